Background: an optimization exercise with open tools, aiming at small area. Do not read the settings as production practice. Only simulation tests tie the RTL to the original design; equivalence was not proved. The runs stand in the order in which they began. Some may have run side by side, so a run need not build on the results above it, and the first need not be the original design. Some runs may be left out. An edit can pass the tests and still lose a function that they never use. Power and IR drop assume default switching activity.

File: flow/design.v
`timescale 1ns / 1ps
module filtering(
input clock,
input reset,
input [3:0]sel_module,  
input [23:0] rgb_C,
input [7:0] gray_center,
input [7:0] gray_up,
input [7:0] gray_down,
input [7:0] gray_right,
input [7:0] gray_right_down,
input [7:0] gray_right_up,
input [7:0] gray_left,
input [7:0] gray_left_down,
input [7:0] gray_left_up,
input [10:0] Hcount_in,
input [10:0] Vcount_in,
output reg [3:0]red,
output reg [3:0] green,
output reg [3:0] blue, 
output reg [10:0] hc,
output reg [10:0] vc,
input Nblank
);
    reg [7:0] gray_nxt, left_nxt, right_nxt, up_nxt, down_nxt, leftup_nxt, leftdown_nxt, rightup_nxt, rightdown_nxt;      
    reg[7:0] red_o, blue_o, green_o,red_o_nxt,blue_o_nxt,green_o_nxt;             
    reg [15:0] r, b, g;
    reg [15:0] r_nxt,g_nxt,b_nxt;                          
    localparam [7:0] val = 8'b00000110;            
   	reg [7:0] tred,tgreen,tblue,tred_nxt,tgreen_nxt,tblue_nxt;
   	reg [3:0] red_nxt,green_nxt,blue_nxt;
   always @(posedge clock) begin
      vc <= Vcount_in;
      hc <= Hcount_in;
end
always @(posedge clock)begin
    if(reset)begin
        red<=4'b0000;
        green<=4'b0000;
        blue<=4'b0000;
        tred <= 8'b0000_0000;
        tblue<= 8'b0000_0000;
        tgreen<= 8'b0000_0000;
        red_o <= 8'b0000_0000;
        green_o <= 8'b0000_0000;
        blue_o <= 8'b0000_0000;
        r<={16{1'b0}};
        g<={16{1'b0}};
        b<={16{1'b0}};
    end else begin
        red<=red_nxt;
        green<=green_nxt;
        blue<=blue_nxt;
        tred<=tred_nxt;
        tgreen<=tgreen_nxt;
        tblue<=tblue_nxt;
        red_o<=red_o_nxt;
        green_o<=green_o_nxt;
        blue_o<=blue_o_nxt;
        r<=r_nxt;
        g<=g_nxt;
        b<=b_nxt;
    end
end
always @*
	begin		
            red_nxt = red;
            green_nxt = green;
            blue_nxt = blue;
            r_nxt = r;
            g_nxt = g;
            b_nxt = b;
            red_o_nxt = red_o;
            green_o_nxt = green_o;
            blue_o_nxt = blue_o;
            tred_nxt = tred;
            tgreen_nxt = tgreen;
            tblue_nxt = tblue;
            if(Nblank == 1'b1)
            begin
                tblue_nxt= rgb_C[23:16];
                tgreen_nxt = rgb_C[15:8];
                tred_nxt = rgb_C[7:0];
              if(sel_module == 4'b0000)begin
                    tblue_nxt  = rgb_C[23:16];
                    tgreen_nxt = rgb_C[15:8];
                    tred_nxt   = rgb_C[7:0];
                    red_o_nxt   = tred_nxt[7:4];
                    green_o_nxt = tgreen_nxt[7:4];
                    blue_o_nxt  = tblue_nxt[7:4];
                    red_nxt   = {red_o[3],   red_o[2],   red_o[1],   red_o[0]};
                    green_nxt = {green_o[3], green_o[2], green_o[1], green_o[0]};
                    blue_nxt  = {blue_o[3],  blue_o[2],  blue_o[1],  blue_o[0]};                      
                    end
                     else if(sel_module == 4'b0001)begin
                            r_nxt = tred + val;
                            g_nxt = tgreen + val;
                            b_nxt = tblue + val;
                            if(r > 255)begin
                                red_o_nxt = 255/16;
                            end else begin
                                red_o_nxt = r[7:0]/16;
                            end
                            if(g > 255)begin
                                green_o_nxt = 255/16;
                            end else begin
                                green_o_nxt = g[7:0]/16;
                            end
                            if(b > 255)begin
                                blue_o_nxt = 255/16;
                            end else begin
                                blue_o_nxt = b[7:0]/16;
                            end
                            red_nxt = {red_o[3],red_o[2], red_o[1], red_o[0]};
                            green_nxt = {green_o[3],green_o[2], green_o[1], green_o[0]};
                            blue_nxt = {blue_o[3],blue_o[2], blue_o[1], blue_o[0]};
                        end
                    else if(sel_module == 4'b0010) begin
                            r_nxt = tred - val;
                            g_nxt = tgreen - val;
                            b_nxt = tblue - val;
                            if(r > 256)begin
                                red_o_nxt = 0;
                            end else begin
                                red_o_nxt = r[7:0] / 16;
                            end
                            if(g > 256)begin
                                green_o_nxt = 0;
                            end else begin
                                green_o_nxt = g[7:0] / 16;
                            end
                            if(b > 256)begin
                                blue_o_nxt = 0;
                            end else begin
                                blue_o_nxt = b[7:0] / 16;
                            end
                            red_nxt = {red_o[3],red_o[2], red_o[1], red_o[0]};
                            green_nxt = {green_o[3],green_o[2], green_o[1], green_o[0]};
                            blue_nxt = {blue_o[3],blue_o[2], blue_o[1], blue_o[0]};
                        end
                    else if(sel_module == 4'b0011)begin
                        red_o_nxt = ((tred >> 2) + (tred >> 5) + (tgreen >> 1) + (tgreen >> 4)+ (tblue >> 4) + (tblue >> 5))/16;
                        green_o_nxt = ((tred >> 2) + (tred >> 5) + (tgreen >> 1) + (tgreen >> 4)+ (tblue >> 4) + (tblue >> 5))/16;
                        blue_o_nxt = ((tred >> 2) + (tred >> 5) + (tgreen >> 1) + (tgreen >> 4)+ (tblue >> 4) + (tblue >> 5))/16;
                        red_nxt = {red_o[3],red_o[2], red_o[1], red_o[0]};
                        green_nxt = {green_o[3],green_o[2], green_o[1], green_o[0]};
                        blue_nxt = {blue_o[3],blue_o[2], blue_o[1], blue_o[0]}; 
                        r_nxt= red_o ;
                        g_nxt= green_o;
                        b_nxt= blue_o;  
                            end
                 else if(sel_module == 4'b0100)begin         
                        blue_o_nxt = tblue/16;
                        green_o_nxt = tgreen/16;
                        red_o_nxt = 255;
                        red_nxt = {red_o[3],red_o[2], red_o[1], red_o[0]};
                        green_nxt = {green_o[3],green_o[2], green_o[1], green_o[0]};
                        blue_nxt = {blue_o[3],blue_o[2], blue_o[1], blue_o[0]};
                        g_nxt= green_o;
                        b_nxt= blue_o;  
                        r_nxt = red_o;
                    end
               else if(sel_module == 4'b0101) begin
                        red_o_nxt = tred/16;
                        green_o_nxt = tgreen/16;
                        blue_o_nxt = 255;
                        red_nxt = {red_o[3],red_o[2], red_o[1], red_o[0]};
                        green_nxt = {green_o[3],green_o[2], green_o[1], green_o[0]};
                        blue_nxt = {blue_o[3],blue_o[2], blue_o[1], blue_o[0]};
                        r_nxt= red_o ;
                        g_nxt= green_o;
                        b_nxt = blue_o;
                    end
                else if(sel_module == 4'b0110)begin
                        red_o_nxt = tred/16;
                        blue_o_nxt = tblue/16;
                        green_o_nxt = 255;
                        red_nxt = red_o[3:0];
                        green_nxt = green_o[3:0];
                        blue_nxt = blue_o[3:0];
                        r_nxt= red_o ;
                        b_nxt= blue_o;  
                        g_nxt = green_o;
                    end
                else if(sel_module == 4'b0111)begin
                        red_o_nxt = tred/16;
                        blue_o_nxt = tblue/16;
                        green_o_nxt = tgreen/16;
                        red_nxt = rgb_C[3:0];
                        green_nxt = rgb_C[11:8];
                        blue_nxt = rgb_C[19:16];
                        r_nxt= red_o ;
                        g_nxt= green_o;
                        b_nxt= blue_o;
                    end
                else if(sel_module == 4'b1000)begin
                       r_nxt = (gray_center + gray_left + gray_right + gray_up +gray_down +gray_left_up +gray_left_down +gray_right_up +gray_right_down)/9;
                       red_o_nxt = r/16;
                       blue_o_nxt = r/16;
                       green_o_nxt = r/16;
                       red_nxt = red_o[3:0];
                       green_nxt = green_o[3:0];
                       blue_nxt = blue_o[3:0];                
                       g_nxt= green_o;
                       b_nxt= blue_o;
                   end
                else if(sel_module == 4'b1001)begin
                       r_nxt = ((gray_right_up)- gray_left_up + (2*gray_right) - (2*gray_left) + gray_right_down - gray_left_down);
                       g_nxt = ((gray_right_up) + (2*gray_up) + gray_left_up - gray_right_down - (2*gray_down) - gray_left_down);
                       if(r > 1024 & g > 1024)begin
                           b_nxt = -(r + g)/2;
                       end else if(r > 1024 & g < 1024)begin
                           b_nxt = (-r  + g)/2;
                       end else if(r < 1024 & g < 1024)begin
                           b_nxt = (r + g)/2;
                       end else begin
                           b_nxt = (r - g)/2;
                       end
                       red_o_nxt = b/16;
                       blue_o_nxt = b/16;
                       green_o_nxt = b/16;
                      red_nxt = red_o[3:0];
                      green_nxt = green_o[3:0];
                      blue_nxt = blue_o[3:0];
                end
                else if(sel_module == 4'b1010)begin
                            r_nxt = ((8*gray_center) - gray_left - gray_right - gray_up - gray_down - gray_left_up - gray_left_down - gray_right_up - gray_right_down);
                            if(r > 2048)begin
                               red_o_nxt = 0;
                               blue_o_nxt = 0;
                               green_o_nxt = 0;
                            end else if(r > 255) begin
                                  red_o_nxt = 255;
                                  blue_o_nxt = 255;
                                  green_o_nxt = 255;
                            end else begin
                               red_o_nxt = r;
                               blue_o_nxt = r;
                               green_o_nxt = r;
                            end
                           red_nxt = red_o>>4;
                           green_nxt = green_o>>4;
                           blue_nxt = blue_o>>4;
                           g_nxt= green_o;
                           b_nxt= blue_o;
                         end
               else if(sel_module == 4'b1011)begin
                        r_nxt = (gray_center + gray_left_down + gray_right_up)/3;
                        red_o_nxt = r/16;
                        blue_o_nxt = r/16;
                        green_o_nxt = r/16;
                       red_nxt = red_o[3:0];
                       green_nxt = green_o[3:0];
                       blue_nxt = blue_o[3:0];
                       g_nxt= green_o;
                       b_nxt= blue_o;
                     end            
                 else if(sel_module == 4'b1100)begin            
                   r_nxt = (gray_center + gray_left - gray_right - gray_up + gray_down + (2*gray_left_down) -(2*gray_right_up));
                       if(r > 1280)begin
                           red_o_nxt = 0;
                           blue_o_nxt = 0;
                           green_o_nxt = 0;
                       end else if(r > 255) begin
                           red_o_nxt = 255;
                           blue_o_nxt = 255;
                           green_o_nxt = 255;
                       end else begin
                           red_o_nxt = r;
                           blue_o_nxt = r;
                           green_o_nxt = r;
                       end
                       g_nxt= green_o;
                       b_nxt= blue_o;
                      red_nxt = red_o>>4;
                      green_nxt = green_o>>4;
                      blue_nxt = blue_o>>4;
               end
               else if(sel_module == 4'b1101)begin          
                      r_nxt = ((5*gray_center) - gray_left - gray_right - gray_up - gray_down);
                          if(r > 1280)begin
                              red_o_nxt = 0;
                              blue_o_nxt = 0;
                              green_o_nxt = 0;
                          end else if(r > 255) begin
                              red_o_nxt = 256;
                              blue_o_nxt = 256;
                              green_o_nxt = 256;
                          end else begin
                              red_o_nxt = r;
                              blue_o_nxt = r;
                              green_o_nxt = r;
                          end
                         red_nxt = red_o>>4;
                         green_nxt = green_o>>4;
                         blue_nxt = blue_o>>4;
                         g_nxt= green_o;
                         b_nxt= blue_o;
                  end
                else if(sel_module == 4'b1110)begin
                       r_nxt = (gray_up + gray_left_up + gray_right_up)/3;
                       red_o_nxt = r/16;
                       blue_o_nxt = r/16;
                       green_o_nxt = r/16;
                      red_nxt = red_o[3:0];
                      green_nxt = green_o[3:0];
                      blue_nxt = blue_o[3:0];
                      g_nxt= green_o;
                      b_nxt= blue_o;
                    end 
              else if(sel_module == 4'b1111)begin
                          r_nxt = (gray_right_up  + (2*gray_up) + gray_left_up + (2*gray_right) + (4*gray_center) + (2*gray_left) + gray_right_down + (2*gray_down) + (2*gray_left_down))/16;
                          red_o_nxt = r/16;
                          blue_o_nxt = r/16;
                          green_o_nxt = r/16;
                         red_nxt = red_o[3:0];
                         green_nxt = green_o[3:0];
                         blue_nxt = blue_o[3:0];
                         g_nxt= green_o;
                         b_nxt= blue_o;
                  end 
             else begin
                red_nxt = red;
               green_nxt = green;
               blue_nxt = blue;
               r_nxt= r ;
               g_nxt= g;
               b_nxt= b; 
               red_o_nxt = red_o;
               blue_o_nxt = blue_o;
               green_o_nxt = green_o;  
               tblue_nxt= rgb_C[23:16];
               tgreen_nxt = rgb_C[15:8];
               tred_nxt = rgb_C[7:0];
             end         
        end    
            else
                  begin
                      red_nxt = 0;
                      green_nxt = 0;
                      blue_nxt = 0;
                      r_nxt= 0 ;
                      g_nxt= 0;
                      b_nxt= 0; 
                      red_o_nxt = 0;
                      blue_o_nxt = 0;
                      green_o_nxt = 0;  
                      tblue_nxt= rgb_C[23:16];
                      tgreen_nxt = rgb_C[15:8];
                      tred_nxt = rgb_C[7:0];                  
   end           
 end  
    endmodule
File: flow/run.sh
#!/bin/bash
# synth_recipe.tcl (not shown) runs the flow's synth.tcl, then flattens the netlist and writes it again
# the make line also repeats each setting of config.mk as NAME=value (left out here)
make -C /OpenROAD-flow-scripts/flow DESIGN_CONFIG=/design/flow/config.mk WORK_HOME=/design/flow/orfs CLKGATE_MAP_FILE= SYNTH_SCRIPT=/design/flow/synth_recipe.tcl finish
File: flow/config.mk
export PLATFORM = sky130hd
export DESIGN_NAME = filtering
export DESIGN_NICKNAME = filtering
export VERILOG_FILES = /design/flow/design.v
export SDC_FILE = /design/flow/constraint.sdc
export NUM_CORES = 4
export LEC_CHECK = 0
export CAP_MARGIN = 20
export CORE_MARGIN = 2
export CORE_UTILIZATION = 40
export SLEW_MARGIN = 20
File: flow/constraint.sdc
create_clock -name core_clock -period 13.0 [get_ports {clock}]
set_input_delay 2.6000 -clock core_clock [delete_from_list [all_inputs] [get_ports {clock}]]
set_output_delay 2.6000 -clock core_clock [all_outputs]
set_load 0.01 [all_outputs]
==> out/results.tsv, run 1 <==
stage	metric	value	unit
status	status	no timing/DRC/antenna violations	
die	row_count	90	
yosys	synth_nets	3647	
sta	finalSetupViolCount	0	
critical_path	crit_cells	39	
clock_tree	postCtsHoldBufs	0	
die	die_h	251	µm
die	fp.dieW	251	µm
clock_tree	cts_buffers	17	
sta	finalClockSkew	0.0129	ns
yosys	avgSynthCellArea	8.12	µm²
sta	maxSlewViolCount	0	
yosys	synth_cells	3014	
sta	period_needed	12.47	ns
critical_path	rrSetupSlack	7.74	ns
yosys	yosysWarnings	1	
detailed_routing	num_vias	23400	
critical_path	worstSetupStartpointType	input port	
critical_path	end_kind	flop	
detailed_routing	vias_per_cell	5.85	
hold_path	whs_path_depth	2	
detailed_routing	ant_nets	0	
critical_path	critPathMaxFanout	7	
sta	clock.fmax	80.2	MHz
die	die-area	63200	µm²
detailed_routing	wl_per_cell	23.4	µm
critical_path	reg2regPathDepth	22	
sta	timing.final.hold_violations	0	
critical_path	cp.buffers_inverters	6	
yosys	netlist.area_leader.share	20.0	%
sta	fin_crit_sh	95.9	%
critical_path	worstSetupStartpoint	gray_center[1]	
die	start_util	40.5	%
global_routing	grt_max_degree	41	
critical_path	slowest_stage	or4b_4	
yosys	netlist_area	24500	µm²
detailed_routing	drt_iter0_drc	1967	
yosys	synth_cell_type_count	106	
run	cap_violations	0	
yosys	async_flop_share	0	%
clock_tree	cts_resized	0	
clock_tree	clockRootBuffer	clkbuf_16	
clock_tree	clkSinkCount	130	
clock_tree	clkTransAtPathRegs	0.06	ns
layout	area_delta_synth_final	15.2	%
critical_path	r2r_start	r[0]	
clock_tree	cts_setup_buffers	0	
yosys	ys.flop_type	dfxtp_1	
global_routing	grt-ovfl-total	0	
yosys	synth_edf_count	0	
place	dp_hpwl	79.3	mm
yosys	synth_largest_area_cell	fa_1	
clock_tree	clk_latency	0.45	ns
detailed_routing	routed_wl	93.6	mm
global_routing	antenna_found_initial	3	
sta	finalSetupTns	0	ns
yosys	synth-seq-area-share	10.6	%
hold_path	min_from	b[12]	
layout	layout.nets	3838	
hold_path	min_path_type	flop to flop	
die	io_pins	159	
detailed_routing	dr.pass1.iters	6	
detailed_routing	drc	0	
layout	drive_above_1_share	6.74	%
yosys	ys_seq_elements	130	
critical_path	crit_family	compound AO/OA/AOI/OAI gates	
global_routing	grt_use_total	29.5	%
critical_path	cpMostUsedCell	fa_1	
critical_path	crit_arrival	12.80	ns
sta	tightest_slew	1.04	ns
yosys	yosys-top-cells-area	fa_1, ha_1, dfxtp_1	
global_routing	grt_pass1_vias	23300	
layout	n_antenna_cell	0	
clock_tree	cts_tree	built	
global_routing	grt_pass1_wl	142	mm
clock_tree	max-clock-path-buffers	2	
critical_path	crit_required	13.33	ns
sta	maxSlewHeadroom	30.6	%
critical_path	crit_path_max_incr_delay	0.61	ns
critical_path	crit_type	input port to flop	
place	io_buffers	158	
clock_tree	h-tree-depth	4	
place	gp_congestion	0.978	
die	core_area	60500	µm²
layout	final_cells	4000	
place	dp.cells	3968	
-- layer usage --
metal | part of all wire, % | track usage, %
met5 | 0.025 | 0
met3 | 7.9 | 4.45
met1 | 44 | 41.2
met4 | 3.8 | 9.66
met2 | 44 | 46.5
-- synthesized netlist by cell type (30+ instances only) --
cell type  instances
xnor2_1          165
nand2_1          156
a21oi_1          258
xor2_1            49
nor2_1           222
ha_1             263
fa_1             245
mux2i_1           30
o211ai_1          37
a211oi_1          50
dfxtp_1          130
nor2b_1           56
o21bai_1          69
clkbuf_1          78
nand3_1           43
inv_1            448
nor3_1            51
a31oi_1           30
o21ai_0          152
a21o_1            83
-- cells by family after synthesis --
logic type / Yosys count / share of synthesized area, %
XOR/XNOR: 216 / 7.79
buffers and inverters: 539 / 8.34
AND/OR/NAND/NOR: 668 / 13.1
multiplexers: 31 / 1.27
AO/OA/AOI/OAI: 920 / 25.3
adder cells (fa/ha/maj): 510 / 33.6
flip-flops: 130 / 10.6
-- sequential cells by signal, indices dropped and copies added, names as in the netlist --
signal,count
b,16
g,16
r,16
hc,11
vc,11
blue_o,8
green_o,8
red_o,8
tblue,8
tgreen,8
tred,8
blue,4
green,4
red,4
-- through the flow --
step,hold slack [ns],setup slack [ns],utilization (%),area [µm²]
2_1_floorplan,0.425,0.676,-,24500
3_3_place_gp,0.443,-0.0299,45.4,27500
3_5_place_dp,0.448,-0.106,45.4,27500
4_1_cts,0.462,0.303,46.4,28100
5_1_grt,0.484,-0.00461,46.6,28200
6_report,0.463,0.533,46.6,28200
-- final timing paths --
check / end
max: r[1]
min: b[12]
max reg2reg: b[15]
min reg2reg: b[12]
-- placed cells by master, fill, tap and decap left out, drive strengths merged, types with 14 or more instances in the layout --
| master | count |
|---|---|
| a211oi | 56 |
| a21o | 83 |
| a21oi | 260 |
| a221oi | 20 |
| a22oi | 19 |
| a31oi | 32 |
| and2 | 15 |
| and3 | 18 |
| buf | 105 |
| clkbuf | 19 |
| clkdlybuf4s50 | 157 |
| dfxtp | 130 |
| fa | 245 |
| ha | 263 |
| inv | 457 |
| mux2i | 30 |
| nand2 | 159 |
| nand2b | 29 |
| nand3 | 43 |
| nor2 | 222 |
| nor2b | 56 |
| nor3 | 53 |
| nor4 | 16 |
| o211a | 14 |
| o211ai | 39 |
| o21a | 24 |
| o21ai | 161 |
| o21bai | 69 |
| o221ai | 25 |
| o22ai | 15 |
| or3 | 14 |
| xnor2 | 166 |
| xor2 | 50 |
-- tightest hold or removal path, cell delays in order, from the launching register on --
cell and delay, ns:
dfxtp_1 0.33, nand2_1 0.05, o21ai_0 0.06
-- layout make-up --
class	count	area, µm²
Timing Repair Buffer	262	2360
Fill cell	5987	32300
Tap cell	782	978
Multi-Input combinational cell	2345	20000
Sequential cell	130	2600
Clock inverter	13	165
Inverter	449	1690
Clock buffer	19	443
Power of run 1 is left out: the tool's default activity adds up to more than one toggle a clock period on the data nets, which glitch-free logic cannot reach.
==> inputs of run 2 (changes only) <==
==> flow/design.v (replaced) <==
`timescale 1ns / 1ps
module fv_csa #(parameter W = 13) (
    input  [W-1:0] a, b, c,
    output [W-1:0] s, co
);
    wire [W-1:0] m = (a & b) | (a & c) | (b & c);
    assign s  = a ^ b ^ c;
    assign co = {m[W-2:0], 1'b0};
endmodule
module fv_rca #(parameter W = 13) (
    input  [W-1:0] a, b,
    input          ci,
    output [W-1:0] s
);
    wire [W:0] c;
    assign c[0] = ci;
    genvar i;
    generate for (i = 0; i < W; i = i + 1) begin : g
        assign s[i]   = a[i] ^ b[i] ^ c[i];
        assign c[i+1] = (a[i] & b[i]) | (a[i] & c[i]) | (b[i] & c[i]);
    end endgenerate
endmodule
module fv_div3 #(parameter W = 12) (
    input  [W-1:0] x,
    output [W-1:0] q
);
    wire [1:0] rem [0:W];
    assign rem[W] = 2'd0;
    genvar i;
    generate for (i = W - 1; i >= 0; i = i - 1) begin : g
        wire [2:0] v = {rem[i+1], x[i]};
        assign q[i] = rem[i+1][1] | (rem[i+1][0] & x[i]);
        assign rem[i] = q[i] ? v - 3'd3 : v[1:0];
    end endgenerate
endmodule
module filtering(
input clock,
input reset,
input [3:0]sel_module,
input [23:0] rgb_C,
input [7:0] gray_center,
input [7:0] gray_up,
input [7:0] gray_down,
input [7:0] gray_right,
input [7:0] gray_right_down,
input [7:0] gray_right_up,
input [7:0] gray_left,
input [7:0] gray_left_down,
input [7:0] gray_left_up,
input [10:0] Hcount_in,
input [10:0] Vcount_in,
output reg [3:0] red,
output reg [3:0] green,
output reg [3:0] blue,
output reg [10:0] hc,
output reg [10:0] vc,
input Nblank
);
    reg [7:0]  tred, tgreen, tblue;
    reg [7:0]  red_o, green_o, blue_o;
    reg [11:0] r;
    reg        d3, d9;    
    reg [10:0] g;
    reg [11:0] b;
    reg        b15;
    reg [11:0] r_nxt;
    reg        d3_nxt, d9_nxt;
    reg [10:0] g_nxt;
    reg [11:0] b_nxt;
    reg        b15_nxt;
    reg [7:0]  red_o_nxt, green_o_nxt, blue_o_nxt;
    reg [3:0]  red_nxt, green_nxt, blue_nxt;
    wire [7:0] C  = gray_center;
    wire [7:0] U  = gray_up;
    wire [7:0] D  = gray_down;
    wire [7:0] L  = gray_left;
    wire [7:0] R  = gray_right;
    wire [7:0] LU = gray_left_up;
    wire [7:0] RU = gray_right_up;
    wire [7:0] LD = gray_left_down;
    wire [7:0] RD = gray_right_down;
    always @(posedge clock) begin
        vc <= Vcount_in;
        hc <= Hcount_in;
    end
    wire [3:0] sel = sel_module;
    wire m8  = (sel == 4'd8);
    wire m9  = (sel == 4'd9);
    wire m10 = (sel == 4'd10);
    wire m11 = (sel == 4'd11);
    wire m12 = (sel == 4'd12);
    wire m13 = (sel == 4'd13);
    wire m14 = (sel == 4'd14);
    wire m15 = (sel == 4'd15);
    function [8:0] slot;
        input [7:0] x;
        input       one, two, neg;
        begin
            slot = ({9{one}} & {1'b0, x}) | ({9{two}} & {x, 1'b0});
            slot = slot ^ {9{neg}};
        end
    endfunction
    wire [8:0] oL  = slot(L,  m8 | m12 | m10 | m13,       m9 | m15,        m9 | m10 | m13);
    wire [8:0] oR  = slot(R,  m8 | m10 | m12 | m13,       m9 | m15,        m10 | m12 | m13);
    wire [8:0] oU  = slot(U,  m8 | m14 | m10 | m12 | m13, m15,             m10 | m12 | m13);
    wire [8:0] oD  = slot(D,  m8 | m12 | m10 | m13,       m15,             m10 | m13);
    wire [8:0] oLU = slot(m13 ? C : LU, m8 | m14 | m15 | m9 | m10 | m13, 1'b0, m9 | m10);
    wire [8:0] oRU = slot(RU, m8 | m9 | m11 | m14 | m15 | m10, m12,        m10 | m12);
    wire [8:0] oLD = slot(LD, m8 | m11 | m9 | m10,        m12 | m15,       m9 | m10);
    wire [8:0] oRD = slot(RD, m8 | m9 | m15 | m10,        1'b0,            m10) | {7'b0, m12, 1'b0};
    wire [12:0] oC = ({13{m8 | m11}} & {5'b00000, C}) |
                     ({13{m12}}       & {5'b11010, C}) |
                     ({13{m13}}       & {3'b110, C, 2'b11}) |
                     ({13{m15}}       & {3'b000, C, 2'b00}) |
                     ({13{m10}}       & {2'b10, C, 3'b111}) |
                     ({13{m9}}        & 13'h1A03);
    wire        tci = m10 | m12 | m13;
    wire [12:0] s1, c1, s2, c2, s3, c3, s4, c4, s5, c5, s6, c6, s7, c7, T;
    fv_csa #(13) u_c1 ({4'b0, oL}, {4'b0, oR}, {4'b0, oU}, s1, c1);
    fv_csa #(13) u_c2 ({4'b0, oD}, {4'b0, oLU}, {4'b0, oRU}, s2, c2);
    fv_csa #(13) u_c3 ({4'b0, oLD}, {4'b0, oRD}, oC, s3, c3);
    fv_csa #(13) u_c4 (s1, c1, s2, s4, c4);
    fv_csa #(13) u_c5 (c2, s3, c3, s5, c5);
    fv_csa #(13) u_c6 (s4, c4, s5, s6, c6);
    fv_csa #(13) u_c7 (s6, c6, c5, s7, c7);
    fv_rca #(13) u_rt (s7, c7, tci, T);
    wire [10:0] y1s, y1c, y2s, y2c, y3s, y3c, y4s, y4c, Y;
    fv_csa #(11) u_y1 ({3'b0, RU}, {3'b0, LU}, {2'b0, U, 1'b1}, y1s, y1c);
    fv_csa #(11) u_y2 ({3'b111, ~RD}, {3'b111, ~LD}, {2'b11, ~D, 1'b1}, y2s, y2c);
    fv_csa #(11) u_y3 (y1s, y1c, y2s, y3s, y3c);
    fv_csa #(11) u_y4 (y3s, y3c, {y2c[10:1], 1'b1}, y4s, y4c);
    fv_rca #(11) u_ry (y4s, y4c, 1'b1, Y);
    wire [11:0] q1;
    wire [9:0]  q2;
    fv_div3 #(12) u_d1 (r, q1);
    fv_div3 #(10) u_d2 (q1[9:0], q2);
    wire        dv = d3 | d9;
    wire [11:0] rv = d9 ? {4'd0, q2[7:0]} : d3 ? {4'd0, q1[7:0]} : r;
    wire r_gt255  = ~dv & |r[11:8];
    wire r_gt256  = ~dv & (|r[11:9] | (r[8] & |r[7:0]));
    wire g_gt255  = |g[10:8];
    wire g_gt256  = |g[10:9] | (g[8] & |g[7:0]);
    wire b_gt255  = b15 | |b[11:8];
    wire b_gt256  = b15 | |b[11:9] | (b[8] & |b[7:0]);
    wire r_gt1024 = ~dv & (r[11] | (r[10] & |r[9:0]));
    wire r_eq1024 = ~dv & (r == 12'h400);
    wire r_gt1280 = ~dv & (r[11] | (r[10] & (r[9] | (r[8] & |r[7:0]))));
    wire neg_r = r_gt1024;
    wire neg_g = g[10] | r_eq1024;
    wire [12:0] ra = {rv[11], rv} ^ {13{neg_r}};
    wire [12:0] ga = {{2{g[10]}}, g} ^ {13{neg_g}};
    wire [12:0] bs, bc, core;
    fv_csa #(13) u_b1 (ra, ga, {12'b0, neg_g}, bs, bc);
    fv_rca #(13) u_rb (bs, bc, neg_r, core);
    wire m2 = (sel == 4'd2);
    wire [11:0] k6 = m2 ? 12'hFFA : 12'h006;
    wire [11:0] tr6, tg6, tb6;
    fv_rca #(12) u_a1 ({4'b0, tred},   k6, 1'b0, tr6);
    fv_rca #(12) u_a2 ({4'b0, tgreen}, k6, 1'b0, tg6);
    fv_rca #(12) u_a3 ({4'b0, tblue},  k6, 1'b0, tb6);
    wire [7:0] gs1, gc1, gs2, gc2, gs3, gc3, gs4, gc4, gsum;
    fv_csa #(8) u_g1 (tred >> 2, tred >> 5, tgreen >> 1, gs1, gc1);
    fv_csa #(8) u_g2 (tgreen >> 4, tblue >> 4, tblue >> 5, gs2, gc2);
    fv_csa #(8) u_g3 (gs1, gc1, gs2, gs3, gc3);
    fv_csa #(8) u_g4 (gs3, gc3, gc2, gs4, gc4);
    fv_rca #(8) u_g5 (gs4, gc4, 1'b0, gsum);
    wire [3:0] gry = gsum[7:4];
    always @* begin
        red_nxt = 4'd0; green_nxt = 4'd0; blue_nxt = 4'd0;
        red_o_nxt = 8'd0; green_o_nxt = 8'd0; blue_o_nxt = 8'd0;
        r_nxt = 12'd0; d3_nxt = 1'b0; d9_nxt = 1'b0; g_nxt = 11'd0; b_nxt = 12'd0; b15_nxt = 1'b0;
        if (Nblank) begin
            case (sel)
                4'd7:                 begin red_nxt = rgb_C[3:0]; green_nxt = rgb_C[11:8]; blue_nxt = rgb_C[19:16]; end
                4'd10, 4'd12, 4'd13: begin red_nxt = red_o[7:4]; green_nxt = green_o[7:4]; blue_nxt = blue_o[7:4]; end
                default:              begin red_nxt = red_o[3:0]; green_nxt = green_o[3:0]; blue_nxt = blue_o[3:0]; end
            endcase
            r_nxt = {4'd0, red_o}; g_nxt = {3'd0, green_o}; b_nxt = {4'd0, blue_o};
            case (sel)
                4'd0: begin r_nxt = r; d3_nxt = d3; d9_nxt = d9; g_nxt = g; b_nxt = b; b15_nxt = b15; end
                4'd1, 4'd2: begin r_nxt = tr6; g_nxt = tg6[10:0]; b_nxt = tb6; b15_nxt = tb6[11]; end
                4'd8:  begin r_nxt = T[11:0]; d9_nxt = 1'b1; end
                4'd11, 4'd14: begin r_nxt = T[11:0]; d3_nxt = 1'b1; end
                4'd9:  begin r_nxt = T[11:0]; g_nxt = Y; b_nxt = core[12:1]; b15_nxt = core[12] ^ rv[11] ^ g[10]; end
                4'd10, 4'd12, 4'd13: r_nxt = T[11:0];
                4'd15: r_nxt = {3'd0, T[12:4]};
                default: ;
            endcase
            case (sel)
                4'd0: begin red_o_nxt = rgb_C[7:4]; green_o_nxt = rgb_C[15:12]; blue_o_nxt = rgb_C[23:20]; end
                4'd1: begin
                    red_o_nxt   = r_gt255 ? 8'd15 : rv[7:4];
                    green_o_nxt = g_gt255 ? 8'd15 : g[7:4];
                    blue_o_nxt  = b_gt255 ? 8'd15 : b[7:4];
                end
                4'd2: begin
                    red_o_nxt   = r_gt256 ? 8'd0 : rv[7:4];
                    green_o_nxt = g_gt256 ? 8'd0 : g[7:4];
                    blue_o_nxt  = b_gt256 ? 8'd0 : b[7:4];
                end
                4'd3: begin red_o_nxt = gry; green_o_nxt = gry; blue_o_nxt = gry; end
                4'd4: begin red_o_nxt = 8'd255;      green_o_nxt = tgreen[7:4]; blue_o_nxt = tblue[7:4]; end
                4'd5: begin red_o_nxt = tred[7:4];   green_o_nxt = tgreen[7:4]; blue_o_nxt = 8'd255; end
                4'd6: begin red_o_nxt = tred[7:4];   green_o_nxt = 8'd255;      blue_o_nxt = tblue[7:4]; end
                4'd7: begin red_o_nxt = tred[7:4];   green_o_nxt = tgreen[7:4]; blue_o_nxt = tblue[7:4]; end
                4'd9: begin red_o_nxt = b[11:4]; green_o_nxt = b[11:4]; blue_o_nxt = b[11:4]; end
                4'd10: begin
                    red_o_nxt = (~dv & r[11]) ? 8'd0 : (~dv & |r[10:8]) ? 8'd255 : rv[7:0];
                    green_o_nxt = red_o_nxt; blue_o_nxt = red_o_nxt;
                end
                4'd12: begin
                    red_o_nxt = r_gt1280 ? 8'd0 : r_gt255 ? 8'd255 : rv[7:0];
                    green_o_nxt = red_o_nxt; blue_o_nxt = red_o_nxt;
                end
                4'd13: begin
                    red_o_nxt = r_gt255 ? 8'd0 : rv[7:0];
                    green_o_nxt = red_o_nxt; blue_o_nxt = red_o_nxt;
                end
                default: begin red_o_nxt = rv[11:4]; green_o_nxt = rv[11:4]; blue_o_nxt = rv[11:4]; end
            endcase
        end
    end
    always @(posedge clock) begin
        if (reset) begin
            tred <= 8'd0; tgreen <= 8'd0; tblue <= 8'd0;
        end else begin
            tred <= rgb_C[7:0]; tgreen <= rgb_C[15:8]; tblue <= rgb_C[23:16];
        end
        if (reset) begin
            red <= 4'd0; green <= 4'd0; blue <= 4'd0;
            red_o <= 8'd0; green_o <= 8'd0; blue_o <= 8'd0;
            r <= 12'd0; d3 <= 1'b0; d9 <= 1'b0; g <= 11'd0; b <= 12'd0; b15 <= 1'b0;
        end else begin
            red <= red_nxt; green <= green_nxt; blue <= blue_nxt;
            red_o <= red_o_nxt; green_o <= green_o_nxt; blue_o <= blue_o_nxt;
            r <= r_nxt; d3 <= d3_nxt; d9 <= d9_nxt; g <= g_nxt; b <= b_nxt; b15 <= b15_nxt;
        end
    end
endmodule
--- a/flow/config.mk
+++ b/flow/config.mk
@@ -5,6 +5,7 @@
 export SDC_FILE = /design/flow/constraint.sdc
 export NUM_CORES = 4
 export LEC_CHECK = 0
+export ABC_AREA = 1
 export CAP_MARGIN = 20
 export CORE_MARGIN = 2
 export CORE_UTILIZATION = 40
==> run 2 against run 1 <==
Net effect: clock-buffer cell count down 2; synthesized cell count down 49%; fmax up 2.5%; setup slack better by 0.30 ns; final cell count down 48%; sequential share of layout area up 7.1 points; register-to-register slack worse by 6.7 ns; via count down 53%; first-iteration DRC count down 40%; worst hold slack better by 0.0059 ns; non-clock buffer count down 79; synthesized area down 51%; critical endpoint is now r[7].
==> out/results.tsv, run 2 <==
stage	metric	value	unit
yosys	netlist_area	12100	µm²
global_routing	grt-ovfl-total	0	
place	dp.cells	2048	
sta	period_needed	12.17	ns
critical_path	crit_path_max_incr_delay	0.71	ns
layout	reg.largest.list	b: 12 flops, r: 12 flops	
sta	finalSetupViolCount	0	
die	row_count	63	
detailed_routing	routed_wl	39.4	mm
die	die-area	31500	µm²
detailed_routing	drc	0	
global_routing	antenna_found_initial	1	
sta	timing.final.hold_violations	0	
status	status	no timing/DRC/antenna violations	
layout	layout_common_cells	inv_1, nand2_1, clkdlybuf4s50_1	
sta	clock.fmax	82.2	MHz
clock_tree	cts_tree	built	
clock_tree	clk_latency	0.43	ns
critical_path	slowest_stage	nor2_1	
critical_path	crit_type	input port to flop	
place	io_buffers	158	
sta	maxSlewViolCount	0	
layout	multi_input_area	8130	µm²
sta	tightest_slew	1.05	ns
critical_path	crit_arrival	12.51	ns
yosys	synthTopCellsByCount	inv_1, nand2_1, fa_1	
detailed_routing	wl_met2	18.1	mm
clock_tree	h-tree-depth	4	
layout	fillers	2995	
yosys	async_flop_share	0	%
clock_tree	cts_buffers	17	
layout	final_cells	2086	
power_and_ir_drop	irDropWorstVdd	0.000120	V
yosys	yosys-top-cells-area	fa_1, dfxtp_1, inv_1	
detailed_routing	drt_iter0_drc	1185	
yosys	avgSynthCellArea	7.90	µm²
yosys	synth.most_common_cell	inv_1	
layout	seqCellArea	2400	µm²
global_routing	grt_max_degree	43	
critical_path	end_kind	flop	
detailed_routing	wl_met3	3.06	mm
layout	drive_above_1_share	7.43	%
clock_tree	clkSinkCount	120	
yosys	synth_cells	1526	
yosys	netlist.area_leader.share	25.7	%
yosys	ys_seq_elements	120	
place	gp_congestion	0.967	
yosys	synth-seq-area-share	19.9	%
detailed_routing	ant_nets	0	
detailed_routing	wl_per_cell	18.9	µm
place	dp_hpwl	32.5	mm
detailed_routing	vias_per_cell	5.27	
clock_tree	max-clock-path-buffers	2	
power_and_ir_drop	power.density	179	nW/µm²
critical_path	crit_required	13.35	ns
die	die_h	178	µm
yosys	synth_nets	1851	
die	core_area	29600	µm²
clock_tree	clockRootBuffer	clkbuf_16	
run	cap_violations	0	
layout	area_delta_synth_final	22.4	%
yosys	yosysWarnings	3	
layout	final_core_util	49.8	%
clock_tree	clkTransAtPathRegs	0.06	ns
hold_path	min_path_type	flop to flop	
critical_path	worstSetupStartpointType	input port	
detailed_routing	highest_layer	met4	
detailed_routing	dr.pass1.iters	9	
layout	layout.nets	2007	
global_routing	grt_use_total	25.4	%
critical_path	cpMostUsedCell	fa_1	
layout	mostFrequentLayoutCell	inv_1	
die	start_util	40.7	%
sta	maxSlewHeadroom	29.9	%
critical_path	critPathMaxFanout	14	
global_routing	grt_pass1_wl	61.0	mm
die	io_pins	159	
detailed_routing	num_vias	11000	
global_routing	grt_pass1_vias	11000	
yosys	synth_largest_area_cell	fa_1	
detailed_routing	met1_length	17.1	mm
yosys	ys.flop_type	dfxtp_1	
yosys	synth_edf_count	0	
power_and_ir_drop	power.leakage	0.00708	µW
yosys	synth_cell_type_count	45	
clock_tree	postCtsHoldBufs	0	
sta	fin_crit_sh	93.6	%
die	fp.dieW	178	µm
sta	rsz0062_at_grt	no	
sta	finalClockSkew	0.0155	ns
sta	holdWs	0.469	ns
==> run 2: cells by family after synthesis <==
family / share of synthesized area, %
buf+inv: 12.9
compound gates: 15.6
simple gates: 15.7
xor+xnor: 5.44
fa+ha+maj: 30.4
flops: 19.9
==> run 2: layout make-up <==
| class | instances | share of cell area [%] |
|---|---|---|
| tap | 390 | 3.31 |
| antenna | 1 | 0.0170 |
| multi-input combinational | 992 | 55.1 |
| sequential | 120 | 16.3 |
| clock inverter | 15 | 1.05 |
| timing repair buffer | 183 | 12.0 |
| inverter | 368 | 9.36 |
| clock buffer | 17 | 2.88 |
==> run 2: worst paths after layout <==
| path | end | start | slack (ns) | depth (start not counted) |
|---|---|---|---|---|
| max | r[7] | sel_module[2] | 0.83 | 32 |
| min | red[1] | red_o[1] | 0.47 | 2 |
| max reg2reg | b15 | r[11] | 1.01 | 72 |
| min reg2reg | red[1] | red_o[1] | 0.47 | 2 |
==> run 2: per-layer routing <==
layer / track usage [%] / vias to the layer above
met1: 35.3 / 5245
met4: 8.09 / 0
met2: 40.3 / 510
met5: 0 / -
met3: 4.48 / 73
li1: - / 5160
==> run 2: timing repair <==
action	4_1_cts	5_1_grt
gates resized for setup	2	13
pin swaps	0	2
gates cloned	0	0
buffers inserted	0	5
endpoints found under the setup margin	1	4
==> run 2: power breakdown <==
| group | internal (µW) | switching [µW] |
|---|---|---|
| clock network | 270 | 201 |
| logic | 699 | 1040 |
| registers | 394 | 29.1 |
==> run 2: worst max-delay path: cells and delay by family <==
kind | cells | cell delay (ns)
AOI/OAI and AO/OA | 5 | 0.89
adders and majority gates | 14 | 6.32
buffers and inverters | 8 | 1.46
and+or+nand+nor | 4 | 1.10
xor gates and xnor gates | 1 | 0.12
==> run 2: per-stage QoR <==
stage | total power [µW] | instance area (µm²) | TNS [ns] | setup WS [ns]
after floorplan | 1640 | 12100 | 0 | 1.26
after global placement | 2100 | 14100 | 0 | 0.126
after detailed placement | 2140 | 14100 | -0.0567 | -0.0567
after CTS | 2610 | 14700 | 0 | 0.0885
after global routing | 2920 | 14700 | 0 | 0.00270
final | 2640 | 14800 | 0 | 0.833
==> inputs of run 3 (changes only) <==
==> flow/flow/run.sh (new file) <==
#!/bin/bash
# The standard layout with three changes:
#  - after synthesis, flow/faopt.py flips the polarity of full-adder cells to
#    drop inverters that extract_fa leaves between them (registers untouched);
#  - plain buf_1 cells as the port buffers;
#  - a clock tree of clkbuf_4 cells without dummy loads.
set -euo pipefail
export BUFFER_PORTS_ARGS="-buffer_cell sky130_fd_sc_hd__buf_1"
export CTS_ARGS="-sink_clustering_enable -repair_clock_nets -dont_use_dummy_load -buf_list sky130_fd_sc_hd__clkbuf_4"
R=$PWD/orfs/results/$FLOW_PLATFORM/filtering/base
bash standard.sh synth > flow_synth.log 2>&1
cp $R/1_2_yosys.v $R/1_2_yosys.std.v
python3 flow/faopt.py $R/1_2_yosys.std.v $R/1_2_yosys.v > faopt.log 2>&1
rm -f $R/1_synth.odb
bash standard.sh > flow_layout.log 2>&1
==> flow/flow/faopt.py (new file) <==
#!/usr/bin/env python3
"""Full-adder polarity clean-up of a mapped Yosys netlist.

A full adder is self-dual: FA(~a,~b,~c) = (~sum, ~cout).  Yosys's extract_fa
leaves many inverters between adder cells.  This script flips the polarity of
full-adder cells (moving inverters from their inputs to their outputs) where
that lowers the number of inverters, then rebuilds one shared inverter per
signal that still needs its complement.  Registers and all other cells are
left as they are.

usage: faopt.py in.v out.v
"""
import re, sys
from collections import defaultdict

src = open(sys.argv[1]).read()
cell_re = re.compile(r'^  (sky130_fd_sc_hd__\w+) (\S+)\s+\((.*?)\n  \);\n', re.S | re.M)
pin_re = re.compile(r'\.(\w+)\(([^()]*)\)')
OUTS = {'X', 'Y', 'Q', 'Q_N', 'SUM', 'COUT', 'HI', 'LO'}

cells = []
first = None
last = None
for m in cell_re.finditer(src):
    if first is None:
        first = m.start()
    last = m.end()
    pins = [(p, n.strip()) for p, n in pin_re.findall(m.group(3))]
    cells.append([m.group(1), m.group(2), pins])
head, tail = src[:first], src[last:]
assert 'assign' not in src[first:last]

def is_inv(c):
    return re.match(r'sky130_fd_sc_hd__inv_\d+$', c[0]) is not None

def is_fa(c):
    return re.match(r'sky130_fd_sc_hd__fa_\d+$', c[0]) is not None

# inverter map: output net -> input net
inv_of = {}
for c in cells:
    if is_inv(c):
        d = dict(c[2])
        inv_of[d['Y']] = d['A']

def root(net):
    """(root net, polarity) following inverter chains."""
    pol = 0
    seen = 0
    while net in inv_of and seen < 100:
        net = inv_of[net]
        pol ^= 1
        seen += 1
    return net, pol

outnets = set()
for m in re.finditer(r'^\s*output (?:\[(\d+):(\d+)\] )?(\S+);', head, re.M):
    if m.group(1):
        for i in range(int(m.group(2)), int(m.group(1)) + 1):
            outnets.add('%s[%d]' % (m.group(3), i))
    else:
        outnets.add(m.group(3))

# consumers: list of (cell index, pin, root, pol) for every non-inverter input pin
fas = [i for i, c in enumerate(cells) if is_fa(c)]
fa_set = set(fas)
cons = []          # [cell, pin, root, pol]
by_root = defaultdict(list)
for i, c in enumerate(cells):
    if is_inv(c):
        continue
    for p, n in c[2]:
        if p in OUTS:
            continue
        r, pol = root(n)
        cons.append([i, p, r, pol])
        by_root[r].append(len(cons) - 1)
# output ports read a net directly; if it is an inverter output, keep a consumer
for n in outnets:
    r, pol = root(n)
    if pol:
        cons.append([-1, n, r, pol])
        by_root[r].append(len(cons) - 1)

# driver of each root: FA index if driven by an FA output
fa_drv = {}
for i in fas:
    for p, n in cells[i][2]:
        if p in OUTS:
            fa_drv[n] = i

flip = defaultdict(int)
fa_inputs = defaultdict(list)
for k, (ci, p, r, pol) in enumerate(cons):
    if ci in fa_set:
        fa_inputs[ci].append(k)

def need(k):
    ci, p, r, pol = cons[k]
    return pol ^ (flip[ci] if ci in fa_set else 0)

def phys(r):
    return flip[fa_drv[r]] if r in fa_drv else 0

def root_cost(r):
    ph = phys(r)
    return 1 if any(need(k) != ph for k in by_root[r]) else 0

def fa_roots(i):
    rs = set(cons[k][2] for k in fa_inputs[i])
    for p, n in cells[i][2]:
        if p in OUTS:
            rs.add(n)
    return rs

before = sum(root_cost(r) for r in by_root)
changed = True
it = 0
while changed and it < 50:
    changed = False
    it += 1
    for i in fas:
        rs = fa_roots(i)
        c0 = sum(root_cost(r) for r in rs)
        flip[i] ^= 1
        c1 = sum(root_cost(r) for r in rs)
        if c1 < c0:
            changed = True
        else:
            flip[i] ^= 1
after = sum(root_cost(r) for r in by_root)

# rebuild: drop all inverters, add one per root that needs its complement
newcells = [c for c in cells if not is_inv(c)]
idx_map = {}
j = 0
for i, c in enumerate(cells):
    if not is_inv(c):
        idx_map[i] = j
        j += 1
inv_net = {}
extra_wires = []
add_cells = []
n_new = 0
def comp_net(r):
    """net carrying the complement of the physical signal of root r"""
    global n_new
    if r not in inv_net:
        n_new += 1
        name = '_faopt_n%d_' % n_new
        extra_wires.append(name)
        add_cells.append(['sky130_fd_sc_hd__inv_1', '_faopt_i%d_' % n_new, [('A', r), ('Y', name)]])
        inv_net[r] = name
    return inv_net[r]

port_fix = []
for k, (ci, p, r, pol) in enumerate(cons):
    want = need(k)
    net = r if want == phys(r) else comp_net(r)
    if ci == -1:
        port_fix.append((p, net))
        continue
    c = newcells[idx_map[ci]]
    c[2] = [(pp, net if pp == p else nn) for pp, nn in c[2]]
# flipped FAs: nothing to rewire on outputs (their nets now carry the complement,
# which need()/phys() accounted for); inputs were rewired above.

# output ports driven through an inverter: drive the port net from the new inverter
# by renaming: add an inverter whose output is the port net itself.
for pnet, net in port_fix:
    if net == pnet:
        continue
    # the port needs signal 'net'; insert a buffer-free connection: an inverter
    # on the complement gives the same signal
    r = None
    add_cells.append(['sky130_fd_sc_hd__inv_1', '_faopt_o%d_' % len(add_cells),
                      [('A', inv_net_src) if False else ('A', None), ('Y', pnet)]])
    raise SystemExit('output port through inverter: not handled')

out = [head]
for w in extra_wires:
    out.append('  wire %s;\n' % w)
for c in newcells + add_cells:
    out.append('  %s %s (\n%s\n  );\n' % (c[0], c[1], ',\n'.join('    .%s(%s)' % (p, n + ' ' if n.startswith('\\') else n) for p, n in c[2])))
out.append(tail)
open(sys.argv[2], 'w').write(''.join(out))
n_inv_before = sum(1 for c in cells if is_inv(c))
print('faopt: %d FA, %d flipped, inverters %d -> %d (root cost %d -> %d)' %
      (len(fas), sum(flip[i] for i in fas), n_inv_before, len(add_cells), before, after))
==> flow/standard.sh (new file) <==
#!/bin/bash
# synth_recipe.tcl (not shown) runs the flow's synth.tcl, then flattens the netlist and writes it again
# the make line also repeats each setting of config.mk as NAME=value (left out here)
make -C /OpenROAD-flow-scripts/flow DESIGN_CONFIG=/design/flow/config.mk WORK_HOME=/design/flow/orfs CLKGATE_MAP_FILE= SYNTH_SCRIPT=/design/flow/synth_recipe.tcl "${@:-finish}"
removed: flow/run.sh
==> run 3 against run 2 <==
Net effect: critical endpoint is now b15; clock power decreased by 61%; synthesized area decreased by 2.5%; power decreased by 12%; clock skew increased by 0.028 ns; utilization decreased by 4.5 points; fmax increased by 0.83%; still clean; first-iteration DRC count decreased by 15%; critical path depth increased by 46; sequential share of layout area increased by 2.1 points; largest cell class unchanged.
==> out/results.tsv, run 3 <==
stage	metric	value	unit
layout	stdcell_area	13000	µm²
critical_path	crit_type	flop to flop	
yosys	avgSynthCellArea	8.13	µm²
layout	area_delta_synth_final	10.9	%
clock_tree	max-clock-path-buffers	2	
place	pre_cts_slack	0.0739	ns
detailed_routing	wl_per_cell	18.8	µm
sta	fin_crit_sh	92.8	%
power_and_ir_drop	power.switching	1200	µW
power_and_ir_drop	power.leakage	0.00601	µW
critical_path	slowest_stage	fa_1	
critical_path	rrSetupSlack	0.93	ns
clock_tree	clkTransAtPathRegs	0.12	ns
die	start_util	40.8	%
power_and_ir_drop	irDropWorstVdd	0.000111	V
yosys	yosysWarnings	3	
die	io_pins	159	
critical_path	cp.buffers_inverters	15	
global_routing	antenna_found_initial	3	
power_and_ir_drop	cellInternalPower	1120	µW
global_routing	grt-ovfl-total	0	
critical_path	crit_required	13.41	ns
detailed_routing	num_vias	10600	
global_routing	grt_max_degree	51	
layout	mostFrequentLayoutCell	inv_1	
layout	layout.nets	1931	
global_routing	grt_pass1_vias	10700	
yosys	synth_cells	1445	
critical_path	crit_arrival	12.47	ns
power_and_ir_drop	power.density	177	nW/µm²
place	dp_hpwl	30.7	mm
clock_tree	clockRootBuffer	clkbuf_4	
critical_path	worstSetupStartpointType	flop	
die	row_count	62	
detailed_routing	drc	0	
critical_path	cpMostUsedCell	nand2_1	
yosys	synth_nets	1770	
detailed_routing	drt_iter0_drc	1005	
detailed_routing	routed_wl	37.5	mm
global_routing	grt_pass1_wl	59.6	mm
clock_tree	postCtsHoldBufs	0	
clock_tree	cts_buffers	17	
critical_path	end_kind	flop	
detailed_routing	wl_met3	2.94	mm
sta	maxSlewHeadroom	30.0	%
global_routing	grt_use_total	25.2	%
sta	holdWs	0.450	ns
sta	maxSlewViolCount	0	
clock_tree	clkSinkCount	120	
clock_tree	cts_tree	built	
die	die_h	175	µm
layout	drive_above_1_share	6.73	%
detailed_routing	wl_met2	17.4	mm
power_and_ir_drop	p_clk_share	8.0	%
sta	timing.final.hold_violations	0	
power_and_ir_drop	switching_share	51.7	%
detailed_routing	met1_length	16.4	mm
critical_path	r2r_end	b15	
critical_path	critPathMaxFanout	6	
sta	finalSetupTns	0	ns
critical_path	crit_path_max_incr_delay	0.46	ns
yosys	netlist_area	11800	µm²
layout	final_core_util	45.3	%
sta	clock.fmax	82.9	MHz
clock_tree	clk_latency	0.55	ns
detailed_routing	vias_per_cell	5.31	
die	die-area	30800	µm²
layout	reg.largest.list	b: 12 flops, r: 12 flops	
hold_path	min_path_type	flop to flop	
power_and_ir_drop	p_comb_share	73.8	%
clock_tree	h-tree-depth	4	
critical_path	r2r_start	r[11]	
detailed_routing	highest_layer	met4	
hold_path	min_to	green[0]	
hold_path	min_from	green_o[0]	
die	fp.dieW	175	µm
sta	finalClockSkew	0.0432	ns
power_and_ir_drop	pwr-share-seq	18.2	%
sta	finalWorstSetupSlack	0.933	ns
layout	layout_common_cells	inv_1, nand2_1, buf_1	
sta	tightest_slew	1.05	ns
critical_path	crit_family	adder cells	
place	placed_cell_area	12900	µm²
sta	period_needed	12.07	ns
run	cap_violations	0	
hold_path	whs_path_depth	2	
place	gp_congestion	0.921	
die	core_area	28800	µm²
sta	finalSetupViolCount	0	
detailed_routing	dr.pass1.iters	5	
status	status	no timing/DRC/antenna violations	
critical_path	reg2regPathDepth	78	
place	io_buffers	158	
detailed_routing	ant_nets	0	
sta	rsz0062_at_grt	no	
run 3: cell types whose count changed in the layout (fill, tap and decap cells not counted), moves of 2 or more:
cell | previous run | this run
buf_1 | 0 | 158
clkdlybuf4s50_1 | 158 | 0
inv_1 | 353 | 279
clkbuf_16 | 17 | 0
clkbuf_4 | 0 | 17
inv_2 | 13 | 6
inv_6 | 6 | 0
buf_4 | 25 | 30
clkinv_4 | 4 | 0
clkinvlp_4 | 2 | 0
inv_8 | 2 | 0
run 3: final cells by class:
cell class | count | area [µm²]
fillers | 2913 | 15700
clock buffers | 17 | 128
diodes | 2 | 5.00
multi-input cells | 992 | 8120
well taps | 384 | 480
flip-flops and latches | 120 | 2400
inverters | 287 | 1080
repair buffers | 188 | 818
run 3: tightest hold or removal path, stage by stage (launching register included):
cell and delay, ns:
dfxtp_1 0.32, nand2_1 0.06, a21oi_1 0.06
run 3: routing by layer:
layer | up-vias | GRT usage (%)
met5 | - | 0
met4 | 0 | 6.35
met1 | 5101 | 34.9
li1 | 4996 | -
met2 | 428 | 40.5
met3 | 51 | 4.96
run 3: power by group through the flow:
stage                     Sequential [µW]  Combinational, µW  Clock (µW)
after floorplan                       421               1210           0
after global placement                427               1660           0
after detailed placement              428               1690           0
after CTS                             419               1700         189
after global routing                  423               1960         203
final                                 420               1710         185
run 3: stage by stage:
step           power [µW]  std cells
2_1_floorplan        1630       1445
3_3_place_gp         2090       1967
3_5_place_dp         2120       1967
4_1_cts              2310       1984
5_1_grt              2590       1990
6_report             2310       1990
run 3: worst max-delay path by stage:
stage,start,end,slack [ns],cells past startpoint
floorplan,r[11],b15,1.02,75
global placement,r[11],b15,0.44,77
detailed placement,r[11],b15,0.07,73
CTS,r[11],b15,0.05,73
global route,r[11],b15,0.06,78
finish,r[11],b15,0.93,78
run 3: repair_timing:
item	in CTS	in global routing
setup endpoints to repair	0	4
gates resized for setup	0	14
buffers inserted	0	4
==> inputs of run 4 (changes only) <==
--- a/flow/design.v
+++ b/flow/design.v
@@ -61,12 +61,12 @@
     reg [11:0] r;
     reg        d3, d9;    
     reg [10:0] g;
-    reg [11:0] b;
+    reg [11:4] b;
     reg        b15;
     reg [11:0] r_nxt;
     reg        d3_nxt, d9_nxt;
     reg [10:0] g_nxt;
-    reg [11:0] b_nxt;
+    reg [11:4] b_nxt;
     reg        b15_nxt;
     reg [7:0]  red_o_nxt, green_o_nxt, blue_o_nxt;
     reg [3:0]  red_nxt, green_nxt, blue_nxt;
@@ -100,25 +100,31 @@
             slot = slot ^ {9{neg}};
         end
     endfunction
-    wire [8:0] oL  = slot(L,  m8 | m12 | m10 | m13,       m9 | m15,        m9 | m10 | m13);
-    wire [8:0] oR  = slot(R,  m8 | m10 | m12 | m13,       m9 | m15,        m10 | m12 | m13);
-    wire [8:0] oU  = slot(U,  m8 | m14 | m10 | m12 | m13, m15,             m10 | m12 | m13);
-    wire [8:0] oD  = slot(D,  m8 | m12 | m10 | m13,       m15,             m10 | m13);
-    wire [8:0] oLU = slot(m13 ? C : LU, m8 | m14 | m15 | m9 | m10 | m13, 1'b0, m9 | m10);
-    wire [8:0] oRU = slot(RU, m8 | m9 | m11 | m14 | m15 | m10, m12,        m10 | m12);
-    wire [8:0] oLD = slot(LD, m8 | m11 | m9 | m10,        m12 | m15,       m9 | m10);
-    wire [8:0] oRD = slot(RD, m8 | m9 | m15 | m10,        1'b0,            m10) | {7'b0, m12, 1'b0};
+    wire m1 = (sel == 4'd1);
+    wire m2 = (sel == 4'd2);
+    wire m3 = (sel == 4'd3);
+    wire [8:0] oL  = slot(L,  m8 | m12 | m10 | m13,       m9 | m15,        m9 | m12) | ({9{m3}} & {3'b0, tred[7:2]});
+    wire [8:0] oR  = slot(R,  m8 | m10 | m12 | m13,       m9 | m15,        1'b0) | ({9{m3}} & {6'b0, tred[7:5]});
+    wire [8:0] oU  = slot(U,  m8 | m14 | m10 | m12 | m13, m15,             1'b0) | ({9{m3}} & {2'b0, tgreen[7:1]});
+    wire [8:0] oD  = slot(D,  m8 | m12 | m10 | m13,       m15,             m12) | ({9{m3}} & {5'b0, tgreen[7:4]});
+    wire [8:0] oLU = slot(m13 ? C : LU, m8 | m14 | m15 | m9 | m10 | m13, 1'b0, m9 | m13) | ({9{m3}} & {5'b0, tblue[7:4]});
+    wire [8:0] oRU = slot(RU, m8 | m9 | m11 | m14 | m15 | m10, m12,        1'b0) | ({9{m3}} & {6'b0, tblue[7:5]});
+    wire [8:0] oLD = slot(LD, m8 | m11 | m9 | m10,        m12 | m15,       m9 | m12);
+    wire [8:0] oRD = slot(RD, m8 | m9 | m15 | m10,        1'b0,            1'b0) | {7'b0, m12, 1'b0} |
+                     ({9{m1 | m2}} & {1'b0, tred});
     wire [12:0] oC = ({13{m8 | m11}} & {5'b00000, C}) |
-                     ({13{m12}}       & {5'b11010, C}) |
-                     ({13{m13}}       & {3'b110, C, 2'b11}) |
+                     ({13{m12}}       & {5'b11001, ~C}) |
+                     ({13{m13}}       & {3'b111, ~C, 2'b11}) |
                      ({13{m15}}       & {3'b000, C, 2'b00}) |
-                     ({13{m10}}       & {2'b10, C, 3'b111}) |
-                     ({13{m9}}        & 13'h1A03);
-    wire        tci = m10 | m12 | m13;
+                     ({13{m10}}       & {2'b11, ~C, 3'b111}) |
+                     ({13{m9}}        & 13'h1A03) |
+                     ({13{m1}}        & 13'h0006) |
+                     ({13{m2}}        & 13'h1FFA);
+    wire        tci = m12 | m13;
     wire [12:0] s1, c1, s2, c2, s3, c3, s4, c4, s5, c5, s6, c6, s7, c7, T;
     fv_csa #(13) u_c1 ({4'b0, oL}, {4'b0, oR}, {4'b0, oU}, s1, c1);
     fv_csa #(13) u_c2 ({4'b0, oD}, {4'b0, oLU}, {4'b0, oRU}, s2, c2);
-    fv_csa #(13) u_c3 ({4'b0, oLD}, {4'b0, oRD}, oC, s3, c3);
+    fv_csa #(13) u_c3 ({4'b0, oLD}, {{4{m13}}, oRD}, oC, s3, c3);
     fv_csa #(13) u_c4 (s1, c1, s2, s4, c4);
     fv_csa #(13) u_c5 (c2, s3, c3, s5, c5);
     fv_csa #(13) u_c6 (s4, c4, s5, s6, c6);
@@ -137,52 +143,41 @@
     wire        dv = d3 | d9;
     wire [11:0] rv = d9 ? {4'd0, q2[7:0]} : d3 ? {4'd0, q1[7:0]} : r;
     wire r_gt255  = ~dv & |r[11:8];
-    wire r_gt256  = ~dv & (|r[11:9] | (r[8] & |r[7:0]));
     wire g_gt255  = |g[10:8];
-    wire g_gt256  = |g[10:9] | (g[8] & |g[7:0]);
     wire b_gt255  = b15 | |b[11:8];
-    wire b_gt256  = b15 | |b[11:9] | (b[8] & |b[7:0]);
     wire r_gt1024 = ~dv & (r[11] | (r[10] & |r[9:0]));
     wire r_eq1024 = ~dv & (r == 12'h400);
     wire r_gt1280 = ~dv & (r[11] | (r[10] & (r[9] | (r[8] & |r[7:0]))));
-    wire neg_r = r_gt1024;
-    wire neg_g = g[10] | r_eq1024;
-    wire [12:0] ra = {rv[11], rv} ^ {13{neg_r}};
-    wire [12:0] ga = {{2{g[10]}}, g} ^ {13{neg_g}};
+    wire m12_ = m1 | m2;
+    wire neg_r = ~m12_ & r_gt1024;
+    wire neg_g = ~m12_ & (g[10] | r_eq1024);
+    wire [12:0] ra = m12_ ? {5'b0, tblue} : {rv[11], rv} ^ {13{neg_r}};
+    wire [12:0] ga = m12_ ? (m2 ? 13'h1FFA : 13'h0006) : {{2{g[10]}}, g} ^ {13{neg_g}};
     wire [12:0] bs, bc, core;
     fv_csa #(13) u_b1 (ra, ga, {12'b0, neg_g}, bs, bc);
     fv_rca #(13) u_rb (bs, bc, neg_r, core);
-    wire m2 = (sel == 4'd2);
     wire [11:0] k6 = m2 ? 12'hFFA : 12'h006;
-    wire [11:0] tr6, tg6, tb6;
-    fv_rca #(12) u_a1 ({4'b0, tred},   k6, 1'b0, tr6);
+    wire [11:0] tg6;
     fv_rca #(12) u_a2 ({4'b0, tgreen}, k6, 1'b0, tg6);
-    fv_rca #(12) u_a3 ({4'b0, tblue},  k6, 1'b0, tb6);
-    wire [7:0] gs1, gc1, gs2, gc2, gs3, gc3, gs4, gc4, gsum;
-    fv_csa #(8) u_g1 (tred >> 2, tred >> 5, tgreen >> 1, gs1, gc1);
-    fv_csa #(8) u_g2 (tgreen >> 4, tblue >> 4, tblue >> 5, gs2, gc2);
-    fv_csa #(8) u_g3 (gs1, gc1, gs2, gs3, gc3);
-    fv_csa #(8) u_g4 (gs3, gc3, gc2, gs4, gc4);
-    fv_rca #(8) u_g5 (gs4, gc4, 1'b0, gsum);
-    wire [3:0] gry = gsum[7:4];
+    wire [3:0] gry = T[7:4];
     always @* begin
         red_nxt = 4'd0; green_nxt = 4'd0; blue_nxt = 4'd0;
         red_o_nxt = 8'd0; green_o_nxt = 8'd0; blue_o_nxt = 8'd0;
-        r_nxt = 12'd0; d3_nxt = 1'b0; d9_nxt = 1'b0; g_nxt = 11'd0; b_nxt = 12'd0; b15_nxt = 1'b0;
+        r_nxt = 12'd0; d3_nxt = 1'b0; d9_nxt = 1'b0; g_nxt = 11'd0; b_nxt = 8'd0; b15_nxt = 1'b0;
         if (Nblank) begin
             case (sel)
                 4'd7:                 begin red_nxt = rgb_C[3:0]; green_nxt = rgb_C[11:8]; blue_nxt = rgb_C[19:16]; end
                 4'd10, 4'd12, 4'd13: begin red_nxt = red_o[7:4]; green_nxt = green_o[7:4]; blue_nxt = blue_o[7:4]; end
                 default:              begin red_nxt = red_o[3:0]; green_nxt = green_o[3:0]; blue_nxt = blue_o[3:0]; end
             endcase
-            r_nxt = {4'd0, red_o}; g_nxt = {3'd0, green_o}; b_nxt = {4'd0, blue_o};
+            r_nxt = {4'd0, red_o}; g_nxt = {3'd0, green_o}; b_nxt = blue_o[7:4];
             case (sel)
                 4'd0: begin r_nxt = r; d3_nxt = d3; d9_nxt = d9; g_nxt = g; b_nxt = b; b15_nxt = b15; end
-                4'd1, 4'd2: begin r_nxt = tr6; g_nxt = tg6[10:0]; b_nxt = tb6; b15_nxt = tb6[11]; end
+                4'd1, 4'd2: begin r_nxt = T[11:0]; g_nxt = tg6[10:0]; b_nxt = core[11:4]; b15_nxt = core[11]; end
                 4'd8:  begin r_nxt = T[11:0]; d9_nxt = 1'b1; end
                 4'd11, 4'd14: begin r_nxt = T[11:0]; d3_nxt = 1'b1; end
-                4'd9:  begin r_nxt = T[11:0]; g_nxt = Y; b_nxt = core[12:1]; b15_nxt = core[12] ^ rv[11] ^ g[10]; end
-                4'd10, 4'd12, 4'd13: r_nxt = T[11:0];
+                4'd9:  begin r_nxt = T[11:0]; g_nxt = Y; b_nxt = core[12:5]; b15_nxt = core[12] ^ rv[11] ^ g[10]; end
+                4'd10, 4'd12, 4'd13: r_nxt = ~T[11:0];
                 4'd15: r_nxt = {3'd0, T[12:4]};
                 default: ;
             endcase
@@ -194,9 +189,9 @@
                     blue_o_nxt  = b_gt255 ? 8'd15 : b[7:4];
                 end
                 4'd2: begin
-                    red_o_nxt   = r_gt256 ? 8'd0 : rv[7:4];
-                    green_o_nxt = g_gt256 ? 8'd0 : g[7:4];
-                    blue_o_nxt  = b_gt256 ? 8'd0 : b[7:4];
+                    red_o_nxt   = r_gt255 ? 8'd0 : rv[7:4];
+                    green_o_nxt = g_gt255 ? 8'd0 : g[7:4];
+                    blue_o_nxt  = b_gt255 ? 8'd0 : b[7:4];
                 end
                 4'd3: begin red_o_nxt = gry; green_o_nxt = gry; blue_o_nxt = gry; end
                 4'd4: begin red_o_nxt = 8'd255;      green_o_nxt = tgreen[7:4]; blue_o_nxt = tblue[7:4]; end
@@ -229,7 +224,7 @@
         if (reset) begin
             red <= 4'd0; green <= 4'd0; blue <= 4'd0;
             red_o <= 8'd0; green_o <= 8'd0; blue_o <= 8'd0;
-            r <= 12'd0; d3 <= 1'b0; d9 <= 1'b0; g <= 11'd0; b <= 12'd0; b15 <= 1'b0;
+            r <= 12'd0; d3 <= 1'b0; d9 <= 1'b0; g <= 11'd0; b <= 8'd0; b15 <= 1'b0;
         end else begin
             red <= red_nxt; green <= green_nxt; blue <= blue_nxt;
             red_o <= red_o_nxt; green_o <= green_o_nxt; blue_o <= blue_o_nxt;
==> flow/flow/run.sh (replaced) <==
#!/bin/bash
# The standard layout with these changes:
#  - after the standard synthesis, the combinational logic between the
#    registers and adder cells is re-mapped by ABC for area (resyn.ys); the
#    registers, the full/half adder cells and all names of registers stay;
#  - flow/faopt.py flips the polarity of full-adder cells to drop inverters
#    that extract_fa leaves between them;
#  - flow/nlcmp.py checks the result against the standard netlist by random
#    simulation and checks that every register is kept and still read; on
#    any failure the standard netlist is used instead;
#  - plain buf_1 cells as the port buffers;
#  - a clock tree of clkbuf_8 cells under a clkbuf_16 root, no dummy loads.
set -euo pipefail
export BUFFER_PORTS_ARGS="-buffer_cell sky130_fd_sc_hd__buf_1"
export CTS_ARGS="-sink_clustering_enable -repair_clock_nets -dont_use_dummy_load -root_buf sky130_fd_sc_hd__clkbuf_16 -buf_list sky130_fd_sc_hd__clkbuf_8"
R=$PWD/orfs/results/$FLOW_PLATFORM/filtering/base
LIB=$FLOW_HOME/platforms/sky130hd/lib/sky130_fd_sc_hd__tt_025C_1v80.lib
bash standard.sh synth > flow_synth.log 2>&1
cp $R/1_2_yosys.v $R/1_2_yosys.std.v
printf 'strash\ndch -f\nmap -a\nmfs2 -a\nstrash\ndch -f\nmap -a\n' > $PWD/area.abc
cat > $PWD/resyn.ys <<E2
read_liberty -ignore_miss_func $LIB
blackbox sky130_fd_sc_hd__fa_1 sky130_fd_sc_hd__ha_1 sky130_fd_sc_hd__dfxtp_1 sky130_fd_sc_hd__conb_1
read_verilog $R/1_2_yosys.std.v
hierarchy -top $FLOW_TOP
flatten
opt_clean
techmap
opt_expr
opt_clean
abc -liberty $LIB -dont_use *clkdly* -dont_use *dlygate* -dont_use *probe* -dont_use *lpflow* -script $PWD/area.abc
opt_clean -purge
rename -hide w:*.*
opt_clean -purge
write_verilog -noattr -noexpr $R/1_2_yosys.rs.v
E2
ok=0
if yosys -s $PWD/resyn.ys > resyn.log 2>&1; then
  if python3 flow/faopt.py $R/1_2_yosys.rs.v $R/1_2_yosys.opt.v > faopt.log 2>&1; then
    NB=$(grep -c dfxtp_1 $R/1_2_yosys.std.v)
    if NLCMP_LIB=$LIB python3 flow/nlcmp.py $R/1_2_yosys.std.v $R/1_2_yosys.opt.v 60 > nlcmp.log 2>&1 && grep -q "^mismatches 0$" nlcmp.log && grep -q "^registers $NB $NB unread 0 *$" nlcmp.log; then
      ok=1
    fi
  fi
fi
if [ $ok = 1 ]; then
  cp $R/1_2_yosys.opt.v $R/1_2_yosys.v
  echo "using the re-mapped netlist" > netlist_choice.log
else
  python3 flow/faopt.py $R/1_2_yosys.std.v $R/1_2_yosys.v > faopt_std.log 2>&1 || cp $R/1_2_yosys.std.v $R/1_2_yosys.v
  echo "using the standard netlist" > netlist_choice.log
fi
rm -f $R/1_synth.odb
bash standard.sh > flow_layout.log 2>&1
--- a/flow/flow/faopt.py
+++ b/flow/flow/faopt.py
@@ -31,7 +31,7 @@
 assert 'assign' not in src[first:last]
 
 def is_inv(c):
-    return re.match(r'sky130_fd_sc_hd__inv_\d+$', c[0]) is not None
+    return re.match(r'sky130_fd_sc_hd__(clk)?inv_\d+$', c[0]) is not None
 
 def is_fa(c):
     return re.match(r'sky130_fd_sc_hd__fa_\d+$', c[0]) is not None
==> flow/flow/nlcmp.py (new file) <==
#!/usr/bin/env python3
"""Random-simulation check that two mapped netlists with the same registers
compute the same next state: every register input is compared for random
register states and primary inputs, with each cell evaluated from its
liberty function.  usage: NLCMP_LIB=lib nlcmp.py a.v b.v [rounds]
Prints "mismatches N"."""
import re,sys,random
import os
lib=open(os.environ['NLCMP_LIB']).read()
funcs={}
ms=list(re.finditer(r'cell\s*\(\s*"?(sky130_fd_sc_hd__\w+)"?\s*\)',lib))
for i,m in enumerate(ms):
    body=lib[m.end():ms[i+1].start() if i+1<len(ms) else len(lib)]
    f={}
    for pm in re.finditer(r'pin\s*\(\s*"?(\w+)"?\s*\)\s*\{',body):
        seg=body[pm.end():pm.end()+4000]
        fm=re.search(r'\bfunction\s*:\s*"([^"]*)"',seg[:seg.find('pin (') if 'pin (' in seg else len(seg)])
        dm=re.search(r'direction\s*:\s*"?(\w+)',seg)
        if fm and dm and dm.group(1)=='output':
            e=fm.group(1).replace('!','~').replace('*','&').replace('+','|')
            f[pm.group(1)]=compile(e,'f','eval')
    funcs[m.group(1)[17:]]=f
def load(fn):
    s=open(fn).read()
    cells=[]
    for m in re.finditer(r'^  (sky130_fd_sc_hd__\w+) (\S+)\s+\((.*?)\n  \);\n', s, re.S|re.M):
        cells.append((m.group(1)[17:], dict([('_name', m.group(2).strip())] + [(p,n.strip()) for p,n in re.findall(r'\.(\w+)\(([^()]*)\)', m.group(3))])))
    return cells
def topo(cells):
    drv={}
    for i,(t,p) in enumerate(cells):
        for k in funcs.get(t,{}):
            if k in p: drv[p[k]]=i
    order=[];seen={}
    def visit(i):
        if seen.get(i)==2: return
        seen[i]=1
        t,p=cells[i]
        if not t.startswith('dfx'):
            for k,n in p.items():
                if k not in funcs[t] and n in drv and seen.get(drv[n])!=1: visit(drv[n])
        seen[i]=2; order.append(i)
    sys.setrecursionlimit(100000)
    for i in range(len(cells)): visit(i)
    return order
def ev(cells,order,v):
    v=dict(v); v["1'h0"]=0; v["1'h1"]=1
    for i in order:
        t,p=cells[i]
        if t.startswith('dfx'): continue
        env={k:v.get(n,0) for k,n in p.items() if k!='_name'}
        for k,code in funcs[t].items():
            if k in p: v[p[k]]=eval(code,{},env)&1
    return v
A=load(sys.argv[1]); B=load(sys.argv[2])
# registers of B whose output nothing reads (they would be removed later)
srcB=open(sys.argv[2]).read()
ports=set()
for m in re.finditer(r'^\s*output (?:\[(\d+):(\d+)\] )?(\S+);', srcB, re.M):
    if m.group(1):
        ports.update('%s[%d]' % (m.group(3), i) for i in range(int(m.group(2)), int(m.group(1)) + 1))
    else:
        ports.add(m.group(3))
readB=set(n for t,p in B for k,n in p.items() if k!='_name' and k not in funcs[t])
dead=[p['_name'] for t,p in B if t.startswith('dfx') and p['Q'] not in readB and p['Q'] not in ports]
nA=sum(1 for t,p in A if t.startswith('dfx')); nB=sum(1 for t,p in B if t.startswith('dfx'))
print('registers', nA, nB, 'unread', len(dead), ' '.join(dead))
oa=topo(A); ob=topo(B)
ins=set()
for c in (A,B):
    for t,p in c:
        for k,n in p.items():
            if k not in funcs[t] and k!='_name': ins.add(n)
random.seed(1); bad=0
for it in range(int(sys.argv[3]) if len(sys.argv)>3 else 300):
    v={n:random.randrange(2) for n in ins}
    fq={}
    for t,p in A:
        if t.startswith('dfx'): fq[p['_name']]=random.randrange(2)
    v1=dict(v); v2=dict(v)
    for t,p in A:
        if t.startswith('dfx'): v1[p['Q']]=fq[p['_name']]
    for t,p in B:
        if t.startswith('dfx'): v2[p['Q']]=fq[p['_name']]
    va=ev(A,oa,v1); vb=ev(B,ob,v2)
    fb={p['_name']:p for t,p in B if t.startswith('dfx')}
    for ta,pa in A:
        if not ta.startswith('dfx'): continue
        pb=fb[pa['_name']]
        if va.get(pa['D'])!=vb.get(pb['D']): bad+=1
    outs=set(n for t,p in A for k,n in p.items() if k in funcs[t] and not n.startswith('_') and k!='_name')

print('mismatches',bad)
==> run 4 against run 3 <==
Net effect: routed wire length shrank 0.60%; utilization grew 2.1 points; clock skew shrank 0.0046 ns.
==> out/results.tsv, run 4 <==
stage	metric	value	unit
critical_path	crit_arrival	12.36	ns
die	die-area	26200	µm²
critical_path	worstSetupStartpointType	flop	
die	core_area	24400	µm²
detailed_routing	dr.pass1.iters	7	
detailed_routing	num_vias	9868	
layout	layout.nets	1709	
detailed_routing	drc	0	
sta	finalClockSkew	0.0386	ns
die	start_util	40.9	%
critical_path	slowest_stage	fa_1	
critical_path	r2r_end	b15	
die	fp.dieW	162	µm
critical_path	critPathMaxFanout	5	
critical_path	reg2regPathDepth	63	
detailed_routing	routed_wl	37.3	mm
critical_path	crit_path_max_incr_delay	0.47	ns
sta	maxSlewViolCount	0	
global_routing	grt_pass1_wl	56.7	mm
status	status	no timing/DRC/antenna violations	
power_and_ir_drop	power.density	207	nW/µm²
layout	area_delta_synth_final	15.8	%
hold_path	whs_path_depth	2	
place	placed_cell_area	11200	µm²
global_routing	grt_pass1_vias	9747	
sta	fin_crit_sh	93.5	%
clock_tree	max-clock-path-buffers	2	
sta	tightest_slew	0.970	ns
yosys	avgSynthCellArea	8.25	µm²
sta	finalSetupTns	0	ns
critical_path	crit_family	adder cells	
detailed_routing	ant_nets	0	
layout	stdcell_area	11500	µm²
place	pre_cts_slack	-0.0546	ns
clock_tree	clkTransAtPathRegs	0.07	ns
place	io_buffers	158	
power_and_ir_drop	irDropWorstVdd	0.000222	V
die	row_count	57	
place	gp_congestion	1.02	
layout	drive_above_1_share	5.86	%
yosys	synth_nets	1499	
sta	period_needed	12.16	ns
layout	layout_common_cells	inv_1, buf_1, nand2_1	
clock_tree	h-tree-depth	4	
sta	holdWs	0.437	ns
yosys	synth_cells	1209	
clock_tree	cts_buffers	17	
sta	finalSetupViolCount	0	
layout	largest_register_ffs	12	
clock_tree	clockRootBuffer	clkbuf_16	
layout	n_antenna_cell	0	
die	die_h	162	µm
clock_tree	clk_latency	0.38	ns
sta	maxSlewHeadroom	35.3	%
layout	fillers	2496	
hold_path	min_path_type	flop to flop	
yosys	yosysWarnings	3	
layout	mostFrequentLayoutCell	inv_1	
sta	timing.final.hold_violations	0	
clock_tree	cts_tree	built	
critical_path	rrSetupSlack	0.84	ns
detailed_routing	wl_per_cell	21.4	µm
global_routing	grt_use_total	28.8	%
global_routing	antenna_found_initial	0	
clock_tree	clkSinkCount	116	
critical_path	crit_type	flop to flop	
sta	clock.fmax	82.3	MHz
critical_path	cp.buffers_inverters	7	
critical_path	end_kind	flop	
clock_tree	postCtsHoldBufs	0	
layout	final_core_util	47.4	%
global_routing	grt-ovfl-total	0	
hold_path	min_to	blue[3]	
sta	finalWorstSetupSlack	0.842	ns
critical_path	r2r_start	r[10]	
place	dp_hpwl	30.2	mm
global_routing	grt_max_degree	61	
yosys	netlist_area	9970	µm²
run	cap_violations	0	
layout	largest_register	r	
critical_path	crit_required	13.21	ns
die	io_pins	159	
detailed_routing	vias_per_cell	5.67	
power_and_ir_drop	power.leakage	0.00508	µW
hold_path	min_from	blue_o[3]	
detailed_routing	drt_iter0_drc	1109	
## run 4: worst register-to-register path: cells and delay by family, from the launching register on
kind            cells  cell delay, ns
compound gates     12            1.64
xor+xnor           11            1.89
fa+ha+maj          19            5.96
buf+inv             7            0.53
flops               1            0.33
simple gates       14            1.66
## run 4: worst max-delay path by stage
stage,startpoint,endpoint,slack [ns],depth (start not counted)
5_1_grt,r[10],b15,-0.06,63
4_1_cts,r[10],b15,0.02,63
3_3_place_gp,r[10],b15,0.43,63
3_5_place_dp,r[10],b15,-0.05,63
2_1_floorplan,sel_module[3],r[8],0.49,33
6_report,r[10],b15,0.84,63
## run 4: final cells by class
cell class | count | area, µm² | area share, %
multi-input cells | 882 | 6940 | 60.1
flip-flops and latches | 116 | 2320 | 20.1
repair buffers | 191 | 841 | 7.28
inverters | 211 | 792 | 6.86
well taps | 324 | 405 | 3.51
clock buffers | 17 | 245 | 2.12
## run 4: power by group
| part | internal (µW) | total (µW) | switching, µW | leakage, µW |
|---|---|---|---|---|
| logic | 683 | 1710 | 1030 | 0.00400 |
| clock network | 123 | 256 | 133 | 0.000127 |
| registers | 386 | 416 | 30.1 | 0.000954 |
| total | 1190 | 2390 | 1200 | 0.00508 |
## run 4: timing repair
item | 4_1_cts | 5_1_grt
endpoints found under the setup margin | 1 | 4
resized for setup | 2 | 20
pin swaps | 0 | 2
buffers inserted | 0 | 0
## run 4: metal layers
layer | GRT usage [%] | vias up | share of wire (%)
met5 | 0 | - | 0
met4 | 15.4 | 0 | 5.7
met3 | 5.36 | 111 | 8.6
met2 | 45.2 | 555 | 46
met1 | 37.7 | 4697 | 40
li1 | - | 4505 | -
## run 4: per-stage QoR
stage                     instances  total power [µW]
final                          1741              2390
after global routing           1741              2620
after CTS                      1741              2340
after detailed placement       1724              2080
after global placement         1724              2030
after floorplan                1209              1600
==> inputs of run 5 (changes only) <==
--- a/flow/flow/run.sh
+++ b/flow/flow/run.sh
@@ -1,8 +1,9 @@
 #!/bin/bash
 # The standard layout with these changes:
 #  - after the standard synthesis, the combinational logic between the
-#    registers and adder cells is re-mapped by ABC for area (resyn.ys); the
-#    registers, the full/half adder cells and all names of registers stay;
+#    registers and full-adder cells is re-mapped by ABC for area (resyn.ys,
+#    area.abc); the registers, the full-adder cells and the names of the
+#    registers stay;
 #  - flow/faopt.py flips the polarity of full-adder cells to drop inverters
 #    that extract_fa leaves between them;
 #  - flow/nlcmp.py checks the result against the standard netlist by random
@@ -17,10 +18,10 @@
 LIB=$FLOW_HOME/platforms/sky130hd/lib/sky130_fd_sc_hd__tt_025C_1v80.lib
 bash standard.sh synth > flow_synth.log 2>&1
 cp $R/1_2_yosys.v $R/1_2_yosys.std.v
-printf 'strash\ndch -f\nmap -a\nmfs2 -a\nstrash\ndch -f\nmap -a\n' > $PWD/area.abc
+printf 'strash\n&get -n\n&deepsyn -T 60\n&put\ndch -f\nmap -a\nmfs2 -a\nstrash\ndch -f\nmap -a\n' > $PWD/area.abc
 cat > $PWD/resyn.ys <<E2
 read_liberty -ignore_miss_func $LIB
-blackbox sky130_fd_sc_hd__fa_1 sky130_fd_sc_hd__ha_1 sky130_fd_sc_hd__dfxtp_1 sky130_fd_sc_hd__conb_1
+blackbox sky130_fd_sc_hd__fa_1 sky130_fd_sc_hd__dfxtp_1 sky130_fd_sc_hd__conb_1
 read_verilog $R/1_2_yosys.std.v
 hierarchy -top $FLOW_TOP
 flatten
==> run 5 against run 4 <==
Net effect: synthesized cell count is 1.5% lower; fmax is 5.4% higher; synthesized area is 4.4% lower; clock skew is 0.0014 ns lower; power is 14% lower; die area is 4.3% lower; clock-buffer cell count stayed put; first-iteration DRC count is 9.3% lower; sequential power is 1% higher; flip-flop and latch count stayed put; utilization is 0.67 points lower; critical path type is now input port to flop; setup slack better by 0.62 ns.
==> out/results.tsv, run 5 <==
stage	metric	value	unit
layout	area_delta_synth_final	14.6	%
clock_tree	clk_latency	0.38	ns
die	core_area	23400	µm²
power_and_ir_drop	irDropWorstVdd	0.000119	V
yosys	yosysWarnings	3	
layout	largest_register	r	
layout	mostFrequentLayoutCell	inv_1	
global_routing	grt_pass1_vias	9438	
layout	final_core_util	46.7	%
sta	holdWs	0.407	ns
die	start_util	40.7	%
global_routing	antenna_found_initial	1	
sta	finalClockSkew	0.0373	ns
die	fp.dieW	158	µm
clock_tree	cts_tree	built	
layout	largest_register_ffs	12	
detailed_routing	drt_iter0_drc	1006	
sta	maxSlewHeadroom	41.0	%
critical_path	crit_path_max_incr_delay	0.58	ns
die	row_count	56	
global_routing	grt_max_degree	33	
hold_path	min_path_type	flop to flop	
layout	layout.nets	1638	
yosys	avgSynthCellArea	8.00	µm²
critical_path	slowest_stage	nor2_1	
critical_path	crit_arrival	11.75	ns
die	die_h	158	µm
detailed_routing	wl_per_cell	21.1	µm
clock_tree	cts_buffers	17	
global_routing	grtUsageMet3	6.59	%
critical_path	crit_type	input port to flop	
global_routing	grtUsageMet1	38.0	%
global_routing	grt_use_total	29.3	%
detailed_routing	drc	0	
clock_tree	max-clock-path-buffers	2	
yosys	synth_cells	1191	
critical_path	crit_required	13.22	ns
critical_path	end_kind	flop	
power_and_ir_drop	power.density	188	nW/µm²
clock_tree	clkTransAtPathRegs	0.06	ns
detailed_routing	num_vias	9736	
sta	tightest_slew	0.880	ns
yosys	netlist_area	9530	µm²
critical_path	critPathMaxFanout	12	
power_and_ir_drop	power.leakage	0.00464	µW
sta	clock.fmax	86.7	MHz
global_routing	top_usage_layer	met2	
critical_path	cpMostUsedCell	fa_1	
critical_path	worstSetupStartpointType	input port	
detailed_routing	routed_wl	36.0	mm
clock_tree	postCtsHoldBufs	0	
run	cap_violations	0	
sta	maxSlewViolCount	0	
clock_tree	cts_resized	0	
global_routing	grt-ovfl-total	0	
sta	period_needed	11.53	ns
sta	finalSetupTns	0	ns
layout	drive_above_1_share	3.46	%
sta	finalSetupViolCount	0	
status	status	no timing/DRC/antenna violations	
layout	layout_common_cells	inv_1, nor2_1, buf_1	
yosys	synth_nets	1441	
detailed_routing	vias_per_cell	5.71	
sta	rsz0062_at_grt	no	
sta	timing.final.hold_violations	0	
sta	fin_crit_sh	88.7	%
place	gp_congestion	0.975	
layout	fillers	2392	
place	dp_hpwl	29.6	mm
clock_tree	cts_setup_buffers	0	
detailed_routing	dr.pass1.iters	6	
die	die-area	25100	µm²
global_routing	grt_pass1_wl	54.3	mm
layout	n_antenna_cell	0	
clock_tree	clockRootBuffer	clkbuf_16	
place	io_buffers	158	
clock_tree	h-tree-depth	4	
clock_tree	clkSinkCount	116	
global_routing	globalRouteMet2Util	46.3	%
detailed_routing	ant_nets	0	
die	io_pins	159	
## run 5: final timing paths
path                                    start      end  slack, ns  depth (start not counted)
worst max-delay path            sel_module[3]     r[7]       1.47                         29
worst min-delay path                blue_o[1]  blue[1]       0.41                          2
worst max register to register          r[10]      b15       3.09                         45
worst min register to register      blue_o[1]  blue[1]       0.41                          2
## run 5: power by group
| group | internal [µW] | switching, µW |
|---|---|---|
| registers | 389 | 32.1 |
| logic | 503 | 869 |
| clock network | 123 | 132 |
| total | 1020 | 1030 |
## run 5: critical path: cells and delay by family
kind / cells / cell delay (ns)
fa+ha+maj: 14 / 6.31
buf+inv: 8 / 1.17
simple gates: 4 / 0.88
compound gates: 3 / 0.77
## run 5: metal layers
layer | vias to the layer above | routed length [µm]
li1 | 4417 | -
met5 | - | 18
met2 | 615 | 16100
met1 | 4601 | 14300
met4 | 2 | 1750
met3 | 101 | 3830
## run 5: stage by stage
| stage | worst slack (ns) | power [µW] | cell area (µm²) | std cells |
|---|---|---|---|---|
| floorplan | 1.12 | 1320 | 9530 | 1191 |
| global placement | 1.38 | 1750 | 10700 | 1688 |
| detailed placement | 1.19 | 1770 | 10700 | 1688 |
| CTS | 1.54 | 2020 | 10900 | 1705 |
| global route | 0.975 | 2230 | 10900 | 1705 |
| finish | 1.47 | 2050 | 10900 | 1705 |
## run 5: area by class of cell
| class | count | area [µm²] | area share [%] |
|---|---|---|---|
| clock buffer | 17 | 245 | 2.24 |
| tap | 319 | 399 | 3.65 |
| multi-input combinational | 861 | 6410 | 58.7 |
| timing repair buffer | 178 | 743 | 6.80 |
| sequential | 116 | 2320 | 21.3 |
| inverter | 214 | 803 | 7.35 |
==> inputs of run 6 (changes only) <==
--- a/flow/config.mk
+++ b/flow/config.mk
@@ -6,7 +6,7 @@
 export NUM_CORES = 4
 export LEC_CHECK = 0
 export ABC_AREA = 1
-export CAP_MARGIN = 20
+export CAP_MARGIN = 5
 export CORE_MARGIN = 2
 export CORE_UTILIZATION = 40
-export SLEW_MARGIN = 20
+export SLEW_MARGIN = 5
==> run 6 against run 5 <==
Net effect: via count is 0.43% lower; global-route usage grew 1.4 points; flip-flop and latch count unchanged; non-clock buffer count is 9 lower; fmax shrank 3.0%; die area shrank 0.55%; synthesized cell count fell by 0.25%; critical path type unchanged; highest routed layer is now met4.
==> out/results.tsv, run 6 <==
stage	metric	value	unit
place	dp_hpwl	30.9	mm
yosys	synth_nets	1438	
detailed_routing	drt_iter0_drc	998	
die	io_pins	159	
sta	maxSlewViolCount	0	
sta	tightest_slew	1.15	ns
layout	largest_register	r	
critical_path	crit_required	13.23	ns
layout	mostFrequentLayoutCell	inv_1	
place	gp_congestion	0.970	
global_routing	antenna_found_initial	0	
critical_path	cpMostUsedCell	fa_1	
clock_tree	h-tree-depth	4	
sta	maxSlewHeadroom	22.7	%
die	core_area	23300	µm²
clock_tree	max-clock-path-buffers	2	
die	fp.dieW	158	µm
run	cap_violations	0	
global_routing	grt_max_degree	26	
yosys	yosysWarnings	3	
power_and_ir_drop	power.density	175	nW/µm²
layout	layout_common_cells	inv_1, nor2_1, buf_1	
global_routing	grt_pass1_vias	9430	
detailed_routing	drc	0	
global_routing	grt_pass1_wl	56.3	mm
layout	fillers	2469	
sta	period_needed	11.88	ns
detailed_routing	num_vias	9694	
layout	largest_register_ffs	12	
sta	finalClockSkew	0.0214	ns
clock_tree	cts_tree	built	
layout	drive_above_1_share	2.55	%
sta	timing.final.hold_violations	0	
place	placed_cell_area	10600	µm²
detailed_routing	ant_nets	0	
layout	stdcell_area	10800	µm²
layout	n_antenna_cell	0	
clock_tree	clockRootBuffer	clkbuf_16	
critical_path	worstSetupStartpointType	input port	
sta	fin_crit_sh	91.4	%
critical_path	end_kind	flop	
layout	final_core_util	46.3	%
power_and_ir_drop	irDropWorstVdd	0.000103	V
clock_tree	postCtsHoldBufs	0	
sta	finalSetupTns	0	ns
clock_tree	cts_resized	0	
sta	finalSetupViolCount	0	
clock_tree	clkSinkCount	116	
yosys	synth_cells	1188	
die	start_util	40.6	%
clock_tree	clk_latency	0.38	ns
power_and_ir_drop	power.leakage	0.00449	µW
global_routing	grt_use_total	30.7	%
yosys	avgSynthCellArea	7.98	µm²
place	io_buffers	158	
status	status	no timing/DRC/antenna violations	
clock_tree	clkTransAtPathRegs	0.06	ns
layout	layout.nets	1626	
layout	area_delta_synth_final	13.9	%
yosys	netlist_area	9480	µm²
critical_path	crit_path_max_incr_delay	0.71	ns
critical_path	slowest_stage	nor2_1	
die	die-area	24900	µm²
critical_path	critPathMaxFanout	10	
detailed_routing	vias_per_cell	5.73	
die	row_count	56	
clock_tree	cts_buffers	17	
sta	clock.fmax	84.1	MHz
detailed_routing	dr.pass1.iters	6	
detailed_routing	routed_wl	37.8	mm
sta	rsz0062_at_grt	no	
global_routing	grt-ovfl-total	0	
hold_path	min_path_type	flop to flop	
critical_path	rrSetupSlack	2.80	ns
die	die_h	158	µm
critical_path	crit_type	input port to flop	
clock_tree	cts_setup_buffers	0	
critical_path	crit_arrival	12.11	ns
sta	holdWs	0.424	ns
detailed_routing	wl_per_cell	22.3	µm
[run 6: power breakdown]
part | switching [µW] | internal [µW]
clock | 132 | 123
combinational | 770 | 441
sequential | 28.6 | 391
[run 6: area by class of cell]
type	count	area (µm²)	share of cell area, %
Timing Repair Buffer	169	676	6.26
Sequential cell	116	2320	21.5
Multi-Input combinational cell	860	6360	58.9
Tap cell	319	399	3.70
Clock buffer	17	245	2.27
Inverter	212	796	7.37
[run 6: routing by layer]
layer  share of wire, %  routed length, µm  vias up  GRT usage (%)
met2                 47              17700      544           50.0
met1                 40              15200     4662           40.3
met3                8.9               3370      106           5.72
met5                  0                  0        -              0
met4                4.1               1560        0           12.9
li1                   -                  -     4382              -
[run 6: through the flow]
step	total power [µW]	std cells	setup slack (ns)
6_report	1890	1693	1.12
5_1_grt	2030	1693	0.657
4_1_cts	1870	1693	1.20
3_5_place_dp	1610	1676	0.884
3_3_place_gp	1600	1676	1.18
2_1_floorplan	1170	1188	2.58
[run 6: path summary, 6_finish.rpt]
check,from,endpoint,cells past startpoint
max reg2reg,r[11],b15,39
min,blue_o[0],blue[0],2
max,sel_module[3],r[7],29
min reg2reg,blue_o[0],blue[0],2
[run 6: critical path, delay by kind of cell]
kind                     cells  cell delay (ns)
adder cells (fa/ha/maj)     14             5.76
buffers and inverters        6             1.55
AND/OR/NAND/NOR              5             1.55
AO/OA/AOI/OAI                4             0.65
==> inputs of run 7 (changes only) <==
--- a/flow/design.v
+++ b/flow/design.v
@@ -57,7 +57,11 @@
 input Nblank
 );
     reg [7:0]  tred, tgreen, tblue;
-    reg [7:0]  red_o, green_o, blue_o;
+    reg [3:0]  n_r, n_g, n_b;
+    reg        fr, fg, fb, s;
+    wire [7:0] red_o   = {s ? n_g : {4{fr}}, fr ? 4'hF : n_r};
+    wire [7:0] green_o = {s ? n_g : {4{fg}}, fg ? 4'hF : s ? n_r : n_g};
+    wire [7:0] blue_o  = {s ? n_g : {4{fb}}, fb ? 4'hF : s ? n_r : n_b};
     reg [11:0] r;
     reg        d3, d9;    
     reg [10:0] g;
@@ -68,7 +72,9 @@
     reg [10:0] g_nxt;
     reg [11:4] b_nxt;
     reg        b15_nxt;
-    reg [7:0]  red_o_nxt, green_o_nxt, blue_o_nxt;
+    reg [3:0]  n_r_nxt, n_g_nxt, n_b_nxt;
+    reg        fr_nxt, fg_nxt, fb_nxt, s_nxt;
+    reg [7:0]  conv;
     reg [3:0]  red_nxt, green_nxt, blue_nxt;
     wire [7:0] C  = gray_center;
     wire [7:0] U  = gray_up;
@@ -135,7 +141,9 @@
     fv_csa #(11) u_y2 ({3'b111, ~RD}, {3'b111, ~LD}, {2'b11, ~D, 1'b1}, y2s, y2c);
     fv_csa #(11) u_y3 (y1s, y1c, y2s, y3s, y3c);
     fv_csa #(11) u_y4 (y3s, y3c, {y2c[10:1], 1'b1}, y4s, y4c);
-    fv_rca #(11) u_ry (y4s, y4c, 1'b1, Y);
+    wire        m12_ = m1 | m2;
+    wire [10:0] k6 = m2 ? 11'h7FA : 11'h006;
+    fv_rca #(11) u_ry (m12_ ? {3'b0, tgreen} : y4s, m12_ ? k6 : y4c, ~m12_, Y);
     wire [11:0] q1;
     wire [9:0]  q2;
     fv_div3 #(12) u_d1 (r, q1);
@@ -148,7 +156,6 @@
     wire r_gt1024 = ~dv & (r[11] | (r[10] & |r[9:0]));
     wire r_eq1024 = ~dv & (r == 12'h400);
     wire r_gt1280 = ~dv & (r[11] | (r[10] & (r[9] | (r[8] & |r[7:0]))));
-    wire m12_ = m1 | m2;
     wire neg_r = ~m12_ & r_gt1024;
     wire neg_g = ~m12_ & (g[10] | r_eq1024);
     wire [12:0] ra = m12_ ? {5'b0, tblue} : {rv[11], rv} ^ {13{neg_r}};
@@ -156,13 +163,12 @@
     wire [12:0] bs, bc, core;
     fv_csa #(13) u_b1 (ra, ga, {12'b0, neg_g}, bs, bc);
     fv_rca #(13) u_rb (bs, bc, neg_r, core);
-    wire [11:0] k6 = m2 ? 12'hFFA : 12'h006;
-    wire [11:0] tg6;
-    fv_rca #(12) u_a2 ({4'b0, tgreen}, k6, 1'b0, tg6);
     wire [3:0] gry = T[7:4];
     always @* begin
         red_nxt = 4'd0; green_nxt = 4'd0; blue_nxt = 4'd0;
-        red_o_nxt = 8'd0; green_o_nxt = 8'd0; blue_o_nxt = 8'd0;
+        conv = 8'd0;
+        n_r_nxt = 4'd0; n_g_nxt = 4'd0; n_b_nxt = 4'd0;
+        fr_nxt = 1'b0; fg_nxt = 1'b0; fb_nxt = 1'b0; s_nxt = 1'b0;
         r_nxt = 12'd0; d3_nxt = 1'b0; d9_nxt = 1'b0; g_nxt = 11'd0; b_nxt = 8'd0; b15_nxt = 1'b0;
         if (Nblank) begin
             case (sel)
@@ -173,7 +179,7 @@
             r_nxt = {4'd0, red_o}; g_nxt = {3'd0, green_o}; b_nxt = blue_o[7:4];
             case (sel)
                 4'd0: begin r_nxt = r; d3_nxt = d3; d9_nxt = d9; g_nxt = g; b_nxt = b; b15_nxt = b15; end
-                4'd1, 4'd2: begin r_nxt = T[11:0]; g_nxt = tg6[10:0]; b_nxt = core[11:4]; b15_nxt = core[11]; end
+                4'd1, 4'd2: begin r_nxt = T[11:0]; g_nxt = Y; b_nxt = core[11:4]; b15_nxt = core[11]; end
                 4'd8:  begin r_nxt = T[11:0]; d9_nxt = 1'b1; end
                 4'd11, 4'd14: begin r_nxt = T[11:0]; d3_nxt = 1'b1; end
                 4'd9:  begin r_nxt = T[11:0]; g_nxt = Y; b_nxt = core[12:5]; b15_nxt = core[12] ^ rv[11] ^ g[10]; end
@@ -181,37 +187,32 @@
                 4'd15: r_nxt = {3'd0, T[12:4]};
                 default: ;
             endcase
+            case (sel[2:0])
+                3'd1:    conv = b[11:4];
+                3'd2:    conv = (~dv & r[11]) ? 8'd0 : (~dv & |r[10:8]) ? 8'd255 : rv[7:0];
+                3'd4:    conv = r_gt1280 ? 8'd0 : r_gt255 ? 8'd255 : rv[7:0];
+                3'd5:    conv = r_gt255 ? 8'd0 : rv[7:0];
+                default: conv = rv[11:4];
+            endcase
+            fr_nxt = (sel == 4'd4);
+            fg_nxt = (sel == 4'd6);
+            fb_nxt = (sel == 4'd5);
+            s_nxt  = sel[3];
             case (sel)
-                4'd0: begin red_o_nxt = rgb_C[7:4]; green_o_nxt = rgb_C[15:12]; blue_o_nxt = rgb_C[23:20]; end
+                4'd0: begin n_r_nxt = rgb_C[7:4]; n_g_nxt = rgb_C[15:12]; n_b_nxt = rgb_C[23:20]; end
                 4'd1: begin
-                    red_o_nxt   = r_gt255 ? 8'd15 : rv[7:4];
-                    green_o_nxt = g_gt255 ? 8'd15 : g[7:4];
-                    blue_o_nxt  = b_gt255 ? 8'd15 : b[7:4];
+                    n_r_nxt = r_gt255 ? 4'd15 : rv[7:4];
+                    n_g_nxt = g_gt255 ? 4'd15 : g[7:4];
+                    n_b_nxt = b_gt255 ? 4'd15 : b[7:4];
                 end
                 4'd2: begin
-                    red_o_nxt   = r_gt255 ? 8'd0 : rv[7:4];
-                    green_o_nxt = g_gt255 ? 8'd0 : g[7:4];
-                    blue_o_nxt  = b_gt255 ? 8'd0 : b[7:4];
+                    n_r_nxt = r_gt255 ? 4'd0 : rv[7:4];
+                    n_g_nxt = g_gt255 ? 4'd0 : g[7:4];
+                    n_b_nxt = b_gt255 ? 4'd0 : b[7:4];
                 end
-                4'd3: begin red_o_nxt = gry; green_o_nxt = gry; blue_o_nxt = gry; end
-                4'd4: begin red_o_nxt = 8'd255;      green_o_nxt = tgreen[7:4]; blue_o_nxt = tblue[7:4]; end
-                4'd5: begin red_o_nxt = tred[7:4];   green_o_nxt = tgreen[7:4]; blue_o_nxt = 8'd255; end
-                4'd6: begin red_o_nxt = tred[7:4];   green_o_nxt = 8'd255;      blue_o_nxt = tblue[7:4]; end
-                4'd7: begin red_o_nxt = tred[7:4];   green_o_nxt = tgreen[7:4]; blue_o_nxt = tblue[7:4]; end
-                4'd9: begin red_o_nxt = b[11:4]; green_o_nxt = b[11:4]; blue_o_nxt = b[11:4]; end
-                4'd10: begin
-                    red_o_nxt = (~dv & r[11]) ? 8'd0 : (~dv & |r[10:8]) ? 8'd255 : rv[7:0];
-                    green_o_nxt = red_o_nxt; blue_o_nxt = red_o_nxt;
-                end
-                4'd12: begin
-                    red_o_nxt = r_gt1280 ? 8'd0 : r_gt255 ? 8'd255 : rv[7:0];
-                    green_o_nxt = red_o_nxt; blue_o_nxt = red_o_nxt;
-                end
-                4'd13: begin
-                    red_o_nxt = r_gt255 ? 8'd0 : rv[7:0];
-                    green_o_nxt = red_o_nxt; blue_o_nxt = red_o_nxt;
-                end
-                default: begin red_o_nxt = rv[11:4]; green_o_nxt = rv[11:4]; blue_o_nxt = rv[11:4]; end
+                4'd3: begin n_r_nxt = gry; n_g_nxt = gry; n_b_nxt = gry; end
+                4'd4, 4'd5, 4'd6, 4'd7: begin n_r_nxt = tred[7:4]; n_g_nxt = tgreen[7:4]; n_b_nxt = tblue[7:4]; end
+                default: begin n_r_nxt = conv[3:0]; n_g_nxt = conv[7:4]; n_b_nxt = tblue[7:4]; end
             endcase
         end
     end
@@ -223,11 +224,11 @@
         end
         if (reset) begin
             red <= 4'd0; green <= 4'd0; blue <= 4'd0;
-            red_o <= 8'd0; green_o <= 8'd0; blue_o <= 8'd0;
+            n_r <= 4'd0; n_g <= 4'd0; n_b <= 4'd0; fr <= 1'b0; fg <= 1'b0; fb <= 1'b0; s <= 1'b0;
             r <= 12'd0; d3 <= 1'b0; d9 <= 1'b0; g <= 11'd0; b <= 8'd0; b15 <= 1'b0;
         end else begin
             red <= red_nxt; green <= green_nxt; blue <= blue_nxt;
-            red_o <= red_o_nxt; green_o <= green_o_nxt; blue_o <= blue_o_nxt;
+            n_r <= n_r_nxt; n_g <= n_g_nxt; n_b <= n_b_nxt; fr <= fr_nxt; fg <= fg_nxt; fb <= fb_nxt; s <= s_nxt;
             r <= r_nxt; d3 <= d3_nxt; d9 <= d9_nxt; g <= g_nxt; b <= b_nxt; b15 <= b15_nxt;
         end
     end
--- a/flow/flow/run.sh
+++ b/flow/flow/run.sh
@@ -10,10 +10,11 @@
 #    simulation and checks that every register is kept and still read; on
 #    any failure the standard netlist is used instead;
 #  - plain buf_1 cells as the port buffers;
-#  - a clock tree of clkbuf_8 cells under a clkbuf_16 root, no dummy loads.
+#  - a clock tree of clkbuf_4 cells (at most 10 sinks each) under a
+#    clkbuf_16 root, no dummy loads.
 set -euo pipefail
 export BUFFER_PORTS_ARGS="-buffer_cell sky130_fd_sc_hd__buf_1"
-export CTS_ARGS="-sink_clustering_enable -repair_clock_nets -dont_use_dummy_load -root_buf sky130_fd_sc_hd__clkbuf_16 -buf_list sky130_fd_sc_hd__clkbuf_8"
+export CTS_ARGS="-sink_clustering_enable -repair_clock_nets -dont_use_dummy_load -root_buf sky130_fd_sc_hd__clkbuf_16 -buf_list sky130_fd_sc_hd__clkbuf_4 -sink_clustering_size 10"
 R=$PWD/orfs/results/$FLOW_PLATFORM/filtering/base
 LIB=$FLOW_HOME/platforms/sky130hd/lib/sky130_fd_sc_hd__tt_025C_1v80.lib
 bash standard.sh synth > flow_synth.log 2>&1
==> run 7 against run 6 <==
Net effect: highest routed layer unchanged; final cell count rose by 3.5%; critical path depth down 2; clock skew hardly changed; still clean on timing, DRC and antenna.
==> out/results.tsv, run 7 <==
stage	metric	value	unit
status	status	no timing/DRC/antenna violations	
layout	layout.nets	1680	
critical_path	r2r_start	r[10]	
sta	holdWs	0.485	ns
clock_tree	cts_tree	built	
global_routing	grt_max_degree	32	
yosys	netlist_area	9520	µm²
yosys	yosysWarnings	3	
place	dp_hpwl	31.8	mm
hold_path	whs_path_depth	2	
critical_path	r2r_end	b15	
critical_path	rrSetupSlack	2.88	ns
yosys	synth_nets	1488	
global_routing	grtUsageMet1	42.0	%
yosys	synth_cells	1244	
global_routing	grtUsageMet3	4.55	%
layout	drive_above_1_share	3.35	%
global_routing	antenna_found_initial	0	
clock_tree	clk_latency	0.36	ns
layout	multi_input_area	6560	µm²
die	die_h	158	µm
clock_tree	max-clock-path-buffers	2	
die	core_area	23400	µm²
layout	stdcell_area	10900	µm²
critical_path	worstSetupStartpointType	input port	
detailed_routing	ant_nets	0	
die	start_util	40.7	%
critical_path	critPathMaxFanout	10	
sta	timing.final.hold_violations	0	
layout	fillers	2455	
layout	layout_common_cells	inv_1, nor2_1, nand2_1	
global_routing	grt-ovfl-total	0	
layout	seqCellArea	2160	µm²
clock_tree	cts_resized	0	
sta	finalSetupTns	0	ns
die	fp.dieW	158	µm
clock_tree	clkTransAtPathRegs	0.08	ns
detailed_routing	wl_per_cell	22.1	µm
sta	tightest_slew	1.20	ns
critical_path	crit_type	input port to flop	
global_routing	grt_pass1_vias	9650	
sta	maxSlewHeadroom	19.7	%
sta	rsz0062_at_grt	no	
detailed_routing	drt_iter0_drc	954	
clock_tree	cts_buffers	9	
critical_path	crit_arrival	11.84	ns
hold_path	min_path_type	flop to flop	
place	io_buffers	158	
die	io_pins	159	
layout	largest_register	r	
sta	clock.fmax	86.2	MHz
global_routing	grt_use_total	31.3	%
detailed_routing	num_vias	10000	
layout	final_core_util	46.6	%
global_routing	grt_pass1_wl	57.8	mm
place	gp_congestion	0.976	
detailed_routing	vias_per_cell	5.72	
layout	largest_register_ffs	12	
power_and_ir_drop	irDropWorstVdd	0.0000988	V
layout	mostFrequentLayoutCell	inv_1	
detailed_routing	drc	0	
detailed_routing	dr.pass1.iters	6	
clock_tree	postCtsHoldBufs	0	
sta	maxSlewViolCount	0	
yosys	avgSynthCellArea	7.65	µm²
power_and_ir_drop	power.density	181	nW/µm²
run	cap_violations	0	
layout	n_antenna_cell	0	
hold_path	min_from	n_g[0]	
detailed_routing	routed_wl	38.7	mm
clock_tree	cts_setup_buffers	0	
power_and_ir_drop	power.leakage	0.00427	µW
clock_tree	h-tree-depth	3	
clock_tree	clockRootBuffer	clkbuf_16	
critical_path	crit_required	13.24	ns
critical_path	reg2regPathDepth	47	
clock_tree	clkSinkCount	108	
die	row_count	56	
die	die-area	25100	µm²
global_routing	globalRouteMet2Util	50.5	%
hold_path	min_to	g[4]	
layout	area_delta_synth_final	14.7	%
sta	finalClockSkew	0.0210	ns
place	placed_cell_area	10700	µm²
global_routing	top_usage_layer	met2	
sta	finalSetupViolCount	0	
critical_path	end_kind	flop	
sta	fin_crit_sh	89.2	%
sta	period_needed	11.60	ns
run 7: power by group:
part	internal (µW)	switching [µW]
registers	358	26.9
logic	482	861
clock network	123	121
total	963	1010
run 7: worst max path at each step:
stage / slack [ns] / from / endpoint / cells after the start
finish: 1.40 / sel_module[0] / r[8] / 27
global route: 0.93 / sel_module[0] / r[7] / 28
CTS: 1.46 / sel_module[0] / r[8] / 27
detailed placement: 1.09 / sel_module[3] / r[8] / 28
global placement: 1.25 / sel_module[0] / r[8] / 27
floorplan: 0.93 / sel_module[0] / r[8] / 25
run 7: stage by stage:
stage / power [µW] / setup slack, ns / std cells
after floorplan: 1260 / 0.932 / 1244
after CTS: 1950 / 1.46 / 1753
after global routing: 2130 / 0.928 / 1753
final: 1970 / 1.40 / 1753
after detailed placement: 1710 / 1.09 / 1744
after global placement: 1700 / 1.25 / 1744
run 7: layout make-up:
class	instances	share of cell area, %
multi-input cells	923	60.1
clock buffers	9	2.06
flip-flops and latches	108	19.8
well taps	319	3.66
repair buffers	181	7.02
inverters	213	7.32
run 7: critical path, stage by stage:
cell and delay, ns:
buf_1 0.26, inv_1 0.16, nor2_1 0.13, buf_4 0.17, inv_1 0.16, nor2_1 0.47, inv_1 0.40, nand3_1 0.22
a211oi_1 0.09, fa_1 0.58, fa_1 0.45, fa_1 0.57, fa_1 0.44, fa_1 0.41, fa_1 0.46, fa_1 0.46
fa_1 0.46, fa_1 0.50, fa_1 0.47, fa_1 0.46, fa_1 0.47, fa_1 0.47, fa_1 0.44, xor2_1 0.17
a22oi_1 0.16, o21a_1 0.14, a21oi_1 0.06
run 7: layer usage:
metal  vias up  wire length [µm]
met1      4756             15700
met4         0              1640
met3        89              3540
met5         -                 0
li1       4596                 -
met2       592             17800
==> inputs of run 8 (changes only) <==
--- a/flow/flow/run.sh
+++ b/flow/flow/run.sh
@@ -10,11 +10,10 @@
 #    simulation and checks that every register is kept and still read; on
 #    any failure the standard netlist is used instead;
 #  - plain buf_1 cells as the port buffers;
-#  - a clock tree of clkbuf_4 cells (at most 10 sinks each) under a
-#    clkbuf_16 root, no dummy loads.
+#  - a clock tree of clkbuf_8 cells under a clkbuf_16 root, no dummy loads.
 set -euo pipefail
 export BUFFER_PORTS_ARGS="-buffer_cell sky130_fd_sc_hd__buf_1"
-export CTS_ARGS="-sink_clustering_enable -repair_clock_nets -dont_use_dummy_load -root_buf sky130_fd_sc_hd__clkbuf_16 -buf_list sky130_fd_sc_hd__clkbuf_4 -sink_clustering_size 10"
+export CTS_ARGS="-sink_clustering_enable -repair_clock_nets -dont_use_dummy_load -root_buf sky130_fd_sc_hd__clkbuf_16 -buf_list sky130_fd_sc_hd__clkbuf_8"
 R=$PWD/orfs/results/$FLOW_PLATFORM/filtering/base
 LIB=$FLOW_HOME/platforms/sky130hd/lib/sky130_fd_sc_hd__tt_025C_1v80.lib
 bash standard.sh synth > flow_synth.log 2>&1
==> run 8 against run 7 <==
Net effect: largest power group unchanged; sequential share of layout area unchanged; power unchanged; synthesized cell count unchanged; clock-buffer cell count unchanged; flip-flop and latch count unchanged; clock skew unchanged; setup slack unchanged; via count unchanged; worst hold slack unchanged; die area unchanged; critical path depth unchanged; highest routed layer unchanged.
==> out/results.tsv, run 8 <==
stage	metric	value	unit
status	status	no timing/DRC/antenna violations	
die	row_count	56	
sta	clock.fmax	86.2	MHz
die	die_h	158	µm
detailed_routing	wl_per_cell	22.1	µm
clock_tree	cts_resized	0	
clock_tree	cts_buffers	9	
sta	maxSlewViolCount	0	
global_routing	grt-ovfl-total	0	
critical_path	slowest_stage	fa_1	
clock_tree	clockRootBuffer	clkbuf_16	
place	gp_congestion	0.976	
hold_path	min_path_type	flop to flop	
run	cap_violations	0	
place	dp.cells	1744	
critical_path	critPathMaxFanout	10	
critical_path	end_kind	flop	
global_routing	antenna_found_initial	0	
yosys	avgSynthCellArea	7.65	µm²
sta	rsz0062_at_grt	no	
critical_path	crit_type	input port to flop	
layout	largest_register	r	
layout	multi_input_area	6560	µm²
layout	fillers	2455	
clock_tree	max-clock-path-buffers	2	
layout	layout.nets	1680	
clock_tree	cts_setup_buffers	0	
detailed_routing	dr.pass1.iters	6	
layout	final_cells	1753	
sta	period_needed	11.60	ns
yosys	synth_cells	1244	
detailed_routing	drt_iter0_drc	954	
global_routing	grt_pass1_wl	57.8	mm
critical_path	crit_path_max_incr_delay	0.58	ns
detailed_routing	routed_wl	38.7	mm
layout	area_delta_synth_final	14.7	%
die	io_pins	159	
sta	tightest_slew	1.20	ns
layout	drive_above_1_share	3.35	%
global_routing	grt_use_total	31.3	%
critical_path	crit_arrival	11.84	ns
critical_path	crit_required	13.24	ns
power_and_ir_drop	power.leakage	0.00427	µW
layout	largest_register_ffs	12	
power_and_ir_drop	power.switching	1010	µW
clock_tree	cts_tree	built	
power_and_ir_drop	power.density	181	nW/µm²
power_and_ir_drop	switching_share	51.2	%
power_and_ir_drop	p_comb_share	68.1	%
clock_tree	h-tree-depth	3	
sta	finalSetupViolCount	0	
die	die-area	25100	µm²
clock_tree	clkSinkCount	108	
layout	mostFrequentLayoutCell	inv_1	
place	dp_hpwl	31.8	mm
clock_tree	postCtsHoldBufs	0	
layout	seqCellArea	2160	µm²
sta	finalSetupTns	0	ns
layout	layout_common_cells	inv_1, nor2_1, nand2_1	
detailed_routing	num_vias	10000	
layout	n_antenna_cell	0	
critical_path	cpMostUsedCell	fa_1	
sta	fin_crit_sh	89.2	%
yosys	netlist_area	9520	µm²
power_and_ir_drop	irDropWorstVdd	0.0000988	V
clock_tree	clk_latency	0.36	ns
sta	timing.final.hold_violations	0	
global_routing	grt_max_degree	32	
detailed_routing	drc	0	
yosys	synth_nets	1488	
power_and_ir_drop	p_clk_share	12.4	%
power_and_ir_drop	cellInternalPower	963	µW
die	start_util	40.7	%
detailed_routing	ant_nets	0	
detailed_routing	vias_per_cell	5.72	
sta	holdWs	0.485	ns
die	core_area	23400	µm²
sta	maxSlewHeadroom	19.7	%
die	fp.dieW	158	µm
clock_tree	clkTransAtPathRegs	0.08	ns
critical_path	worstSetupStartpointType	input port	
sta	finalClockSkew	0.0210	ns
yosys	yosysWarnings	3	
power_and_ir_drop	pwr-share-seq	19.5	%
place	io_buffers	158	
global_routing	grt_pass1_vias	9650	
-- run 8: layer usage --
layer | part of all wire (%) | vias to the layer above | GRT usage (%)
met4 | 4.2 | 0 | 13.6
met5 | 0 | - | 0
met3 | 9.1 | 89 | 4.55
met1 | 41 | 4756 | 42.0
met2 | 46 | 592 | 50.5
li1 | - | 4596 | -
-- run 8: stage by stage --
| stage | instance area [µm²] | worst slack [ns] | total power [µW] | util (%) |
|---|---|---|---|---|
| detailed placement | 10700 | 1.09 | 1710 | 45.7 |
| floorplan | 9520 | 0.932 | 1260 | - |
| finish | 10900 | 1.40 | 1970 | 46.6 |
| global route | 10900 | 0.928 | 2130 | 46.6 |
| CTS | 10900 | 1.46 | 1950 | 46.6 |
| global placement | 10700 | 1.25 | 1700 | 45.7 |
-- run 8: final timing paths --
| path | start | to | slack [ns] | cells past startpoint |
|---|---|---|---|---|
| hold reg to reg | n_g[0] | g[4] | 0.49 | 2 |
| setup / recovery | sel_module[0] | r[8] | 1.40 | 27 |
| hold / removal | n_g[0] | g[4] | 0.49 | 2 |
| setup reg to reg | r[10] | b15 | 2.88 | 47 |
-- run 8: power by group through the flow --
stage                     Combinational [µW]  Sequential (µW)  Clock [µW]
after floorplan                          874              384           0
after global placement                  1310              392           0
after detailed placement                1310              392           0
after CTS                               1320              385         246
after global routing                    1490              388         257
final                                   1340              385         244
-- run 8: cell type report --
cell class | count | share of cell area (%)
multi-input combinational | 923 | 60.1
sequential | 108 | 19.8
tap | 319 | 3.66
timing repair buffer | 181 | 7.02
clock buffer | 9 | 2.06
inverter | 213 | 7.32
-- run 8: worst max-delay path, delay by kind of cell --
kind            cells  cell delay, ns
fa+ha+maj          14            6.64
buf+inv             5            1.15
xor+xnor            1            0.17
compound gates      4            0.45
simple gates        3            0.82
==> inputs of run 9 (changes only) <==
==> flow/flow/run.sh (replaced) <==
#!/bin/bash
# The standard layout with these changes:
#  - after the standard synthesis, the combinational logic between the
#    registers and full-adder cells is re-mapped by ABC for area (resyn.ys,
#    with eight random seeds of &deepsyn); the registers, the full-adder
#    cells and the names of the registers stay;
#  - flow/faopt.py flips the polarity of full-adder cells to drop inverters
#    that extract_fa leaves between them;
#  - flow/nlcmp.py checks the result against the standard netlist by random
#    simulation and checks that every register is kept and still read; on
#    any failure that candidate is dropped; the smallest one left is used,
#    or the standard netlist if none is left;
#  - plain buf_1 cells as the port buffers;
#  - a clock tree of clkbuf_4 cells (at most 10 sinks each) under a
#    clkbuf_16 root, no dummy loads.
set -euo pipefail
export BUFFER_PORTS_ARGS="-buffer_cell sky130_fd_sc_hd__buf_1"
export CTS_ARGS="-sink_clustering_enable -repair_clock_nets -dont_use_dummy_load -root_buf sky130_fd_sc_hd__clkbuf_16 -buf_list sky130_fd_sc_hd__clkbuf_4 -sink_clustering_size 10"
R=$PWD/orfs/results/$FLOW_PLATFORM/filtering/base
LIB=$FLOW_HOME/platforms/sky130hd/lib/sky130_fd_sc_hd__tt_025C_1v80.lib
bash standard.sh synth > flow_synth.log 2>&1
cp $R/1_2_yosys.v $R/1_2_yosys.std.v
cat > $PWD/resyn.ys <<E2
read_liberty -ignore_miss_func $LIB
blackbox sky130_fd_sc_hd__fa_1 sky130_fd_sc_hd__dfxtp_1 sky130_fd_sc_hd__conb_1
read_verilog $R/1_2_yosys.std.v
hierarchy -top $FLOW_TOP
flatten
opt_clean
techmap
opt_expr
opt_clean
abc -liberty $LIB -dont_use *clkdly* -dont_use *dlygate* -dont_use *probe* -dont_use *lpflow* -script $PWD/area_SEED.abc
opt_clean -purge
rename -hide w:*.*
opt_clean -purge
write_verilog -noattr -noexpr $R/1_2_yosys.rs_SEED.v
E2
NB=$(grep -c dfxtp_1 $R/1_2_yosys.std.v)
# one re-mapping per random seed of ABC's &deepsyn, in parallel; each result
# must pass the checks, and the smallest one is used
resyn_one() {
  S=$1
  printf 'strash\n&get -n\n&deepsyn -T 60 -S %d\n&put\ndch -f\nmap -a\nmfs2 -a\nstrash\ndch -f\nmap -a\n' $S > $PWD/area_$S.abc
  sed "s/SEED/$S/g" $PWD/resyn.ys > $PWD/resyn_$S.ys
  yosys -s $PWD/resyn_$S.ys > resyn_$S.log 2>&1 || return 0
  python3 flow/faopt.py $R/1_2_yosys.rs_$S.v $R/1_2_yosys.opt_$S.v > faopt_$S.log 2>&1 || return 0
  NLCMP_LIB=$LIB python3 flow/nlcmp.py $R/1_2_yosys.std.v $R/1_2_yosys.opt_$S.v 60 > nlcmp_$S.log 2>&1 || return 0
  if grep -q "^mismatches 0$" nlcmp_$S.log && grep -q "^registers $NB $NB unread 0 *$" nlcmp_$S.log; then
    touch ok_$S
  fi
}
for S in 1 2 3 4; do resyn_one $S & done
wait
for S in 5 6 7 8; do resyn_one $S & done
wait
CANDS=""
for S in 1 2 3 4 5 6 7 8; do
  if [ -f ok_$S ]; then CANDS="$CANDS $R/1_2_yosys.opt_$S.v"; fi
done
if [ -n "$CANDS" ]; then
  python3 flow/pick.py $LIB $R/1_2_yosys.v $CANDS > netlist_choice.log 2>&1
else
  python3 flow/faopt.py $R/1_2_yosys.std.v $R/1_2_yosys.v > faopt_std.log 2>&1 || cp $R/1_2_yosys.std.v $R/1_2_yosys.v
  echo "using the standard netlist" > netlist_choice.log
fi
rm -f $R/1_synth.odb
bash standard.sh > flow_layout.log 2>&1
==> flow/flow/pick.py (new file) <==
#!/usr/bin/env python3
"""usage: pick.py lib out.v cand1.v [cand2.v ...]
Copies the candidate netlist with the smallest standard-cell area to out.v
and prints the areas."""
import re, sys, shutil
lib = open(sys.argv[1]).read()
area = {}
ms = list(re.finditer(r'cell\s*\(\s*"?(\w+)"?\s*\)', lib))
for i, m in enumerate(ms):
    end = ms[i + 1].start() if i + 1 < len(ms) else len(lib)
    a = re.search(r'\barea\s*:\s*([\d.]+)', lib[m.end():end])
    if a:
        area[m.group(1)] = float(a.group(1))
best = None
for f in sys.argv[3:]:
    s = open(f).read()
    t = sum(area.get(c, 0.0) for c in re.findall(r'^\s*(sky130_fd_sc_hd__\w+) ', s, re.M))
    print('%s %.1f' % (f, t))
    if best is None or t < best[0]:
        best = (t, f)
print('picked', best[1])
shutil.copy(best[1], sys.argv[2])
==> run 9 against run 8 <==
Net effect: via count shrank 1.4%; global-route usage shrank 1.2 points; final cell count shrank 1.4%; clock-buffer cell count is the same; largest power group unchanged; still clean; clock power shrank 4%; sequential share of layout area grew 0.27 points; synthesized cell count shrank 1.8%.
==> out/results.tsv, run 9 <==
stage	metric	value	unit
status	status	no timing/DRC/antenna violations	
sta	period_needed	11.85	ns
die	fp.dieW	157	µm
power_and_ir_drop	power.leakage	0.00430	µW
die	core_area	23300	µm²
place	gp_congestion	0.957	
place	placed_cell_area	10500	µm²
detailed_routing	dr.pass1.iters	8	
layout	final_cells	1728	
critical_path	crit_type	input port to flop	
clock_tree	clockRootBuffer	clkbuf_16	
sta	tightest_slew	1.21	ns
yosys	avgSynthCellArea	7.69	µm²
clock_tree	clkTransAtPathRegs	0.06	ns
clock_tree	clkSinkCount	108	
sta	finalClockSkew	0.0261	ns
sta	fin_crit_sh	91.2	%
critical_path	crit_arrival	12.07	ns
layout	area_delta_synth_final	14.6	%
global_routing	grt_max_degree	26	
detailed_routing	drc	0	
sta	finalSetupTns	0	ns
global_routing	top_usage_layer	met2	
critical_path	crit_required	13.21	ns
global_routing	grt_pass1_wl	55.5	mm
yosys	synth_cells	1221	
layout	n_antenna_cell	0	
critical_path	r2r_end	b15	
place	dp_hpwl	30.5	mm
global_routing	grtUsageMet1	40.9	%
die	io_pins	159	
power_and_ir_drop	power.density	165	nW/µm²
critical_path	worstSetupStartpointType	input port	
detailed_routing	wl_per_cell	21.5	µm
layout	layout.nets	1655	
detailed_routing	num_vias	9896	
yosys	synth_nets	1465	
layout	drive_above_1_share	2.91	%
global_routing	antenna_found_initial	0	
clock_tree	cts_setup_buffers	0	
die	die-area	24700	µm²
critical_path	worstSetupStartpoint	sel_module[3]	
die	row_count	56	
sta	maxSlewViolCount	0	
layout	stdcell_area	10800	µm²
yosys	netlist_area	9390	µm²
power_and_ir_drop	cellInternalPower	904	µW
sta	maxSlewHeadroom	16.9	%
detailed_routing	vias_per_cell	5.73	
detailed_routing	ant_nets	0	
yosys	yosysWarnings	3	
critical_path	r2r_start	r[10]	
global_routing	grtUsageMet3	4.57	%
power_and_ir_drop	p_comb_share	65.2	%
clock_tree	cts_tree	built	
sta	clock.fmax	84.4	MHz
power_and_ir_drop	total_power	1780	µW
power_and_ir_drop	irDropWorstVdd	0.0000868	V
die	die_h	157	µm
global_routing	grt_pass1_vias	9436	
die	start_util	40.4	%
hold_path	min_from	b15	
power_and_ir_drop	pwr-share-seq	21.6	%
layout	largest_register	r	
critical_path	end_kind	flop	
detailed_routing	drt_iter0_drc	1005	
hold_path	min_path_type	flop to flop	
global_routing	grt_use_total	30.1	%
sta	holdWs	0.519	ns
place	dp.cells	1719	
clock_tree	cts_resized	0	
clock_tree	clk_latency	0.36	ns
clock_tree	postCtsHoldBufs	0	
global_routing	grt-ovfl-total	0	
global_routing	globalRouteMet2Util	48.7	%
detailed_routing	routed_wl	37.1	mm
hold_path	min_to	b15	
place	io_buffers	158	
critical_path	rrSetupSlack	3.35	ns
layout	mostFrequentLayoutCell	inv_1	
layout	largest_register_ffs	12	
power_and_ir_drop	power.switching	873	µW
layout	fillers	2421	
layout	layout_common_cells	inv_1, nor2_1, buf_1	
clock_tree	h-tree-depth	3	
clock_tree	max-clock-path-buffers	2	
critical_path	critPathMaxFanout	22	
sta	timing.final.hold_violations	0	
critical_path	reg2regPathDepth	46	
run	cap_violations	0	
sta	finalSetupViolCount	0	
hold_path	whs_path_depth	2	
power_and_ir_drop	p_clk_share	13.2	%
power_and_ir_drop	switching_share	49.1	%
clock_tree	cts_buffers	9	
sta	rsz0062_at_grt	no	
==> run 9: layer usage <==
metal | wire [µm] | part of all wire (%) | vias up
met4 | 1420 | 3.8 | 0
li1 | - | - | 4523
met2 | 17200 | 46 | 555
met1 | 15300 | 41 | 4729
met3 | 3240 | 8.7 | 89
met5 | 0 | 0 | -
==> run 9: worst max path at each step <==
stage               cells after the start  slack, ns   end
floorplan                              26       1.35  r[7]
global placement                       26       0.95  r[7]
detailed placement                     26       0.82  r[7]
CTS                                    26       1.17  r[7]
global route                           26       0.60  r[7]
finish                                 26       1.15  r[7]
==> run 9: critical path: stages <==
cell and delay, ns:
buf_1 0.17, buf_4 0.22, inv_1 0.37, nor2_1 0.21, inv_1 0.11, nor2_1 0.06
inv_1 0.59, o22ai_1 0.15, nor4_1 0.49, fa_1 0.52, fa_1 0.50, fa_1 0.58
fa_1 0.44, fa_1 0.41, fa_1 0.46, fa_1 0.46, fa_1 0.46, fa_1 0.49
fa_1 0.47, fa_1 0.46, fa_1 0.46, fa_1 0.46, fa_1 0.60, o22ai_1 0.09
a21oi_1 0.13, nand4_1 0.10
==> run 9: metrics by stage <==
| step | util [%] | setup slack [ns] |
|---|---|---|
| detailed placement | 45.3 | 0.824 |
| CTS | 46.3 | 1.17 |
| global placement | 45.3 | 0.950 |
| global route | 46.3 | 0.601 |
| finish | 46.3 | 1.15 |
| floorplan | - | 1.35 |
==> run 9: cell type report <==
class                   instances  area (µm²)  area share [%]
clock buffers                   9         225            2.09
inverters                     217         815            7.56
multi-input cells             896        6420            59.6
flip-flops and latches        108        2160            20.1
well taps                     319         399            3.71
repair buffers                179         751            6.97
==> run 9: power groups by stage <==
stage	clock network [µW]	logic (µW)	registers [µW]
after CTS	238	1140	383
after global routing	250	1280	387
after detailed placement	0	1140	390
final	235	1160	384
after global placement	0	1130	391
after floorplan	0	747	383
==> inputs of run 10 (changes only) <==
--- a/flow/design.v
+++ b/flow/design.v
@@ -28,9 +28,8 @@
     assign rem[W] = 2'd0;
     genvar i;
     generate for (i = W - 1; i >= 0; i = i - 1) begin : g
-        wire [2:0] v = {rem[i+1], x[i]};
         assign q[i] = rem[i+1][1] | (rem[i+1][0] & x[i]);
-        assign rem[i] = q[i] ? v - 3'd3 : v[1:0];
+        assign rem[i] = rem[i+1][1] ? {x[i], ~x[i]} : {rem[i+1][0] & ~x[i], ~rem[i+1][0] & x[i]};
     end endgenerate
 endmodule
 module filtering(
--- a/flow/flow/run.sh
+++ b/flow/flow/run.sh
@@ -2,7 +2,7 @@
 # The standard layout with these changes:
 #  - after the standard synthesis, the combinational logic between the
 #    registers and full-adder cells is re-mapped by ABC for area (resyn.ys,
-#    with eight random seeds of &deepsyn); the registers, the full-adder
+#    with sixteen random seeds of &deepsyn); the registers, the full-adder
 #    cells and the names of the registers stay;
 #  - flow/faopt.py flips the polarity of full-adder cells to drop inverters
 #    that extract_fa leaves between them;
@@ -41,7 +41,7 @@
 # must pass the checks, and the smallest one is used
 resyn_one() {
   S=$1
-  printf 'strash\n&get -n\n&deepsyn -T 60 -S %d\n&put\ndch -f\nmap -a\nmfs2 -a\nstrash\ndch -f\nmap -a\n' $S > $PWD/area_$S.abc
+  printf 'strash\n&get -n\n&deepsyn -T 60 -S %d\n&put\ndch -f\nmap -a\nmfs2 -a\nstrash\ndch -f\nmap -a\nmfs2 -a\nstrash\ndch -f\nmap -a\n' $S > $PWD/area_$S.abc
   sed "s/SEED/$S/g" $PWD/resyn.ys > $PWD/resyn_$S.ys
   yosys -s $PWD/resyn_$S.ys > resyn_$S.log 2>&1 || return 0
   python3 flow/faopt.py $R/1_2_yosys.rs_$S.v $R/1_2_yosys.opt_$S.v > faopt_$S.log 2>&1 || return 0
@@ -54,8 +54,12 @@
 wait
 for S in 5 6 7 8; do resyn_one $S & done
 wait
+for S in 9 10 11 12; do resyn_one $S & done
+wait
+for S in 13 14 15 16; do resyn_one $S & done
+wait
 CANDS=""
-for S in 1 2 3 4 5 6 7 8; do
+for S in $(seq 1 16); do
   if [ -f ok_$S ]; then CANDS="$CANDS $R/1_2_yosys.opt_$S.v"; fi
 done
 if [ -n "$CANDS" ]; then
--- a/flow/config.mk
+++ b/flow/config.mk
@@ -6,7 +6,8 @@
 export NUM_CORES = 4
 export LEC_CHECK = 0
 export ABC_AREA = 1
-export CAP_MARGIN = 5
+export CAP_MARGIN = 0
 export CORE_MARGIN = 2
 export CORE_UTILIZATION = 40
-export SLEW_MARGIN = 5
+export GPL_TIMING_DRIVEN = 0
+export SLEW_MARGIN = 0
==> run 10 against run 9 <==
Net effect: routed wire length down 0.76%; clock-buffer cell count is the same; final cell count fell by 1.3%; clock power grew 2%; clock skew down 0.0076 ns; synthesized area hardly changed; flip-flop and latch count unchanged; critical path type unchanged; largest power group unchanged.
==> out/results.tsv, run 10 <==
stage	metric	value	unit
yosys	netlist_area	9400	µm²
sta	finalWorstSetupSlack	0.322	ns
power_and_ir_drop	power.density	175	nW/µm²
die	core_area	23300	µm²
die	die-area	24700	µm²
critical_path	crit_type	input port to flop	
sta	maxSlewViolCount	0	
clock_tree	clkSinkCount	108	
sta	tightest_slew	1.38	ns
critical_path	worstSetupStartpointType	input port	
die	row_count	56	
hold_path	min_to	b15	
layout	final_core_util	46.0	%
run	cap_violations	0	
die	start_util	40.4	%
clock_tree	clk_latency	0.35	ns
hold_path	min_from	b15	
layout	fillers	2450	
layout	drive_above_1_share	2.16	%
hold_path	whs_path_depth	2	
yosys	avgSynthCellArea	7.74	µm²
power_and_ir_drop	irDropWorstVdd	0.000133	V
status	status	no timing/DRC/antenna violations	
detailed_routing	num_vias	9896	
clock_tree	cts_tree	built	
critical_path	crit_arrival	12.89	ns
layout	layout_common_cells	inv_1, nor2_1, buf_1	
detailed_routing	wl_per_cell	21.6	µm
sta	holdWs	0.501	ns
layout	largest_register_ffs	12	
detailed_routing	drt_iter0_drc	1275	
yosys	yosysWarnings	3	
clock_tree	h-tree-depth	3	
place	dp_hpwl	29.5	mm
sta	timing.final.hold_violations	0	
global_routing	grt_use_total	29.9	%
die	fp.dieW	157	µm
place	io_buffers	158	
critical_path	crit_required	13.21	ns
global_routing	grt_pass1_vias	9582	
critical_path	critPathMaxFanout	16	
sta	finalClockSkew	0.0185	ns
yosys	synth_cells	1214	
power_and_ir_drop	power.leakage	0.00435	µW
die	die_h	157	µm
critical_path	r2r_start	r[9]	
sta	period_needed	12.68	ns
hold_path	min_path_type	flop to flop	
sta	fin_crit_sh	97.5	%
critical_path	cpMostUsedCell	fa_1	
detailed_routing	drc	0	
yosys	synth_nets	1458	
layout	mostFrequentLayoutCell	inv_1	
sta	rsz0062_at_grt	no	
clock_tree	cts_buffers	9	
sta	finalSetupTns	0	ns
die	io_pins	159	
place	gp_congestion	0.953	
sta	clock.fmax	78.9	MHz
global_routing	grt_pass1_wl	55.1	mm
layout	layout.nets	1633	
detailed_routing	ant_nets	0	
detailed_routing	dr.pass1.iters	5	
detailed_routing	vias_per_cell	5.80	
critical_path	r2r_end	b15	
place	pre_cts_slack	-1.95	ns
sta	finalSetupViolCount	0	
clock_tree	clkTransAtPathRegs	0.06	ns
global_routing	grt_max_degree	27	
critical_path	slowest_stage	fa_1	
layout	largest_register	r	
clock_tree	max-clock-path-buffers	2	
critical_path	crit_path_max_incr_delay	0.59	ns
sta	maxSlewHeadroom	8.18	%
layout	area_delta_synth_final	14.0	%
critical_path	end_kind	flop	
critical_path	rrSetupSlack	3.39	ns
global_routing	grt-ovfl-total	0	
global_routing	antenna_found_initial	1	
detailed_routing	routed_wl	36.8	mm
layout	n_antenna_cell	0	
clock_tree	clockRootBuffer	clkbuf_16	
critical_path	reg2regPathDepth	42	
run 10: worst max path at each step:
stage	to	slack [ns]	startpoint
after floorplan	r[11]	1.51	sel_module[2]
after global placement	r[7]	-2.17	sel_module[3]
after detailed placement	r[7]	-1.95	sel_module[3]
after CTS	r[7]	0.25	sel_module[3]
after global routing	r[7]	0.01	sel_module[3]
final	r[7]	0.32	sel_module[3]
run 10: layout make-up:
| type | instances | area [µm²] | area share (%) |
|---|---|---|---|
| sequential | 108 | 2160 | 20.2 |
| tap | 319 | 399 | 3.73 |
| timing repair inverter | 1 | 5.00 | 0.0467 |
| clock buffer | 9 | 225 | 2.10 |
| multi-input combinational | 884 | 6420 | 60.0 |
| buffer | 1 | 3.75 | 0.0351 |
| inverter | 221 | 833 | 7.78 |
| timing repair buffer | 163 | 653 | 6.10 |
run 10: what timing repair did:
action                                  CTS  global route
resized for setup                         7             1
buffers inserted                          0             3
gates cloned                              1             0
endpoints found under the setup margin   16             2
pin swaps                                 0             0
hold buffers                              0             0
run 10: routing by layer:
layer  GRT usage (%)  routed length, µm  up-vias
met3            4.05               3770       95
li1                -                  -     4472
met5               0                  0        -
met2            48.6              16900      633
met1            40.5              14800     4696
met4            11.4               1390        0
run 10: where the power goes:
group	total, µW	internal, µW	switching, µW	leakage, µW
combinational	1240	448	790	0.00334
clock	240	123	117	0.000111
sequential	394	362	32.1	0.000890
run 10: worst max-delay path: cells and delay by family:
kind,cells,cell delay (ns)
AO/OA/AOI/OAI,3,0.50
adder cells (fa/ha/maj),14,6.11
AND/OR/NAND/NOR,6,1.56
buffers and inverters,8,2.10
run 10: through the flow:
step | cell area, µm² | std cells | power [µW]
floorplan | 9400 | 1214 | 1180
global placement | 10400 | 1691 | 1580
detailed placement | 10400 | 1693 | 1600
CTS | 10700 | 1703 | 1840
global route | 10700 | 1706 | 2010
finish | 10700 | 1706 | 1870
==> inputs of run 11 (changes only) <==
--- a/flow/design.v
+++ b/flow/design.v
@@ -28,8 +28,9 @@
     assign rem[W] = 2'd0;
     genvar i;
     generate for (i = W - 1; i >= 0; i = i - 1) begin : g
+        wire [2:0] v = {rem[i+1], x[i]};
         assign q[i] = rem[i+1][1] | (rem[i+1][0] & x[i]);
-        assign rem[i] = rem[i+1][1] ? {x[i], ~x[i]} : {rem[i+1][0] & ~x[i], ~rem[i+1][0] & x[i]};
+        assign rem[i] = q[i] ? v - 3'd3 : v[1:0];
     end endgenerate
 endmodule
 module filtering(
--- a/flow/flow/run.sh
+++ b/flow/flow/run.sh
@@ -11,11 +11,11 @@
 #    any failure that candidate is dropped; the smallest one left is used,
 #    or the standard netlist if none is left;
 #  - plain buf_1 cells as the port buffers;
-#  - a clock tree of clkbuf_4 cells (at most 10 sinks each) under a
+#  - a clock tree of clkbuf_8 cells (up to 24 sinks each) under a
 #    clkbuf_16 root, no dummy loads.
 set -euo pipefail
 export BUFFER_PORTS_ARGS="-buffer_cell sky130_fd_sc_hd__buf_1"
-export CTS_ARGS="-sink_clustering_enable -repair_clock_nets -dont_use_dummy_load -root_buf sky130_fd_sc_hd__clkbuf_16 -buf_list sky130_fd_sc_hd__clkbuf_4 -sink_clustering_size 10"
+export CTS_ARGS="-sink_clustering_enable -repair_clock_nets -dont_use_dummy_load -root_buf sky130_fd_sc_hd__clkbuf_16 -buf_list sky130_fd_sc_hd__clkbuf_8 -sink_clustering_size 24"
 R=$PWD/orfs/results/$FLOW_PLATFORM/filtering/base
 LIB=$FLOW_HOME/platforms/sky130hd/lib/sky130_fd_sc_hd__tt_025C_1v80.lib
 bash standard.sh synth > flow_synth.log 2>&1
--- a/flow/config.mk
+++ b/flow/config.mk
@@ -6,8 +6,8 @@
 export NUM_CORES = 4
 export LEC_CHECK = 0
 export ABC_AREA = 1
-export CAP_MARGIN = 0
+export CAP_MARGIN = 5
 export CORE_MARGIN = 2
 export CORE_UTILIZATION = 40
 export GPL_TIMING_DRIVEN = 0
-export SLEW_MARGIN = 0
+export SLEW_MARGIN = 5
==> run 11 against run 10 <==
Net effect: register-to-register slack worse by 0.26 ns; highest routed layer unchanged; global-route usage decreased by 0.37 points; still clean on timing, DRC and antenna; power is 8.7% lower; die area is 0.37% lower; routed wire length shrank 2.2%; first-iteration DRC count decreased by 28%; worst hold slack worse by 0.027 ns; critical path depth down 5; synthesized cell count is 0.58% lower; fmax up 1.2%; utilization increased by 0.85 points; largest power group unchanged; clock power hardly changed.
==> out/results.tsv, run 11 <==
stage	metric	value	unit
detailed_routing	wl_per_cell	21.2	µm
sta	maxSlewViolCount	0	
yosys	yosysWarnings	3	
critical_path	end_kind	flop	
run	cap_violations	0	
power_and_ir_drop	power.leakage	0.00418	µW
critical_path	crit_family	adder cells	
sta	fin_crit_sh	96.3	%
critical_path	critPathMaxFanout	22	
clock_tree	max-clock-path-buffers	2	
global_routing	antenna_found_initial	0	
sta	finalWorstSetupSlack	0.477	ns
global_routing	grt-ovfl-total	0	
yosys	netlist_area	9360	µm²
clock_tree	clk_latency	0.35	ns
global_routing	grtUsageMet1	40.7	%
yosys	avgSynthCellArea	7.75	µm²
critical_path	crit_required	13.20	ns
layout	largest_register_ffs	12	
global_routing	grt_use_total	29.5	%
global_routing	globalRouteMet2Util	47.4	%
place	io_buffers	158	
global_routing	top_usage_layer	met2	
sta	clock.fmax	79.9	MHz
place	gp_congestion	0.954	
clock_tree	postCtsHoldBufs	0	
sta	timing.final.hold_violations	0	
die	start_util	41.1	%
die	io_pins	159	
clock_tree	clkTransAtPathRegs	0.07	ns
global_routing	grt_pass1_wl	54.5	mm
critical_path	cpMostUsedCell	fa_1	
global_routing	grtUsageMet3	4.57	%
place	dp_hpwl	29.5	mm
sta	finalSetupViolCount	0	
status	status	no timing/DRC/antenna violations	
clock_tree	h-tree-depth	3	
detailed_routing	vias_per_cell	5.75	
global_routing	grt_pass1_vias	9515	
layout	drive_above_1_share	2.32	%
yosys	synth_cells	1207	
power_and_ir_drop	power.density	160	nW/µm²
critical_path	worstSetupStartpointType	input port	
die	fp.dieW	157	µm
critical_path	crit_type	input port to flop	
hold_path	min_path_type	flop to flop	
detailed_routing	routed_wl	36.0	mm
sta	tightest_slew	1.35	ns
clock_tree	cts_tree	built	
sta	maxSlewHeadroom	9.49	%
critical_path	cp.buffers_inverters	5	
clock_tree	clkSinkCount	108	
layout	n_antenna_cell	0	
critical_path	crit_arrival	12.72	ns
die	core_area	22800	µm²
critical_path	slowest_stage	fa_1	
layout	area_delta_synth_final	14.1	%
detailed_routing	ant_nets	0	
die	die_h	157	µm
clock_tree	clockRootBuffer	clkbuf_16	
layout	layout.nets	1627	
layout	mostFrequentLayoutCell	inv_1	
detailed_routing	drc	0	
sta	finalClockSkew	0.0185	ns
detailed_routing	drt_iter0_drc	913	
detailed_routing	dr.pass1.iters	6	
sta	rsz0062_at_grt	no	
die	die-area	24600	µm²
detailed_routing	num_vias	9742	
layout	largest_register	r	
sta	period_needed	12.52	ns
clock_tree	cts_buffers	9	
power_and_ir_drop	irDropWorstVdd	0.0000772	V
die	row_count	55	
critical_path	crit_path_max_incr_delay	0.59	ns
layout	layout_common_cells	inv_1, nor2_1, buf_1	
sta	finalSetupTns	0	ns
yosys	synth_nets	1451	
global_routing	grt_max_degree	26	
place	pre_cts_slack	-0.174	ns
## run 11: layout make-up
type / instances / area [µm²]
repair buffers: 165 / 676
inverters: 223 / 845
fillers: 2376 / 12100
clock buffers: 9 / 225
flip-flops and latches: 108 / 2160
well taps: 313 / 392
multi-input cells: 876 / 6380
## run 11: per-layer routing
metal | part of all wire [%] | up-vias | wire (µm)
li1 | - | 4457 | -
met1 | 43 | 4655 | 15300
met2 | 46 | 544 | 16500
met3 | 8.4 | 86 | 3030
met4 | 3.3 | 0 | 1180
met5 | 0 | - | 0
## run 11: worst register-to-register path: cells and delay by family (launching register included)
kind            cells  cell delay (ns)
fa+ha+maj           9             4.18
compound gates     18             3.29
simple gates        9             1.21
xor+xnor            2             0.38
flops               1             0.37
buf+inv             3             0.35
## run 11: final timing paths
kind / depth (start not counted) / from / to / slack (ns)
max: 26 / sel_module[3] / r[7] / 0.48
min reg2reg: 2 / tgreen[0] / g[0] / 0.47
min: 2 / tgreen[0] / g[0] / 0.47
max reg2reg: 41 / r[10] / b15 / 3.13
## run 11: report_power, final
group / switching (µW) / internal, µW / leakage (µW)
logic: 684 / 403 / 0.00318
registers: 26.3 / 357 / 0.000889
clock network: 117 / 123 / 0.000111
## run 11: through the flow
step,util (%),cells,hold WS (ns),total power (µW),instance area [µm²]
floorplan,-,1207,0.445,1110,9360
global placement,45.4,1678,0.469,1440,10300
finish,46.9,1694,0.475,1710,10700
detailed placement,45.7,1682,0.462,1460,10400
CTS,46.7,1691,0.478,1690,10600
global route,46.9,1694,0.499,1840,10700
## run 11: what timing repair did
action,CTS,global route
gates resized for setup,0,4
buffers inserted,0,3
setup endpoints to repair,0,2
==> inputs of run 12 (changes only) <==
--- a/flow/flow/run.sh
+++ b/flow/flow/run.sh
@@ -11,11 +11,11 @@
 #    any failure that candidate is dropped; the smallest one left is used,
 #    or the standard netlist if none is left;
 #  - plain buf_1 cells as the port buffers;
-#  - a clock tree of clkbuf_8 cells (up to 24 sinks each) under a
+#  - a clock tree of clkbuf_4 cells (at most 10 sinks each) under a
 #    clkbuf_16 root, no dummy loads.
 set -euo pipefail
 export BUFFER_PORTS_ARGS="-buffer_cell sky130_fd_sc_hd__buf_1"
-export CTS_ARGS="-sink_clustering_enable -repair_clock_nets -dont_use_dummy_load -root_buf sky130_fd_sc_hd__clkbuf_16 -buf_list sky130_fd_sc_hd__clkbuf_8 -sink_clustering_size 24"
+export CTS_ARGS="-sink_clustering_enable -repair_clock_nets -dont_use_dummy_load -root_buf sky130_fd_sc_hd__clkbuf_16 -buf_list sky130_fd_sc_hd__clkbuf_4 -sink_clustering_size 10"
 R=$PWD/orfs/results/$FLOW_PLATFORM/filtering/base
 LIB=$FLOW_HOME/platforms/sky130hd/lib/sky130_fd_sc_hd__tt_025C_1v80.lib
 bash standard.sh synth > flow_synth.log 2>&1
==> run 12 against run 11 <==
Net effect: clock power hardly changed; clock skew is the same; synthesized cell count unchanged; global-route usage is the same; largest power group unchanged; critical path type unchanged.
==> out/results.tsv, run 12 <==
stage	metric	value	unit
detailed_routing	ant_nets	0	
global_routing	grt_use_total	29.5	%
layout	n_antenna_cell	0	
power_and_ir_drop	switching_share	48.4	%
sta	finalClockSkew	0.0185	ns
critical_path	rrSetupSlack	3.13	ns
sta	clock.fmax	79.9	MHz
place	dp_hpwl	29.5	mm
sta	rsz0062_at_grt	no	
hold_path	min_to	g[0]	
layout	mostFrequentLayoutCell	inv_1	
clock_tree	max-clock-path-buffers	2	
die	start_util	41.1	%
sta	finalWorstSetupSlack	0.477	ns
detailed_routing	wl_per_cell	21.2	µm
power_and_ir_drop	p_clk_share	14.0	%
detailed_routing	drt_iter0_drc	913	
sta	period_needed	12.52	ns
power_and_ir_drop	power.density	160	nW/µm²
global_routing	grt_pass1_vias	9515	
critical_path	worstSetupStartpointType	input port	
die	core_area	22800	µm²
yosys	synth_cells	1207	
die	fp.dieW	157	µm
layout	fillers	2376	
critical_path	end_kind	flop	
critical_path	r2r_end	b15	
sta	fin_crit_sh	96.3	%
yosys	avgSynthCellArea	7.75	µm²
power_and_ir_drop	power.switching	827	µW
global_routing	grt_max_degree	26	
power_and_ir_drop	irDropWorstVdd	0.0000772	V
layout	drive_above_1_share	2.32	%
power_and_ir_drop	p_comb_share	63.6	%
sta	tightest_slew	1.35	ns
clock_tree	h-tree-depth	3	
status	status	no timing/DRC/antenna violations	
sta	maxSlewHeadroom	9.49	%
clock_tree	clkTransAtPathRegs	0.07	ns
global_routing	grt_pass1_wl	54.5	mm
hold_path	min_from	tgreen[0]	
sta	finalSetupTns	0	ns
die	die_h	157	µm
clock_tree	clk_latency	0.35	ns
die	io_pins	159	
sta	finalSetupViolCount	0	
power_and_ir_drop	pwr-share-seq	22.4	%
clock_tree	clkSinkCount	108	
yosys	yosysWarnings	3	
global_routing	grt-ovfl-total	0	
die	die-area	24600	µm²
place	pre_cts_slack	-0.174	ns
critical_path	reg2regPathDepth	41	
critical_path	crit_required	13.20	ns
layout	largest_register_ffs	12	
power_and_ir_drop	power.leakage	0.00418	µW
critical_path	r2r_start	r[10]	
clock_tree	cts_tree	built	
hold_path	whs_path_depth	2	
clock_tree	postCtsHoldBufs	0	
layout	layout_common_cells	inv_1, nor2_1, buf_1	
place	gp_congestion	0.954	
place	io_buffers	158	
detailed_routing	vias_per_cell	5.75	
detailed_routing	routed_wl	36.0	mm
critical_path	crit_arrival	12.72	ns
yosys	synth_nets	1451	
run	cap_violations	0	
clock_tree	clockRootBuffer	clkbuf_16	
sta	timing.final.hold_violations	0	
layout	layout.nets	1627	
layout	largest_register	r	
critical_path	crit_type	input port to flop	
global_routing	antenna_found_initial	0	
detailed_routing	drc	0	
detailed_routing	num_vias	9742	
power_and_ir_drop	cellInternalPower	883	µW
hold_path	min_path_type	flop to flop	
sta	maxSlewViolCount	0	
die	row_count	55	
critical_path	critPathMaxFanout	22	
layout	area_delta_synth_final	14.1	%
clock_tree	cts_buffers	9	
detailed_routing	dr.pass1.iters	6	
yosys	netlist_area	9360	µm²
-- run 12: metal layers --
metal | vias to the layer above | global-route usage, % | wire (µm)
met4 | 0 | 10.0 | 1180
met5 | - | 0 | 0
met3 | 86 | 4.57 | 3030
met2 | 544 | 47.4 | 16500
met1 | 4655 | 40.7 | 15300
li1 | 4457 | - | -
-- run 12: what timing repair did --
action                     in CTS  in global routing
gates resized for setup         0                  4
setup endpoints to repair       0                  2
buffers inserted                0                  3
-- run 12: power by group through the flow --
| stage | Sequential [µW] | Combinational [µW] | Clock (µW) |
|---|---|---|---|
| floorplan | 382 | 725 | 0 |
| global placement | 390 | 1050 | 0 |
| detailed placement | 389 | 1070 | 0 |
| CTS | 382 | 1070 | 241 |
| global route | 386 | 1200 | 253 |
| finish | 384 | 1090 | 239 |
-- run 12: layout make-up --
class	instances	area (µm²)	area share, %
multi-input cells	876	6380	59.7
flip-flops and latches	108	2160	20.2
inverters	223	845	7.91
repair buffers	165	676	6.33
well taps	313	392	3.67
clock buffers	9	225	2.11
-- run 12: metrics by stage --
| step | area [µm²] | cells | utilization, % | hold WS [ns] | total power (µW) |
|---|---|---|---|---|---|
| 5_1_grt | 10700 | 1694 | 46.9 | 0.499 | 1840 |
| 6_report | 10700 | 1694 | 46.9 | 0.475 | 1710 |
| 4_1_cts | 10600 | 1691 | 46.7 | 0.478 | 1690 |
| 3_3_place_gp | 10300 | 1678 | 45.4 | 0.469 | 1440 |
| 3_5_place_dp | 10400 | 1682 | 45.7 | 0.462 | 1460 |
| 2_1_floorplan | 9360 | 1207 | - | 0.445 | 1110 |
-- run 12: critical path: stages --
cell        delay, ns
buf_1            0.57
clkinvlp_4       0.38
nor2_1           0.40
inv_1            0.14
nor2_2           0.27
buf_8            0.24
clkinvlp_4       0.43
o22ai_1          0.25
nor4_1           0.12
fa_1             0.57
fa_1             0.45
fa_1             0.57
fa_1             0.44
fa_1             0.40
fa_1             0.47
fa_1             0.47
fa_1             0.46
fa_1             0.48
fa_1             0.50
fa_1             0.49
fa_1             0.46
fa_1             0.47
fa_1             0.59
o22ai_1          0.09
a221oi_1         0.22
o211ai_1         0.14
-- run 12: worst max-delay path by stage --
stage / to / slack, ns / start
5_1_grt: r[7] / 0.1 / sel_module[2]
4_1_cts: r[7] / 0.21 / sel_module[3]
3_3_place_gp: r[7] / -1.44 / sel_module[3]
3_5_place_dp: r[7] / -0.17 / sel_module[3]
2_1_floorplan: r[7] / 1.23 / sel_module[2]
6_report: r[7] / 0.48 / sel_module[3]
==> inputs of run 13 (changes only) <==
--- a/flow/flow/run.sh
+++ b/flow/flow/run.sh
@@ -11,11 +11,11 @@
 #    any failure that candidate is dropped; the smallest one left is used,
 #    or the standard netlist if none is left;
 #  - plain buf_1 cells as the port buffers;
-#  - a clock tree of clkbuf_4 cells (at most 10 sinks each) under a
-#    clkbuf_16 root, no dummy loads.
+#  - a clock tree of clkbuf_8 cells only,
+#    no dummy loads.
 set -euo pipefail
 export BUFFER_PORTS_ARGS="-buffer_cell sky130_fd_sc_hd__buf_1"
-export CTS_ARGS="-sink_clustering_enable -repair_clock_nets -dont_use_dummy_load -root_buf sky130_fd_sc_hd__clkbuf_16 -buf_list sky130_fd_sc_hd__clkbuf_4 -sink_clustering_size 10"
+export CTS_ARGS="-sink_clustering_enable -repair_clock_nets -dont_use_dummy_load -root_buf sky130_fd_sc_hd__clkbuf_8 -buf_list sky130_fd_sc_hd__clkbuf_8"
 R=$PWD/orfs/results/$FLOW_PLATFORM/filtering/base
 LIB=$FLOW_HOME/platforms/sky130hd/lib/sky130_fd_sc_hd__tt_025C_1v80.lib
 bash standard.sh synth > flow_synth.log 2>&1
==> run 13 against run 12 <==
Net effect: largest cell class unchanged; via count is 0.54% lower; final cell count is 0.18% lower; worst hold slack better by 0.0047 ns; final area is 1.3% lower; register-to-register slack worse by 0.02 ns.
==> out/results.tsv, run 13 <==
stage	metric	value	unit
clock_tree	clk_latency	0.38	ns
global_routing	grt_pass1_vias	9477	
clock_tree	clkSinkCount	108	
detailed_routing	wl_per_cell	21.2	µm
status	status	no timing/DRC/antenna violations	
layout	largest_register_ffs	12	
power_and_ir_drop	cellInternalPower	822	µW
yosys	synth_cells	1207	
clock_tree	clockRootBuffer	clkbuf_8	
detailed_routing	dr.pass1.iters	6	
layout	fillers	2386	
detailed_routing	drc	0	
critical_path	critPathMaxFanout	17	
clock_tree	cts_setup_buffers	0	
sta	timing.final.hold_violations	0	
layout	largest_register	r	
power_and_ir_drop	pwr-share-seq	23.4	%
sta	holdWs	0.479	ns
detailed_routing	ant_nets	0	
sta	period_needed	12.69	ns
critical_path	crit_required	13.24	ns
critical_path	cpMostUsedCell	fa_1	
power_and_ir_drop	power.leakage	0.00413	µW
global_routing	grt-ovfl-total	0	
layout	drive_above_1_share	1.89	%
clock_tree	clkTransAtPathRegs	0.09	ns
critical_path	crit_type	input port to flop	
clock_tree	cts_resized	0	
layout	layout.nets	1624	
die	fp.dieW	157	µm
sta	maxSlewViolCount	0	
place	io_buffers	158	
yosys	synth_nets	1451	
critical_path	reg2regPathDepth	46	
layout	n_antenna_cell	0	
run	cap_violations	0	
global_routing	grt_use_total	29.5	%
die	row_count	55	
hold_path	whs_path_depth	2	
global_routing	antenna_found_initial	0	
place	dp_hpwl	29.5	mm
sta	clock.fmax	78.8	MHz
detailed_routing	vias_per_cell	5.73	
detailed_routing	routed_wl	35.8	mm
clock_tree	cts_tree	built	
sta	finalClockSkew	0.0286	ns
global_routing	grt_pass1_wl	54.4	mm
power_and_ir_drop	power.density	155	nW/µm²
yosys	netlist_area	9360	µm²
power_and_ir_drop	p_comb_share	66.2	%
die	start_util	41.1	%
global_routing	grt_max_degree	26	
sta	finalSetupViolCount	0	
critical_path	crit_path_max_incr_delay	0.71	ns
die	die-area	24600	µm²
layout	area_delta_synth_final	12.6	%
clock_tree	cts_buffers	9	
sta	tightest_slew	1.34	ns
die	io_pins	159	
yosys	yosysWarnings	3	
sta	maxSlewHeadroom	10.1	%
yosys	avgSynthCellArea	7.75	µm²
hold_path	min_path_type	flop to flop	
die	die_h	157	µm
clock_tree	postCtsHoldBufs	0	
critical_path	slowest_stage	nor2_1	
place	gp_congestion	0.954	
place	dp.cells	1682	
power_and_ir_drop	p_clk_share	10.4	%
detailed_routing	drt_iter0_drc	1028	
die	core_area	22800	µm²
power_and_ir_drop	power.switching	815	µW
critical_path	end_kind	flop	
sta	fin_crit_sh	97.6	%
clock_tree	h-tree-depth	3	
detailed_routing	num_vias	9689	
power_and_ir_drop	switching_share	49.8	%
critical_path	crit_arrival	12.93	ns
layout	layout_common_cells	inv_1, nor2_1, buf_1	
layout	final_cells	1691	
layout	mostFrequentLayoutCell	inv_1	
critical_path	crit_path_cell_trace	buf_1, inv_1, nor2_1, inv_1, nor2_1, a2111oi_0, fa_1, fa_1, fa_1, fa_1, fa_1, fa_1, fa_1, fa_1, fa_1, fa_1, fa_1, fa_1, fa_1, fa_1, o22ai_1, a221oi_1, o211ai_1	
sta	rsz0062_at_grt	no	
critical_path	worstSetupStartpointType	input port	
power_and_ir_drop	irDropWorstVdd	0.0000758	V
clock_tree	max-clock-path-buffers	2	
run 13: cell type report:
class                      count  area (µm²)  share of cell area [%]
multi-input combinational    876        6380                    60.5
inverter                     223         837                    7.94
clock buffer                   9         124                    1.17
sequential                   108        2160                    20.5
tap                          313         392                    3.71
timing repair buffer         162         653                    6.19
run 13: path summary, 6_finish.rpt:
check	from	endpoint	slack, ns
worst min-delay path	tgreen[0]	g[0]	0.48
worst max-delay path	sel_module[3]	r[7]	0.31
worst min register to register	tgreen[0]	g[0]	0.48
worst max register to register	r[10]	b15	3.11
run 13: per-layer routing:
metal / up-vias / wire length [µm] / track usage [%]
li1: 4448 / - / -
met1: 4648 / 15100 / 40.7
met2: 515 / 16600 / 47.3
met3: 78 / 3090 / 4.57
met4: 0 / 1110 / 9.79
met5: - / 0 / 0
run 13: per-stage QoR:
| stage | util [%] | instance area (µm²) | power [µW] | worst slack (ns) | setup TNS (ns) |
|---|---|---|---|---|---|
| 2_1_floorplan | - | 9360 | 1110 | 1.23 | 0 |
| 3_3_place_gp | 45.4 | 10300 | 1440 | -1.44 | -6.51 |
| 3_5_place_dp | 45.7 | 10400 | 1460 | -0.174 | -0.264 |
| 4_1_cts | 46.3 | 10500 | 1620 | 0.254 | 0 |
| 5_1_grt | 46.3 | 10500 | 1770 | 0.0167 | 0 |
| 6_report | 46.3 | 10500 | 1640 | 0.309 | 0 |
run 13: critical path: cells and delay by family:
family	cells	cell delay, ns
AOI/OAI and AO/OA	4	0.75
buffers and inverters	3	1.33
and+or+nand+nor	2	1.42
adders and majority gates	14	6.80
run 13: power groups by stage:
stage                     combinational (µW)  clock, µW  sequential, µW
after CTS                               1070        173             382
after global placement                  1050          0             390
after global routing                    1200        186             386
after detailed placement                1070          0             389
final                                   1080        170             383
after floorplan                          725          0             382
==> inputs of run 14 (changes only) <==
--- a/flow/flow/run.sh
+++ b/flow/flow/run.sh
@@ -11,11 +11,11 @@
 #    any failure that candidate is dropped; the smallest one left is used,
 #    or the standard netlist if none is left;
 #  - plain buf_1 cells as the port buffers;
-#  - a clock tree of clkbuf_8 cells only,
-#    no dummy loads.
+#  - a clock tree of clkbuf_4 cells under a
+#    clkbuf_8 root, no dummy loads.
 set -euo pipefail
 export BUFFER_PORTS_ARGS="-buffer_cell sky130_fd_sc_hd__buf_1"
-export CTS_ARGS="-sink_clustering_enable -repair_clock_nets -dont_use_dummy_load -root_buf sky130_fd_sc_hd__clkbuf_8 -buf_list sky130_fd_sc_hd__clkbuf_8"
+export CTS_ARGS="-sink_clustering_enable -repair_clock_nets -dont_use_dummy_load -root_buf sky130_fd_sc_hd__clkbuf_8 -buf_list sky130_fd_sc_hd__clkbuf_4"
 R=$PWD/orfs/results/$FLOW_PLATFORM/filtering/base
 LIB=$FLOW_HOME/platforms/sky130hd/lib/sky130_fd_sc_hd__tt_025C_1v80.lib
 bash standard.sh synth > flow_synth.log 2>&1
==> run 14 against run 13 <==
Net effect: still clean; sequential power about the same; global-route usage unchanged; synthesized area stayed put; via count unchanged; non-clock buffer count is the same; critical path depth did not move; final cell count unchanged; clock power about the same; flip-flop and latch count did not move; critical endpoint unchanged; highest routed layer unchanged.
==> out/results.tsv, run 14 <==
stage	metric	value	unit
clock_tree	clk_latency	0.38	ns
yosys	netlist_area	9360	µm²
clock_tree	h-tree-depth	3	
detailed_routing	vias_per_cell	5.73	
detailed_routing	drt_iter0_drc	1028	
sta	rsz0062_at_grt	no	
sta	maxSlewViolCount	0	
layout	n_antenna_cell	0	
place	placed_cell_area	10400	µm²
hold_path	min_path_type	flop to flop	
place	io_buffers	158	
sta	tightest_slew	1.34	ns
yosys	synth_nets	1451	
die	row_count	55	
die	fp.dieW	157	µm
clock_tree	clkSinkCount	108	
place	dp_hpwl	29.5	mm
global_routing	grt_pass1_vias	9477	
status	status	no timing/DRC/antenna violations	
layout	largest_register	r	
clock_tree	cts_setup_buffers	0	
clock_tree	cts_tree	built	
power_and_ir_drop	power.leakage	0.00413	µW
layout	fillers	2386	
die	io_pins	159	
sta	timing.final.hold_violations	0	
sta	finalClockSkew	0.0286	ns
die	die_h	157	µm
layout	mostFrequentLayoutCell	inv_1	
detailed_routing	wl_per_cell	21.2	µm
layout	multi_input_area	6380	µm²
clock_tree	max-clock-path-buffers	2	
clock_tree	cts_buffers	9	
detailed_routing	routed_wl	35.8	mm
die	die-area	24600	µm²
layout	seqCellArea	2160	µm²
run	cap_violations	0	
layout	drive_above_1_share	1.89	%
critical_path	critPathMaxFanout	17	
global_routing	grt-ovfl-total	0	
global_routing	grt_max_degree	26	
power_and_ir_drop	power.density	155	nW/µm²
layout	area_delta_synth_final	12.6	%
place	gp_congestion	0.954	
critical_path	worstSetupStartpointType	input port	
detailed_routing	ant_nets	0	
critical_path	crit_path_cell_trace	buf_1, inv_1, nor2_1, inv_1, nor2_1, a2111oi_0, fa_1, fa_1, fa_1, fa_1, fa_1, fa_1, fa_1, fa_1, fa_1, fa_1, fa_1, fa_1, fa_1, fa_1, o22ai_1, a221oi_1, o211ai_1	
detailed_routing	dr.pass1.iters	6	
global_routing	grt_use_total	29.5	%
detailed_routing	drc	0	
global_routing	antenna_found_initial	0	
critical_path	end_kind	flop	
die	core_area	22800	µm²
clock_tree	clkTransAtPathRegs	0.09	ns
global_routing	grt_pass1_wl	54.4	mm
yosys	avgSynthCellArea	7.75	µm²
sta	maxSlewHeadroom	10.1	%
sta	clock.fmax	78.8	MHz
layout	stdcell_area	10500	µm²
place	pre_cts_slack	-0.174	ns
yosys	yosysWarnings	3	
critical_path	cpMostUsedCell	fa_1	
sta	period_needed	12.69	ns
critical_path	crit_path_max_incr_delay	0.71	ns
clock_tree	clockRootBuffer	clkbuf_8	
die	start_util	41.1	%
layout	layout.nets	1624	
power_and_ir_drop	irDropWorstVdd	0.0000758	V
sta	finalSetupViolCount	0	
critical_path	crit_type	input port to flop	
critical_path	crit_arrival	12.93	ns
critical_path	slowest_stage	nor2_1	
layout	largest_register_ffs	12	
critical_path	crit_required	13.24	ns
detailed_routing	num_vias	9689	
yosys	synth_cells	1207	
sta	finalWorstSetupSlack	0.309	ns
layout	layout_common_cells	inv_1, nor2_1, buf_1	
sta	fin_crit_sh	97.6	%
run 14: worst paths after layout:
path | start | end | depth (start not counted) | slack (ns)
setup / recovery | sel_module[3] | r[7] | 23 | 0.31
hold / removal | tgreen[0] | g[0] | 2 | 0.48
setup reg to reg | r[10] | b15 | 46 | 3.11
hold reg to reg | tgreen[0] | g[0] | 2 | 0.48
run 14: area by class of cell:
type	count	area share, %
Clock buffer	9	1.17
Inverter	223	7.94
Multi-Input combinational cell	876	60.5
Sequential cell	108	20.5
Tap cell	313	3.71
Timing Repair Buffer	162	6.19
run 14: routing by layer:
layer,GRT usage (%),vias to the layer above,routed length [µm]
met5,0,-,0
met4,9.79,0,1110
met3,4.57,78,3090
met2,47.3,515,16600
met1,40.7,4648,15100
li1,-,4448,-
run 14: critical path: cells and delay by family:
kind / cells / cell delay, ns
AOI/OAI and AO/OA: 4 / 0.75
adders and majority gates: 14 / 6.80
and+or+nand+nor: 2 / 1.42
buffers and inverters: 3 / 1.33
run 14: repair_timing:
| item | in CTS | in global routing |
|---|---|---|
| hold endpoints to repair | 0 | 0 |
| resized for setup | 0 | 1 |
| endpoints found under the setup margin | 0 | 2 |
| hold buffers | 0 | 0 |
run 14: stage by stage:
step / hold slack, ns / instances / TNS (ns) / power, µW / utilization, %
2_1_floorplan: 0.445 / 1207 / 0 / 1110 / -
3_3_place_gp: 0.469 / 1678 / -6.51 / 1440 / 45.4
3_5_place_dp: 0.462 / 1682 / -0.264 / 1460 / 45.7
4_1_cts: 0.484 / 1691 / 0 / 1620 / 46.3
5_1_grt: 0.505 / 1691 / 0 / 1770 / 46.3
6_report: 0.479 / 1691 / 0 / 1640 / 46.3
run 14: report_power, final:
group / switching, µW / total, µW / internal (µW) / leakage [µW]
sequential: 26.0 / 383 / 357 / 0.000889
clock: 107 / 170 / 62.6 / 0.0000647
combinational: 681 / 1080 / 402 / 0.00317

[re-timing with driven ports]
Ports are ideal in the flow. The routed layouts listed here were re-timed in OpenROAD. Step 1 sets driving cells, clkbuf_16 on the clock port and buf_2 on the other inputs (assumed; they add their load-dependent delay and slew). Step 2 moves the port delays by t, midway between the first and last clock arrival at a register: inputs arrive t later, outputs are due t later. That takes back most of the time a late clock gives input paths. Slacks: ideal ports / drivers / drivers and shift; pairs: ideal ports / drivers.
run	t, ns	setup WS [ns]	worst data-port slew with drivers (ns)
run 1	0.494	0.533 / 0.565 / 0.071	0.08
run 2	0.469	0.833 / 0.858 / 0.390	0.09
run 3	0.568	0.933 / 0.933 / 0.933	0.08
run 4	0.411	0.842 / 0.842 / 0.694	0.05
run 5	0.407	1.466 / 1.476 / 1.069	0.05
run 6	0.411	1.115 / 1.134 / 0.723	0.04
run 7	0.396	1.401 / 1.389 / 0.994	0.06
run 8	0.396	1.401 / 1.389 / 0.994	0.06
run 9	0.394	1.149 / 1.174 / 0.780	0.05
run 10	0.389	0.322 / 0.343 / -0.046	0.06
run 11	0.394	0.477 / 0.497 / 0.103	0.05
run 12	0.394	0.477 / 0.497 / 0.103	0.05
run 13	0.415	0.309 / 0.325 / -0.090	0.05
run 14	0.415	0.309 / 0.325 / -0.090	0.05
With both steps, setup timing fails in run 10, run 13 and run 14, where it was met with ideal ports. For run 1, which loses most, drivers alone change the setup slack by +0.032 ns; drivers and shift together by -0.462 ns.
